This design comes from an exercise in tuning for small area on the open sky130 flow, not from production work.
Where RTL was checked, it was by simulation tests only, not by an equivalence proof against the original.
The runs stand in the order in which they began. Some may have run side by side, so a run need not build on the results above it, and the first need not be the original design.
Not every run is shown, and edits may drop behaviour that the tests do not exercise.
Only the layout flow was run in runs 10 to 12; the RTL was not checked for function there.
Power figures rest on the tool's default switching activity, not on a simulated workload. The clock port is modelled as an ideal driver; clocking choices that lean on that would not hold on a real chip.

`design/flow/run.sh`:
```
#!/bin/bash
# synth_recipe.tcl (not shown) runs the flow's synth.tcl, then flattens the netlist and writes it again
# the make line also repeats each setting of config.mk as NAME=value (left out here)
make -C /OpenROAD-flow-scripts/flow DESIGN_CONFIG=/design/flow/config.mk WORK_HOME=/design/flow/orfs CLKGATE_MAP_FILE= SYNTH_SCRIPT=/design/flow/synth_recipe.tcl finish
```
`design/flow/config.mk`:
```
export PLATFORM = sky130hd
export DESIGN_NAME = selen_l1_cache
export DESIGN_NICKNAME = selen_l1_cache
export VERILOG_FILES = /design/flow/design.v
export SDC_FILE = /design/flow/constraint.sdc
export NUM_CORES = 8
export LEC_CHECK = 0
export CAP_MARGIN = 20
export CORE_MARGIN = 2
export CORE_UTILIZATION = 25
export PLACE_DENSITY = 0.45
export SLEW_MARGIN = 20
```
`design/flow/constraint.sdc`:
```
create_clock -name core_clock -period 12.0 [get_ports {clk}]
set_input_delay 2.4000 -clock core_clock [delete_from_list [all_inputs] [get_ports {clk}]]
set_output_delay 2.4000 -clock core_clock [all_outputs]
set_load 0.01 [all_outputs]
```
`design/flow/design.v`:
```
module sync_fifo
#(
  parameter DWIDTH = 8,
  parameter AWIDTH = 8
)
(
  input                        clk,
  input                        rst,
  input                        fifo_we,
  input                        fifo_re,
  input         [DWIDTH -1 :0] fifo_wd,
  output reg    [DWIDTH -1 :0] fifo_rd,
  output wire                  fifo_full,
  output wire                  fifo_empty
);
  wire [AWIDTH-1:0] fifo_wa, fifo_ra;
  reg [DWIDTH-1:0] fifo_array [0:(1<<AWIDTH)-1];
  reg [AWIDTH:0] fifo_wptr, fifo_rptr;
  wire                            fifo_full_w;
  wire                            fifo_empty_w;
  assign fifo_full = fifo_full_w;
  assign fifo_empty = fifo_empty_w;
  always @(posedge clk, posedge rst)
    if(rst) fifo_wptr <= {AWIDTH+1{1'b0}};
    else if (fifo_we & !fifo_full_w) fifo_wptr <= fifo_wptr + {{AWIDTH{1'b0}},1'b1};
  always @(posedge clk, posedge rst)
    if(rst) fifo_rptr <= {AWIDTH+1{1'b0}};
    else if (fifo_re & !fifo_empty_w) fifo_rptr <= fifo_rptr + {{AWIDTH{1'b0}},1'b1};
  assign fifo_wa = fifo_wptr[AWIDTH-1:0];
  assign fifo_ra = fifo_re? (fifo_rptr[AWIDTH-1:0] + {{AWIDTH-1{1'b0}},1'b1}) : fifo_rptr[AWIDTH-1:0];
  always @(posedge clk)
    if(fifo_we & !fifo_full_w) fifo_array[fifo_wa] <= fifo_wd;
  always @(posedge clk, posedge rst)
    if(rst) fifo_rd <= {DWIDTH{1'b0}};
    else if (fifo_we & (fifo_wa == fifo_ra) & !fifo_full_w) fifo_rd <= fifo_wd;
    else fifo_rd <= fifo_array[fifo_ra];
  assign fifo_full_w = (fifo_wptr[AWIDTH]^fifo_rptr[AWIDTH]) & (fifo_wptr[AWIDTH-1:0] == fifo_rptr[AWIDTH-1:0]);
  assign fifo_empty_w = (fifo_wptr[AWIDTH:0] == fifo_rptr[AWIDTH:0]);
endmodule
module sram_sp
#(
	parameter WIDTH = 32,
	parameter DEPTH = 10234
)
(
	input 											clka,
	input 											ena,
	input 											wea,
	input  [$clog2(DEPTH)-1:0] 	addra,
	input  [WIDTH-1:0] 					dina,
	output [WIDTH-1:0]          douta
);
	reg [WIDTH-1:0] ram [0:DEPTH-1];
	reg [$clog2(DEPTH)-1:0] addr_r;
	always @(posedge clka) begin
		if(ena) begin
			if(wea) ram[addra] <= dina;
			addr_r <= addra;
		end
	end
	assign douta = ram[addr_r];
endmodule
module sram_sp_be
#(
	parameter WIDTH = 32,
	parameter DEPTH = 10234
)
(
	input 											clka,
	input 											ena,
	input  [WIDTH/8-1:0]				wea,
	input  [$clog2(DEPTH)-1:0] 	addra,
	input  [WIDTH-1:0] 					dina,
	output [WIDTH-1:0]          douta
);
	reg [WIDTH-1:0] ram [0:DEPTH-1];
	reg [$clog2(DEPTH)-1:0] addr_r;
	wire [WIDTH-1:0] mask_data;
	genvar i;
	generate
		for(i = 0; i < WIDTH/8; i = i + 1) begin
			assign mask_data[i*8+:8] = (wea[i]) ? dina[i*8+:8] : ram[addra][i*8+:8];
		end
	endgenerate
	always @(posedge clka) begin
		if(ena) begin
			ram[addra] <= mask_data;
			addr_r <= addra;
		end
	end
	assign douta = ram[addr_r];
endmodule
module sram_dp
#(
	parameter WIDTH = 32,
	parameter DEPTH = 10234
)
(
	input 											clka,
	input 											ena,
	input 											wea,
	input  [$clog2(DEPTH)-1:0] 	addra,
	input  [WIDTH-1:0] 					dina,
	output [WIDTH-1:0]          douta,
	input 											clkb,
	input 											enb,
	input 											web,
	input  [$clog2(DEPTH)-1:0] 	addrb,
	input  [WIDTH-1:0] 					dinb,
	output [WIDTH-1:0]          doutb
);
	reg [WIDTH-1:0] ram [0:DEPTH-1];
	reg [$clog2(DEPTH)-1:0] addra_r;
	reg [$clog2(DEPTH)-1:0] addrb_r;
	always @(posedge clka) begin
		if(ena) begin
			if(wea) ram[addra] <= dina;
			else addra_r <= addra;
		end
	end
	assign douta = ram[addra_r];
	always @(posedge clkb) begin
		if(enb) begin
			if(web) ram[addrb] <= dinb;
			else addrb_r <= addrb;
		end
	end
	assign doutb = ram[addrb_r];
endmodule
module l1_lrum
(
	input 												clk,
	input 												rst_n,
	input 												req,
  input 	[1-1:0] idx,
  output                        ready,
  input   [4-1:0]     ld_val_vect,
  input   [4-1:0]     tag_cmp_vect,
	output 												hit,
  output                        evict_val,
	output 	[4-1:0] 	  way_vect
);
  localparam IDLE   = 1'b0;
  localparam READY  = 1'b1;
  reg                        rst_state_r;
  reg [1-1:0]  rst_addr_r;
  wire                       wen;
  wire [1-1:0] waddr;
  wire [4-1:0]     wdata;
  reg                        req_r;
  reg  [1-1:0] idx_r;
  reg                        bypass_r;
  reg  [4-1:0]     lru_used_bypass_r;
  wire [4-1:0]     lru_used_sram;
  wire [4-1:0]     lru_used;
  wire [4-1:0]     lru_used_inv;
  wire [4-1:0]     lru_used_upd;
 	wire [4-1:0] 		 lru_used_next;
	wire [4-1:0] 		 hit_vect;
	wire [4-1:0] 		 lru_ev_aloc_way_vect;
	wire 											 lru_is_evict;
  function [0:4-1] ms1_vec;
    input [0:4-1] vec;  
    integer i,j;
    reg     res0;
    for (i=0; i<4; i=i+1)
      if (i<(4-1)) begin
        res0=1'b0;
        for (j=i+1; j<4; j=j+1) res0=res0|vec[j];
        ms1_vec[i]=vec[i]& ~res0;
      end
      else
        ms1_vec[i]=vec[i];
  endfunction
  always @(posedge clk or negedge rst_n) begin
    if(~rst_n) begin
      rst_state_r <= IDLE;
    end else begin
      if(rst_state_r == IDLE) begin
        if(rst_addr_r == {1{1'b1}}) rst_state_r <= READY;
      end
    end
  end
  always @(posedge clk or negedge rst_n) begin
    if(~rst_n) begin
      rst_addr_r <= 0;
    end else begin
      if(rst_state_r == IDLE)
        rst_addr_r <= rst_addr_r + 1;
    end
  end
  assign ready  = ~(rst_state_r == IDLE);
  assign wen    = (rst_state_r == IDLE) ? 1'b1 : req_r;
  assign waddr  = (rst_state_r == IDLE) ? rst_addr_r : idx_r;
  assign wdata = (rst_state_r == IDLE) ? {4{1'b0}} : lru_used_next;
  always @(posedge clk, negedge rst_n)
    if(~rst_n) req_r <= 0;
    else req_r       <= req;
  always @(posedge clk) idx_r <= idx;
  always @(posedge clk,negedge rst_n)
    if(~rst_n)   bypass_r <= 0;
    else if(req) bypass_r <= (idx == idx_r);
  always @(posedge clk,negedge rst_n)
    if(~rst_n)     lru_used_bypass_r <= 0;
    else if(req_r) lru_used_bypass_r <= lru_used_next;
  assign lru_used = (bypass_r) ? lru_used_bypass_r : lru_used_sram;
	assign hit_vect = ld_val_vect & tag_cmp_vect;
  assign hit = |hit_vect & req_r;
  assign way_vect = (hit) ? hit_vect : lru_ev_aloc_way_vect;
  assign lru_is_evict  = &ld_val_vect;
  assign evict_val = ~hit & lru_is_evict;
  assign lru_used_inv = ~lru_used;
  assign lru_ev_aloc_way_vect = (lru_used == 0) ? (4'b1) : ms1_vec(lru_used_inv);
  assign lru_used_upd  = lru_used | way_vect;
  assign lru_used_next = (&lru_used_upd) ? way_vect : lru_used_upd;
  sram_dp
  #(
    .WIDTH (4),
    .DEPTH ((1 << 1))
  )
  mem
  (
    .clka   (clk),
    .ena    (wen),
    .wea    (1'b1),
    .addra  (waddr),
    .dina   (wdata),
    .douta  (),
    .clkb   (clk),
    .enb    (req),
    .web    (1'b0),
    .addrb  (idx),
    .dinb   (),
    .doutb  (lru_used_sram)
  );
endmodule
module l1_ld_mem
#(
	parameter WIDTH = 32,
	parameter DEPTH = 1024
)
(
	input 											CLK,
	input 											RST_N,
	input                       EN,
	input 	[$clog2(DEPTH)-1:0] ADDR,
	input                       WE,
	input 	[WIDTH-1:0] 				WDATA,
	output 	[WIDTH-1:0] 				RDATA,
	output                      ready
);
	localparam IDLE 	= 1'b0;
	localparam READY 	= 1'b1;
	reg 										rst_state_r;
	reg [$clog2(DEPTH)-1:0] rst_addr_r;
	wire 										 en;
	wire [$clog2(DEPTH)-1:0] addr;
	wire                     we;
	wire [WIDTH-1:0] 				 wdata;
	always @(posedge CLK or negedge RST_N) begin
		if(~RST_N) begin
			rst_state_r <= IDLE;
		end else begin
			if(rst_state_r == IDLE) begin
				if(rst_addr_r == {1{1'b1}}) rst_state_r <= READY;
			end
		end
	end
	always @(posedge CLK or negedge RST_N) begin
		if(~RST_N) begin
			rst_addr_r <= 0;
		end else begin
			if(rst_state_r == IDLE)
				rst_addr_r <= rst_addr_r + 1;
		end
	end
	assign ready = ~(rst_state_r == IDLE);
	assign en    = (rst_state_r == IDLE) ? 1'b1 : EN;
	assign we    = (rst_state_r == IDLE) ? 1'b1 : WE;
	assign addr  = (rst_state_r == IDLE) ? rst_addr_r : ADDR;
	assign wdata = (rst_state_r == IDLE) ? {WIDTH{1'b0}} : WDATA;
	sram_sp
	#(
		.WIDTH  (WIDTH),
		.DEPTH 	(DEPTH)
	)
	mem
	(
		.clka 	(CLK),
		.ena 		(en),
		.wea 		(we),
		.addra 	(addr),
		.dina 	(wdata),
		.douta 	(RDATA)
	);
endmodule
module l1_ld_dp_mem
#(
	parameter WIDTH = 32,
	parameter DEPTH = 1024
)
(
	input 											CLK,
	input 											RST_N,
	input                       REN,
	input 	[$clog2(DEPTH)-1:0] RADDR,
	output 	[WIDTH-1:0] 				RDATA,
	input                       WEN,
	input 	[$clog2(DEPTH)-1:0] WADDR,
	input 	[WIDTH-1:0] 				WDATA,
	output                      ready
);
	localparam IDLE 	= 1'b0;
	localparam READY 	= 1'b1;
	reg 										rst_state_r;
	reg [$clog2(DEPTH)-1:0] rst_addr_r;
	wire                     wen;
	wire [$clog2(DEPTH)-1:0] waddr;
	wire [WIDTH-1:0] 				 wdata;
	always @(posedge CLK or negedge RST_N) begin
		if(~RST_N) begin
			rst_state_r <= IDLE;
		end else begin
			if(rst_state_r == IDLE) begin
				if(rst_addr_r == {1{1'b1}}) rst_state_r <= READY;
			end
		end
	end
	always @(posedge CLK or negedge RST_N) begin
		if(~RST_N) begin
			rst_addr_r <= 0;
		end else begin
			if(rst_state_r == IDLE)
				rst_addr_r <= rst_addr_r + 1;
		end
	end
	assign ready = ~(rst_state_r == IDLE);
	assign wen   = (rst_state_r == IDLE) ? 1'b1 : WEN;
	assign waddr = (rst_state_r == IDLE) ? rst_addr_r : WADDR;
	assign wdata = (rst_state_r == IDLE) ? {WIDTH{1'b0}} : WDATA;
  sram_dp
  #(
    .WIDTH (WIDTH),
    .DEPTH (DEPTH)
  )
  mem
  (
		.clka 	(CLK),
		.ena 		(wen),
		.wea 		(1'b1),
		.addra 	(waddr),
		.dina 	(wdata),
		.douta 	(),
		.clkb 	(CLK),
		.enb 		(REN),
		.web 		(1'b0),
		.addrb 	(RADDR),
		.dinb 	(),
		.doutb 	(RDATA)
  );
endmodule
module l1_dm_mem
#(
	parameter WIDTH = 32,
	parameter DEPTH = 1024
)
(
	input 											CLK,
	input                       EN,
	input 	[$clog2(DEPTH)-1:0] ADDR,
	input                       WE,
	input   [WIDTH/8-1:0]       WBE,
	input 	[WIDTH-1:0] 				WDATA,
	output 	[WIDTH-1:0] 				RDATA
);
	wire [WIDTH/8-1:0] we;
	assign we = WBE & {WIDTH/8{WE}};
	sram_sp_be
	#(
		.WIDTH  (WIDTH),
		.DEPTH 	(DEPTH)
	)
	mem
	(
		.clka 	(CLK),
		.ena 		(EN),
		.wea 		(we),
		.addra 	(ADDR),
		.dina 	(WDATA),
		.douta 	(RDATA)
	);
endmodule
module l1_mau
(
	input	 												l1i_req_val,
	input  [32-1:0]	l1i_req_addr,
	output 												l1i_req_ack,
	output [256-1:0] 		l1i_ack_data,
	input	 												l1d_req_val,
	input                         l1d_req_nc,
	input                       	l1d_req_we,
	input  [32-1:0]	l1d_req_addr,
	input  [32-1:0] l1d_req_wdata,
	input  [(32 / 8)-1:0]   l1d_req_be,
	output 												l1d_req_ack,
	output [256-1:0] 		l1d_ack_data,
	output                        l1d_ack_nc,
	output                        l1d_ack_we,
	input 											 	wb_clk_i,
	input 											 	wb_rst_i,
	input  [32-1:0] wb_dat_i,
	output [32-1:0] wb_dat_o,
	input 											 	wb_ack_i,
	output [32-1:0] wb_adr_o,
	output                       	wb_cyc_o,
	input                        	wb_stall_i,
	input                        	wb_err_i, 	 
	output                      	wb_lock_o, 	 
	input                        	wb_rty_i, 	 
	output [(32 / 8)-1:0]   wb_sel_o,
	output                       	wb_stb_o,
	output                       	wb_tga_o, 	 
	output                       	wb_tgc_o, 	 
	output                       	wb_we_o
);
	localparam REQ_HDR_BUF_WIDTH = (1 + 1 + 32 + (32 / 8));
	localparam TR_IDLE 		= 1'b0;
	localparam TR_REQ 		= 1'b1;
	localparam TR_CNT_MAX = 256/32;
	parameter  ACK_BUF_WIDTH = $clog2(TR_CNT_MAX) + 1 + 1 + 1;
	localparam ACK_I  = 1'b0;
	localparam ACK_D  = 1'b1;
	localparam ACK_IDLE 	= 1'b0;
	localparam ACK_REC 		= 1'b1;
	wire 													req_wr;
	wire 													req_nc;
	wire [32-1:0] 	req_addr;
	wire [(32 / 8)-1:0]   	req_be;
	wire [32-1:0] 	req_wdata;
	wire [REQ_HDR_BUF_WIDTH-1:0]  req_hdr_data;
	wire                          req_hdr_val;
	wire                          req_hdr_finished;
	wire                          req_dat_val;
	wire                          req_dat_finished;
	wire                          req_ack;
	wire [REQ_HDR_BUF_WIDTH-1:0]  tr_hdr_data;
	wire 													tr_wr;
	wire 													tr_nc;
	wire [32-1:0] 	tr_addr;
	wire [(32 / 8)-1:0]   	tr_be;
	wire [32-1:0] 	tr_wdata;
	wire                        	req_hdr_buf_full;
	wire                        	req_hdr_buf_empty;
	wire                        	req_dat_buf_full;
	wire                        	req_dat_buf_empty;
	wire 													req_d_val;
	wire 													req_i_val;
	reg                           d_req_rd_accepted_r;
	reg                           i_req_rd_accepted_r;
	wire 													w_ack_type;
	wire 													w_ack_wr;
	wire                          w_ack_nc;
	wire [$clog2(TR_CNT_MAX)-1:0] w_ack_cnt;
	wire [ACK_BUF_WIDTH-1:0] 			w_ack_data;
	wire 													ack_type;
	wire 													ack_wr;
	wire                          ack_nc;
	wire [$clog2(TR_CNT_MAX)-1:0] ack_cnt;
	wire [ACK_BUF_WIDTH-1:0] 			ack_data;
	reg 													ack_type_r;
	reg 													ack_wr_r;
	reg                          	ack_nc_r;
	wire                          w_ack;
	wire                          r_ack;
	wire                          ack_buf_full;
	wire                          ack_buf_empty;
	reg [0:0]											tr_state_r;
	reg [0:0]											tr_state_next;
	reg [32-1:0] 		tr_addr_r;
	reg [32-1:0] 		tr_addr_next;
	reg [$clog2(TR_CNT_MAX)-1:0] 	tr_cnt_r;
	reg [$clog2(TR_CNT_MAX)-1:0]  tr_cnt_next;
	reg 													ack_state_r;
	reg 													ack_state_next;
	reg  [256-1:0] 			ack_data_r;
	reg  [$clog2(TR_CNT_MAX)-1:0] ack_cnt_r;
	reg  [$clog2(TR_CNT_MAX)-1:0] ack_cnt_next;
	assign req_d_val = l1d_req_val & ~req_hdr_buf_full & (~req_dat_buf_full | ~l1d_req_we) &
										~d_req_rd_accepted_r & ~ack_buf_full;
	assign req_i_val = l1i_req_val & ~req_hdr_buf_full & (~l1d_req_val | d_req_rd_accepted_r) &
	                   ~i_req_rd_accepted_r & ~ack_buf_full;
	always @(posedge wb_clk_i or posedge wb_rst_i) begin
		if(wb_rst_i) d_req_rd_accepted_r <= 1'b0;
		else begin
			if(d_req_rd_accepted_r) d_req_rd_accepted_r <= ~(req_ack & ~ack_wr_r & (ack_type_r == ACK_D));
			else d_req_rd_accepted_r <= req_d_val & ~l1d_req_we;
		end
	end
	always @(posedge wb_clk_i or posedge wb_rst_i) begin
		if(wb_rst_i) i_req_rd_accepted_r <= 1'b0;
		else begin
			if(i_req_rd_accepted_r) i_req_rd_accepted_r <= ~(req_ack & (ack_type_r == ACK_I));
			else i_req_rd_accepted_r <= req_i_val;
		end
	end
	assign req_hdr_val  = req_d_val | req_i_val;
	assign req_hdr_data = {req_wr, req_nc, req_be, req_addr};
	assign {tr_wr, tr_nc, tr_be, tr_addr} = tr_hdr_data;
	sync_fifo
	#(
		.DWIDTH (REQ_HDR_BUF_WIDTH),
		.AWIDTH (2)
	)
	req_hdr_buf
	(
  	.clk 				(wb_clk_i),
  	.rst 				(wb_rst_i),
  	.fifo_re 		(req_hdr_finished),
  	.fifo_we 		(req_hdr_val),
  	.fifo_wd 		(req_hdr_data),
  	.fifo_empty (req_hdr_buf_empty),
  	.fifo_full 	(req_hdr_buf_full),
  	.fifo_rd 		(tr_hdr_data)
	);
	assign req_dat_val = req_d_val & req_wr;
	sync_fifo
	#(
		.DWIDTH (32),
		.AWIDTH (1)
	)
	req_data_buf
	(
  	.clk 				(wb_clk_i),
  	.rst 				(wb_rst_i),
  	.fifo_re 		(req_dat_finished),
  	.fifo_we 		(req_dat_val),
  	.fifo_wd 		(req_wdata),
  	.fifo_empty (req_dat_buf_empty),
  	.fifo_full 	(req_dat_buf_full),
  	.fifo_rd 		(tr_wdata)
	);
	assign req_wdata = l1d_req_wdata;
	assign req_wr    = req_d_val & l1d_req_we;
	assign req_be    = l1d_req_be;
	assign req_nc    = req_d_val & l1d_req_nc;
	assign req_addr  = (req_d_val) ? l1d_req_addr : l1i_req_addr;
	assign w_ack_data = {w_ack_type, w_ack_wr, w_ack_nc, w_ack_cnt};
	assign {ack_type, ack_wr, ack_nc, ack_cnt} = ack_data;
	assign w_ack 		  = req_d_val | req_i_val;
	assign w_ack_type = (req_d_val) ? ACK_D : ACK_I;
	assign w_ack_cnt  = (req_d_val & (req_nc | req_wr)) ? 0 : TR_CNT_MAX - 1;
	assign w_ack_wr   = req_d_val & req_wr;
	assign w_ack_nc   = req_d_val & req_nc;
	assign r_ack   = (ack_state_next == ACK_REC) & (ack_cnt_next == 1'b0);
	assign req_ack = (ack_state_r == ACK_REC) & (ack_cnt_r == 0);
	always @(posedge wb_clk_i) begin
		if(r_ack) begin
			ack_type_r <= ack_type;
			ack_nc_r   <= ack_nc;
			ack_wr_r   <= ack_wr;
		end
	end
	sync_fifo
	#(
		.DWIDTH (ACK_BUF_WIDTH),
		.AWIDTH (2)
	)
	ack_buff
	(
  	.clk 				(wb_clk_i),
  	.rst 				(wb_rst_i),
  	.fifo_re 		(r_ack),
  	.fifo_we 		(w_ack),
  	.fifo_wd 		(w_ack_data),
  	.fifo_empty	(ack_buf_empty),
  	.fifo_full 	(ack_buf_full),
  	.fifo_rd 		(ack_data)
	);
	assign req_hdr_finished = (tr_state_r == TR_REQ) & (tr_cnt_r == 0) & ~wb_stall_i;
	assign req_dat_finished = (tr_state_r == TR_REQ) & (tr_cnt_r == 0) & ~wb_stall_i & tr_wr;
	always @(posedge wb_clk_i or posedge wb_rst_i) begin
		if(wb_rst_i) begin
			tr_state_r <= TR_IDLE;
			tr_addr_r  <= 0;
			tr_cnt_r 	 <= 0;
		end
		else begin
			tr_state_r <= tr_state_next;
			tr_addr_r  <= tr_addr_next;
			tr_cnt_r   <= tr_cnt_next;
		end
	end
	always @* begin
		case(tr_state_r)
			TR_IDLE: begin
				if(~req_hdr_buf_empty) begin
					tr_state_next = TR_REQ;
					tr_addr_next = tr_addr;
					if(tr_nc | tr_wr) tr_cnt_next = 0;
					else tr_cnt_next = TR_CNT_MAX - 1;
				end
				else begin
					tr_state_next = TR_IDLE;
					tr_addr_next = tr_addr_r;
					tr_cnt_next  = tr_cnt_r;
				end
			end
			TR_REQ: begin
				if(wb_stall_i) begin
					tr_state_next = TR_REQ;
					tr_addr_next = tr_addr_r;
					tr_cnt_next  = tr_cnt_r;
				end
				else begin
					if(tr_cnt_r == 0) begin
						tr_state_next = TR_IDLE;
						tr_addr_next = tr_addr_r;
						tr_cnt_next  = tr_cnt_r;
					end
					else begin
						tr_state_next = TR_REQ;
						tr_addr_next = tr_addr_r + 32/8;
						tr_cnt_next  = tr_cnt_r - 1'b1;
					end
				end
			end
		endcase
	end
	always @(posedge wb_clk_i or posedge wb_rst_i) begin
		if(wb_rst_i) begin
			ack_state_r <= ACK_IDLE;
			ack_cnt_r <= 0;
		end
		else begin
			ack_state_r <= ack_state_next;
			ack_cnt_r <= ack_cnt_next;
		end
	end
	always @* begin
		case(ack_state_r)
			ACK_IDLE: begin
				if(wb_ack_i) begin
					ack_state_next = ACK_REC;
					ack_cnt_next = ack_cnt;
				end
				else begin
					ack_state_next = ACK_IDLE;
					ack_cnt_next = ack_cnt_r;
				end
			end
			ACK_REC: begin
				if(ack_cnt_r == 0) begin
					if(wb_ack_i) begin
						ack_state_next = ACK_REC;
						ack_cnt_next = ack_cnt;
					end
					else begin
						ack_state_next = ACK_IDLE;
						ack_cnt_next = ack_cnt_r;
					end
				end
				else begin
					ack_state_next = ACK_REC;
					if(wb_ack_i) ack_cnt_next = ack_cnt_r - 1;
					else ack_cnt_next = ack_cnt_r;
				end
			end
		endcase
	end
	always @(posedge wb_clk_i or posedge wb_rst_i) begin
		if(wb_rst_i) begin
			ack_data_r   <= 0;
		end
		else begin
			if(wb_ack_i) ack_data_r <= {wb_dat_i, ack_data_r[256-1:32]};
		end
	end
	assign wb_cyc_o = ~ack_buf_empty;
	assign wb_stb_o = (tr_state_r == TR_REQ);
	assign wb_adr_o = tr_addr_r;
	assign wb_we_o  = tr_wr;
	assign wb_sel_o = tr_be;
	assign wb_dat_o = tr_wdata;
	assign l1i_req_ack = req_ack & (ack_type_r == ACK_I);
	assign l1i_ack_data = ack_data_r;
	assign l1d_req_ack = (w_ack & w_ack_wr) | (req_ack & (ack_type_r == ACK_D) & ~ack_wr_r);
	assign l1d_ack_data = ack_data_r;
	assign l1d_ack_nc 	= (w_ack & w_ack_wr & w_ack_nc) | ack_nc_r;
	assign l1d_ack_we   = w_ack_wr;
endmodule
module l1d_top
(
	input 															clk,
	input 															rst_n,
	input 															core_req_val,
	input 		 [32-1:0] 	core_req_addr,
	input 		 [3-1:0]   	core_req_cop,
	input 		 [32-1:0] 	core_req_wdata,
	input 	 	 [3-1:0]  	core_req_size,
	output                        			core_req_ack,
	output reg [32-1:0] 	core_ack_data,
	output	 														mau_req_val,
	output                         			mau_req_nc,
	output                       				mau_req_we,
	output 	   [32-1:0]		mau_req_addr,
	output     [32-1:0] 	mau_req_wdata,
	output reg [(32 / 8)-1:0]     mau_req_be,
	input 															mau_req_ack,
	input                               mau_ack_nc,
	input                               mau_ack_we,
	input 		 [256-1:0] 			mau_ack_data
);
  function [$clog2(4)-1:0] one_hot_num;
    input [4-1:0] one_hot_vector;
    integer i,j;
    reg [4-1:0] tmp;
    for(i = 0; i < $clog2(4); i=i+1) begin
      for(j = 0; j < 4; j=j+1) begin
        tmp[j] = one_hot_vector[j] & j[i];
      end
      one_hot_num[i] = |tmp;
    end
  endfunction
  wire 														cache_ready;
	wire                          	s0_req_val;
	wire [26-1:0] 			s0_req_tag;
	wire [1-1:0] 			s0_req_idx;
	wire [5-1:0] 	s0_req_offset;
  reg  [256/8-1:0]      s0_req_be;
	wire 														s0_req_nc;
	wire 														s0_req_wr;
	wire 														s0_req_rd;
  reg  [32/8-1:0]   s0_word_be;
  reg 											 			del_buf_val_r;
  reg  [32-1:0] 		del_buf_addr_r;
  reg  [32-1:0] 		del_buf_data_r;
  reg                             del_buf_hit_r;
  reg  [256/8-1:0]      del_buf_be_r;
  reg  [4-1:0]          del_buf_way_vect_r;
	wire [26-1:0] 			del_buf_tag;
	wire [1-1:0] 			del_buf_idx;
	wire [5-1:0] 	del_buf_offset;
	wire                            del_buf_clean;
	reg                             del_buf_dm_wr_r;
  wire 														del_buf_need_dm_wr;
  wire                            del_buf_addr_hit;
  wire                            del_buf_be_hit;
  reg                             del_buf_addr_hit_r;
  reg                             del_buf_be_hit_r;
  reg  [32/8-1:0]   del_buf_word_be_r;
	wire [32-1:0] 	  del_buf_dm_combined_data;
	reg                           	s1_req_val_r;
  reg  [32-1:0]     s1_req_addr_r;
	wire [26-1:0] 			s1_req_tag_r;
	wire [1-1:0] 			s1_req_idx_r;
	wire [5-1:0] 	s1_req_offset_r;
	reg  [32-1:0] 		s1_req_wdata_r;
	reg  [3-1:0]  		s1_req_size_r;
	reg                             s1_req_we_r;
	reg                             s1_req_nc_r;
	wire  [5-1:0] 	s1_alligned_offset;
	wire                           	stall;
	wire [4-1:0] 					tag_cmp_vect;
	wire                            req_ack;
	wire                            req_we_ack;
	wire                            req_rd_ack;
	wire [256-1:0]        core_line_data;
	wire [32-1:0] 	  core_line_dm_word;
	reg 														mau_req_ack_r;
	reg  [256-1:0]        mau_ack_data_r;
	reg      												mau_ack_nc_r;
	wire [4-1:0]					ld_ready_vect;
	wire [4-1:0]          ld_ren_vect;
	wire [1-1:0]      ld_raddr;
	wire [1-1:0]      ld_waddr;
	wire [(26 + 1)-1:0] 		ld_rdata 		[0:4-1];
	wire [4-1:0] 					ld_rd_val_vect;
	wire [26-1:0] 			ld_rd_tag   [0:4-1];
	wire [4-1:0]          ld_wen_vect;
	wire [(26 + 1)-1:0] 		ld_wdata;
	wire  													ld_wr_val;
	wire [26-1:0] 			ld_wr_tag;
	wire                            lru_req;
	reg                             lru_req_r;
	wire                            lru_ready;
	wire [4-1:0] 					lru_way_vect;
	reg  [4-1:0] 					lru_way_vect_r;
	wire 														lru_hit;
	wire                            lru_evict_val;
	wire [$clog2(4)-1:0]  lru_way_pos;
	reg  [4-1:0]          dm_en_vect;
	reg  [4-1:0]          dm_we_vect;
	reg  [1-1:0]      dm_addr;
	wire [256-1:0]        dm_rdata [0:4-1];
	wire [256-1:0] 				dm_wdata;
	wire [256/8-1:0]      dm_wr_be;
	wire                            dm_blocked;
	assign cache_ready = &ld_ready_vect & lru_ready;
	assign s0_req_val = core_req_val & ~stall;
	assign s0_req_nc = (core_req_cop == 3'b010) | (core_req_cop == 3'b011);
	assign s0_req_wr = (core_req_cop == 3'b001);
	assign s0_req_rd = (core_req_cop == 3'b000);
	assign {s0_req_tag, s0_req_idx, s0_req_offset} = core_req_addr;
	always @* begin
		if     (core_req_size == 1) s0_req_be = 4'b0001 << s0_req_offset;
		else if(core_req_size == 2) s0_req_be = 4'b0011 << s0_req_offset;
		else                        s0_req_be = 4'b1111 << s0_req_offset;
	end
	always @* begin
		if     (core_req_size == 1) s0_word_be = 4'b0001 << core_req_addr[1:0];
		else if(core_req_size == 2) s0_word_be = 4'b0011 << core_req_addr[1:0];
		else                        s0_word_be = 4'b1111;
	end
  assign del_buf_need_dm_wr = s1_req_val_r & s1_req_we_r & lru_hit;
  assign dm_blocked = (s0_req_val & s0_req_rd) | (mau_req_ack & ~mau_ack_nc & ~mau_ack_we);
  assign del_buf_clean = (del_buf_dm_wr_r & ~dm_blocked) | (~del_buf_dm_wr_r & ~del_buf_need_dm_wr);
	assign {del_buf_tag, del_buf_idx, del_buf_offset} = del_buf_addr_r;
	assign del_buf_addr_hit = (del_buf_addr_r[31:2] == core_req_addr[31:2]);
	assign del_buf_be_hit = (s0_word_be == (del_buf_word_be_r & s0_word_be));
	always @(posedge clk or negedge rst_n) begin
		if(~rst_n) begin
			del_buf_val_r <= 1'b0;
			del_buf_hit_r <= 1'b0;
		end else begin
			del_buf_val_r      <= (s0_req_val & s0_req_wr) | (del_buf_val_r & ~del_buf_clean);
			del_buf_addr_hit_r <= del_buf_val_r & s0_req_val & s0_req_rd & del_buf_addr_hit;
			del_buf_be_hit_r   <= del_buf_val_r & s0_req_val & s0_req_rd & del_buf_be_hit;
			del_buf_hit_r      <= del_buf_val_r & s0_req_val & s0_req_rd & del_buf_addr_hit & del_buf_be_hit;
		end
	end
	always @(posedge clk) begin
		if(s0_req_val & s0_req_wr) begin
			del_buf_addr_r 		<= core_req_addr;
			del_buf_data_r 		<= core_req_wdata;
			del_buf_be_r     	<= s0_req_be;
			del_buf_word_be_r <= s0_word_be;
		end
	end
	always @(posedge clk or negedge rst_n) begin
		if(~rst_n) begin
			del_buf_way_vect_r <= 0;
		end else begin
			if(del_buf_need_dm_wr) del_buf_way_vect_r <= lru_way_vect;
		end
	end
	always @(posedge clk or negedge rst_n) begin
		if(~rst_n) begin
			del_buf_dm_wr_r <= 1'b0;
		end else begin
			del_buf_dm_wr_r <= (del_buf_need_dm_wr & dm_blocked) | (del_buf_dm_wr_r & ~del_buf_clean);
		end
	end
	assign ld_ren_vect = {4{(s0_req_val & ~s0_req_nc)}};
	assign ld_raddr    = s0_req_idx;
	assign ld_wen_vect = {4{mau_req_ack & ~mau_ack_nc & ~mau_ack_we}} & (lru_way_vect_r);
	assign ld_waddr    = s1_req_idx_r;
	assign ld_wdata    = {ld_wr_val, ld_wr_tag};
	assign ld_wr_val   = 1'b1;
	assign ld_wr_tag   = s1_req_tag_r;
	assign lru_req = s0_req_val & (~s0_req_nc);
	always @(posedge clk or negedge rst_n) begin
		if(~rst_n) begin
			lru_req_r <= 1'b0;
		end else begin
			lru_req_r <= lru_req;
		end
	end
	always @(posedge clk) if(lru_req_r) lru_way_vect_r <= lru_way_vect;
	assign lru_way_pos = one_hot_num(lru_way_vect);
	always @* begin
		if(s0_req_val & s0_req_rd) begin
			dm_en_vect = {4{1'b1}};
			dm_we_vect = {4{1'b0}};
			dm_addr    = s0_req_idx;
		end
		else begin
			if(mau_req_ack & ~mau_ack_nc & ~mau_ack_we) begin
				dm_en_vect = lru_way_vect_r;
				dm_we_vect = lru_way_vect_r;
				dm_addr    = s1_req_idx_r;
			end
			else begin
				if(del_buf_val_r & del_buf_need_dm_wr) begin
					dm_en_vect = lru_way_vect;
					dm_we_vect = lru_way_vect;
					dm_addr    = del_buf_idx;
				end
				else begin
					dm_en_vect = del_buf_way_vect_r & {4{del_buf_dm_wr_r}};
					dm_we_vect = del_buf_way_vect_r;
					dm_addr    = del_buf_idx;
				end
			end
		end
	end
	assign dm_wdata = (mau_req_ack & ~mau_ack_nc & ~mau_ack_we) ? mau_ack_data : {256/32{del_buf_data_r}};
	assign dm_wr_be = (mau_req_ack & ~mau_ack_nc & ~mau_ack_we) ? {256/8{1'b1}} : del_buf_be_r;
	always @(posedge clk, negedge rst_n) begin
		if(~rst_n) s1_req_val_r <= 1'b0;
		else if(~stall) s1_req_val_r <= s0_req_val;
		else s1_req_val_r <= ~mau_req_ack ;
	end
	always @(posedge clk) if(~stall) s1_req_we_r    <= (core_req_cop == 3'b011) | (core_req_cop == 3'b001);
	always @(posedge clk) if(~stall) s1_req_nc_r    <= s0_req_nc;
	always @(posedge clk) if(~stall) s1_req_addr_r  <= core_req_addr;
	always @(posedge clk) if(~stall) s1_req_wdata_r <= core_req_wdata;
	always @(posedge clk) if(~stall) s1_req_size_r  <= core_req_size;
	assign {s1_req_tag_r, s1_req_idx_r, s1_req_offset_r} = s1_req_addr_r;
	assign stall = (s1_req_we_r) ? (s1_req_val_r & ~mau_req_ack) :
																 (s1_req_val_r & ~(lru_hit | del_buf_hit_r));
	assign mau_req_val 	 = s1_req_val_r & (s1_req_nc_r | s1_req_we_r | ~(lru_hit | del_buf_hit_r));
	assign mau_req_nc    = s1_req_nc_r;
  assign mau_req_we    = s1_req_we_r;
	assign mau_req_addr  = (s1_req_we_r | s1_req_nc_r) ? s1_req_addr_r : {s1_req_tag_r, s1_req_idx_r, {5{1'b0}}};
	assign mau_req_wdata = s1_req_wdata_r;
	always @* begin
		if     (s1_req_size_r == 1) mau_req_be = 4'b0001;
		else if(s1_req_size_r == 2) mau_req_be = 4'b0011;
		else                     		mau_req_be = 4'b1111;
	end
	always @(posedge clk) mau_req_ack_r  <= mau_req_ack & ~mau_ack_we;
	always @(posedge clk) mau_ack_data_r <= mau_ack_data;
	always @(posedge clk) mau_ack_nc_r   <= mau_ack_nc;
	assign req_ack    = req_rd_ack  | req_we_ack | mau_req_ack_r;
	assign req_rd_ack = ~s1_req_we_r & (lru_hit | del_buf_hit_r);
	assign req_we_ack = s1_req_val_r & s1_req_we_r & ~stall;
	assign core_req_ack   = req_ack;
	assign core_line_data = (lru_hit) ? dm_rdata[lru_way_pos] : mau_ack_data_r;
	assign s1_alligned_offset = {s1_req_offset_r[5-1:2], 2'b00};
	assign core_line_dm_word = core_line_data[s1_alligned_offset*8+:32];
	genvar b;
	generate
		for(b = 0; b < 4; b = b + 1) begin
			assign del_buf_dm_combined_data[b*8+:8] =
			(del_buf_word_be_r[b]) ? del_buf_data_r[b*8+:8] : core_line_dm_word[b*8+:8];
		end
	endgenerate
	always @* begin
		if(del_buf_hit_r) core_ack_data = del_buf_data_r;
		else if(del_buf_addr_hit_r) core_ack_data = del_buf_dm_combined_data;
		else if(mau_req_ack_r & mau_ack_nc_r) core_ack_data = core_line_data[256-1:256-32];
		else core_ack_data = core_line_data[s1_alligned_offset*8+:32];
	end
	genvar way;
	generate
		for(way = 0; way < 4; way = way + 1) begin
			assign {ld_rd_val_vect[way], ld_rd_tag[way]} = ld_rdata[way];
			assign tag_cmp_vect[way] = (ld_rd_tag[way] == s1_req_tag_r);
			l1_ld_dp_mem
			#(
				.WIDTH ((26 + 1)),
				.DEPTH ((1 << 1))
			)
			ld_mem
			(
				.CLK 		(clk),
				.RST_N 	(rst_n),
				.REN    (ld_ren_vect[way]),
				.RADDR  (ld_raddr),
				.RDATA 	(ld_rdata[way]),
				.WEN    (ld_wen_vect[way]),
				.WADDR 	(ld_waddr),
				.WDATA 	(ld_wdata),
				.ready  (ld_ready_vect[way])
			);
			l1_dm_mem
			#(
				.WIDTH (256),
				.DEPTH ((1 << 1))
			)
			dm_mem
			(
				.CLK 		(clk),
				.EN 		(dm_en_vect[way]),
				.ADDR 	(dm_addr),
				.WE 		(dm_we_vect[way]),
				.WBE    (dm_wr_be),
				.WDATA 	(dm_wdata),
				.RDATA 	(dm_rdata[way])
			);
		end
	endgenerate
	l1_lrum lrum
	(
		.clk 					(clk),
		.rst_n 				(rst_n),
		.req 					(lru_req),
 		.idx 					(s0_req_idx),
 		.ready        (lru_ready),
  	.tag_cmp_vect (tag_cmp_vect),
  	.ld_val_vect  (ld_rd_val_vect),
		.hit 					(lru_hit),
		.evict_val   	(lru_evict_val),
		.way_vect 		(lru_way_vect)
	);
endmodule
module l1i_top
(
	input 															clk,
	input 															rst_n,
	input 															core_req_val,
	input 			[32-1:0] 	core_req_addr,
	output                        			core_req_ack,
	output			[32-1:0] 	core_ack_data,
	output	 														mau_req_val,
	output 		 	[32-1:0]	mau_req_addr,
	input 															mau_req_ack,
	input 			[256-1:0] 		mau_ack_data
);
	reg  [32-1:0]   	core_req_addr_r;
	reg                           	core_req_val_r;
	wire                            cache_ready;
	reg                             cache_ready_r;
	wire [32-1:0]   	req_addr;
	wire [26-1:0] 			req_tag;
	wire [1-1:0] 			req_idx;
	wire [5-1:0] 	req_offset;
	wire                          	req_val;
	reg  [26-1:0] 			req_tag_r;
	reg  [1-1:0] 			req_idx_r;
	reg  [5-1:0] 	req_offset_r;
	reg                           	req_val_r;
	wire [4-1:0] 					tag_cmp_vect;
	wire                            req_ack;
	wire [256-1:0]        core_line_data;
	reg 														mau_req_was_send_r;
	reg 														mau_req_ack_r;
	reg  [256-1:0]        mau_ack_data_r;
	wire [4-1:0]					ld_ready_vect;
	wire [4-1:0]          ld_en_vect;
	wire [1-1:0]      ld_addr;
	wire [(26 + 1)-1:0] 		ld_rdata 		[0:4];
	wire [4-1:0] 					ld_rd_val_vect;
	wire [26-1:0] 			ld_rd_tag   [0:4];
	wire [4-1:0]          ld_we_vect;
	wire [(26 + 1)-1:0] 		ld_wdata;
	wire  													ld_wr_val;
	wire [26-1:0] 			ld_wr_tag;
	wire                            lru_ready;
	wire [4-1:0] 					lru_way_vect;
	reg  [4-1:0] 					lru_way_vect_r;
	wire 														lru_hit;
	wire                            lru_evict_val;
	wire [$clog2(4)-1:0]  lru_way_pos;
	wire [4-1:0]          dm_en_vect;
	wire [4-1:0]          dm_we_vect;
	wire [1-1:0]      dm_addr;
	wire [256-1:0]        dm_rdata [0:4];
	wire [256-1:0] 				dm_wdata;
  function [$clog2(4)-1:0] one_hot_num;
    input [4-1:0] one_hot_vector;
    integer i,j;
    reg [4-1:0] tmp;
    for(i = 0; i < $clog2(4); i=i+1) begin
      for(j = 0; j < 4; j=j+1) begin
        tmp[j] = one_hot_vector[j] & j[i];
      end
      one_hot_num[i] = |tmp;
    end
  endfunction
	always @(posedge clk) cache_ready_r <= cache_ready;
	assign req_val = cache_ready & core_req_val & (req_ack | ~cache_ready_r);
	assign req_addr = (cache_ready & ~cache_ready_r) ? core_req_addr_r : core_req_addr;
	assign {req_tag, req_idx, req_offset} = req_addr;
	always @(posedge clk) if(req_val) req_tag_r    <= req_tag;
	always @(posedge clk) if(req_val) req_idx_r    <= req_idx;
	always @(posedge clk) if(req_val) req_offset_r <= req_offset;
	always @(posedge clk, negedge rst_n) begin
		if(~rst_n) core_req_val_r <= 1'b0;
		else core_req_val_r <= core_req_val;
	end
	always @(posedge clk)
		if(~core_req_val_r) core_req_addr_r <= core_req_addr;
	always @(posedge clk, negedge rst_n)
		if(~rst_n) req_val_r <= 1'b0;
		else req_val_r <= req_val;
	assign req_ack = mau_req_ack_r | lru_hit;
	assign cache_ready = &ld_ready_vect & lru_ready;
	always @(posedge clk) if(req_val_r) lru_way_vect_r <= lru_way_vect;
	assign lru_way_pos = one_hot_num(lru_way_vect);
	assign ld_en_vect = {4{(req_val)}} | (lru_way_vect_r & ({4{(mau_req_ack)}}));
	assign ld_we_vect = lru_way_vect_r & ({4{(mau_req_ack)}});
	assign ld_addr   = (req_val) ? req_idx : req_idx_r;
	assign ld_wdata  = {ld_wr_val, ld_wr_tag};
	assign ld_wr_val = 1'b1;
	assign ld_wr_tag = req_tag_r;
	always @(posedge clk, negedge rst_n) begin
		if(~rst_n) mau_req_was_send_r <= 1'b0;
		else if(mau_req_was_send_r) mau_req_was_send_r <= ~mau_req_ack;
	 	else mau_req_was_send_r <= mau_req_val;
	end
	assign mau_req_val = (req_val_r & ~lru_hit) | mau_req_was_send_r;
	assign mau_req_addr = {req_tag_r, req_idx_r, {5{1'b0}}};
	always @(posedge clk) mau_req_ack_r  <= mau_req_ack;
	always @(posedge clk) mau_ack_data_r <= mau_ack_data;
	assign core_req_ack = req_ack;
	assign core_line_data = (lru_hit) ? dm_rdata[lru_way_pos] : mau_ack_data_r;
	assign core_ack_data = core_line_data[req_offset_r*8+:32];
	assign dm_en_vect = {4{(req_val)}} | (lru_way_vect_r & ({4{(mau_req_ack)}}));
	assign dm_we_vect = lru_way_vect_r & ({4{(mau_req_ack)}});
	assign dm_addr  = (req_val) ? req_idx : req_idx_r;
	assign dm_wdata = mau_ack_data;
	genvar way;
	generate
		for(way = 0; way < 4; way = way + 1) begin
			assign {ld_rd_val_vect[way], ld_rd_tag[way]} = ld_rdata[way];
			assign tag_cmp_vect[way] = (ld_rd_tag[way] == req_tag_r);
			l1_ld_mem
			#(
				.WIDTH ((26 + 1)),
				.DEPTH ((1 << 1))
			)
			ld_mem
			(
				.CLK 		(clk),
				.RST_N 	(rst_n),
				.EN     (ld_en_vect[way]),
				.WE     (ld_we_vect[way]),
				.ADDR 	(ld_addr),
				.RDATA 	(ld_rdata[way]),
				.WDATA 	(ld_wdata),
				.ready  (ld_ready_vect[way])
			);
			l1_dm_mem
			#(
				.WIDTH (256),
				.DEPTH ((1 << 1))
			)
			dm_mem
			(
				.CLK 		(clk),
				.EN 		(dm_en_vect[way]),
				.ADDR 	(dm_addr),
				.WE 		(dm_we_vect[way]),
				.WBE    ({256/8{1'b1}}),
				.WDATA 	(dm_wdata),
				.RDATA  (dm_rdata[way])
			);
		end
	endgenerate
	l1_lrum lrum
	(
		.clk 					(clk),
		.rst_n 				(rst_n),
		.req 					(req_val),
 		.idx 					(req_idx),
 		.ready        (lru_ready),
  	.tag_cmp_vect (tag_cmp_vect),
  	.ld_val_vect  (ld_rd_val_vect),
		.hit 					(lru_hit),
		.evict_val   	(lru_evict_val),
		.way_vect 		(lru_way_vect)
	);
endmodule
module l1_top
(
	input 													clk,
	input 													rst_n,
	input 													l1i_req_val,
	input 	[32-1:0] 	l1i_req_addr,
	output                        	l1i_req_ack,
	output	[32-1:0] 	l1i_ack_data,
	input 													l1d_req_val,
	input 	[32-1:0] 	l1d_req_addr,
	input 	[3-1:0]   l1d_req_cop,
	input 	[32-1:0] 	l1d_req_wdata,
	input 	[3-1:0]  l1d_req_size,
	output                        	l1d_req_ack,
	output	[32-1:0] 	l1d_ack_data,
	input 											 		wb_clk_i,
	input 											 		wb_rst_i,
	input  [32-1:0] 	wb_dat_i,
	output [32-1:0] 	wb_dat_o,
	input 											 		wb_ack_i,
	output [32-1:0] 	wb_adr_o,
	output                       		wb_cyc_o,
	input                        		wb_stall_i,
	input                        		wb_err_i, 	 
	output                      		wb_lock_o, 	 
	input                        		wb_rty_i, 	 
	output [(32 / 8)-1:0]   	wb_sel_o,
	output                       		wb_stb_o,
	output                       		wb_tga_o, 	 
	output                       		wb_tgc_o, 	 
	output                       		wb_we_o
);
	wire	 												l1i_mau_req_val;
	wire 	[32-1:0]	l1i_mau_req_addr;
	wire 													l1i_mau_req_ack;
	wire 	[256-1:0] 		l1i_mau_ack_data;
	wire	 												l1d_mau_req_val;
	wire                         	l1d_mau_req_nc;
	wire                       		l1d_mau_req_we;
	wire 	[32-1:0]	l1d_mau_req_addr;
	wire  [32-1:0] 	l1d_mau_req_wdata;
	wire  [(32 / 8)-1:0]    l1d_mau_req_be;
	wire 													l1d_mau_req_ack;
	wire 	[256-1:0] 		l1d_mau_ack_data;
	wire                          l1d_mau_ack_nc;
	wire                          l1d_mau_ack_we;
	l1i_top l1i
	(
		.clk 						 (clk),
		.rst_n 					 (rst_n),
		.core_req_val 	 (l1i_req_val),
		.core_req_addr 	 (l1i_req_addr),
		.core_req_ack 	 (l1i_req_ack),
		.core_ack_data 	 (l1i_ack_data),
		.mau_req_val 		 (l1i_mau_req_val),
		.mau_req_addr 	 (l1i_mau_req_addr),
		.mau_req_ack 		 (l1i_mau_req_ack),
		.mau_ack_data 	 (l1i_mau_ack_data)
	);
	l1d_top l1d
	(
		.clk 						(clk),
		.rst_n 					(rst_n),
		.core_req_val 	(l1d_req_val),
		.core_req_addr 	(l1d_req_addr),
		.core_req_cop 	(l1d_req_cop),
		.core_req_wdata (l1d_req_wdata),
		.core_req_size 	(l1d_req_size),
		.core_req_ack 	(l1d_req_ack),
		.core_ack_data 	(l1d_ack_data),
		.mau_req_val 		(l1d_mau_req_val),
		.mau_req_nc 		(l1d_mau_req_nc),
		.mau_req_we 		(l1d_mau_req_we),
		.mau_req_addr 	(l1d_mau_req_addr),
		.mau_req_wdata 	(l1d_mau_req_wdata),
		.mau_req_be 		(l1d_mau_req_be),
		.mau_req_ack 		(l1d_mau_req_ack),
		.mau_ack_data 	(l1d_mau_ack_data),
		.mau_ack_nc    	(l1d_mau_ack_nc),
		.mau_ack_we     (l1d_mau_ack_we)
	);
	l1_mau mau
	(
		.l1i_req_val 		 (l1i_mau_req_val),
		.l1i_req_addr 	 (l1i_mau_req_addr),
		.l1i_req_ack 		 (l1i_mau_req_ack),
		.l1i_ack_data 	 (l1i_mau_ack_data),
		.l1d_req_val 		 (l1d_mau_req_val),
		.l1d_req_we 		 (l1d_mau_req_we),
		.l1d_req_nc   	 (l1d_mau_req_nc),
		.l1d_req_addr 	 (l1d_mau_req_addr),
		.l1d_req_wdata 	 (l1d_mau_req_wdata),
		.l1d_req_be 		 (l1d_mau_req_be),
		.l1d_req_ack 	 	 (l1d_mau_req_ack),
		.l1d_ack_data 	 (l1d_mau_ack_data),
		.l1d_ack_nc      (l1d_mau_ack_nc),
		.l1d_ack_we   	 (l1d_mau_ack_we),
		.wb_clk_i 			 (wb_clk_i),
		.wb_rst_i 			 (wb_rst_i),
		.wb_dat_i 			 (wb_dat_i),
		.wb_dat_o 			 (wb_dat_o),
		.wb_ack_i 			 (wb_ack_i),
		.wb_adr_o 			 (wb_adr_o),
		.wb_cyc_o 			 (wb_cyc_o),
		.wb_stall_i 		 (wb_stall_i),
		.wb_err_i 			 (wb_err_i), 	 
		.wb_lock_o 			 (wb_lock_o), 	 
		.wb_rty_i 			 (wb_rty_i), 	 
		.wb_sel_o 			 (wb_sel_o),
		.wb_stb_o 			 (wb_stb_o),
		.wb_tga_o 			 (wb_tga_o), 	 
		.wb_tgc_o 			 (wb_tgc_o), 	 
		.wb_we_o 				 (wb_we_o)
	);
endmodule
module selen_l1_cache
(
	input                           clk,
	input                           rst_n,
	input                           l1i_req_val,
	input   [32-1:0]  l1i_req_addr,
	output                          l1i_req_ack,
	output  [32-1:0]  l1i_ack_data,
	input                           l1d_req_val,
	input   [32-1:0]  l1d_req_addr,
	input   [3-1:0]   l1d_req_cop,
	input   [32-1:0]  l1d_req_wdata,
	input   [3-1:0]  l1d_req_size,
	output                          l1d_req_ack,
	output  [32-1:0]  l1d_ack_data,
	input   [32-1:0]  wb_dat_i,
	output  [32-1:0]  wb_dat_o,
	input                           wb_ack_i,
	output  [32-1:0]  wb_adr_o,
	output                          wb_cyc_o,
	input                           wb_stall_i,
	output  [(32 / 8)-1:0]    wb_sel_o,
	output                          wb_stb_o,
	output                          wb_we_o
);
	l1_top l1
	(
		.clk           (clk),
		.rst_n         (rst_n),
		.l1i_req_val   (l1i_req_val),
		.l1i_req_addr  (l1i_req_addr),
		.l1i_req_ack   (l1i_req_ack),
		.l1i_ack_data  (l1i_ack_data),
		.l1d_req_val   (l1d_req_val),
		.l1d_req_addr  (l1d_req_addr),
		.l1d_req_cop   (l1d_req_cop),
		.l1d_req_wdata (l1d_req_wdata),
		.l1d_req_size  (l1d_req_size),
		.l1d_req_ack   (l1d_req_ack),
		.l1d_ack_data  (l1d_ack_data),
		.wb_clk_i      (clk),
		.wb_rst_i      (~rst_n),
		.wb_dat_i      (wb_dat_i),
		.wb_dat_o      (wb_dat_o),
		.wb_ack_i      (wb_ack_i),
		.wb_adr_o      (wb_adr_o),
		.wb_cyc_o      (wb_cyc_o),
		.wb_stall_i    (wb_stall_i),
		.wb_err_i      (1'b0),
		.wb_lock_o     (),
		.wb_rty_i      (1'b0),
		.wb_sel_o      (wb_sel_o),
		.wb_stb_o      (wb_stb_o),
		.wb_tga_o      (),
		.wb_tgc_o      (),
		.wb_we_o       (wb_we_o)
	);
endmodule
```
==> run notes, run 1 <==
- Most frequent cell after synthesis: edfxtp_1
- Final Cell Area: 0.280 sq mm
- Yosys warns: 269
- CTS Buf Count: 650
- Fraction of layout cells with a size suffix above 1: 0.148
- Routability Congestion: 0.984
- Synth top area share: 0.636
- Unique masters post-synth: 110
- Starting Density: 0.251
- Hold-fix buffers, CTS: 0
- Cell type with the highest aggregate area in the netlist: edfxtp_1
- Synth top cells by count: edfxtp_1, mux2i_1, nand2_1, a21oi_1, nor2_1
- MaxCap Viol Count: 0
- Synth Instances: 16065
- Crit Path Class: reg2out
- Synth top area cells: edfxtp_1, mux2i_1, dfrtp_1
- Leak pwr: 0.0955 uW
- Slew Limit Fails: 0
- Synth-to-layout area growth: 17.9%
- RSZ-0062 raised after global routing: no
- Setup Buffers After CTS: 0
- Final setup vio count: 0
- Via-to-Cell Ratio: 5.16
- First-pass GRT wire length: 1400 mm
- CP max FO: 49
- Routed via count: 153395
- Drt drc: 0
- All-Layer GR Usage: 0.216
- DIE AREA: 0.956 sq mm
- Gr ovfl total: 0
- Final cell count without fillers: 29739
- Post-Syn Area: 0.237 sq mm
- Ys flop type: edfxtp_1
- Gates resized, CTS repair: 0
- Fmax: 0.0844 GHz
- CTS tree: built
- Total Wirelength: 1070 mm
- Chip Width: 978 um
- Core area: 0.945 sq mm
- Iter 0 DRT Violations: 19808
- EDFF count, synth: 5024
- Power density over the cells: 243 mW/mm^2
- Skew final: 0.0838 ns
- Post-Syn Area per Cell: 14.8 sq um
- Placement row count: 357
- Register bit total from synthesis: 5730
- Setup WS pre-CTS: 1.21 ns
- Worst vdd ir: 0.000251 V
- Fin nets: 16710
- CTS Sinks: 5730
- Status: no timing/DRC/antenna violations
- WL per Instance: 36.1 um
- CP Launch Type: flop
- DP Cell Count: 28454
- Tcrit/Tclk final: 0.988
- Total number of H-tree levels: 6
- Post-layout util: 0.296
- Worst-Margin Slew: 1.42 ns
- Worst setup margin: 0.146 ns
- Die Height: 978 um
- Clock Latency Late Sink: 1.18 ns
- Pin count of the biggest net entering global routing: 146
- Crit path DAT: 9.45 ns
- Post-route minimum period: 11.85 ns
- Post-DP HPWL: 746 mm
- Number of port buffers: 276
- Crit path capture type: output pin
- TritonRoute pass-1 iters: 8
- Fraction of registers with async set/reset: 0.0749
- Clock slew seen by the registers of the worst setup and hold paths: 0.06 ns
- WP data required: 9.60 ns
- Seq/Total Area, Yosys: 0.705
- Initial antenna violation count: 127
- Clk root buf: clkbuf_16
- Placed inst area: 0.258 sq mm
- I/O pin cnt: 277
- Final hold violation count: 0
- Max-slew headroom: 0.0548
- Post-route antenna net violation count: 0
- Buffers from clock root to sink, at most: 4
- Number of global-route vias before repair: 145891
- Hold Path Class: reg2reg
[cell type report]
class / count / area (sq um)
Antenna cell: 67 / 168
Clock buffer: 909 / 18100
Clock inverter: 299 / 3140
Fill cell: 94752 / 666000
Inverter: 66 / 277
Multi-Input combinational cell: 9190 / 66200
Sequential cell: 5730 / 167000
Tap cell: 12565 / 15700
Timing Repair Buffer: 913 / 8800
[power breakdown]
| part | internal [uW] | total (uW) | switching, uW |
|---|---|---|---|
| clock network | 11400 | 20000 | 8560 |
| registers | 24200 | 27500 | 3220 |
| logic | 5790 | 20400 | 14700 |
[state kept, by name, indices dropped and copies added, names as in the netlist, 64 cells and up, named ones only]
name,flops
l1.mau.req_data_buf.fifo_array,64
l1.l1d.genblk2.ld_mem.mem.ram,216
l1.l1i.genblk1.dm_mem.mem.ram,2048
l1.mau.req_hdr_buf.fifo_array,144
l1.l1d.genblk2.dm_mem.mem.ram,2048
l1.l1i.genblk1.ld_mem.mem.ram,216
l1.mau.ack_data_r,256
l1.l1i.mau_ack_data_r,256
[metal layers]
layer / global-route usage / wire, um
met5: 0 / 145
met4: 0.137 / 83500
met2: 0.334 / 476000
met1: 0.274 / 424000
met3: 0.0475 / 89600
[critical path: stages, from the launching register on]
cell and delay [ns]:
dfxtp_4 0.91, buf_4 0.56, mux2i_1 0.27, xor2_1 0.17, nand4_1 0.13, or4_1 0.54, nor3_2 0.76, or4_1 0.26
nor2b_1 0.39, nand2_4 0.54, buf_12 0.42, a21oi_1 0.18, o22ai_1 0.14, o21ai_0 0.83, o21ai_0 0.14, o21ai_0 0.64
a21o_1 0.57, clkdlybuf4s50_1 0.64
[placed cells by master, fill, tap and decap left out, types with 94 or more instances in the layout]
master / count
clkbuf_1: 187
o221ai_1: 208
a211oi_1: 179
dfxtp_1: 268
nand2_1: 1355
buf_4: 537
mux2_2: 677
mux2i_1: 1980
a21oi_1: 884
nand3_1: 146
o21ai_0: 528
clkinv_1: 100
xnor2_1: 202
dfrtp_1: 425
edfxtp_1: 5024
buf_12: 94
nor2b_1: 163
nor2_1: 788
o22ai_1: 298
and2_1: 247
clkbuf_16: 662
clkdlybuf4s50_1: 274
a22oi_1: 130
[per-stage QoR]
stage | TNS [ns] | total power [uW] | hold WS, ns
after floorplan | -6745.87 | 35600 | 0.401
after global placement | 0 | 47800 | 0.406
after detailed placement | 0 | 47900 | 0.409
after CTS | 0 | 67800 | 0.424
after global routing | 0 | 69400 | 0.437
final | 0 | 67900 | 0.422
[worst paths after layout]
kind,start,endpoint,slack (ns),cells after the start
min in group asynchronous,rst_n,l1.l1i.lrum.req_r,1.34,1
worst max-delay path,flop,l1d_ack_data[2],0.15,17
worst min register to register,l1.mau.ack_buff.fifo_rd[5],l1.mau.ack_type_r,0.42,0
worst min-delay path,l1.mau.ack_buff.fifo_rd[5],l1.mau.ack_type_r,0.42,0
worst max register to register,flop,l1.l1d.genblk2[3].dm_mem.mem.ram[1][253],2.78,20
max in group asynchronous,rst_n,l1.mau.ack_data_r[137],8.44,3
[cells by family after synthesis]
group / share of synthesized area
other: 0.0000158
adder cells (fa/ha/maj): 0.00100
AND/OR/NAND/NOR: 0.0586
flip-flops: 0.705
XOR/XNOR: 0.0100
buffers and inverters: 0.0195
multiplexers: 0.122
AO/OA/AOI/OAI: 0.0838
==> run 2: changes to the inputs <==
==> design/flow/design.v (replaced) <==
module l1_lrum
(
	input               clk,
	input               rst_n,
	input               req,
	input               idx,
	input   [3:0]       ld_val_vect,
	input   [3:0]       tag_cmp_vect,
	output              hit,
	output  [3:0]       hit_vect,
	output  [3:0]       way_vect
);
	reg        req_r;
	reg        idx_r;
	reg        bypass_r;
	reg  [3:0] bypass_used_r;
	reg  [3:0] used0_r;
	reg  [3:0] used1_r;
	wire [3:0] used;
	wire [3:0] alloc;
	wire [3:0] upd;
	wire [3:0] used_next;
	always @(posedge clk or negedge rst_n)
		if(~rst_n) req_r <= 1'b0;
		else req_r <= req;
	always @(posedge clk) idx_r <= idx;
	always @(posedge clk or negedge rst_n)
		if(~rst_n) bypass_r <= 1'b0;
		else if(req) bypass_r <= (idx == idx_r);
	always @(posedge clk or negedge rst_n)
		if(~rst_n) bypass_used_r <= 4'b0;
		else if(req_r) bypass_used_r <= used_next;
	always @(posedge clk or negedge rst_n)
		if(~rst_n) used0_r <= 4'b0;
		else if(req_r & ~idx_r) used0_r <= used_next;
	always @(posedge clk or negedge rst_n)
		if(~rst_n) used1_r <= 4'b0;
		else if(req_r & idx_r) used1_r <= used_next;
	assign used = bypass_r ? bypass_used_r : (idx_r ? used1_r : used0_r);
	assign hit_vect = ld_val_vect & tag_cmp_vect;
	assign hit      = (|hit_vect) & req_r;
	assign alloc[0] = ~used[0];
	assign alloc[1] = ~used[1] & used[0];
	assign alloc[2] = ~used[2] & (&used[1:0]);
	assign alloc[3] = ~used[3] & (&used[2:0]);
	assign way_vect  = hit ? hit_vect : alloc;
	assign upd       = used | way_vect;
	assign used_next = (&upd) ? way_vect : upd;
endmodule
module l1_mau
(
	input               clk,
	input               rst_n,
	input               l1i_req_val,
	input       [26:0]  l1i_req_line,
	output              l1i_req_ack,
	output              l1i_beat_we,
	input               l1d_req_val,
	input               l1d_req_nc,
	input               l1d_req_we,
	input       [31:0]  l1d_req_addr,
	input       [31:0]  l1d_req_wdata,
	input       [1:0]   l1d_req_sz,
	output              l1d_req_ack,
	output              l1d_ack_nc,
	output              l1d_ack_we,
	output              l1d_beat_we,
	output              l1d_beat_nc_we,
	output      [2:0]   beat_idx,
	input               wb_ack_i,
	output      [31:0]  wb_dat_o,
	output      [31:0]  wb_adr_o,
	output              wb_cyc_o,
	input               wb_stall_i,
	output      [3:0]   wb_sel_o,
	output              wb_stb_o,
	output              wb_we_o
);
	reg  [2:0]  tok_r [0:3];
	reg  [2:0]  wp_r, ip_r, ap_r;
	reg  [31:0] ws_addr_r [0:1];
	reg  [31:0] ws_data_r [0:1];
	reg  [1:0]  ws_sz_r   [0:1];
	reg  [1:0]  wsw_r, wsr_r;
	wire        ack_full, ack_empty, hdr_empty, dat_full;
	wire        req_d_val, req_i_val, w_ack, w_ack_wr, w_ack_nc;
	reg         d_req_rd_accepted_r;
	reg         i_req_rd_accepted_r;
	reg         tr_state_r;
	reg  [2:0]  tr_cnt_r;
	wire [2:0]  h_tok = tok_r[ip_r[1:0]];
	wire        h_d  = h_tok[2];
	wire        h_wr = h_tok[1];
	wire        h_nc = h_tok[0];
	wire        tr_fin;
	reg         ack_state_r;
	reg  [2:0]  ack_cnt_r;
	reg         ack_state_next;
	reg  [2:0]  ack_cnt_next;
	wire [2:0]  a_tok = tok_r[ap_r[1:0]];
	wire        a_d  = a_tok[2];
	wire        a_wr = a_tok[1];
	wire        a_nc = a_tok[0];
	wire [2:0]  ack_cnt = (a_wr | a_nc) ? 3'd0 : 3'd7;
	wire        r_ack;
	wire        req_ack;
	reg         ack_type_r, ack_wr_r, ack_nc_r;
	assign ack_full  = (wp_r[2] ^ ap_r[2]) & (wp_r[1:0] == ap_r[1:0]);
	assign ack_empty = (wp_r == ap_r);
	assign hdr_empty = (wp_r == ip_r);
	assign dat_full  = (wsw_r[1] ^ wsr_r[1]) & (wsw_r[0] == wsr_r[0]);
	assign req_d_val = l1d_req_val & (~dat_full | ~l1d_req_we) & ~d_req_rd_accepted_r & ~ack_full;
	assign req_i_val = l1i_req_val & (~l1d_req_val | d_req_rd_accepted_r) & ~i_req_rd_accepted_r & ~ack_full;
	assign w_ack    = req_d_val | req_i_val;
	assign w_ack_wr = req_d_val & l1d_req_we;
	assign w_ack_nc = req_d_val & l1d_req_nc;
	always @(posedge clk or negedge rst_n) begin
		if(~rst_n) d_req_rd_accepted_r <= 1'b0;
		else if(d_req_rd_accepted_r) d_req_rd_accepted_r <= ~(req_ack & ~ack_wr_r & ack_type_r);
		else d_req_rd_accepted_r <= req_d_val & ~l1d_req_we;
	end
	always @(posedge clk or negedge rst_n) begin
		if(~rst_n) i_req_rd_accepted_r <= 1'b0;
		else if(i_req_rd_accepted_r) i_req_rd_accepted_r <= ~(req_ack & ~ack_type_r);
		else i_req_rd_accepted_r <= req_i_val;
	end
	always @(posedge clk) if(w_ack) tok_r[wp_r[1:0]] <= {req_d_val, w_ack_wr, w_ack_nc};
	always @(posedge clk)
		if(w_ack_wr) begin
			ws_addr_r[wsw_r[0]] <= l1d_req_addr;
			ws_data_r[wsw_r[0]] <= l1d_req_wdata;
			ws_sz_r[wsw_r[0]]   <= l1d_req_sz;
		end
	always @(posedge clk or negedge rst_n) begin
		if(~rst_n) begin
			wp_r  <= 3'd0;
			ip_r  <= 3'd0;
			ap_r  <= 3'd0;
			wsw_r <= 2'd0;
			wsr_r <= 2'd0;
		end else begin
			if(w_ack)           wp_r  <= wp_r + 3'd1;
			if(tr_fin)          ip_r  <= ip_r + 3'd1;
			if(r_ack)           ap_r  <= ap_r + 3'd1;
			if(w_ack_wr)        wsw_r <= wsw_r + 2'd1;
			if(tr_fin & h_wr)   wsr_r <= wsr_r + 2'd1;
		end
	end
	assign tr_fin = tr_state_r & (tr_cnt_r == 3'd0) & ~wb_stall_i;
	always @(posedge clk or negedge rst_n) begin
		if(~rst_n) begin
			tr_state_r <= 1'b0;
			tr_cnt_r   <= 3'd0;
		end else if(~tr_state_r) begin
			if(~hdr_empty) begin
				tr_state_r <= 1'b1;
				tr_cnt_r   <= (h_nc | h_wr) ? 3'd0 : 3'd7;
			end
		end else if(~wb_stall_i) begin
			if(tr_cnt_r == 3'd0) tr_state_r <= 1'b0;
			else tr_cnt_r <= tr_cnt_r - 3'd1;
		end
	end
	wire [31:0] ws_addr = ws_addr_r[wsr_r[0]];
	wire [31:0] h_addr  = h_wr ? ws_addr : h_d ? l1d_req_addr : {l1i_req_line, 5'b0};
	wire [1:0]  ws_sz   = ws_sz_r[wsr_r[0]];
	assign wb_stb_o = tr_state_r;
	assign wb_we_o  = h_wr;
	assign wb_adr_o = (h_wr | h_nc) ? h_addr : {h_addr[31:5], ~tr_cnt_r, 2'b00};
	assign wb_sel_o = ws_sz[0] ? 4'b0001 : ws_sz[1] ? 4'b0011 : 4'b1111;
	assign wb_dat_o = ws_data_r[wsr_r[0]];
	assign wb_cyc_o = ~ack_empty;
	always @* begin
		ack_state_next = ack_state_r;
		ack_cnt_next   = ack_cnt_r;
		if(~ack_state_r | (ack_cnt_r == 3'd0)) begin
			if(wb_ack_i) begin
				ack_state_next = 1'b1;
				ack_cnt_next   = ack_cnt;
			end else begin
				ack_state_next = 1'b0;
			end
		end else if(wb_ack_i) begin
			ack_cnt_next = ack_cnt_r - 3'd1;
		end
	end
	assign r_ack   = ack_state_next & (ack_cnt_next == 3'd0);
	assign req_ack = ack_state_r & (ack_cnt_r == 3'd0);
	always @(posedge clk or negedge rst_n) begin
		if(~rst_n) begin
			ack_state_r <= 1'b0;
			ack_cnt_r   <= 3'd0;
		end else begin
			ack_state_r <= ack_state_next;
			ack_cnt_r   <= ack_cnt_next;
		end
	end
	always @(posedge clk) begin
		if(r_ack) begin
			ack_type_r <= a_d;
			ack_nc_r   <= a_nc;
			ack_wr_r   <= a_wr;
		end
	end
	assign beat_idx       = (~ack_state_r | (ack_cnt_r == 3'd0)) ? 3'd0 : (3'd0 - ack_cnt_r);
	assign l1i_beat_we    = wb_ack_i & ~a_d;
	assign l1d_beat_we    = wb_ack_i & a_d & ~a_wr & ~a_nc;
	assign l1d_beat_nc_we = wb_ack_i & a_d & ~a_wr & a_nc;
	assign l1i_req_ack = req_ack & ~ack_type_r;
	assign l1d_req_ack = w_ack_wr | (req_ack & ack_type_r & ~ack_wr_r);
	assign l1d_ack_nc  = (w_ack_wr & w_ack_nc) | ack_nc_r;
	assign l1d_ack_we  = w_ack_wr;
endmodule
module l1d_top
(
	input               clk,
	input               rst_n,
	input               core_req_val,
	input       [31:0]  core_req_addr,
	input       [2:0]   core_req_cop,
	input       [31:0]  core_req_wdata,
	input       [2:0]   core_req_size,
	output              core_req_ack,
	output reg  [31:0]  core_ack_data,
	output              mau_req_val,
	output              mau_req_nc,
	output              mau_req_we,
	output      [31:0]  mau_req_addr,
	output      [31:0]  mau_req_wdata,
	output      [1:0]   mau_req_sz,
	input               mau_req_ack,
	input               mau_ack_nc,
	input               mau_ack_we,
	input               beat_we,
	input               beat_nc_we,
	input       [2:0]   beat_idx,
	input       [31:0]  beat_data
);
	wire        s0_req_val;
	wire        s0_req_nc;
	wire        s0_req_wr;
	wire        s0_req_rd;
	reg  [3:0]  s0_word_be;
	reg         del_buf_val_r;
	reg  [29:0] del_buf_addr_r;
	reg  [31:0] del_buf_data_r;
	reg  [3:0]  del_buf_word_be_r;
	reg         del_buf_hit_r;
	reg  [3:0]  del_buf_way_vect_r;
	reg         del_buf_dm_wr_r;
	wire        del_buf_need_dm_wr;
	wire        del_buf_clean;
	wire        del_buf_addr_hit;
	wire        del_buf_be_hit;
	reg         del_buf_addr_hit_r;
	wire        del_buf_idx = del_buf_addr_r[3];
	wire [2:0]  del_buf_word = del_buf_addr_r[2:0];
	wire [31:0] del_buf_dm_combined_data;
	reg         s1_req_val_r;
	reg  [31:0] s1_req_addr_r;
	reg         s1_req_we_r;
	reg         s1_req_nc_r;
	reg  [31:0] s1_req_wdata_r;
	reg  [1:0]  s1_req_sz_r;
	wire [25:0] s1_req_tag_r  = s1_req_addr_r[31:6];
	wire        s1_req_idx_r  = s1_req_addr_r[5];
	wire [2:0]  s1_req_word_r = s1_req_addr_r[4:2];
	wire        stall;
	wire        fill_ack;
	wire        dm_blocked;
	wire        req_ack;
	wire        req_we_ack;
	wire        req_rd_ack;
	reg         mau_req_ack_r;
	reg         mau_ack_nc_r;
	reg  [31:0] nc_data_r;
	reg  [25:0] tag_r [0:7];
	reg  [7:0]  vld_r;
	wire [3:0]  tag_cmp_vect;
	wire [3:0]  ld_val_vect;
	wire        lru_req;
	reg         lru_req_r;
	wire        lru_hit;
	wire [3:0]  hit_vect;
	wire [3:0]  lru_way_vect;
	reg  [3:0]  lru_way_vect_r;
	reg  [31:0] dm_r [0:63];
	wire        dbw_we;
	wire [3:0]  dbw_way;
	wire [31:0] dm_wdata;
	wire [3:0]  rd_way;
	reg  [31:0] dm_word;
	assign s0_req_val = core_req_val & ~stall;
	assign s0_req_nc  = (core_req_cop == 3'b010) | (core_req_cop == 3'b011);
	assign s0_req_wr  = (core_req_cop == 3'b001);
	assign s0_req_rd  = (core_req_cop == 3'b000);
	always @* begin
		if     (core_req_size == 1) s0_word_be = 4'b0001 << core_req_addr[1:0];
		else if(core_req_size == 2) s0_word_be = 4'b0011 << core_req_addr[1:0];
		else                        s0_word_be = 4'b1111;
	end
	assign del_buf_need_dm_wr = s1_req_val_r & s1_req_we_r & lru_hit;
	assign fill_ack   = mau_req_ack & ~mau_ack_nc & ~mau_ack_we;
	assign dm_blocked = (s0_req_val & s0_req_rd) | fill_ack;
	assign del_buf_clean = (del_buf_dm_wr_r & ~dm_blocked) | (~del_buf_dm_wr_r & ~del_buf_need_dm_wr);
	assign del_buf_addr_hit = (del_buf_addr_r == core_req_addr[31:2]);
	assign del_buf_be_hit   = (s0_word_be == (del_buf_word_be_r & s0_word_be));
	always @(posedge clk or negedge rst_n) begin
		if(~rst_n) begin
			del_buf_val_r      <= 1'b0;
			del_buf_hit_r      <= 1'b0;
			del_buf_addr_hit_r <= 1'b0;
		end else begin
			del_buf_val_r      <= (s0_req_val & s0_req_wr) | (del_buf_val_r & ~del_buf_clean);
			del_buf_addr_hit_r <= del_buf_val_r & s0_req_val & s0_req_rd & del_buf_addr_hit;
			del_buf_hit_r      <= del_buf_val_r & s0_req_val & s0_req_rd & del_buf_addr_hit & del_buf_be_hit;
		end
	end
	always @(posedge clk) begin
		if(s0_req_val & s0_req_wr) begin
			del_buf_addr_r    <= core_req_addr[31:2];
			del_buf_word_be_r <= s0_word_be;
		end
	end
	always @(posedge clk) if(s0_req_val & s0_req_wr) del_buf_data_r <= core_req_wdata;
	always @(posedge clk or negedge rst_n) begin
		if(~rst_n) del_buf_way_vect_r <= 4'b0;
		else if(del_buf_need_dm_wr) del_buf_way_vect_r <= lru_way_vect;
	end
	always @(posedge clk or negedge rst_n) begin
		if(~rst_n) del_buf_dm_wr_r <= 1'b0;
		else del_buf_dm_wr_r <= (del_buf_need_dm_wr & dm_blocked) | (del_buf_dm_wr_r & ~del_buf_clean);
	end
	assign lru_req = s0_req_val & ~s0_req_nc;
	always @(posedge clk or negedge rst_n) begin
		if(~rst_n) lru_req_r <= 1'b0;
		else lru_req_r <= lru_req;
	end
	always @(posedge clk) if(lru_req_r) lru_way_vect_r <= lru_way_vect;
	l1_lrum lrum
	(
		.clk          (clk),
		.rst_n        (rst_n),
		.req          (lru_req),
		.idx          (core_req_addr[5]),
		.ld_val_vect  (ld_val_vect),
		.tag_cmp_vect (tag_cmp_vect),
		.hit          (lru_hit),
		.hit_vect     (hit_vect),
		.way_vect     (lru_way_vect)
	);
	always @(posedge clk, negedge rst_n) begin
		if(~rst_n) s1_req_val_r <= 1'b0;
		else if(~stall) s1_req_val_r <= s0_req_val;
		else s1_req_val_r <= ~mau_req_ack;
	end
	always @(posedge clk) if(~stall) s1_req_we_r   <= (core_req_cop == 3'b011) | (core_req_cop == 3'b001);
	always @(posedge clk) if(~stall) s1_req_nc_r   <= s0_req_nc;
	always @(posedge clk) if(~stall) s1_req_addr_r <= core_req_addr;
	always @(posedge clk) if(~stall) s1_req_wdata_r <= core_req_wdata;
	always @(posedge clk) if(~stall) s1_req_sz_r    <= {core_req_size == 2, core_req_size == 1};
	assign stall = (s1_req_we_r) ? (s1_req_val_r & ~mau_req_ack) :
	                               (s1_req_val_r & ~(lru_hit | del_buf_hit_r));
	assign mau_req_val   = s1_req_val_r & (s1_req_nc_r | s1_req_we_r | ~(lru_hit | del_buf_hit_r));
	assign mau_req_nc    = s1_req_nc_r;
	assign mau_req_we    = s1_req_we_r;
	assign mau_req_addr  = (s1_req_we_r | s1_req_nc_r) ? s1_req_addr_r : {s1_req_tag_r, s1_req_idx_r, 5'b0};
	assign mau_req_wdata = s1_req_wdata_r;
	assign mau_req_sz    = s1_req_sz_r;
	always @(posedge clk or negedge rst_n)
		if(~rst_n) mau_req_ack_r <= 1'b0;
		else mau_req_ack_r <= mau_req_ack & ~mau_ack_we;
	always @(posedge clk) mau_ack_nc_r <= mau_ack_nc;
	always @(posedge clk) if(beat_nc_we) nc_data_r <= beat_data;
	assign req_ack    = req_rd_ack | req_we_ack | mau_req_ack_r;
	assign req_rd_ack = ~s1_req_we_r & (lru_hit | del_buf_hit_r);
	assign req_we_ack = s1_req_val_r & s1_req_we_r & ~stall;
	assign dbw_we  = ~(s0_req_val & s0_req_rd) & ~fill_ack &
	                 ((del_buf_val_r & del_buf_need_dm_wr) | del_buf_dm_wr_r);
	assign dbw_way = (del_buf_val_r & del_buf_need_dm_wr) ? lru_way_vect : del_buf_way_vect_r;
	assign dm_wdata = beat_we ? beat_data : del_buf_data_r;
	genvar w, k, b;
	generate
		for(w = 0; w < 4; w = w + 1) begin : g_way
			assign tag_cmp_vect[w] = (tag_r[{s1_req_idx_r, w[1:0]}] == s1_req_tag_r);
			assign ld_val_vect[w]  = vld_r[{s1_req_idx_r, w[1:0]}];
		end
		for(k = 0; k < 8; k = k + 1) begin : g_tag
			always @(posedge clk)
				if(fill_ack & lru_way_vect_r[k%4] & (s1_req_idx_r == k/4))
					tag_r[k] <= s1_req_tag_r;
			always @(posedge clk or negedge rst_n)
				if(~rst_n) vld_r[k] <= 1'b0;
				else if(fill_ack & lru_way_vect_r[k%4] & (s1_req_idx_r == k/4))
					vld_r[k] <= 1'b1;
		end
		for(k = 0; k < 64; k = k + 1) begin : g_dm
			wire fill_we = beat_we & lru_way_vect_r[(k/8)%4] & (s1_req_idx_r == k/32) & (beat_idx == k%8);
			wire dbw_hit = dbw_we & dbw_way[(k/8)%4] & (del_buf_idx == k/32) & (del_buf_word == k%8);
			for(b = 0; b < 4; b = b + 1) begin : g_byte
				always @(posedge clk)
					if(fill_we | dbw_hit & del_buf_word_be_r[b])
						dm_r[k][b*8+:8] <= dm_wdata[b*8+:8];
			end
		end
	endgenerate
	assign rd_way = lru_hit ? hit_vect : lru_way_vect_r;
	integer i;
	always @* begin
		dm_word = 32'b0;
		for(i = 0; i < 4; i = i + 1)
			if(rd_way[i]) dm_word = dm_word | dm_r[{s1_req_idx_r, i[1:0], s1_req_word_r}];
	end
	genvar bb;
	generate
		for(bb = 0; bb < 4; bb = bb + 1) begin : g_comb
			assign del_buf_dm_combined_data[bb*8+:8] =
				del_buf_word_be_r[bb] ? del_buf_data_r[bb*8+:8] : dm_word[bb*8+:8];
		end
	endgenerate
	assign core_req_ack = req_ack;
	always @* begin
		if(del_buf_hit_r) core_ack_data = del_buf_data_r;
		else if(del_buf_addr_hit_r) core_ack_data = del_buf_dm_combined_data;
		else if(mau_req_ack_r & mau_ack_nc_r) core_ack_data = nc_data_r;
		else core_ack_data = dm_word;
	end
endmodule
module l1i_top
(
	input               clk,
	input               rst_n,
	input               core_req_val,
	input       [31:0]  core_req_addr,
	output              core_req_ack,
	output      [31:0]  core_ack_data,
	output              mau_req_val,
	output      [26:0]  mau_req_line,
	input               mau_req_ack,
	input               beat_we,
	input       [2:0]   beat_idx,
	input       [31:0]  beat_data
);
	reg         rdy1_r, rdy2_r, rdy3_r;
	wire        req_val;
	reg  [29:0] req_addr_r;
	reg         req_val_r;
	wire [25:0] req_tag_r  = req_addr_r[29:4];
	wire        req_idx_r  = req_addr_r[3];
	wire [2:0]  req_word_r = req_addr_r[2:0];
	wire        req_ack;
	reg         mau_req_was_send_r;
	reg         mau_req_ack_r;
	reg  [25:0] tag_r [0:7];
	reg  [7:0]  vld_r;
	wire [3:0]  tag_cmp_vect;
	wire [3:0]  ld_val_vect;
	wire        lru_hit;
	wire [3:0]  hit_vect;
	wire [3:0]  lru_way_vect;
	reg  [3:0]  lru_way_vect_r;
	reg  [31:0] dm_r [0:63];
	wire [3:0]  rd_way;
	always @(posedge clk or negedge rst_n)
		if(~rst_n) begin
			rdy1_r <= 1'b0;
			rdy2_r <= 1'b0;
			rdy3_r <= 1'b0;
		end else begin
			rdy1_r <= 1'b1;
			rdy2_r <= rdy1_r;
			rdy3_r <= rdy2_r;
		end
	assign req_val = rdy2_r & core_req_val & (req_ack | ~rdy3_r);
	always @(posedge clk) if(req_val) req_addr_r <= core_req_addr[31:2];
	always @(posedge clk or negedge rst_n)
		if(~rst_n) req_val_r <= 1'b0;
		else req_val_r <= req_val;
	assign req_ack = mau_req_ack_r | lru_hit;
	always @(posedge clk) if(req_val_r) lru_way_vect_r <= lru_way_vect;
	l1_lrum lrum
	(
		.clk          (clk),
		.rst_n        (rst_n),
		.req          (req_val),
		.idx          (core_req_addr[5]),
		.ld_val_vect  (ld_val_vect),
		.tag_cmp_vect (tag_cmp_vect),
		.hit          (lru_hit),
		.hit_vect     (hit_vect),
		.way_vect     (lru_way_vect)
	);
	always @(posedge clk or negedge rst_n) begin
		if(~rst_n) mau_req_was_send_r <= 1'b0;
		else if(mau_req_was_send_r) mau_req_was_send_r <= ~mau_req_ack;
		else mau_req_was_send_r <= mau_req_val;
	end
	assign mau_req_val  = (req_val_r & ~lru_hit) | mau_req_was_send_r;
	assign mau_req_line = {req_tag_r, req_idx_r};
	always @(posedge clk or negedge rst_n)
		if(~rst_n) mau_req_ack_r <= 1'b0;
		else mau_req_ack_r <= mau_req_ack;
	genvar w, k;
	generate
		for(w = 0; w < 4; w = w + 1) begin : g_way
			assign tag_cmp_vect[w] = (tag_r[{req_idx_r, w[1:0]}] == req_tag_r);
			assign ld_val_vect[w]  = vld_r[{req_idx_r, w[1:0]}];
		end
		for(k = 0; k < 8; k = k + 1) begin : g_tag
			always @(posedge clk)
				if(mau_req_ack & lru_way_vect_r[k%4] & (req_idx_r == k/4))
					tag_r[k] <= req_tag_r;
			always @(posedge clk or negedge rst_n)
				if(~rst_n) vld_r[k] <= 1'b0;
				else if(mau_req_ack & lru_way_vect_r[k%4] & (req_idx_r == k/4))
					vld_r[k] <= 1'b1;
		end
		for(k = 0; k < 64; k = k + 1) begin : g_dm
			always @(posedge clk)
				if(beat_we & lru_way_vect_r[(k/8)%4] & (req_idx_r == k/32) & (beat_idx == k%8))
					dm_r[k] <= beat_data;
		end
	endgenerate
	assign rd_way = req_val_r ? hit_vect : lru_way_vect_r;
	reg [31:0] rd_data;
	integer i;
	always @* begin
		rd_data = 32'b0;
		for(i = 0; i < 4; i = i + 1)
			if(rd_way[i]) rd_data = rd_data | dm_r[{req_idx_r, i[1:0], req_word_r}];
	end
	assign core_req_ack  = req_ack;
	assign core_ack_data = rd_data;
endmodule
module selen_l1_cache
(
	input                           clk,
	input                           rst_n,
	input                           l1i_req_val,
	input   [32-1:0]  l1i_req_addr,
	output                          l1i_req_ack,
	output  [32-1:0]  l1i_ack_data,
	input                           l1d_req_val,
	input   [32-1:0]  l1d_req_addr,
	input   [3-1:0]   l1d_req_cop,
	input   [32-1:0]  l1d_req_wdata,
	input   [3-1:0]  l1d_req_size,
	output                          l1d_req_ack,
	output  [32-1:0]  l1d_ack_data,
	input   [32-1:0]  wb_dat_i,
	output  [32-1:0]  wb_dat_o,
	input                           wb_ack_i,
	output  [32-1:0]  wb_adr_o,
	output                          wb_cyc_o,
	input                           wb_stall_i,
	output  [(32 / 8)-1:0]    wb_sel_o,
	output                          wb_stb_o,
	output                          wb_we_o
);
	wire        i_mau_req_val;
	wire [26:0] i_mau_req_line;
	wire        i_mau_req_ack;
	wire        i_beat_we;
	wire        d_mau_req_val;
	wire        d_mau_req_nc;
	wire        d_mau_req_we;
	wire [31:0] d_mau_req_addr;
	wire [31:0] d_mau_req_wdata;
	wire [1:0]  d_mau_req_sz;
	wire        d_mau_req_ack;
	wire        d_mau_ack_nc;
	wire        d_mau_ack_we;
	wire        d_beat_we;
	wire        d_beat_nc_we;
	wire [2:0]  beat_idx;
	l1i_top l1i
	(
		.clk           (clk),
		.rst_n         (rst_n),
		.core_req_val  (l1i_req_val),
		.core_req_addr (l1i_req_addr),
		.core_req_ack  (l1i_req_ack),
		.core_ack_data (l1i_ack_data),
		.mau_req_val   (i_mau_req_val),
		.mau_req_line  (i_mau_req_line),
		.mau_req_ack   (i_mau_req_ack),
		.beat_we       (i_beat_we),
		.beat_idx      (beat_idx),
		.beat_data     (wb_dat_i)
	);
	l1d_top l1d
	(
		.clk            (clk),
		.rst_n          (rst_n),
		.core_req_val   (l1d_req_val),
		.core_req_addr  (l1d_req_addr),
		.core_req_cop   (l1d_req_cop),
		.core_req_wdata (l1d_req_wdata),
		.core_req_size  (l1d_req_size),
		.core_req_ack   (l1d_req_ack),
		.core_ack_data  (l1d_ack_data),
		.mau_req_val    (d_mau_req_val),
		.mau_req_nc     (d_mau_req_nc),
		.mau_req_we     (d_mau_req_we),
		.mau_req_addr   (d_mau_req_addr),
		.mau_req_wdata  (d_mau_req_wdata),
		.mau_req_sz     (d_mau_req_sz),
		.mau_req_ack    (d_mau_req_ack),
		.mau_ack_nc     (d_mau_ack_nc),
		.mau_ack_we     (d_mau_ack_we),
		.beat_we        (d_beat_we),
		.beat_nc_we     (d_beat_nc_we),
		.beat_idx       (beat_idx),
		.beat_data      (wb_dat_i)
	);
	l1_mau mau
	(
		.clk            (clk),
		.rst_n          (rst_n),
		.l1i_req_val    (i_mau_req_val),
		.l1i_req_line   (i_mau_req_line),
		.l1i_req_ack    (i_mau_req_ack),
		.l1i_beat_we    (i_beat_we),
		.l1d_req_val    (d_mau_req_val),
		.l1d_req_nc     (d_mau_req_nc),
		.l1d_req_we     (d_mau_req_we),
		.l1d_req_addr   (d_mau_req_addr),
		.l1d_req_wdata  (d_mau_req_wdata),
		.l1d_req_sz     (d_mau_req_sz),
		.l1d_req_ack    (d_mau_req_ack),
		.l1d_ack_nc     (d_mau_ack_nc),
		.l1d_ack_we     (d_mau_ack_we),
		.l1d_beat_we    (d_beat_we),
		.l1d_beat_nc_we (d_beat_nc_we),
		.beat_idx       (beat_idx),
		.wb_ack_i       (wb_ack_i),
		.wb_dat_o       (wb_dat_o),
		.wb_adr_o       (wb_adr_o),
		.wb_cyc_o       (wb_cyc_o),
		.wb_stall_i     (wb_stall_i),
		.wb_sel_o       (wb_sel_o),
		.wb_stb_o       (wb_stb_o),
		.wb_we_o        (wb_we_o)
	);
endmodule
--- a/design/flow/config.mk
+++ b/design/flow/config.mk
@@ -7,6 +7,6 @@
 export LEC_CHECK = 0
 export CAP_MARGIN = 20
 export CORE_MARGIN = 2
-export CORE_UTILIZATION = 25
-export PLACE_DENSITY = 0.45
+export CORE_UTILIZATION = 55
+export PLACE_DENSITY = 0.65
 export SLEW_MARGIN = 20
==> run 2 against run 1 <==
Compared with the run above:
- still clean
- via count fell by 26%
- synthesized area fell by 21%
- sequential share of layout area rose by 9.7 points
- synthesized cell count fell by 33%
- core utilization rose by 34 points
- setup slack improved by 1.9 ns
- clock skew fell by 0.030 ns
- non-clock buffer count fell by 67
- wire length fell by 43%
- die area fell by 64%
- critical path type unchanged
- largest power group unchanged
- highest routed layer unchanged
==> run notes, run 2 <==
- Status: no timing/DRC/antenna violations
- Leak pwr: 0.0676 uW
- Tcrit/Tclk final: 0.827
- Simple logic cell fraction of the synthesized area: 0.0398
- First-pass GRT wire length: 848 mm
- Synth Area in Adders: 0.000938
- Clock Latency Late Sink: 1.02 ns
- All-Layer GR Usage: 0.351
- Number of global-route vias before repair: 108169
- Hold-fix buffers, CTS: 0
- Die Height: 587 um
- Clk root buf: clkbuf_16
- Power density over the cells: 215 mW/mm^2
- Post-Syn Area: 0.187 sq mm
- Core area: 0.337 sq mm
- Setup_tns: 0 ns
- Fraction of layout cells with a size suffix above 1: 0.137
- Length in cells of the worst reg-to-reg path: 10
- Setup Buffers After CTS: 0
- Fmax: 0.101 GHz
- R2R Setup Slk: 5.92 ns
- Post-DP HPWL: 359 mm
- Drt drc: 0
- Yosys warns: 8
- Unique masters post-synth: 90
- Iter 0 DRT Violations: 18016
- Mux contribution to synthesized area: 0.0226
- Synth-to-layout area growth: 14.2%
- CP Launch Type: flop
- Synth top cells by count: edfxtp_1, a22oi_1, clkbuf_1, o21ai_0, a22o_1
- MaxCap Viol Count: 0
- Worst reg2reg endpoint: l1d.dm_r[45][3]
- Gates resized, CTS repair: 0
- Fin nets: 11524
- EDFF count, synth: 4863
- I/O pin cnt: 277
- Hold path endpoint: l1i.rdy2_r
- Final hold violation count: 0
- Clock slew seen by the registers of the worst setup and hold paths: 0.06 ns
- Total power: 45900 uW
- Post-route antenna net violation count: 0
- Number of port buffers: 273
- Routability Congestion: 0.998
- Critical Path Start: l1d.s1_req_addr_r[5]
- Synth Instances: 10755
- Total Wirelength: 615 mm
- Worst setup margin: 2.07 ns
- Skew final: 0.0533 ns
- Post-Syn Area per Cell: 17.4 sq um
- Chip Width: 587 um
- Starting Density: 0.554
- Hold_sp: l1i.rdy1_r
- Register bit total from synthesis: 4948
- Total number of H-tree levels: 5
- Final setup vio count: 0
- CTS tree: built
- WP data required: 9.60 ns
- Ys flop type: edfxtp_1
- Initial antenna violation count: 41
- Via-to-Cell Ratio: 6.95
- Most frequent cell after synthesis: edfxtp_1
- Most frequent cells in the layout: edfxtp_1, a22oi_1, buf_4
- Biggest regs: l1d.dm_r x2048, l1i.dm_r x2048
- Max-slew headroom: 0.153
- DR WL met3: 76.1 mm
- Met2 routed WL: 282 mm
- Crit path DAT: 7.53 ns
- Buffers from clock root to sink, at most: 4
- Commonest non-fill, non-tap cell in the layout: edfxtp_1
- TritonRoute pass-1 iters: 6
- Post-route minimum period: 9.93 ns
- RSZ-0062 raised after global routing: no
- Gr ovfl total: 0
- WL per Instance: 37.6 um
- Crit path capture type: output pin
- Fill count: 23593
- CTS Sinks: 4948
- Worst hold stages: 0
- XOR/XNOR Fraction of Synth Area: 0.0119
- CTS Buf Count: 481
- DIE AREA: 0.344 sq mm
- Synth top area share: 0.782
- Pin count of the biggest net entering global routing: 118
- Routed via count: 113680
- Fraction of registers with async set/reset: 0.0166
- Crit Path Class: reg2out
- Largest family of logic cells by synthesized area: compound AO/OA/AOI/OAI gates
- Seq/Total Area, Yosys: 0.793
- Met1 wire length: 216 mm
- Top sig layer: met5
- Setup WS pre-CTS: 3.30 ns
- Hold Path Class: reg2reg
- Worst vdd ir: 0.000323 V
- Cell type with the highest aggregate area in the netlist: edfxtp_1
- Slew Limit Fails: 0
- Worst-Margin Slew: 1.26 ns
- Placement row count: 213
- CP max FO: 117
- Synth top area cells: edfxtp_1, a22oi_1, a22o_1
- Synth Area in Compound Gates: 0.115
- Reg2Reg Launch Point: l1d.s1_req_addr_r[5]
==> run 2: changes by cell type after synthesis, moves of 274 or more <==
cell,change
a21oi_1,-627
a22o_1,+310
a22oi_1,+934
dfrtp_1,-347
dfxtp_1,-274
mux2_2,-578
mux2i_1,-1698
nand2_1,-1085
nor2_1,-547
==> run 2: cells by family after synthesis <==
family / count (synthesis)
AO/OA/AOI/OAI: 2949
XOR/XNOR: 254
adder cells (fa/ha/maj): 14
buffers and inverters: 757
flip-flops: 4948
multiplexers: 395
other: 1
AND/OR/NAND/NOR: 1437
==> run 2: worst max-delay path by stage <==
stage	slack [ns]	endpoint	depth (start not counted)
after global placement	3.38	l1d_ack_data[8]	13
final	2.07	l1d_ack_data[14]	12
after detailed placement	3.30	l1d_ack_data[8]	13
after CTS	2.21	l1d_ack_data[8]	13
after floorplan	3.70	l1d.del_buf_addr_r[0]	3
after global routing	1.99	l1d_ack_data[8]	13
==> run 2: cell type report <==
type                    count  area [sq um]  area share
multi-input cells        5051         36700       0.172
inverters                  42           158    0.000739
well taps                4515          5650      0.0265
flip-flops and latches   4948        148000       0.695
clock buffers             617         12700      0.0598
diodes                     54           135    0.000634
clock inverters           276          2480      0.0116
repair buffers            846          7270      0.0341
==> run 2: metrics by stage <==
stage	util	std cells	cell area, sq um	hold WS, ns
after detailed placement	0.586	15399	198000	0.350
after floorplan	-	10756	187000	0.331
after CTS	0.631	16292	213000	0.365
after global routing	0.632	16325	213000	0.379
final	0.632	16349	213000	0.346
after global placement	0.586	15398	198000	0.333
==> run 2: power by group <==
group,internal (uW),leakage [uW],switching [uW],total (uW)
logic,3040,0.0153,7440,10500
registers,20300,0.0448,452,20800
clock network,8290,0.00742,6410,14700
==> run 2: worst max-delay path, cell delays in order (launching register included) <==
cell and delay [ns]:
edfxtp_1 0.37, buf_12 0.61, mux2i_1 0.29, xor2_1 0.22, nor4b_1 0.32, nand4_1 0.32, or2_2 0.56, a31oi_4 0.49
buf_4 0.44, o22ai_1 0.32, a211oi_1 1.05, o21ai_0 0.69, clkdlybuf4s50_1 0.65
==> run 2: metal layers <==
metal | GRT usage | vias up
li1 | - | 45611
met1 | 0.458 | 57984
met2 | 0.544 | 8444
met3 | 0.0827 | 1626
met4 | 0.198 | 15
met5 | 0.00291 | -
==> run 3: changes to the inputs <==
==> design/flow/config.mk (replaced) <==
export PLATFORM = sky130hd
export DESIGN_NAME = selen_l1_cache
export DESIGN_NICKNAME = selen_l1_cache
export VERILOG_FILES = /design/flow/design.v
export SDC_FILE = /design/flow/constraint.sdc
export NUM_CORES = 8
export LEC_CHECK = 0
export CAP_MARGIN = 0
export CORE_MARGIN = 2
export CORE_UTILIZATION = 70
export CTS_CLUSTER_DIAMETER = 100
export CTS_CLUSTER_SIZE = 30
export PLACE_DENSITY = 0.75
export SLEW_MARGIN = 0
==> run 3 against run 2 <==
Compared with the run above:
- combinational power is essentially flat
- synthesized area unchanged
- wire length decreased by 3.9%
- power down 15%
- register-to-register slack lost 0.43 ns
- setup slack worse by 0.71 ns
- hold slack better by 0.031 ns
- cell area decreased by 5.4%
- sequential cell count stayed put
- clock-buffer cell count down 384
==> run notes, run 3 <==
- Via-to-Cell Ratio: 7.67
- Placement row count: 189
- Worst vdd ir: 0.000202 V
- TritonRoute pass-1 iters: 9
- Synth top cells by count: edfxtp_1, a22oi_1, clkbuf_1, o21ai_0, a22o_1
- Leak pwr: 0.0626 uW
- Hold Path Class: reg2reg
- Max-slew headroom: 0.0639
- Cell type with the highest aggregate area in the netlist: edfxtp_1
- Worst-path cell chain: buf_12 > mux2i_1 > xnor2_1 > nor4_1 > nand4_1 > o22a_1 > a31oi_4 > buf_4 > nor2_1 > o41ai_1 > nand2_1 > clkdlybuf4s50_1
- Placed inst area: 0.196 sq mm
- Synth-to-layout area growth: 8.03%
- Clock Latency Late Sink: 0.94 ns
- Fin nets: 11248
- Fraction of layout cells with a size suffix above 1: 0.104
- Seq/Total Area, Yosys: 0.793
- Most frequent cell after synthesis: edfxtp_1
- Power density over the cells: 193 mW/mm^2
- Yosys warns: 8
- WP data required: 9.60 ns
- Commonest non-fill, non-tap cell in the layout: edfxtp_1
- Hold-fix buffers, CTS: 0
- Register bit total from synthesis: 4948
- Biggest regs: l1d.dm_r x2048, l1i.dm_r x2048
- Synth top area cells: edfxtp_1, a22oi_1, a22o_1
- First-pass GRT wire length: 814 mm
- WL per Instance: 40.2 um
- Final cell count without fillers: 14725
- Die Height: 521 um
- Post-route minimum period: 10.64 ns
- Buffers from clock root to sink, at most: 4
- Fill count: 15127
- Clk root buf: clkbuf_16
- Number of port buffers: 273
- Initial antenna violation count: 53
- Tcrit/Tclk final: 0.886
- Total number of H-tree levels: 4
- Final hold violation count: 0
- Reg2Reg Launch Point: l1d.s1_req_addr_r[5]
- Fmax: 0.0940 GHz
- Total Wirelength: 591 mm
- Slew Limit Fails: 0
- CTS Sinks: 4948
- Hold_sp: l1i.rdy1_r
- DP Cell Count: 14433
- Unique masters post-synth: 90
- Status: no timing/DRC/antenna violations
- Routed via count: 112912
- MaxCap Viol Count: 0
- EDFF count, synth: 4863
- Skew final: 0.0655 ns
- Drt drc: 0
- CP Launch Type: flop
- Most frequent cells in the layout: edfxtp_1, a22oi_1, buf_4
- I/O pin cnt: 277
- Starting Density: 0.704
- Crit-path slowest cell: edfxtp_1
- Area of the multi-input gates: 0.0365 sq mm
- Register area: 0.148 sq mm
- Crit path capture type: output pin
- Final Cell Area: 0.202 sq mm
- Crit path DAT: 8.24 ns
- CTS tree: built
- Post-route antenna net violation count: 0
- Core area: 0.265 sq mm
- Synth Instances: 10755
- Setup_tns: 0 ns
- All-Layer GR Usage: 0.434
- Gates resized, CTS repair: 0
- Number of global-route vias before repair: 106699
- Routability Congestion: 1.01
- Ys flop type: edfxtp_1
- Chip Width: 521 um
- Critical Path Start: l1d.s1_req_addr_r[5]
- Post-DP HPWL: 349 mm
- Post-Syn Area per Cell: 17.4 sq um
- Setup Buffers After CTS: 0
- DIE AREA: 0.271 sq mm
- Final setup vio count: 0
- CP max FO: 55
- CTS Buf Count: 192
- Worst-Margin Slew: 1.40 ns
- Gr ovfl total: 0
- Synth top area share: 0.782
- Pin count of the biggest net entering global routing: 104
- Crit Path Class: reg2out
- RSZ-0062 raised after global routing: no
- Clock slew seen by the registers of the worst setup and hold paths: 0.11 ns
- Post-Syn Area: 0.187 sq mm
- Fraction of registers with async set/reset: 0.0166
- Iter 0 DRT Violations: 20257
- CP peak stage delay: 1.11 ns
run 3: cell counts after synthesis:
No cell type changed its count.
run 3: per-stage QoR:
stage | utilization | total power (uW) | setup slack, ns | hold slack, ns
global placement | 0.741 | 30600 | 2.87 | 0.333
finish | 0.760 | 38900 | 1.36 | 0.378
CTS | 0.760 | 38400 | 1.92 | 0.385
global route | 0.760 | 39500 | 1.49 | 0.382
floorplan | - | 25800 | 3.70 | 0.331
detailed placement | 0.741 | 30900 | 2.91 | 0.361
run 3: final timing paths:
| kind | end | slack, ns | cells after the start |
|---|---|---|---|
| min in group asynchronous | l1d.del_buf_way_vect_r[2] | 1.43 | 1 |
| max reg2reg | l1d.dm_r[20][13] | 5.49 | 12 |
| min | l1i.rdy2_r | 0.38 | 0 |
| max in group asynchronous | mau.wsr_r[0] | 9.34 | 2 |
| max | l1d_ack_data[15] | 1.36 | 12 |
| min reg2reg | l1i.rdy2_r | 0.38 | 0 |
run 3: worst max-delay path: cells and delay by family, from the launching register on:
kind / cells / cell delay (ns)
flip-flops: 1 / 1.11
AND/OR/NAND/NOR: 4 / 1.76
AO/OA/AOI/OAI: 3 / 2.39
buffers and inverters: 3 / 1.62
multiplexers: 1 / 0.26
XOR/XNOR: 1 / 0.08
run 3: power breakdown:
group / switching (uW) / total, uW / internal (uW)
Clock: 4880 / 7890 / 3010
Combinational: 7270 / 10300 / 3010
Sequential: 409 / 20700 / 20300
Total: 12600 / 38900 / 26300
run 3: cell families (layout without fill, tap and decap cells):
family,count (synthesis),count (layout),share of synthesized area
adders and majority gates,14,14,0.000938
other,1,50,0.0000201
AOI/OAI and AO/OA,2949,2949,0.115
xor gates and xnor gates,254,254,0.0119
muxes,395,395,0.0226
and+or+nand+nor,1437,1437,0.0398
buffers and inverters,757,1145,0.0168
DFF,4948,4948,0.793
run 3: area by class of cell:
type                            instances  share of cell area
Clock inverter                         11            0.000757
Sequential cell                      4948               0.734
Tap cell                             3533              0.0219
Timing Repair Buffer                  859              0.0358
Multi-Input combinational cell       5051               0.181
Clock buffer                          233              0.0248
Antenna cell                           48            0.000595
Inverter                               42            0.000781
run 3: per-layer routing:
layer / vias to the layer above / GRT usage / part of all wire
met5: - / 0.00351 / 0.00055
met2: 10234 / 0.651 / 0.45
met4: 30 / 0.284 / 0.084
met1: 55983 / 0.566 / 0.32
met3: 2091 / 0.121 / 0.15
li1: 44574 / - / -
==> run 4: changes to the inputs <==
==> design/flow/config.mk (replaced) <==
export PLATFORM = sky130hd
export DESIGN_NAME = selen_l1_cache
export DESIGN_NICKNAME = selen_l1_cache
export VERILOG_FILES = /design/flow/design.v
export SDC_FILE = /design/flow/constraint.sdc
export NUM_CORES = 8
export LEC_CHECK = 0
export CAP_MARGIN = 20
export CORE_MARGIN = 2
export CORE_UTILIZATION = 70
export CTS_CLUSTER_DIAMETER = 120
export CTS_CLUSTER_SIZE = 24
export PLACE_DENSITY = 0.75
export SLEW_MARGIN = 20
==> run 4 against run 3 <==
Compared with the run above:
- synthesized area stayed put
- critical endpoint unchanged
- hold slack worse by 0.0080 ns
- clock skew down 0.0035 ns
- clock power grew 8.9%
- core utilization grew 0.46 points
- highest routed layer unchanged
- sequential share of layout area decreased by 0.44 points
- first-iteration DRC count is 0.17% higher
- fmax up 4.2%
- power up 2.0%
- cell area is 0.60% higher
- global-route usage grew 0.33 points
- register-to-register slack better by 0.40 ns
==> run notes, run 4 <==
- CP peak stage delay: 0.97 ns
- CTS tree: built
- Final setup vio count: 0
- Setup_tns: 0 ns
- Biggest regs: l1d.dm_r x2048, l1i.dm_r x2048
- Crit path DAT: 7.80 ns
- CTS Buf Count: 232
- Chip Width: 521 um
- Post-DP HPWL: 349 mm
- Number of port buffers: 273
- Fraction of registers with async set/reset: 0.0166
- Via-to-Cell Ratio: 7.69
- Mux contribution to synthesized area: 0.0226
- TritonRoute pass-1 iters: 9
- Synth top area cells: edfxtp_1, a22oi_1, a22o_1
- Post-Syn Area per Cell: 17.4 sq um
- Worst-path cell chain: buf_12 > mux2i_1 > xnor2_1 > nor4_1 > nand4_1 > o22a_1 > a31oi_4 > buf_4 > nor2_1 > o41ai_1 > nand2_1 > clkdlybuf4s50_1
- Synth-to-layout area growth: 8.68%
- Area of the multi-input gates: 0.0367 sq mm
- Fill count: 15022
- Synth Area in Adders: 0.000938
- Reg2Reg Launch Point: l1d.s1_req_addr_r[5]
- Unique masters post-synth: 90
- Iter 0 DRT Violations: 20291
- Total number of H-tree levels: 4
- Core area: 0.265 sq mm
- Die Height: 521 um
- Simple logic cell fraction of the synthesized area: 0.0398
- Yosys warns: 8
- Worst-Margin Slew: 1.27 ns
- Hold Path Class: reg2reg
- Seq/Total Area, Yosys: 0.793
- Worst vdd ir: 0.000197 V
- Synth top area share: 0.782
- Buffers from clock root to sink, at most: 4
- Clock slew seen by the registers of the worst setup and hold paths: 0.09 ns
- All-Layer GR Usage: 0.438
- Gates resized, CTS repair: 0
- Post-route antenna net violation count: 0
- First-pass GRT wire length: 820 mm
- Most frequent cells in the layout: edfxtp_1, a22oi_1, buf_4
- Post-Syn Area: 0.187 sq mm
- MaxCap Viol Count: 0
- Fin nets: 11293
- Ys flop type: edfxtp_1
- Synth Area in Compound Gates: 0.115
- CTS Sinks: 4948
- Tcrit/Tclk final: 0.850
- Max-slew headroom: 0.148
- Register area: 0.148 sq mm
- DIE AREA: 0.271 sq mm
- EDFF count, synth: 4863
- RSZ-0062 raised after global routing: no
- CP max FO: 55
- Commonest non-fill, non-tap cell in the layout: edfxtp_1
- Leak pwr: 0.0633 uW
- Fraction of layout cells with a size suffix above 1: 0.108
- XOR/XNOR Fraction of Synth Area: 0.0119
- WP data required: 9.60 ns
- Routed via count: 113548
- Synth top cells by count: edfxtp_1, a22oi_1, clkbuf_1, o21ai_0, a22o_1
- Drt drc: 0
- Routability Congestion: 1.01
- WL per Instance: 40.2 um
- Number of global-route vias before repair: 107278
- Post-layout util: 0.765
- Hold-fix buffers, CTS: 0
- Gr ovfl total: 0
- Length in cells of the worst reg-to-reg path: 12
- Clock Latency Late Sink: 0.97 ns
- Crit Path Class: reg2out
- Post-route minimum period: 10.20 ns
- Pin count of the biggest net entering global routing: 104
- Cell type with the highest aggregate area in the netlist: edfxtp_1
- Setup Buffers After CTS: 0
- Total Wirelength: 594 mm
- Starting Density: 0.704
- Worst hold stages: 0
- Crit-path slowest cell: o41ai_1
- Register bit total from synthesis: 4948
- Power density over the cells: 195 mW/mm^2
- Largest family of logic cells by synthesized area: compound AO/OA/AOI/OAI gates
- Skew final: 0.0621 ns
- Initial antenna violation count: 48
- Clk root buf: clkbuf_16
- R2R Setup Slk: 5.89 ns
- Placement row count: 189
- Slew Limit Fails: 0
- Most frequent cell after synthesis: edfxtp_1
- Fmax: 0.0980 GHz
- Hold_sp: l1i.rdy1_r
- Final hold violation count: 0
- Crit path capture type: output pin
- CP Launch Type: flop
- Synth Instances: 10755
- Status: no timing/DRC/antenna violations
- I/O pin cnt: 277
- Hold path endpoint: l1i.rdy2_r
- Worst reg2reg endpoint: l1d.dm_r[9][5]
==> run 4: worst max path at each step <==
stage                                     from                     to  slack (ns)
after floorplan                    l1d_req_val  l1d.del_buf_addr_r[0]        3.70
after global placement    l1d.s1_req_addr_r[5]        l1d_ack_data[8]        2.87
after detailed placement  l1d.s1_req_addr_r[5]        l1d_ack_data[9]        2.92
after CTS                 l1d.s1_req_addr_r[5]        l1d_ack_data[9]        1.85
after global routing      l1d.s1_req_addr_r[5]       l1d_ack_data[15]        2.00
final                     l1d.s1_req_addr_r[5]       l1d_ack_data[15]        1.80
==> run 4: cell families (layout without fill, tap and decap cells) <==
logic type / count (synthesis) / count (layout)
simple gates: 1437 / 1437
buf+inv: 757 / 1197
other cells: 1 / 40
mux: 395 / 395
xor+xnor: 254 / 254
compound gates: 2949 / 2949
fa+ha+maj: 14 / 14
flops: 4948 / 4948
==> run 4: power breakdown <==
| group | internal (uW) | leakage, uW | switching, uW |
|---|---|---|---|
| Clock | 3570 | 0.00300 | 5020 |
| Sequential | 20300 | 0.0448 | 398 |
| Combinational | 3050 | 0.0154 | 7330 |
==> run 4: critical path, delay by kind of cell, from the launching register on <==
kind / cells / cell delay [ns]
multiplexers: 1 / 0.28
AO/OA/AOI/OAI: 3 / 2.33
buffers and inverters: 3 / 1.64
flip-flops: 1 / 0.59
XOR/XNOR: 1 / 0.11
AND/OR/NAND/NOR: 4 / 1.82
==> run 4: per-stage QoR <==
stage                     instance area, sq um  hold slack (ns)  worst slack [ns]  cells  total power [uW]
after floorplan                         187000            0.331              3.70  10756             25800
after global placement                  196000            0.333              2.87  14433             30600
after detailed placement                196000            0.361              2.92  14433             30900
after CTS                               203000            0.373              1.85  14724             39100
after global routing                    203000            0.373              2.00  14748             40300
final                                   203000            0.370              1.80  14767             39600
==> run 4: final cells by class <==
class                      count  share of cell area
clock inverter                 4            0.000370
tap                         3533              0.0218
inverter                      42            0.000777
timing repair buffer         864              0.0361
antenna                       38            0.000469
sequential                  4948               0.730
multi-input combinational   5051               0.181
clock buffer                 287              0.0300
==> run 4: routing by layer <==
layer  up-vias  part of all wire  global-route usage
met5         -           0.00047             0.00140
met4        36             0.084               0.285
met3      2183              0.15               0.125
met2     10425              0.45               0.656
met1     56195              0.32               0.569
li1      44709                 -                   -
==> run 5: changes to the inputs <==
--- a/design/flow/design.v
+++ b/design/flow/design.v
@@ -65,9 +65,10 @@
 	output              l1d_ack_nc,
 	output              l1d_ack_we,
 	output              l1d_beat_we,
-	output              l1d_beat_nc_we,
 	output      [2:0]   beat_idx,
+	output      [31:0]  nc_data,
 	input               wb_ack_i,
+	input       [31:0]  wb_dat_i,
 	output      [31:0]  wb_dat_o,
 	output      [31:0]  wb_adr_o,
 	output              wb_cyc_o,
@@ -103,6 +104,7 @@
 	wire        a_nc = a_tok[0];
 	wire [2:0]  ack_cnt = (a_wr | a_nc) ? 3'd0 : 3'd7;
 	wire        r_ack;
+	wire        l1d_beat_nc_we;
 	wire        req_ack;
 	reg         ack_type_r, ack_wr_r, ack_nc_r;
 	assign ack_full  = (wp_r[2] ^ ap_r[2]) & (wp_r[1:0] == ap_r[1:0]);
@@ -128,9 +130,11 @@
 	always @(posedge clk)
 		if(w_ack_wr) begin
 			ws_addr_r[wsw_r[0]] <= l1d_req_addr;
-			ws_data_r[wsw_r[0]] <= l1d_req_wdata;
 			ws_sz_r[wsw_r[0]]   <= l1d_req_sz;
 		end
+	always @(posedge clk)
+		if(w_ack_wr | l1d_beat_nc_we)
+			ws_data_r[wsw_r[0]] <= w_ack_wr ? l1d_req_wdata : wb_dat_i;
 	always @(posedge clk or negedge rst_n) begin
 		if(~rst_n) begin
 			wp_r  <= 3'd0;
@@ -169,6 +173,7 @@
 	assign wb_adr_o = (h_wr | h_nc) ? h_addr : {h_addr[31:5], ~tr_cnt_r, 2'b00};
 	assign wb_sel_o = ws_sz[0] ? 4'b0001 : ws_sz[1] ? 4'b0011 : 4'b1111;
 	assign wb_dat_o = ws_data_r[wsr_r[0]];
+	assign nc_data  = wb_dat_o;
 	assign wb_cyc_o = ~ack_empty;
 	always @* begin
 		ack_state_next = ack_state_r;
@@ -232,7 +237,7 @@
 	input               mau_ack_nc,
 	input               mau_ack_we,
 	input               beat_we,
-	input               beat_nc_we,
+	input       [31:0]  nc_data,
 	input       [2:0]   beat_idx,
 	input       [31:0]  beat_data
 );
@@ -273,7 +278,6 @@
 	wire        req_rd_ack;
 	reg         mau_req_ack_r;
 	reg         mau_ack_nc_r;
-	reg  [31:0] nc_data_r;
 	reg  [25:0] tag_r [0:7];
 	reg  [7:0]  vld_r;
 	wire [3:0]  tag_cmp_vect;
@@ -371,7 +375,6 @@
 		if(~rst_n) mau_req_ack_r <= 1'b0;
 		else mau_req_ack_r <= mau_req_ack & ~mau_ack_we;
 	always @(posedge clk) mau_ack_nc_r <= mau_ack_nc;
-	always @(posedge clk) if(beat_nc_we) nc_data_r <= beat_data;
 	assign req_ack    = req_rd_ack | req_we_ack | mau_req_ack_r;
 	assign req_rd_ack = ~s1_req_we_r & (lru_hit | del_buf_hit_r);
 	assign req_we_ack = s1_req_val_r & s1_req_we_r & ~stall;
@@ -422,7 +425,7 @@
 	always @* begin
 		if(del_buf_hit_r) core_ack_data = del_buf_data_r;
 		else if(del_buf_addr_hit_r) core_ack_data = del_buf_dm_combined_data;
-		else if(mau_req_ack_r & mau_ack_nc_r) core_ack_data = nc_data_r;
+		else if(mau_req_ack_r & mau_ack_nc_r) core_ack_data = nc_data;
 		else core_ack_data = dm_word;
 	end
 endmodule
@@ -438,7 +441,6 @@
 	output      [26:0]  mau_req_line,
 	input               mau_req_ack,
 	input               beat_we,
-	input       [2:0]   beat_idx,
 	input       [31:0]  beat_data
 );
 	reg         rdy1_r, rdy2_r, rdy3_r;
@@ -516,18 +518,31 @@
 					vld_r[k] <= 1'b1;
 		end
 		for(k = 0; k < 64; k = k + 1) begin : g_dm
+			wire [31:0] shift_in;
+			if(k%8 == 7) begin : g_top
+				assign shift_in = beat_data;
+			end else begin : g_mid
+				assign shift_in = dm_r[k+1];
+			end
 			always @(posedge clk)
-				if(beat_we & lru_way_vect_r[(k/8)%4] & (req_idx_r == k/32) & (beat_idx == k%8))
-					dm_r[k] <= beat_data;
+				if(beat_we & lru_way_vect_r[(k/8)%4] & (req_idx_r == k/32))
+					dm_r[k] <= shift_in;
 		end
 	endgenerate
 	assign rd_way = req_val_r ? hit_vect : lru_way_vect_r;
-	reg [31:0] rd_data;
+	wire [63:0] rd_sel;
+	reg  [31:0] rd_data;
+	genvar q;
+	generate
+		for(q = 0; q < 64; q = q + 1) begin : g_sel
+			assign rd_sel[q] = rd_way[(q/8)%4] & (req_idx_r == q/32) & (req_word_r == q%8);
+		end
+	endgenerate
 	integer i;
 	always @* begin
 		rd_data = 32'b0;
-		for(i = 0; i < 4; i = i + 1)
-			if(rd_way[i]) rd_data = rd_data | dm_r[{req_idx_r, i[1:0], req_word_r}];
+		for(i = 0; i < 64; i = i + 1)
+			rd_data = rd_data | ({32{rd_sel[i]}} & dm_r[i]);
 	end
 	assign core_req_ack  = req_ack;
 	assign core_ack_data = rd_data;
@@ -571,7 +586,7 @@
 	wire        d_mau_ack_nc;
 	wire        d_mau_ack_we;
 	wire        d_beat_we;
-	wire        d_beat_nc_we;
+	wire [31:0] nc_data;
 	wire [2:0]  beat_idx;
 	l1i_top l1i
 	(
@@ -585,7 +600,6 @@
 		.mau_req_line  (i_mau_req_line),
 		.mau_req_ack   (i_mau_req_ack),
 		.beat_we       (i_beat_we),
-		.beat_idx      (beat_idx),
 		.beat_data     (wb_dat_i)
 	);
 	l1d_top l1d
@@ -609,7 +623,7 @@
 		.mau_ack_nc     (d_mau_ack_nc),
 		.mau_ack_we     (d_mau_ack_we),
 		.beat_we        (d_beat_we),
-		.beat_nc_we     (d_beat_nc_we),
+		.nc_data        (nc_data),
 		.beat_idx       (beat_idx),
 		.beat_data      (wb_dat_i)
 	);
@@ -631,9 +645,10 @@
 		.l1d_ack_nc     (d_mau_ack_nc),
 		.l1d_ack_we     (d_mau_ack_we),
 		.l1d_beat_we    (d_beat_we),
-		.l1d_beat_nc_we (d_beat_nc_we),
 		.beat_idx       (beat_idx),
+		.nc_data        (nc_data),
 		.wb_ack_i       (wb_ack_i),
+		.wb_dat_i       (wb_dat_i),
 		.wb_dat_o       (wb_dat_o),
 		.wb_adr_o       (wb_adr_o),
 		.wb_cyc_o       (wb_cyc_o),
==> run 5 against run 4 <==
Compared with the run above:
- via count up 3.2%
- synthesized cell count up 1.1%
- critical path depth up 1
- critical endpoint is now l1i_ack_data[22]
- wire length up 0.89%
- global-route usage about the same
- non-clock buffer count down 60
- first-iteration DRC count up 5.7%
- sequential power about the same
- synthesized area up 0.49%
- combinational power down 17%
- register-to-register slack worse by 0.58 ns
==> run notes, run 5 <==
- Status: no timing/DRC/antenna violations
- Biggest regs: l1d.dm_r x2048, l1i.dm_r x2048
- Synth Instances: 10869
- First-pass GRT wire length: 834 mm
- Core area: 0.267 sq mm
- Power density over the cells: 187 mW/mm^2
- Placed inst area: 0.199 sq mm
- Final setup vio count: 0
- Total number of H-tree levels: 4
- Fraction of layout cells with a size suffix above 1: 0.116
- CP max FO: 121
- Leak pwr: 0.0660 uW
- Final hold violation count: 0
- Crit path DAT: 7.44 ns
- Max-slew headroom: 0.0818
- Iter 0 DRT Violations: 21452
- Fraction of registers with async set/reset: 0.0167
- Final Cell Area: 0.205 sq mm
- Most frequent cells in the layout: edfxtp_1, a22oi_1, buf_4
- Worst vdd ir: 0.000181 V
- R2R Setup Slk: 5.31 ns
- Clock Latency Late Sink: 0.98 ns
- Gates resized, CTS repair: 0
- Post-route antenna net violation count: 0
- Fin nets: 11271
- EDFF count, synth: 4831
- Post-Syn Area: 0.188 sq mm
- Number of port buffers: 273
- Worst-Margin Slew: 1.38 ns
- Synth top area share: 0.773
- Gr ovfl total: 0
- CP Launch Type: flop
- Skew final: 0.0744 ns
- Fmax: 0.102 GHz
- Post-DP HPWL: 358 mm
- Length in cells of the worst reg-to-reg path: 12
- Unique masters post-synth: 104
- WL per Instance: 40.6 um
- Clock slew seen by the registers of the worst setup and hold paths: 0.10 ns
- Crit path capture type: output pin
- Yosys warns: 8
- Hold_sp: l1i.rdy1_r
- Via-to-Cell Ratio: 7.94
- Synth top area cells: edfxtp_1, a22oi_1, mux2i_1
- Pin count of the biggest net entering global routing: 170
- Drt drc: 0
- Buffers from clock root to sink, at most: 4
- CTS tree: built
- DIE AREA: 0.272 sq mm
- All-Layer GR Usage: 0.437
- Synth top cells by count: edfxtp_1, a22oi_1, clkbuf_1, nand2_1, a22o_1
- Synth-to-layout area growth: 9.37%
- Placement row count: 190
- MaxCap Viol Count: 0
- Routability Congestion: 0.939
- Chip Width: 522 um
- CTS Buf Count: 226
- Post-Syn Area per Cell: 17.3 sq um
- Clk root buf: clkbuf_16
- Hold-fix buffers, CTS: 0
- Post-route minimum period: 9.84 ns
- Worst hold stages: 0
- Reg2Reg Launch Point: l1d.s1_req_addr_r[5]
- Critical Path End: l1i_ack_data[22]
- CTS Sinks: 4916
- Critical Path Start: l1i.req_addr_r[3]
- Hold Path Class: reg2reg
- Ys flop type: edfxtp_1
- I/O pin cnt: 277
- Die Height: 522 um
- Total Wirelength: 599 mm
- Tcrit/Tclk final: 0.820
- TritonRoute pass-1 iters: 9
- Routed via count: 117228
- Minimum hold slack: 0.365 ns
- Initial antenna violation count: 37
- Register bit total from synthesis: 4916
- Seq/Total Area, Yosys: 0.784
- Most frequent cell after synthesis: edfxtp_1
- WP data required: 9.60 ns
- Setup Buffers After CTS: 0
- Slew Limit Fails: 0
- Starting Density: 0.702
- Commonest non-fill, non-tap cell in the layout: edfxtp_1
- Cell type with the highest aggregate area in the netlist: edfxtp_1
- Worst reg2reg endpoint: l1d.dm_r[34][16]
- RSZ-0062 raised after global routing: no
- Crit Path Class: reg2out
- Number of global-route vias before repair: 112372
- Setup_tns: 0 ns
==> run 5: worst min path at each step <==
| stage | to | slack [ns] |
|---|---|---|
| after global placement | l1i.rdy2_r | 0.33 |
| after detailed placement | l1i.rdy2_r | 0.35 |
| after CTS | l1i.rdy2_r | 0.36 |
| final | l1i.rdy2_r | 0.37 |
| after global routing | l1i.rdy2_r | 0.38 |
| after floorplan | l1i.rdy2_r | 0.33 |
==> run 5: where the power goes <==
part	internal [uW]	switching, uW	total, uW
clock network	3540	5100	8640
logic	2750	5930	8680
registers	20400	592	21000
total	26700	11600	38300
==> run 5: routing by layer <==
metal  GRT usage  vias up  wire (um)  part of all wire
li1            -    45363          -                 -
met1       0.572    57951     190000              0.32
met2       0.644    11370     262000              0.44
met3       0.124     2512      93400              0.16
met4       0.302       32      53100             0.089
met5           0        -        251           0.00042
==> run 5: cell type report <==
type	count	area, sq um
antenna	26	65.1
clock buffer	286	6010
clock inverter	5	72.6
fill	14767	62000
inverter	45	171
multi-input combinational	5124	40300
sequential	4916	147000
tap	3552	4440
timing repair buffer	804	7050
==> run 5: cell families after synthesis <==
kind of cell / Yosys count / share of synthesized area
flip-flops: 4916 / 0.784
AO/OA/AOI/OAI: 2918 / 0.119
AND/OR/NAND/NOR: 1545 / 0.0431
buffers and inverters: 830 / 0.0182
multiplexers: 391 / 0.0221
XOR/XNOR: 254 / 0.0119
adder cells (fa/ha/maj): 14 / 0.000933
other: 1 / 0.0000200
==> run 5: critical path, stage by stage (launching register included) <==
cell	delay, ns
edfxtp_1	0.40
buf_12	0.62
mux2i_1	0.30
xnor2_1	0.08
nor4_1	0.86
nand2_1	0.36
o31ai_4	0.46
buf_4	0.52
nand2_1	0.77
buf_4	0.46
o211ai_1	0.21
and4b_1	0.22
nand4_1	0.36
clkdlybuf4s50_1	0.63
==> run 5: through the flow <==
step                       util  setup WS, ns  power [uW]  cells
after global placement    0.743          3.44       29400  14432
after floorplan               -          2.57       25800  10870
final                     0.768          2.16       38300  14758
after global routing      0.768          2.14       39100  14738
after CTS                 0.767          2.31       37900  14726
after detailed placement  0.744          3.38       29700  14435
==> run 6: changes to the inputs <==
--- a/design/flow/config.mk
+++ b/design/flow/config.mk
@@ -7,8 +7,8 @@
 export LEC_CHECK = 0
 export CAP_MARGIN = 20
 export CORE_MARGIN = 2
-export CORE_UTILIZATION = 70
+export CORE_UTILIZATION = 80
 export CTS_CLUSTER_DIAMETER = 120
 export CTS_CLUSTER_SIZE = 24
-export PLACE_DENSITY = 0.75
+export PLACE_DENSITY = 0.85
 export SLEW_MARGIN = 20
==> run 6 against run 5 <==
Compared with the run above:
- still clean on timing, DRC and antenna
- sequential power barely moved
- register-to-register slack improved by 0.10 ns
- global-route usage rose by 7.3 points
- cell area fell by 0.38%
- clock power fell by 2%
- clock skew fell by 0.025 ns
- setup slack got worse by 0.18 ns
- die area fell by 12%
- sequential share of layout area rose by 0.27 points
- critical path type unchanged
==> run notes, run 6 <==
- Biggest regs: l1d.dm_r x2048, l1i.dm_r x2048
- TritonRoute pass-1 iters: 11
- I/O pin cnt: 277
- Internal power: 26600 uW
- Drt drc: 0
- Sw Ratio: 0.307
- Chip Width: 488 um
- Post-DP HPWL: 357 mm
- CP Launch Type: flop
- Setup Buffers After CTS: 0
- Seq/Total Area, Yosys: 0.784
- Pin count of the biggest net entering global routing: 157
- Fraction of registers with async set/reset: 0.0167
- EDFF count, synth: 4831
- Crit Path Class: reg2out
- Fin nets: 11245
- Placed inst area: 0.198 sq mm
- CP max FO: 89
- Routed via count: 121423
- Starting Density: 0.805
- Most frequent cell after synthesis: edfxtp_1
- Post-Syn Area: 0.188 sq mm
- DIE AREA: 0.238 sq mm
- Synth top area share: 0.773
- NetSw: 11800 uW
- Clk root buf: clkbuf_16
- Number of port buffers: 273
- Hold-fix buffers, CTS: 0
- Clock slew seen by the registers of the worst setup and hold paths: 0.09 ns
- First-pass GRT wire length: 845 mm
- Initial antenna violation count: 48
- Fraction of layout cells with a size suffix above 1: 0.114
- Total power: 38400 uW
- RSZ-0062 raised after global routing: no
- Ys flop type: edfxtp_1
- CTS Buf Count: 222
- Clock power share: 0.221
- CTS tree: built
- Total number of H-tree levels: 4
- Buffers from clock root to sink, at most: 3
- Synth Instances: 10869
- Worst vdd ir: 0.000268 V
- All-Layer GR Usage: 0.510
- Final Cell Area: 0.204 sq mm
- Setup_tns: 0 ns
- Most frequent cells in the layout: edfxtp_1, a22oi_1, buf_4
- Clock Latency Late Sink: 0.94 ns
- Gates resized, CTS repair: 0
- WL per Instance: 42.4 um
- Leak pwr: 0.0660 uW
- Minimum hold slack: 0.357 ns
- Seq pwr share: 0.551
- MaxCap Viol Count: 0
- Routability Congestion: 1.00
- Yosys warns: 8
- Post-route minimum period: 10.02 ns
- Comb pwr share: 0.228
- Post-route antenna net violation count: 0
- Final setup vio count: 0
- Via-to-Cell Ratio: 8.47
- Tcrit/Tclk final: 0.835
- Status: no timing/DRC/antenna violations
- Final hold violation count: 0
- Iter 0 DRT Violations: 26113
- WP data required: 9.60 ns
- Crit path DAT: 7.62 ns
- Power density over the cells: 188 mW/mm^2
- Post-Syn Area per Cell: 17.3 sq um
- Synth-to-layout area growth: 8.95%
- Crit path capture type: output pin
- Synth top cells by count: edfxtp_1, a22oi_1, clkbuf_1, nand2_1, a22o_1
- Worst-Margin Slew: 1.41 ns
- Fill count: 8798
- Unique masters post-synth: 104
- Total Wirelength: 608 mm
- Core area: 0.233 sq mm
- Die Height: 488 um
- R2R Setup Slk: 5.41 ns
- Synth top area cells: edfxtp_1, a22oi_1, mux2i_1
- Skew final: 0.0496 ns
- Gr ovfl total: 0
- Cell type with the highest aggregate area in the netlist: edfxtp_1
- Fmax: 0.0998 GHz
- Slew Limit Fails: 0
- Commonest non-fill, non-tap cell in the layout: edfxtp_1
- Number of global-route vias before repair: 117503
- Register bit total from synthesis: 4916
- Hold Path Class: reg2reg
- Max-slew headroom: 0.0617
- Placement row count: 177
- CTS Sinks: 4916
## run 6: cell counts after synthesis
Identical to the previous run, type by type.
## run 6: logic make-up (layout without fill, tap and decap cells)
family / count (synthesis) / after routing / synth area share
buf+inv: 830 / 1117 / 0.0182
mux: 391 / 391 / 0.0221
xor+xnor: 254 / 254 / 0.0119
flops: 4916 / 4916 / 0.784
compound gates: 2918 / 2918 / 0.119
other cells: 1 / 55 / 0.0000200
fa+ha+maj: 14 / 14 / 0.000933
simple gates: 1545 / 1545 / 0.0431
## run 6: power by group through the flow
stage | Sequential [uW] | Clock [uW] | Combinational (uW)
after global placement | 21400 | 0 | 7810
after floorplan | 21300 | 0 | 4530
after detailed placement | 21500 | 0 | 8110
after global routing | 21200 | 8830 | 8810
final | 21100 | 8460 | 8760
after CTS | 21100 | 8330 | 8230
## run 6: critical path, stage by stage (launching register included)
cell	delay, ns
edfxtp_1	0.37
buf_4	0.53
buf_4	0.69
mux2i_1	0.33
xnor2_1	0.10
nor4_1	0.67
nand4_1	0.38
o31ai_4	0.37
buf_12	0.47
and2_1	1.08
a2111oi_0	0.27
and4b_1	0.26
nand4_1	0.30
clkdlybuf4s50_1	0.63
## run 6: path summary, 6_finish.rpt
check | from | to | cells past startpoint
worst min register to register | l1i.rdy1_r | l1i.rdy2_r | 0
worst max register to register | l1d.s1_req_addr_r[5] | l1d.dm_r[34][17] | 11
max in group asynchronous | rst_n | mau.wsr_r[0] | 2
worst max-delay path | l1i.req_addr_r[3] | l1i_ack_data[22] | 13
min in group asynchronous | rst_n | l1d.vld_r[5] | 1
worst min-delay path | l1i.rdy1_r | l1i.rdy2_r | 0
## run 6: layout make-up
type	count	area [sq um]	share of cell area
Antenna cell	53	133	0.000649
Clock buffer	283	5910	0.0289
Clock inverter	7	61.3	0.000300
Inverter	45	170	0.000832
Multi-Input combinational cell	5124	40300	0.197
Sequential cell	4916	147000	0.720
Tap cell	3132	3920	0.0192
Timing Repair Buffer	782	6780	0.0332
## run 6: layer usage
metal | track usage | wire length (um) | share of wire
met3 | 0.201 | 114000 | 0.19
met1 | 0.626 | 170000 | 0.28
met2 | 0.717 | 255000 | 0.42
met5 | 0.00408 | 560 | 0.00092
met4 | 0.432 | 68000 | 0.11
## run 6: per-stage QoR
stage,utilization,setup slack (ns),cells
5_1_grt,0.877,2.07,14299
3_5_place_dp,0.850,3.32,13995
4_1_cts,0.876,2.38,14285
2_1_floorplan,-,2.57,10870
3_3_place_gp,0.849,3.52,13993
6_report,0.878,1.98,14342
==> run 7: changes to the inputs <==
==> design/flow/flow/run.sh (new file) <==
#!/bin/bash
# Own layout flow: the standard flow (standard.sh) with these changes:
#  - synthesis maps the logic with an area-oriented ABC script (flow/abc_area.script)
#    in place of ORFS's delay-oriented one; everything else in the synthesis, and so
#    every register, its name and its cell, is the standard synthesis's
#  - the port buffers are sky130_fd_sc_hd__buf_1
#  - clock tree: sink clusters of up to 24 flip-flops within 120 um, no dummy loads
# Each tool's output is in orfs/logs/ (one log per step) and in flow.log here.
set -euo pipefail
W=$(pwd)
F=$W/flow

# The standard flow's synthesis script, with yosys' abc command given our script
{
	echo "proc abc {args} { set i [lsearch -exact \$args -script]; if {\$i >= 0} { lset args [expr {\$i + 1}] $F/abc_area.script }; yosys abc {*}\$args }"
	cat "$W/synth_recipe.tcl"
} > "$W/own_synth.tcl"
sed -e "s#SYNTH_SCRIPT=[^ ]*synth_recipe.tcl#SYNTH_SCRIPT=$W/own_synth.tcl#" "$W/standard.sh" > "$W/own_standard.sh"
grep -q "SYNTH_SCRIPT=$W/own_synth.tcl" "$W/own_standard.sh"

bash "$W/own_standard.sh" \
	"BUFFER_PORTS_ARGS=-buffer_cell sky130_fd_sc_hd__buf_1" \
	"CTS_ARGS=-sink_clustering_enable -repair_clock_nets -sink_clustering_size 24 -sink_clustering_max_diameter 120 -dont_use_dummy_load" \
	finish > "$W/flow.log" 2>&1
==> design/flow/flow/abc_area.script (new file) <==
strash
&get -n
&fraig -x
&put
scorr
dc2
dretime
strash
&get -n
&dch -f
&nf
&put
buffer -c
topo
stime -c
upsize -c
dnsize -c
==> design/flow/standard.sh (new file) <==
#!/bin/bash
# synth_recipe.tcl (not shown) runs the flow's synth.tcl, then flattens the netlist and writes it again
# the make line also repeats each setting of config.mk as NAME=value (left out here)
make -C /OpenROAD-flow-scripts/flow DESIGN_CONFIG=/design/flow/config.mk WORK_HOME=/design/flow/orfs CLKGATE_MAP_FILE= SYNTH_SCRIPT=/design/flow/synth_recipe.tcl "${@:-finish}"
--- a/design/flow/config.mk
+++ b/design/flow/config.mk
@@ -7,8 +7,6 @@
 export LEC_CHECK = 0
 export CAP_MARGIN = 20
 export CORE_MARGIN = 2
-export CORE_UTILIZATION = 80
-export CTS_CLUSTER_DIAMETER = 120
-export CTS_CLUSTER_SIZE = 24
-export PLACE_DENSITY = 0.85
+export CORE_UTILIZATION = 70
+export PLACE_DENSITY = 0.75
 export SLEW_MARGIN = 20
removed: design/flow/run.sh
==> run 7 against run 6 <==
Compared with the run above:
- combinational power down 29%
- sequential share of layout area rose by 3.4 points
- final cell count decreased by 4.6%
- clock-buffer cell count shrank 53
- critical path depth stayed put
- non-clock buffer count is 211 lower
- fmax increased by 0.16%
- core utilization shrank 13 points
- setup slack gained 0.016 ns
- highest routed layer unchanged
==> run notes, run 7 <==
- Status: no timing/DRC/antenna violations
- Total number of H-tree levels: 4
- Hold_sp: l1i.rdy1_r
- Cell type with the highest aggregate area in the netlist: edfxtp_1
- Register bit total from synthesis: 4916
- Crit Path Class: reg2out
- Synth top cells by count: edfxtp_1, a222oi_1, a22oi_1, clkbuf_1, nand2_1
- Routability Congestion: 0.939
- Post-layout util: 0.746
- Worst reg2reg endpoint: l1d.dm_r[19][18]
- Final hold violation count: 0
- Post-Syn Area: 0.184 sq mm
- Seq/Total Area, Yosys: 0.801
- First-pass GRT wire length: 748 mm
- Synth Instances: 10023
- Via-to-Cell Ratio: 7.93
- Hold-fix buffers, CTS: 0
- Area of the multi-input gates: 0.0339 sq mm
- Worst setup margin: 2.00 ns
- Synth top area share: 0.790
- Fraction of registers with async set/reset: 0.0167
- Drt drc: 0
- Gates resized, CTS repair: 0
- Fill count: 14800
- Synth-to-layout area growth: 6.25%
- Length in cells of the worst reg-to-reg path: 13
- Hold Path Class: reg2reg
- R2R Setup Slk: 6.28 ns
- All-Layer GR Usage: 0.399
- Post-DP HPWL: 312 mm
- Total power: 35400 uW
- EDFF count, synth: 4831
- I/O pin cnt: 277
- MaxCap Viol Count: 0
- Initial antenna violation count: 31
- Die Height: 516 um
- Clock slew seen by the registers of the worst setup and hold paths: 0.09 ns
- Leak pwr: 0.0603 uW
- WP data required: 9.60 ns
- Setup Buffers After CTS: 0
- TritonRoute pass-1 iters: 15
- Core area: 0.262 sq mm
- Buffers from clock root to sink, at most: 4
- Tcrit/Tclk final: 0.833
- Post-route antenna net violation count: 0
- Unique masters post-synth: 98
- CTS tree: built
- Slew Limit Fails: 0
- RSZ-0062 raised after global routing: no
- Setup WS pre-CTS: 3.37 ns
- Worst-Margin Slew: 1.27 ns
- WL per Instance: 39.2 um
- Synth top area cells: edfxtp_1, a222oi_1, a22oi_1
- Clock Latency Late Sink: 0.97 ns
- Total Wirelength: 536 mm
- Crit path capture type: output pin
- Fraction of layout cells with a size suffix above 1: 0.0824
- Yosys warns: 8
- Post-route minimum period: 10.00 ns
- Ys flop type: edfxtp_1
- CP Launch Type: flop
- Number of global-route vias before repair: 103275
- Most frequent cells in the layout: edfxtp_1, a222oi_1, a22oi_1
- Gr ovfl total: 0
- Setup_tns: 0 ns
- Starting Density: 0.702
- Commonest non-fill, non-tap cell in the layout: edfxtp_1
- Reg2Reg Launch Point: l1d.s1_req_addr_r[5]
- Most frequent cell after synthesis: edfxtp_1
- Fin nets: 10298
- Pin count of the biggest net entering global routing: 185
- Chip Width: 516 um
- CTS Sinks: 4916
- Post-Syn Area per Cell: 18.3 sq um
- Hold path endpoint: l1i.rdy2_r
- Final setup vio count: 0
- Placement row count: 188
- Biggest regs: l1d.dm_r x2048, l1i.dm_r x2048
- CP max FO: 120
- Fmax: 0.100 GHz
- DIE AREA: 0.267 sq mm
- Crit path DAT: 7.60 ns
- Iter 0 DRT Violations: 24081
- Power density over the cells: 181 mW/mm^2
- CTS Buf Count: 230
- Skew final: 0.0699 ns
- Clk root buf: clkbuf_16
- Number of port buffers: 273
- Worst hold stages: 0
- Worst vdd ir: 0.000177 V
- Max-slew headroom: 0.153
- Routed via count: 108411
- Register area: 0.147 sq mm
## run 7: changes by cell type in the layout (fill, tap and decap cells not counted), sizes merged, moves of 70 or more
cell | previous run | this run
a222oi | 95 | 846
a22oi | 1005 | 534
clkdlybuf4s50 | 272 | 0
a31o | 1 | 260
o41ai | 253 | 4
a22o | 293 | 51
a21oi | 272 | 88
a221oi | 281 | 153
xnor2 | 219 | 103
nor2 | 184 | 290
o22ai | 163 | 63
nand2 | 401 | 319
nor3 | 60 | 130
## run 7: area by class of cell
type                       count  area share
sequential                  4916       0.754
multi-input combinational   4357       0.174
clock buffer                 230      0.0295
tap                         3515      0.0225
timing repair buffer         571      0.0186
inverter                      68     0.00131
antenna                       22    0.000282
## run 7: logic make-up after synthesis
family	Yosys count	share of synthesized area
mux	381	0.0220
xor+xnor	141	0.00676
buf+inv	751	0.0187
simple gates	1437	0.0403
compound gates	2382	0.110
flops	4916	0.801
fa+ha+maj	14	0.000953
other cells	1	0.0000204
## run 7: power by group
part           internal (uW)  switching [uW]  leakage [uW]
Clock                   3410            4960       0.00283
Sequential             20300             548        0.0447
Combinational           1750            4460        0.0128
## run 7: layer usage
layer	share of wire	global-route usage
met1	0.32	0.538
met2	0.45	0.599
met3	0.15	0.0965
met4	0.076	0.243
met5	0.00018	0
## run 7: worst max-delay path, stage by stage (launching register included)
cell,delay (ns)
edfxtp_1,0.40
buf_12,0.63
mux2i_1,0.47
o22ai_1,0.17
or4_1,0.48
nor4_1,0.81
a31oi_4,0.53
nor3_4,1.10
buf_4,0.65
a222oi_1,0.43
nand4_1,0.22
a2111oi_0,0.09
nand3_1,0.25
buf_1,0.19
## run 7: worst max-delay path by stage
stage / startpoint / to / slack (ns) / depth (start not counted)
4_1_cts: l1i.req_addr_r[3] / l1i_ack_data[30] / 2.26 / 13
3_3_place_gp: l1i.req_addr_r[3] / l1i_ack_data[30] / 3.39 / 13
2_1_floorplan: wb_ack_i / l1i.dm_r[0][0] / -2.19 / 4
6_report: l1i.req_addr_r[3] / l1i_ack_data[30] / 2.00 / 13
3_5_place_dp: l1i.req_addr_r[3] / l1i_ack_data[30] / 3.37 / 13
5_1_grt: l1i.req_addr_r[3] / l1i_ack_data[21] / 1.89 / 14
## run 7: per-stage QoR
stage	hold slack (ns)	area, sq um	instances
global placement	0.337	189000	13425
global route	0.381	195000	13663
CTS	0.367	195000	13655
floorplan	0.331	184000	10024
finish	0.363	195000	13679
detailed placement	0.346	189000	13425
==> run 8: changes to the inputs <==
--- a/design/flow/design.v
+++ b/design/flow/design.v
@@ -260,7 +260,6 @@
 	reg         del_buf_addr_hit_r;
 	wire        del_buf_idx = del_buf_addr_r[3];
 	wire [2:0]  del_buf_word = del_buf_addr_r[2:0];
-	wire [31:0] del_buf_dm_combined_data;
 	reg         s1_req_val_r;
 	reg  [31:0] s1_req_addr_r;
 	reg         s1_req_we_r;
@@ -292,6 +291,11 @@
 	wire        dbw_we;
 	wire [3:0]  dbw_way;
 	wire [31:0] dm_wdata;
+	wire [3:0]  wr_way;
+	wire        wr_idx;
+	wire [2:0]  wr_word_idx;
+	wire [3:0]  wr_be;
+	wire        nc_sel;
 	wire [3:0]  rd_way;
 	reg  [31:0] dm_word;
 	assign s0_req_val = core_req_val & ~stall;
@@ -381,7 +385,11 @@
 	assign dbw_we  = ~(s0_req_val & s0_req_rd) & ~fill_ack &
 	                 ((del_buf_val_r & del_buf_need_dm_wr) | del_buf_dm_wr_r);
 	assign dbw_way = (del_buf_val_r & del_buf_need_dm_wr) ? lru_way_vect : del_buf_way_vect_r;
-	assign dm_wdata = beat_we ? beat_data : del_buf_data_r;
+	assign dm_wdata    = beat_we ? beat_data : del_buf_data_r;
+	assign wr_way      = beat_we ? lru_way_vect_r : dbw_way;
+	assign wr_idx      = beat_we ? s1_req_idx_r : del_buf_idx;
+	assign wr_word_idx = beat_we ? beat_idx : del_buf_word;
+	assign wr_be       = {4{beat_we}} | ({4{dbw_we}} & del_buf_word_be_r);
 	genvar w, k, b;
 	generate
 		for(w = 0; w < 4; w = w + 1) begin : g_way
@@ -398,36 +406,30 @@
 					vld_r[k] <= 1'b1;
 		end
 		for(k = 0; k < 64; k = k + 1) begin : g_dm
-			wire fill_we = beat_we & lru_way_vect_r[(k/8)%4] & (s1_req_idx_r == k/32) & (beat_idx == k%8);
-			wire dbw_hit = dbw_we & dbw_way[(k/8)%4] & (del_buf_idx == k/32) & (del_buf_word == k%8);
+			wire wr_word = wr_way[(k/8)%4] & (wr_idx == k/32) & (wr_word_idx == k%8);
 			for(b = 0; b < 4; b = b + 1) begin : g_byte
 				always @(posedge clk)
-					if(fill_we | dbw_hit & del_buf_word_be_r[b])
+					if(wr_word & wr_be[b])
 						dm_r[k][b*8+:8] <= dm_wdata[b*8+:8];
 			end
 		end
 	endgenerate
-	assign rd_way = lru_hit ? hit_vect : lru_way_vect_r;
+	assign nc_sel = mau_req_ack_r & mau_ack_nc_r;
+	assign rd_way = lru_hit ? hit_vect : (lru_way_vect_r & {4{~nc_sel}});
 	integer i;
 	always @* begin
-		dm_word = 32'b0;
+		dm_word = {32{nc_sel}} & nc_data;
 		for(i = 0; i < 4; i = i + 1)
 			if(rd_way[i]) dm_word = dm_word | dm_r[{s1_req_idx_r, i[1:0], s1_req_word_r}];
 	end
 	genvar bb;
 	generate
-		for(bb = 0; bb < 4; bb = bb + 1) begin : g_comb
-			assign del_buf_dm_combined_data[bb*8+:8] =
-				del_buf_word_be_r[bb] ? del_buf_data_r[bb*8+:8] : dm_word[bb*8+:8];
+		for(bb = 0; bb < 4; bb = bb + 1) begin : g_out
+			wire db_byte = del_buf_hit_r | (del_buf_addr_hit_r & del_buf_word_be_r[bb]);
+			always @* core_ack_data[bb*8+:8] = db_byte ? del_buf_data_r[bb*8+:8] : dm_word[bb*8+:8];
 		end
 	endgenerate
 	assign core_req_ack = req_ack;
-	always @* begin
-		if(del_buf_hit_r) core_ack_data = del_buf_data_r;
-		else if(del_buf_addr_hit_r) core_ack_data = del_buf_dm_combined_data;
-		else if(mau_req_ack_r & mau_ack_nc_r) core_ack_data = nc_data;
-		else core_ack_data = dm_word;
-	end
 endmodule
 module l1i_top
 (
==> design/flow/flow/abc_area.script (replaced) <==
strash
&get -n
&fraig -x
&put
scorr
dc2
dretime
strash
&get -n
&dch -f
&nf -R 1000
&put
==> run 8 against run 7 <==
Compared with the run above:
- still clean on timing, DRC and antenna
- fmax is 3.7% higher
- non-clock buffer count decreased by 21
- power is 1.9% lower
- setup slack better by 0.36 ns
- wire length down 2.1%
- via count shrank 3.9%
- sequential share of layout area up 1.5 points
- global-route usage increased by 0.66 points
- highest routed layer unchanged
==> run notes, run 8 <==
- Status: no timing/DRC/antenna violations
- Total Wirelength: 525 mm
- Tcrit/Tclk final: 0.804
- First-pass GRT wire length: 732 mm
- Sw Ratio: 0.278
- Post-layout util: 0.761
- CP Launch Type: flop
- Worst vdd ir: 0.000167 V
- Fmax: 0.104 GHz
- WL per Instance: 39.6 um
- CP peak stage delay: 1.07 ns
- Clock Latency Late Sink: 0.94 ns
- Max-slew headroom: 0.177
- Seq/Total Area, Yosys: 0.830
- Crit path capture type: output pin
- Gates resized, CTS repair: 0
- Iter 0 DRT Violations: 22541
- Post-DP HPWL: 305 mm
- Synth top area share: 0.819
- Register bit total from synthesis: 4916
- Post-Syn Area: 0.177 sq mm
- Final setup vio count: 0
- Total number of H-tree levels: 4
- I/O pin cnt: 277
- Crit Path Class: reg2out
- Synth top area cells: edfxtp_1, a222oi_1, a22oi_1
- Seq pwr share: 0.597
- Most frequent CP cell: buf_4
- Number of port buffers: 273
- EDFF count, synth: 4831
- Cell type with the highest aggregate area in the netlist: edfxtp_1
- Fraction of layout cells with a size suffix above 1: 0.0684
- Routability Congestion: 0.930
- Gr ovfl total: 0
- CTS tree: built
- Via-to-Cell Ratio: 7.85
- Post-route antenna net violation count: 0
- Initial antenna violation count: 36
- DP Cell Count: 13023
- Die Height: 507 um
- Final hold violation count: 0
- RSZ-0062 raised after global routing: no
- Skew final: 0.0639 ns
- Unique masters post-synth: 56
- CTS Sinks: 4916
- Most frequent cell after synthesis: edfxtp_1
- Worst-Margin Slew: 1.23 ns
- Setup WS pre-CTS: 3.33 ns
- Yosys warns: 8
- Starting Density: 0.704
- Core area: 0.252 sq mm
- Fill count: 13763
- CP max FO: 27
- Internal power: 25100 uW
- Crit path DAT: 7.24 ns
- All-Layer GR Usage: 0.406
- Setup_tns: 0 ns
- Pin count of the biggest net entering global routing: 171
- WP data required: 9.60 ns
- Routed via count: 104208
- Leak pwr: 0.0587 uW
- Buffers from clock root to sink, at most: 3
- MaxCap Viol Count: 0
- Most frequent cells in the layout: edfxtp_1, a222oi_1, nand2_1
- Placed inst area: 0.186 sq mm
- Commonest non-fill, non-tap cell in the layout: edfxtp_1
- Ys flop type: edfxtp_1
- Chip Width: 507 um
- Number of global-route vias before repair: 100579
- Fraction of registers with async set/reset: 0.0167
- Synth-to-layout area growth: 8.01%
- Setup Buffers After CTS: 0
- Drt drc: 0
- CTS Buf Count: 222
- TritonRoute pass-1 iters: 14
- Post-route minimum period: 9.64 ns
- Final cell count without fillers: 13269
- Hold-fix buffers, CTS: 0
- Synth top cells by count: edfxtp_1, a222oi_1, nor2_1, nand2_1, a22oi_1
- Slew Limit Fails: 0
- Fin nets: 10059
- Worst setup margin: 2.36 ns
- DIE AREA: 0.257 sq mm
- Biggest regs: l1d.dm_r x2048, l1i.dm_r x2048
- Post-Syn Area per Cell: 19.4 sq um
- Power density over the cells: 181 mW/mm^2
- Final Cell Area: 0.191 sq mm
- Comb pwr share: 0.167
- NetSw: 9650 uW
- Clock power share: 0.236
- Hold Path Class: reg2reg
- Synth Instances: 9132
- Placement row count: 184
- Clock slew seen by the registers of the worst setup and hold paths: 0.09 ns
- Clk root buf: clkbuf_16
- Worst-path cell chain: buf_4 > buf_4 > mux2i_1 > o21ai_0 > a211oi_1 > nand4_1 > nor4_1 > nand2_1 > o21ai_0 > nand2b_1 > nor2_4 > buf_4 > a222oi_1 > nand3_1 > nor4_1 > nand4_1 > buf_1
- Crit-path slowest cell: nor2_4
## run 8: final cells by class
| class | instances | area (sq um) | share of cell area |
|---|---|---|---|
| multi-input combinational | 4154 | 30800 | 0.161 |
| inverter | 61 | 229 | 0.00120 |
| timing repair buffer | 550 | 3430 | 0.0179 |
| tap | 3348 | 4190 | 0.0219 |
| antenna | 18 | 45.0 | 0.000235 |
| clock buffer | 222 | 5560 | 0.0290 |
| sequential | 4916 | 147000 | 0.769 |
## run 8: final timing paths
path | start | end | slack (ns) | depth (start not counted)
setup reg to reg | l1d.s1_req_addr_r[5] | l1d.dm_r[31][14] | 3.10 | 24
hold / removal | l1i.rdy1_r | l1i.rdy2_r | 0.36 | 0
max in group asynchronous | rst_n | mau.wsr_r[0] | 9.18 | 2
setup / recovery | l1i.req_addr_r[3] | l1i_ack_data[12] | 2.36 | 17
hold reg to reg | l1i.rdy1_r | l1i.rdy2_r | 0.36 | 0
min in group asynchronous | rst_n | l1i.vld_r[5] | 1.47 | 1
## run 8: layer usage
layer	part of all wire	track usage
met4	0.080	0.258
met3	0.15	0.0974
met1	0.32	0.537
met2	0.45	0.617
met5	0.00039	0
## run 8: stage by stage
step	total power (uW)	hold slack, ns
2_1_floorplan	24400	0.331
3_3_place_gp	26500	0.332
3_5_place_dp	26700	0.335
4_1_cts	34500	0.375
5_1_grt	35500	0.396
6_report	34700	0.359
## run 8: cell families (layout without fill, tap and decap cells)
family	Yosys count	after routing	share of synthesized area
other	1	20	0.0000212
flip-flops	4916	4916	0.830
multiplexers	347	347	0.0206
AND/OR/NAND/NOR	1610	1610	0.0420
adder cells (fa/ha/maj)	14	14	0.000988
buffers and inverters	63	833	0.00138
AO/OA/AOI/OAI	2043	2043	0.0977
XOR/XNOR	138	138	0.00682
## run 8: power groups by stage
stage	combinational [uW]	sequential (uW)	clock (uW)
after global placement	5450	21000	0
after floorplan	3090	21300	0
after global routing	6030	20800	8660
after CTS	5620	20700	8140
final	5810	20700	8190
after detailed placement	5600	21100	0
## run 8: critical path: cells and delay by family, from the launching register on
family                 cells  cell delay [ns]
buffers and inverters      4             1.66
multiplexers               1             0.30
flip-flops                 1             0.43
AND/OR/NAND/NOR            8             3.22
AO/OA/AOI/OAI              4             0.71
==> run 9: changes to the inputs <==
--- a/design/flow/design.v
+++ b/design/flow/design.v
@@ -79,10 +79,11 @@
 );
 	reg  [2:0]  tok_r [0:3];
 	reg  [2:0]  wp_r, ip_r, ap_r;
-	reg  [31:0] ws_addr_r [0:1];
-	reg  [31:0] ws_data_r [0:1];
-	reg  [1:0]  ws_sz_r   [0:1];
-	reg  [1:0]  wsw_r, wsr_r;
+	reg  [31:0] ws0_addr_r, ws1_addr_r;
+	reg  [31:0] ws0_data_r, ws1_data_r;
+	reg  [1:0]  ws0_sz_r,   ws1_sz_r;
+	reg         ws0_val_r,  ws1_val_r;
+	wire        ws_pop, ws_move;
 	wire        ack_full, ack_empty, hdr_empty, dat_full;
 	wire        req_d_val, req_i_val, w_ack, w_ack_wr, w_ack_nc;
 	reg         d_req_rd_accepted_r;
@@ -110,7 +111,7 @@
 	assign ack_full  = (wp_r[2] ^ ap_r[2]) & (wp_r[1:0] == ap_r[1:0]);
 	assign ack_empty = (wp_r == ap_r);
 	assign hdr_empty = (wp_r == ip_r);
-	assign dat_full  = (wsw_r[1] ^ wsr_r[1]) & (wsw_r[0] == wsr_r[0]);
+	assign dat_full  = ws0_val_r & ws1_val_r;
 	assign req_d_val = l1d_req_val & (~dat_full | ~l1d_req_we) & ~d_req_rd_accepted_r & ~ack_full;
 	assign req_i_val = l1i_req_val & (~l1d_req_val | d_req_rd_accepted_r) & ~i_req_rd_accepted_r & ~ack_full;
 	assign w_ack    = req_d_val | req_i_val;
@@ -127,27 +128,40 @@
 		else i_req_rd_accepted_r <= req_i_val;
 	end
 	always @(posedge clk) if(w_ack) tok_r[wp_r[1:0]] <= {req_d_val, w_ack_wr, w_ack_nc};
+	assign ws_pop  = tr_fin & h_wr;
+	assign ws_move = ws1_val_r & (~ws0_val_r | ws_pop);
 	always @(posedge clk)
 		if(w_ack_wr) begin
-			ws_addr_r[wsw_r[0]] <= l1d_req_addr;
-			ws_sz_r[wsw_r[0]]   <= l1d_req_sz;
+			ws1_addr_r <= l1d_req_addr;
+			ws1_sz_r   <= l1d_req_sz;
 		end
 	always @(posedge clk)
 		if(w_ack_wr | l1d_beat_nc_we)
-			ws_data_r[wsw_r[0]] <= w_ack_wr ? l1d_req_wdata : wb_dat_i;
+			ws1_data_r <= w_ack_wr ? l1d_req_wdata : wb_dat_i;
+	always @(posedge clk)
+		if(ws_move) begin
+			ws0_addr_r <= ws1_addr_r;
+			ws0_data_r <= ws1_data_r;
+			ws0_sz_r   <= ws1_sz_r;
+		end
+	always @(posedge clk or negedge rst_n) begin
+		if(~rst_n) begin
+			ws0_val_r <= 1'b0;
+			ws1_val_r <= 1'b0;
+		end else begin
+			ws0_val_r <= ws_move | (ws0_val_r & ~ws_pop);
+			ws1_val_r <= w_ack_wr | (ws1_val_r & ~ws_move);
+		end
+	end
 	always @(posedge clk or negedge rst_n) begin
 		if(~rst_n) begin
 			wp_r  <= 3'd0;
 			ip_r  <= 3'd0;
 			ap_r  <= 3'd0;
-			wsw_r <= 2'd0;
-			wsr_r <= 2'd0;
 		end else begin
 			if(w_ack)           wp_r  <= wp_r + 3'd1;
 			if(tr_fin)          ip_r  <= ip_r + 3'd1;
 			if(r_ack)           ap_r  <= ap_r + 3'd1;
-			if(w_ack_wr)        wsw_r <= wsw_r + 2'd1;
-			if(tr_fin & h_wr)   wsr_r <= wsr_r + 2'd1;
 		end
 	end
 	assign tr_fin = tr_state_r & (tr_cnt_r == 3'd0) & ~wb_stall_i;
@@ -165,15 +179,14 @@
 			else tr_cnt_r <= tr_cnt_r - 3'd1;
 		end
 	end
-	wire [31:0] ws_addr = ws_addr_r[wsr_r[0]];
-	wire [31:0] h_addr  = h_wr ? ws_addr : h_d ? l1d_req_addr : {l1i_req_line, 5'b0};
-	wire [1:0]  ws_sz   = ws_sz_r[wsr_r[0]];
+	wire [31:0] h_addr  = h_wr ? ws0_addr_r : h_d ? l1d_req_addr : {l1i_req_line, 5'b0};
+	wire [1:0]  ws_sz   = ws0_sz_r;
 	assign wb_stb_o = tr_state_r;
 	assign wb_we_o  = h_wr;
 	assign wb_adr_o = (h_wr | h_nc) ? h_addr : {h_addr[31:5], ~tr_cnt_r, 2'b00};
 	assign wb_sel_o = ws_sz[0] ? 4'b0001 : ws_sz[1] ? 4'b0011 : 4'b1111;
-	assign wb_dat_o = ws_data_r[wsr_r[0]];
-	assign nc_data  = wb_dat_o;
+	assign wb_dat_o = ws0_data_r;
+	assign nc_data  = ws1_data_r;
 	assign wb_cyc_o = ~ack_empty;
 	always @* begin
 		ack_state_next = ack_state_r;
--- a/design/flow/flow/run.sh
+++ b/design/flow/flow/run.sh
@@ -4,7 +4,7 @@
 #    in place of ORFS's delay-oriented one; everything else in the synthesis, and so
 #    every register, its name and its cell, is the standard synthesis's
 #  - the port buffers are sky130_fd_sc_hd__buf_1
-#  - clock tree: sink clusters of up to 24 flip-flops within 120 um, no dummy loads
+#  - clock tree: sink clusters of up to 28 flip-flops within 100 um, clkbuf_8 above the leaves, no dummy loads
 # Each tool's output is in orfs/logs/ (one log per step) and in flow.log here.
 set -euo pipefail
 W=$(pwd)
@@ -20,5 +20,5 @@
 
 bash "$W/own_standard.sh" \
 	"BUFFER_PORTS_ARGS=-buffer_cell sky130_fd_sc_hd__buf_1" \
-	"CTS_ARGS=-sink_clustering_enable -repair_clock_nets -sink_clustering_size 24 -sink_clustering_max_diameter 120 -dont_use_dummy_load" \
+	"CTS_ARGS=-sink_clustering_enable -repair_clock_nets -sink_clustering_size 28 -sink_clustering_max_diameter 100 -tree_buf sky130_fd_sc_hd__clkbuf_8 -dont_use_dummy_load" \
 	finish > "$W/flow.log" 2>&1
==> run 9 against run 8 <==
Compared with the run above:
- register-to-register slack improved by 0.54 ns
- clock skew is 0.023 ns higher
- final cell count fell by 1.3%
- via count shrank 1.9%
- still clean
- fmax decreased by 9.6%
- combinational power down 11%
- critical path type unchanged
==> run notes, run 9 <==
- Synth top area cells: edfxtp_1, a222oi_1, a22oi_1
- Gr ovfl total: 0
- TritonRoute pass-1 iters: 14
- Post-Syn Area: 0.176 sq mm
- I/O pin cnt: 277
- Hold-fix buffers, CTS: 0
- Fraction of registers with async set/reset: 0.0163
- Commonest non-fill, non-tap cell in the layout: edfxtp_1
- EDFF count, synth: 4831
- Synth Instances: 9033
- Area of the multi-input gates: 0.0300 sq mm
- XOR/XNOR Fraction of Synth Area: 0.00661
- Fmax: 0.0937 GHz
- CP Launch Type: flop
- Sw Ratio: 0.271
- Core area: 0.251 sq mm
- Simple logic cell fraction of the synthesized area: 0.0413
- Most frequent cell after synthesis: edfxtp_1
- Buffers from clock root to sink, at most: 3
- All-Layer GR Usage: 0.393
- Gates resized, CTS repair: 0
- First-pass GRT wire length: 710 mm
- Via-to-Cell Ratio: 7.81
- Chip Width: 506 um
- Power density over the cells: 177 mW/mm^2
- Placement row count: 184
- RSZ-0062 raised after global routing: no
- Final cell count without fillers: 13097
- Most frequent CP cell: nor4_1
- R2R Setup Slk: 3.64 ns
- WL per Instance: 38.7 um
- DP Cell Count: 12887
- Tcrit/Tclk final: 0.889
- Slew Limit Fails: 0
- Initial antenna violation count: 14
- Internal power: 24400 uW
- NetSw: 9070 uW
- Synth Area in Adders: 0.000993
- DIE AREA: 0.256 sq mm
- Largest family of logic cells by synthesized area: compound AO/OA/AOI/OAI gates
- Starting Density: 0.703
- Synth-to-layout area growth: 7.34%
- MaxCap Viol Count: 0
- Cell type with the highest aggregate area in the netlist: edfxtp_1
- Clock Latency Late Sink: 0.97 ns
- Register bit total from synthesis: 4914
- Clock slew seen by the registers of the worst setup and hold paths: 0.11 ns
- Number of port buffers: 273
- Synth Area in Compound Gates: 0.0972
- Comb pwr share: 0.155
- Minimum hold slack: 0.360 ns
- Die Height: 506 um
- Register area: 0.147 sq mm
- Fill count: 13953
- Status: no timing/DRC/antenna violations
- CTS Sinks: 4914
- CTS Buf Count: 193
- Final hold violation count: 0
- CP max FO: 133
- Pin count of the biggest net entering global routing: 186
- Crit path DAT: 8.27 ns
- Hold Path Class: reg2reg
- Biggest regs: l1d.dm_r x2048, l1i.dm_r x2048
- Skew final: 0.0869 ns
- WP data required: 9.60 ns
- Final setup vio count: 0
- Drt drc: 0
- Setup Buffers After CTS: 0
- Routability Congestion: 0.914
- Max-slew headroom: 0.176
- Seq/Total Area, Yosys: 0.834
- CP peak stage delay: 1.13 ns
- Clock power share: 0.224
- Fraction of layout cells with a size suffix above 1: 0.0616
- Yosys warns: 8
- Routed via count: 102265
- Leak pwr: 0.0578 uW
- Post-DP HPWL: 299 mm
- Mux contribution to synthesized area: 0.0182
- Unique masters post-synth: 60
- Synth top cells by count: edfxtp_1, a222oi_1, nor2_1, nand2_1, a22oi_1
- Post-route minimum period: 10.67 ns
- Setup_tns: 0 ns
- Most frequent cells in the layout: edfxtp_1, a222oi_1, nand2_1
- Post-Syn Area per Cell: 19.5 sq um
- Total Wirelength: 507 mm
- Synth top area share: 0.823
- Worst vdd ir: 0.000202 V
- Crit path capture type: output pin
- Seq pwr share: 0.621
- Iter 0 DRT Violations: 22814
- Worst-path cell chain: buf_12 > mux2i_1 > nor2_1 > a211oi_1 > o2111ai_1 > nor4_1 > nand3_1 > nor4_1 > mux2i_1 > nand2b_1 > nor2_4 > buf_4 > a222oi_1 > nand4_1 > nor4_1 > nand4_1 > buf_1
- Worst-Margin Slew: 1.23 ns
- CTS tree: built
- Total number of H-tree levels: 4
- Total power: 33400 uW
- Crit Path Class: reg2out
- Post-route antenna net violation count: 0
- Number of global-route vias before repair: 98250
- Clk root buf: clkbuf_16
- Crit-path slowest cell: nor2_4
- Fin nets: 9893
- Ys flop type: edfxtp_1
[run 9: cell count changes after synthesis, moves of 20 or more]
cell | previous run | this run
a22o_1 | 106 | 86
o211ai_1 | 33 | 5
xor2_1 | 66 | 38
nand4_1 | 211 | 188
nor2_1 | 508 | 543
a222oi_1 | 796 | 876
a221oi_1 | 270 | 240
xnor2_1 | 72 | 95
a2111oi_0 | 22 | 55
nand2b_1 | 43 | 17
a22oi_1 | 450 | 375
mux2_1 | 87 | 46
[run 9: metrics by stage]
step	utilization	worst slack [ns]	cell area [sq um]
6_report	0.754	1.33	189000
3_5_place_dp	0.735	2.63	184000
5_1_grt	0.754	1.27	189000
4_1_cts	0.753	1.58	189000
3_3_place_gp	0.735	2.63	184000
2_1_floorplan	-	-16.55	176000
[run 9: power groups by stage]
stage | Clock (uW) | Sequential, uW | Combinational (uW)
2_1_floorplan | 0 | 21200 | 2860
3_3_place_gp | 0 | 21100 | 4860
3_5_place_dp | 0 | 21100 | 5000
4_1_cts | 7460 | 20700 | 5020
5_1_grt | 7970 | 20800 | 5410
6_report | 7500 | 20800 | 5170
[run 9: worst paths after layout]
path / start / to / depth (start not counted)
hold reg to reg: l1i.rdy1_r / l1i.rdy2_r / 0
min in group asynchronous: rst_n / l1d.del_buf_val_r / 1
setup reg to reg: l1d.s1_req_addr_r[5] / l1d.dm_r[36][3] / 25
setup / recovery: l1i.req_addr_r[3] / l1i_ack_data[10] / 17
max in group asynchronous: rst_n / l1i.vld_r[5] / 2
hold / removal: l1i.rdy1_r / l1i.rdy2_r / 0
[run 9: metal layers]
metal | global-route usage | share of wire | up-vias
li1 | - | - | 40466
met1 | 0.539 | 0.32 | 50967
met2 | 0.593 | 0.45 | 9316
met3 | 0.0947 | 0.15 | 1508
met4 | 0.217 | 0.068 | 8
met5 | 0 | 0.000091 | -
[run 9: kinds of logic after synthesis]
kind of cell | count (synthesis)
compound gates | 2004
xor+xnor | 133
fa+ha+maj | 14
buf+inv | 54
flops | 4914
mux | 309
other cells | 1
simple gates | 1604
[run 9: area by class of cell]
type | count | area share
flip-flops and latches | 4914 | 0.777
multi-input cells | 4066 | 0.158
clock buffers | 193 | 0.0246
well taps | 3348 | 0.0221
repair buffers | 512 | 0.0163
inverters | 52 | 0.00104
diodes | 12 | 0.000159
[run 9: critical path, delay by kind of cell (launching register included)]
family	cells	cell delay (ns)
AOI/OAI and AO/OA	3	0.61
buffers and inverters	3	1.70
DFF	1	0.39
muxes	2	0.63
and+or+nand+nor	9	3.65
==> run 10: changes to the inputs <==
--- a/design/flow/design.v
+++ b/design/flow/design.v
@@ -264,7 +264,6 @@
 	reg  [31:0] del_buf_data_r;
 	reg  [3:0]  del_buf_word_be_r;
 	reg         del_buf_hit_r;
-	reg  [3:0]  del_buf_way_vect_r;
 	reg         del_buf_dm_wr_r;
 	wire        del_buf_need_dm_wr;
 	wire        del_buf_clean;
@@ -302,12 +301,10 @@
 	reg  [3:0]  lru_way_vect_r;
 	reg  [31:0] dm_r [0:63];
 	wire        dbw_we;
-	wire [3:0]  dbw_way;
 	wire [31:0] dm_wdata;
 	wire [3:0]  wr_way;
-	wire        wr_idx;
+	wire        wr_en;
 	wire [2:0]  wr_word_idx;
-	wire [3:0]  wr_be;
 	wire        nc_sel;
 	wire [3:0]  rd_way;
 	reg  [31:0] dm_word;
@@ -345,10 +342,6 @@
 	end
 	always @(posedge clk) if(s0_req_val & s0_req_wr) del_buf_data_r <= core_req_wdata;
 	always @(posedge clk or negedge rst_n) begin
-		if(~rst_n) del_buf_way_vect_r <= 4'b0;
-		else if(del_buf_need_dm_wr) del_buf_way_vect_r <= lru_way_vect;
-	end
-	always @(posedge clk or negedge rst_n) begin
 		if(~rst_n) del_buf_dm_wr_r <= 1'b0;
 		else del_buf_dm_wr_r <= (del_buf_need_dm_wr & dm_blocked) | (del_buf_dm_wr_r & ~del_buf_clean);
 	end
@@ -395,15 +388,18 @@
 	assign req_ack    = req_rd_ack | req_we_ack | mau_req_ack_r;
 	assign req_rd_ack = ~s1_req_we_r & (lru_hit | del_buf_hit_r);
 	assign req_we_ack = s1_req_val_r & s1_req_we_r & ~stall;
-	assign dbw_we  = ~(s0_req_val & s0_req_rd) & ~fill_ack &
-	                 ((del_buf_val_r & del_buf_need_dm_wr) | del_buf_dm_wr_r);
-	assign dbw_way = (del_buf_val_r & del_buf_need_dm_wr) ? lru_way_vect : del_buf_way_vect_r;
-	assign dm_wdata    = beat_we ? beat_data : del_buf_data_r;
-	assign wr_way      = beat_we ? lru_way_vect_r : dbw_way;
-	assign wr_idx      = beat_we ? s1_req_idx_r : del_buf_idx;
-	assign wr_word_idx = beat_we ? beat_idx : del_buf_word;
-	assign wr_be       = {4{beat_we}} | ({4{dbw_we}} & del_buf_word_be_r);
-	genvar w, k, b;
+	assign dbw_we      = del_buf_need_dm_wr;
+	assign wr_way      = beat_we ? lru_way_vect_r : lru_way_vect;
+	assign wr_word_idx = beat_we ? beat_idx : s1_req_word_r;
+	assign wr_en       = beat_we | dbw_we;
+	genvar mb;
+	generate
+		for(mb = 0; mb < 4; mb = mb + 1) begin : g_merge
+			assign dm_wdata[mb*8+:8] = beat_we ? beat_data[mb*8+:8] :
+			                           del_buf_word_be_r[mb] ? del_buf_data_r[mb*8+:8] : dm_word[mb*8+:8];
+		end
+	endgenerate
+	genvar w, k;
 	generate
 		for(w = 0; w < 4; w = w + 1) begin : g_way
 			assign tag_cmp_vect[w] = (tag_r[{s1_req_idx_r, w[1:0]}] == s1_req_tag_r);
@@ -419,12 +415,9 @@
 					vld_r[k] <= 1'b1;
 		end
 		for(k = 0; k < 64; k = k + 1) begin : g_dm
-			wire wr_word = wr_way[(k/8)%4] & (wr_idx == k/32) & (wr_word_idx == k%8);
-			for(b = 0; b < 4; b = b + 1) begin : g_byte
-				always @(posedge clk)
-					if(wr_word & wr_be[b])
-						dm_r[k][b*8+:8] <= dm_wdata[b*8+:8];
-			end
+			always @(posedge clk)
+				if(wr_en & wr_way[(k/8)%4] & (s1_req_idx_r == k/32) & (wr_word_idx == k%8))
+					dm_r[k] <= dm_wdata;
 		end
 	endgenerate
 	assign nc_sel = mau_req_ack_r & mau_ack_nc_r;
==> run 10 against run 9 <==
Compared with the run above:
- setup slack better by 0.56 ns
- core utilization grew 0.84 points
- first-iteration DRC count is 0.34% lower
- sequential share of layout area down 0.28 points
- via count grew 0.62%
- synthesized area is 0.54% lower
- clock power hardly changed
- hold slack worse by 0.0072 ns
- critical path type unchanged
- critical endpoint is now l1d_ack_data[29]
- largest power group unchanged
- highest routed layer unchanged
==> run notes, run 10 <==
- Skew final: 0.142 ns
- Biggest regs: l1d.dm_r x2048, l1i.dm_r x2048
- Hold-fix buffers, CTS: 0
- Crit path DAT: 7.71 ns
- Synth Instances: 8848
- Slew Limit Fails: 0
- Gr ovfl total: 0
- Synth top area cells: edfxtp_1, a222oi_1, a22oi_1
- MaxCap Viol Count: 0
- Post-Syn Area per Cell: 19.8 sq um
- RSZ-0062 raised after global routing: no
- Setup_tns: 0 ns
- Seq/Total Area, Yosys: 0.838
- Via-to-Cell Ratio: 7.92
- Fin nets: 9797
- Gates resized, CTS repair: 0
- Register bit total from synthesis: 4910
- Post-route antenna net violation count: 0
- Number of global-route vias before repair: 98628
- Buffers from clock root to sink, at most: 3
- Final hold violation count: 0
- Reg2Reg Launch Point: l1d.s1_req_addr_r[5]
- CP max FO: 72
- Post-DP HPWL: 294 mm
- Routed via count: 102894
- EDFF count, synth: 4831
- DIE AREA: 0.255 sq mm
- TritonRoute pass-1 iters: 12
- Setup WS pre-CTS: 3.05 ns
- Max-slew headroom: 0.105
- Starting Density: 0.705
- CTS Buf Count: 193
- Crit path capture type: output pin
- Post-layout util: 0.763
- Power density over the cells: 189 mW/mm^2
- Critical Path Start: l1d.s1_req_addr_r[5]
- Most frequent cells in the layout: edfxtp_1, a222oi_1, nand2_1
- CTS tree: built
- Leak pwr: 0.0583 uW
- Chip Width: 505 um
- Hold Path Class: reg2reg
- Setup Buffers After CTS: 0
- Clock slew seen by the registers of the worst setup and hold paths: 0.11 ns
- Drt drc: 0
- Hold_sp: l1i.dm_r[53][7]
- Routability Congestion: 0.882
- Most frequent cell after synthesis: edfxtp_1
- Iter 0 DRT Violations: 22736
- Placement row count: 183
- Fmax: 0.0989 GHz
- Fraction of registers with async set/reset: 0.0155
- Unique masters post-synth: 61
- Fraction of layout cells with a size suffix above 1: 0.0778
- Worst-Margin Slew: 1.34 ns
- Synth-to-layout area growth: 8.23%
- Worst setup margin: 1.89 ns
- Tcrit/Tclk final: 0.843
- Synth top area share: 0.827
- Crit Path Class: reg2out
- CP Launch Type: flop
- First-pass GRT wire length: 724 mm
- WP data required: 9.60 ns
- Status: no timing/DRC/antenna violations
- Final setup vio count: 0
- Die Height: 505 um
- Yosys warns: 8
- Number of port buffers: 273
- Post-Syn Area: 0.175 sq mm
- Cell type with the highest aggregate area in the netlist: edfxtp_1
- Total power: 35800 uW
- Pin count of the biggest net entering global routing: 183
- WL per Instance: 40.2 um
- CTS Sinks: 4910
- Ys flop type: edfxtp_1
- Commonest non-fill, non-tap cell in the layout: edfxtp_1
- Clock Latency Late Sink: 1.00 ns
- Core area: 0.249 sq mm
- Worst vdd ir: 0.000235 V
- All-Layer GR Usage: 0.405
- Clk root buf: clkbuf_16
- Synth top cells by count: edfxtp_1, a222oi_1, nand2_1, a22oi_1, nor2_1
- Total Wirelength: 522 mm
- Minimum hold slack: 0.353 ns
- Total number of H-tree levels: 4
- I/O pin cnt: 277
- Post-route minimum period: 10.11 ns
- Initial antenna violation count: 26
==> run 10: changes by cell type after synthesis, sizes merged, moves of 14 or more <==
cell | previous run | this run
clkinv | 52 | 83
a221oi | 240 | 281
mux2 | 46 | 18
o21ai | 98 | 112
a31oi | 29 | 12
nor2 | 543 | 320
a2111oi | 55 | 28
a211oi | 38 | 20
==> run 10: worst max-delay path: stages (launching register included) <==
cell	delay [ns]
edfxtp_1	0.97
buf_12	0.43
buf_12	0.38
mux2i_1	0.36
o21ai_0	0.12
or4_1	0.49
nor4_1	0.30
nand4_1	0.13
nor2_1	0.30
o41ai_4	0.23
nor2_1	0.24
a21o_2	0.45
buf_4	0.53
a31oi_1	0.29
a2111oi_0	0.80
a21oi_1	0.31
buf_1	0.21
==> run 10: cell families after synthesis <==
kind of cell / Yosys count / share of synthesized area
other cells: 1 / 0.0000214
xor+xnor: 135 / 0.00674
fa+ha+maj: 14 / 0.000999
compound gates: 2021 / 0.0984
mux: 270 / 0.0159
buf+inv: 85 / 0.00186
flops: 4910 / 0.838
simple gates: 1412 / 0.0377
==> run 10: power breakdown <==
group	internal, uW	switching [uW]	total (uW)
Clock	2740	4760	7500
Combinational	1590	4990	6590
Sequential	21200	575	21700
==> run 10: per-stage QoR <==
stage	instances	instance area [sq um]
after floorplan	8849	176000
after global placement	12771	185000
after detailed placement	12773	185000
after CTS	12966	189000
after global routing	12979	190000
final	12994	190000
==> run 10: final timing paths <==
kind / to / slack (ns) / cells after the start
max in group asynchronous: mau.ack_cnt_r[2] / 9.40 / 2
max: l1d_ack_data[29] / 1.89 / 16
min: l1i.dm_r[52][7] / 0.35 / 0
min in group asynchronous: l1d.vld_r[0] / 1.47 / 1
min reg2reg: l1i.dm_r[52][7] / 0.35 / 0
max reg2reg: l1d.dm_r[37][15] / 4.20 / 19
==> run 10: metal layers <==
layer	routed length (um)	vias to the layer above	track usage
met4	34000	26	0.208
met2	235000	10022	0.615
met1	165000	50962	0.542
met5	441	-	0
li1	-	40093	-
met3	87000	1791	0.120
==> run 10: final cells by class <==
cell class,instances,area (sq um)
fill,13572,59100
antenna,23,57.6
multi-input combinational,3854,29700
timing repair buffer,601,3930
clock buffer,193,4650
tap,3330,4170
sequential,4910,147000
inverter,83,314
==> run 11: changes to the inputs <==
--- a/design/flow/design.v
+++ b/design/flow/design.v
@@ -1,4 +1,7 @@
 module l1_lrum
+#(
+	parameter BYPASS = 1
+)
 (
 	input               clk,
 	input               rst_n,
@@ -24,12 +27,21 @@
 		if(~rst_n) req_r <= 1'b0;
 		else req_r <= req;
 	always @(posedge clk) idx_r <= idx;
-	always @(posedge clk or negedge rst_n)
-		if(~rst_n) bypass_r <= 1'b0;
-		else if(req) bypass_r <= (idx == idx_r);
-	always @(posedge clk or negedge rst_n)
-		if(~rst_n) bypass_used_r <= 4'b0;
-		else if(req_r) bypass_used_r <= used_next;
+	generate
+		if(BYPASS) begin : g_bypass
+			always @(posedge clk or negedge rst_n)
+				if(~rst_n) bypass_r <= 1'b0;
+				else if(req) bypass_r <= (idx == idx_r);
+			always @(posedge clk or negedge rst_n)
+				if(~rst_n) bypass_used_r <= 4'b0;
+				else if(req_r) bypass_used_r <= used_next;
+		end else begin : g_no_bypass
+			always @* begin
+				bypass_r      = 1'b0;
+				bypass_used_r = 4'b0;
+			end
+		end
+	endgenerate
 	always @(posedge clk or negedge rst_n)
 		if(~rst_n) used0_r <= 4'b0;
 		else if(req_r & ~idx_r) used0_r <= used_next;
@@ -264,6 +276,7 @@
 	reg  [31:0] del_buf_data_r;
 	reg  [3:0]  del_buf_word_be_r;
 	reg         del_buf_hit_r;
+	reg  [3:0]  del_buf_way_vect_r;
 	reg         del_buf_dm_wr_r;
 	wire        del_buf_need_dm_wr;
 	wire        del_buf_clean;
@@ -301,10 +314,12 @@
 	reg  [3:0]  lru_way_vect_r;
 	reg  [31:0] dm_r [0:63];
 	wire        dbw_we;
+	wire [3:0]  dbw_way;
 	wire [31:0] dm_wdata;
 	wire [3:0]  wr_way;
-	wire        wr_en;
+	wire        wr_idx;
 	wire [2:0]  wr_word_idx;
+	wire [3:0]  wr_be;
 	wire        nc_sel;
 	wire [3:0]  rd_way;
 	reg  [31:0] dm_word;
@@ -342,6 +357,10 @@
 	end
 	always @(posedge clk) if(s0_req_val & s0_req_wr) del_buf_data_r <= core_req_wdata;
 	always @(posedge clk or negedge rst_n) begin
+		if(~rst_n) del_buf_way_vect_r <= 4'b0;
+		else if(del_buf_need_dm_wr) del_buf_way_vect_r <= lru_way_vect;
+	end
+	always @(posedge clk or negedge rst_n) begin
 		if(~rst_n) del_buf_dm_wr_r <= 1'b0;
 		else del_buf_dm_wr_r <= (del_buf_need_dm_wr & dm_blocked) | (del_buf_dm_wr_r & ~del_buf_clean);
 	end
@@ -388,18 +407,15 @@
 	assign req_ack    = req_rd_ack | req_we_ack | mau_req_ack_r;
 	assign req_rd_ack = ~s1_req_we_r & (lru_hit | del_buf_hit_r);
 	assign req_we_ack = s1_req_val_r & s1_req_we_r & ~stall;
-	assign dbw_we      = del_buf_need_dm_wr;
-	assign wr_way      = beat_we ? lru_way_vect_r : lru_way_vect;
-	assign wr_word_idx = beat_we ? beat_idx : s1_req_word_r;
-	assign wr_en       = beat_we | dbw_we;
-	genvar mb;
-	generate
-		for(mb = 0; mb < 4; mb = mb + 1) begin : g_merge
-			assign dm_wdata[mb*8+:8] = beat_we ? beat_data[mb*8+:8] :
-			                           del_buf_word_be_r[mb] ? del_buf_data_r[mb*8+:8] : dm_word[mb*8+:8];
-		end
-	endgenerate
-	genvar w, k;
+	assign dbw_we  = ~(s0_req_val & s0_req_rd) & ~fill_ack &
+	                 ((del_buf_val_r & del_buf_need_dm_wr) | del_buf_dm_wr_r);
+	assign dbw_way = (del_buf_val_r & del_buf_need_dm_wr) ? lru_way_vect : del_buf_way_vect_r;
+	assign dm_wdata    = beat_we ? beat_data : del_buf_data_r;
+	assign wr_way      = beat_we ? lru_way_vect_r : dbw_way;
+	assign wr_idx      = beat_we ? s1_req_idx_r : del_buf_idx;
+	assign wr_word_idx = beat_we ? beat_idx : del_buf_word;
+	assign wr_be       = {4{beat_we}} | ({4{dbw_we}} & del_buf_word_be_r);
+	genvar w, k, b;
 	generate
 		for(w = 0; w < 4; w = w + 1) begin : g_way
 			assign tag_cmp_vect[w] = (tag_r[{s1_req_idx_r, w[1:0]}] == s1_req_tag_r);
@@ -415,9 +431,12 @@
 					vld_r[k] <= 1'b1;
 		end
 		for(k = 0; k < 64; k = k + 1) begin : g_dm
-			always @(posedge clk)
-				if(wr_en & wr_way[(k/8)%4] & (s1_req_idx_r == k/32) & (wr_word_idx == k%8))
-					dm_r[k] <= dm_wdata;
+			wire wr_word = wr_way[(k/8)%4] & (wr_idx == k/32) & (wr_word_idx == k%8);
+			for(b = 0; b < 4; b = b + 1) begin : g_byte
+				always @(posedge clk)
+					if(wr_word & wr_be[b])
+						dm_r[k][b*8+:8] <= dm_wdata[b*8+:8];
+			end
 		end
 	endgenerate
 	assign nc_sel = mau_req_ack_r & mau_ack_nc_r;
@@ -488,7 +507,7 @@
 		else req_val_r <= req_val;
 	assign req_ack = mau_req_ack_r | lru_hit;
 	always @(posedge clk) if(req_val_r) lru_way_vect_r <= lru_way_vect;
-	l1_lrum lrum
+	l1_lrum #(.BYPASS(0)) lrum
 	(
 		.clk          (clk),
 		.rst_n        (rst_n),
==> run 11 against run 10 <==
Compared with the run above:
- still clean on timing, DRC and antenna
- fmax is 0.69% lower
- setup slack worse by 0.070 ns
- die area is 0.51% higher
- sequential power is 5% lower
- via count is 0.15% lower
- register-to-register slack worse by 0.99 ns
- first-iteration DRC count is 3.0% lower
- sequential share of layout area is 0.14 points higher
- critical path type unchanged
- largest cell class unchanged
==> run notes, run 11 <==
- Status: no timing/DRC/antenna violations
- Worst-Margin Slew: 1.26 ns
- Hold-fix buffers, CTS: 0
- Clock Latency Late Sink: 0.95 ns
- CP max FO: 119
- Drt drc: 0
- Synth-to-layout area growth: 7.46%
- RSZ-0062 raised after global routing: no
- Clk root buf: clkbuf_16
- Seq/Total Area, Yosys: 0.834
- Commonest non-fill, non-tap cell in the layout: edfxtp_1
- Post-route minimum period: 10.18 ns
- Most frequent cells in the layout: edfxtp_1, a222oi_1, nand2_1
- Cell type with the highest aggregate area in the netlist: edfxtp_1
- Crit path capture type: output pin
- EDFF count, synth: 4831
- Fraction of layout cells with a size suffix above 1: 0.0635
- Setup WS pre-CTS: 3.04 ns
- Total number of H-tree levels: 4
- Die Height: 506 um
- Routed via count: 102742
- Chip Width: 506 um
- Placement row count: 184
- CP peak stage delay: 0.91 ns
- Hold Path Class: reg2reg
- Crit Path Class: reg2out
- Worst vdd ir: 0.000165 V
- Cell family with most CP delay: simple AND/OR/NAND/NOR gates
- Gr ovfl total: 0
- Number of global-route vias before repair: 98065
- Via-to-Cell Ratio: 7.82
- Crit path DAT: 7.78 ns
- MaxCap Viol Count: 0
- Fraction of registers with async set/reset: 0.0153
- Final Cell Area: 0.189 sq mm
- Register bit total from synthesis: 4909
- Buf+Inv Stages, Crit Path: 4
- I/O pin cnt: 277
- Met1 wire length: 166 mm
- Setup_tns: 0 ns
- All-Layer GR Usage: 0.397
- Number of port buffers: 273
- Met2 routed WL: 232 mm
- Skew final: 0.0921 ns
- Max-slew headroom: 0.158
- WL per Instance: 39.2 um
- Unique masters post-synth: 59
- Worst setup margin: 1.82 ns
- Routability Congestion: 0.907
- DR WL met3: 81.2 mm
- Gates resized, CTS repair: 0
- Iter 0 DRT Violations: 22063
- Core area: 0.251 sq mm
- Biggest regs: l1d.dm_r x2048, l1i.dm_r x2048
- Yosys warns: 9
- DIE AREA: 0.256 sq mm
- Initial antenna violation count: 30
- Synth Instances: 9020
- CTS Buf Count: 193
- Final setup vio count: 0
- Total Wirelength: 515 mm
- Fmax: 0.0982 GHz
- Crit-path slowest cell: nor4_1
- CP Launch Type: flop
- CTS tree: built
- Ys flop type: edfxtp_1
- Starting Density: 0.702
- CTS Sinks: 4909
- WP data required: 9.60 ns
- Synth top area cells: edfxtp_1, a222oi_1, a22oi_1
- Buffers from clock root to sink, at most: 3
- Fin nets: 9916
- Clock slew seen by the registers of the worst setup and hold paths: 0.11 ns
- Power density over the cells: 177 mW/mm^2
- Post-route antenna net violation count: 0
- Most frequent cell after synthesis: edfxtp_1
- Final hold violation count: 0
- Minimum hold slack: 0.363 ns
- First-pass GRT wire length: 716 mm
- Placed inst area: 0.185 sq mm
- Slew Limit Fails: 0
- Post-DP HPWL: 306 mm
- Pin count of the biggest net entering global routing: 175
- Leak pwr: 0.0579 uW
- Setup Buffers After CTS: 0
- Synth top area share: 0.823
- Worst-path cell chain: buf_12 > mux2i_1 > nor2_1 > or4_1 > or4_1 > nor4_1 > o31ai_1 > nand2_1 > nor2_1 > nor2_4 > buf_4 > o22ai_1 > a2111oi_0 > buf_4 > a21oi_1 > buf_1
- Post-Syn Area per Cell: 19.5 sq um
- Top sig layer: met5
- Tcrit/Tclk final: 0.848
- TritonRoute pass-1 iters: 11
- Fill count: 14059
- Post-Syn Area: 0.176 sq mm
- Synth top cells by count: edfxtp_1, a222oi_1, nor2_1, nand2_1, a22oi_1
run 11: cell count changes in the layout (fill, tap and decap cells not counted), sizes merged, moves of 19 or more:
cell / delta
nand3: -27
a222oi: -39
nor2: +199
a22o: +39
buf: -53
clkinv: -32
a22oi: -23
a21oi: -19
mux2: +30
o21ai: -20
run 11: layout make-up:
| cell class | count | area (sq um) | share of cell area |
|---|---|---|---|
| diodes | 26 | 65.1 | 0.000343 |
| clock buffers | 193 | 4650 | 0.0245 |
| inverters | 51 | 194 | 0.00102 |
| multi-input cells | 4059 | 29900 | 0.158 |
| flip-flops and latches | 4909 | 147000 | 0.776 |
| well taps | 3348 | 4190 | 0.0221 |
| repair buffers | 548 | 3380 | 0.0178 |
run 11: where the power goes:
group	total [uW]	switching [uW]	internal, uW
Sequential	20600	498	20100
Clock	7500	4760	2740
Combinational	5420	3930	1490
run 11: kinds of logic (layout without fill, tap and decap cells):
| kind of cell | after synthesis | in the layout | share of synthesized area |
|---|---|---|---|
| AO/OA/AOI/OAI | 1995 | 1995 | 0.0973 |
| adder cells (fa/ha/maj) | 14 | 14 | 0.000994 |
| multiplexers | 303 | 303 | 0.0179 |
| XOR/XNOR | 135 | 135 | 0.00671 |
| AND/OR/NAND/NOR | 1610 | 1610 | 0.0419 |
| other | 1 | 28 | 0.0000213 |
| buffers and inverters | 53 | 792 | 0.00117 |
| flip-flops | 4909 | 4909 | 0.834 |
run 11: path summary, 6_finish.rpt:
kind	to	from	slack, ns	depth (start not counted)
min in group asynchronous	l1i.vld_r[6]	rst_n	1.39	1
min	l1i.rdy2_r	l1i.rdy1_r	0.36	0
max in group asynchronous	mau.wp_r[0]	rst_n	9.32	2
max	l1d_ack_data[2]	l1d.s1_req_addr_r[5]	1.82	16
max reg2reg	l1d.dm_r[5][2]	l1d.s1_req_addr_r[5]	3.21	23
min reg2reg	l1i.rdy2_r	l1i.rdy1_r	0.36	0
run 11: per-layer routing:
metal	GRT usage	vias to the layer above
met2	0.595	9646
met4	0.228	16
li1	-	40525
met3	0.112	1520
met1	0.533	51035
met5	0	-
run 11: metrics by stage:
step            util  cells  total power [uW]
5_1_grt        0.755  13118             34300
3_5_place_dp   0.736  12911             26200
2_1_floorplan      -   9021             24000
3_3_place_gp   0.735  12907             26000
6_report       0.755  13134             33500
4_1_cts        0.754  13104             33300
==> run 12: changes to the inputs <==
--- a/design/flow/design.v
+++ b/design/flow/design.v
@@ -276,7 +276,6 @@
 	reg  [31:0] del_buf_data_r;
 	reg  [3:0]  del_buf_word_be_r;
 	reg         del_buf_hit_r;
-	reg  [3:0]  del_buf_way_vect_r;
 	reg         del_buf_dm_wr_r;
 	wire        del_buf_need_dm_wr;
 	wire        del_buf_clean;
@@ -314,12 +313,10 @@
 	reg  [3:0]  lru_way_vect_r;
 	reg  [31:0] dm_r [0:63];
 	wire        dbw_we;
-	wire [3:0]  dbw_way;
 	wire [31:0] dm_wdata;
 	wire [3:0]  wr_way;
-	wire        wr_idx;
+	wire        wr_en;
 	wire [2:0]  wr_word_idx;
-	wire [3:0]  wr_be;
 	wire        nc_sel;
 	wire [3:0]  rd_way;
 	reg  [31:0] dm_word;
@@ -357,10 +354,6 @@
 	end
 	always @(posedge clk) if(s0_req_val & s0_req_wr) del_buf_data_r <= core_req_wdata;
 	always @(posedge clk or negedge rst_n) begin
-		if(~rst_n) del_buf_way_vect_r <= 4'b0;
-		else if(del_buf_need_dm_wr) del_buf_way_vect_r <= lru_way_vect;
-	end
-	always @(posedge clk or negedge rst_n) begin
 		if(~rst_n) del_buf_dm_wr_r <= 1'b0;
 		else del_buf_dm_wr_r <= (del_buf_need_dm_wr & dm_blocked) | (del_buf_dm_wr_r & ~del_buf_clean);
 	end
@@ -407,15 +400,18 @@
 	assign req_ack    = req_rd_ack | req_we_ack | mau_req_ack_r;
 	assign req_rd_ack = ~s1_req_we_r & (lru_hit | del_buf_hit_r);
 	assign req_we_ack = s1_req_val_r & s1_req_we_r & ~stall;
-	assign dbw_we  = ~(s0_req_val & s0_req_rd) & ~fill_ack &
-	                 ((del_buf_val_r & del_buf_need_dm_wr) | del_buf_dm_wr_r);
-	assign dbw_way = (del_buf_val_r & del_buf_need_dm_wr) ? lru_way_vect : del_buf_way_vect_r;
-	assign dm_wdata    = beat_we ? beat_data : del_buf_data_r;
-	assign wr_way      = beat_we ? lru_way_vect_r : dbw_way;
-	assign wr_idx      = beat_we ? s1_req_idx_r : del_buf_idx;
-	assign wr_word_idx = beat_we ? beat_idx : del_buf_word;
-	assign wr_be       = {4{beat_we}} | ({4{dbw_we}} & del_buf_word_be_r);
-	genvar w, k, b;
+	assign dbw_we      = del_buf_need_dm_wr;
+	assign wr_way      = beat_we ? lru_way_vect_r : lru_way_vect;
+	assign wr_word_idx = beat_we ? beat_idx : s1_req_word_r;
+	assign wr_en       = beat_we | dbw_we;
+	genvar mb;
+	generate
+		for(mb = 0; mb < 4; mb = mb + 1) begin : g_merge
+			assign dm_wdata[mb*8+:8] = beat_we ? beat_data[mb*8+:8] :
+			                           del_buf_word_be_r[mb] ? del_buf_data_r[mb*8+:8] : dm_word[mb*8+:8];
+		end
+	endgenerate
+	genvar w, k;
 	generate
 		for(w = 0; w < 4; w = w + 1) begin : g_way
 			assign tag_cmp_vect[w] = (tag_r[{s1_req_idx_r, w[1:0]}] == s1_req_tag_r);
@@ -431,12 +427,9 @@
 					vld_r[k] <= 1'b1;
 		end
 		for(k = 0; k < 64; k = k + 1) begin : g_dm
-			wire wr_word = wr_way[(k/8)%4] & (wr_idx == k/32) & (wr_word_idx == k%8);
-			for(b = 0; b < 4; b = b + 1) begin : g_byte
-				always @(posedge clk)
-					if(wr_word & wr_be[b])
-						dm_r[k][b*8+:8] <= dm_wdata[b*8+:8];
-			end
+			always @(posedge clk)
+				if(wr_en & wr_way[(k/8)%4] & (s1_req_idx_r == k/32) & (wr_word_idx == k%8))
+					dm_r[k] <= dm_wdata;
 		end
 	endgenerate
 	assign nc_sel = mau_req_ack_r & mau_ack_nc_r;
==> run 12 against run 11 <==
Compared with the run above:
- die area decreased by 0.61%
- setup slack got worse by 0.15 ns
- clock power about the same
- final cell count down 1.3%
- power up 6.8%
- hold slack about the same
- still clean on timing, DRC and antenna
- combinational power increased by 25%
- wire length is 1.6% higher
- non-clock buffer count grew 49
- critical path type unchanged
- synthesized cell count decreased by 2.2%
==> run notes, run 12 <==
- Status: no timing/DRC/antenna violations
- Fill count: 13623
- Slew Limit Fails: 0
- Most frequent cell after synthesis: edfxtp_1
- Critical Path End: l1i_ack_data[8]
- RSZ-0062 raised after global routing: no
- CP Launch Type: flop
- Setup Buffers After CTS: 0
- Post-route minimum period: 10.33 ns
- Most frequent cells in the layout: edfxtp_1, a222oi_1, nand2_1
- Core area: 0.249 sq mm
- Crit path DAT: 7.93 ns
- Post-Syn Area per Cell: 19.9 sq um
- Yosys warns: 9
- Clock power share: 0.209
- Initial antenna violation count: 34
- NetSw: 10400 uW
- Number of global-route vias before repair: 98044
- Iter 0 DRT Violations: 22204
- Final hold violation count: 0
- Total number of H-tree levels: 4
- All-Layer GR Usage: 0.407
- Synth top area share: 0.828
- Cell type with the highest aggregate area in the netlist: edfxtp_1
- Biggest regs: l1d.dm_r x2048, l1i.dm_r x2048
- Critical Path Start: l1i.req_addr_r[3]
- Chip Width: 504 um
- Gr ovfl total: 0
- WL per Instance: 40.3 um
- Internal power: 25400 uW
- Via-to-Cell Ratio: 7.89
- Worst-Margin Slew: 1.23 ns
- Crit path capture type: output pin
- Seq pwr share: 0.603
- Synth Instances: 8822
- Number of port buffers: 273
- Clk root buf: clkbuf_16
- CTS tree: built
- Buffers from clock root to sink, at most: 3
- Placement row count: 183
- Starting Density: 0.705
- Routed via count: 102281
- Seq/Total Area, Yosys: 0.839
- Power density over the cells: 189 mW/mm^2
- Leak pwr: 0.0584 uW
- Post-route antenna net violation count: 0
- TritonRoute pass-1 iters: 13
- MaxCap Viol Count: 0
- Unique masters post-synth: 59
- Register bit total from synthesis: 4905
- Hold-fix buffers, CTS: 0
- Synth top cells by count: edfxtp_1, a222oi_1, nand2_1, nor2_1, a22oi_1
- Drt drc: 0
- Sw Ratio: 0.291
- Clock slew seen by the registers of the worst setup and hold paths: 0.10 ns
- Hold Path Class: reg2reg
- Fraction of registers with async set/reset: 0.0145
- Synth-to-layout area growth: 8.29%
- Final setup vio count: 0
- Worst vdd ir: 0.000209 V
- CP max FO: 28
- Crit Path Class: reg2out
- Placed inst area: 0.185 sq mm
- Die Height: 504 um
- Setup_tns: 0 ns
- Gates resized, CTS repair: 0
- Max-slew headroom: 0.179
- Fraction of layout cells with a size suffix above 1: 0.0791
- EDFF count, synth: 4831
- Skew final: 0.108 ns
- Routability Congestion: 0.868
- Reg2Reg Launch Point: l1d.s1_req_addr_r[5]
- Post-layout util: 0.763
- Total Wirelength: 523 mm
- I/O pin cnt: 277
- Worst reg2reg endpoint: l1d.dm_r[8][9]
- First-pass GRT wire length: 726 mm
- Ys flop type: edfxtp_1
- Final Cell Area: 0.190 sq mm
- CTS Sinks: 4905
- Post-Syn Area: 0.175 sq mm
- CTS Buf Count: 193
- Comb pwr share: 0.189
- Fin nets: 9767
- Fmax: 0.0968 GHz
- Synth top area cells: edfxtp_1, a222oi_1, mux2i_1
- Tcrit/Tclk final: 0.861
- Length in cells of the worst reg-to-reg path: 15
- Pin count of the biggest net entering global routing: 172
- Clock Latency Late Sink: 0.97 ns
- R2R Setup Slk: 4.61 ns
- Commonest non-fill, non-tap cell in the layout: edfxtp_1
- DIE AREA: 0.254 sq mm
- WP data required: 9.60 ns
- Post-DP HPWL: 289 mm
-- run 12: cell types whose count changed after synthesis, moves of 21 or more --
cell	change
o21ai_0	+26
mux2_1	-35
a221oi_1	-45
nand3_1	+41
xor2_1	+25
a22o_1	-38
clkinv_1	+40
a222oi_1	+92
a22oi_1	-44
xnor2_1	-26
nor2_1	-219
nand4_1	-21
-- run 12: worst max-delay path, stage by stage (launching register included) --
cell       delay, ns
edfxtp_1        1.02
buf_4           0.55
mux2i_1         0.33
o21ai_0         0.14
or4_1           0.53
a2111oi_0       0.39
nand4_1         0.30
o21ai_0         0.29
nand2b_1        0.55
nor2_4          1.05
buf_4           0.63
a22o_1          0.24
a221oi_1        0.06
and4_1          0.24
nand3_1         0.08
nor4_1          0.07
nand4_1         0.27
buf_1           0.20
-- run 12: worst min-delay path by stage --
stage	startpoint	to	slack [ns]	cells after the start
2_1_floorplan	l1i.rdy1_r	l1i.rdy2_r	0.33	0
3_3_place_gp	l1i.rdy1_r	l1i.rdy2_r	0.34	0
3_5_place_dp	l1i.rdy1_r	l1i.rdy2_r	0.34	0
4_1_cts	l1i.rdy1_r	l1i.rdy2_r	0.37	0
5_1_grt	l1i.rdy1_r	l1i.rdy2_r	0.38	0
6_report	l1i.rdy1_r	l1i.rdy2_r	0.36	0
-- run 12: per-layer routing --
metal,vias up,global-route usage,part of all wire,routed length [um]
met5,-,0,0.00024,128
met4,16,0.236,0.074,38700
met3,1764,0.114,0.16,84100
met2,9756,0.620,0.45,236000
met1,50743,0.535,0.31,164000
li1,40002,-,-,-
-- run 12: logic make-up after synthesis --
family	after synthesis	synth area share
DFF	4905	0.839
AOI/OAI and AO/OA	1984	0.0979
and+or+nand+nor	1423	0.0380
muxes	268	0.0158
xor gates and xnor gates	134	0.00670
buffers and inverters	93	0.00204
adders and majority gates	14	0.00100
other	1	0.0000214
-- run 12: power groups by stage --
stage / clock [uW] / sequential, uW / combinational [uW]
2_1_floorplan: 0 / 22100 / 3410
3_3_place_gp: 0 / 21900 / 6240
3_5_place_dp: 0 / 22000 / 6480
4_1_cts: 7460 / 21600 / 6490
5_1_grt: 7990 / 21700 / 6970
6_report: 7480 / 21600 / 6760
-- run 12: area by class of cell --
class	instances	area, sq um	share of cell area
Antenna cell	26	65.1	0.000343
Clock buffer	193	4650	0.0245
Inverter	91	344	0.00181
Multi-Input combinational cell	3825	29700	0.156
Sequential cell	4905	147000	0.774
Tap cell	3330	4170	0.0220
Timing Repair Buffer	597	3910	0.0206
-- run 12: metrics by stage --
stage	hold WS (ns)	power (uW)	worst slack (ns)	instances
5_1_grt	0.376	36600	1.49	12949
4_1_cts	0.366	35500	1.76	12933
2_1_floorplan	0.331	25500	-16.53	8823
6_report	0.363	35800	1.67	12967
3_5_place_dp	0.339	28400	2.83	12740
3_3_place_gp	0.335	28100	2.93	12734
==> run 13: changes to the inputs <==
==> design/flow/design.v: back to that of run 9 <==
--- a/design/flow/config.mk
+++ b/design/flow/config.mk
@@ -7,6 +7,6 @@
 export LEC_CHECK = 0
 export CAP_MARGIN = 20
 export CORE_MARGIN = 2
-export CORE_UTILIZATION = 70
-export PLACE_DENSITY = 0.75
+export CORE_UTILIZATION = 76
+export PLACE_DENSITY = 0.8
 export SLEW_MARGIN = 20
==> run 13 against run 12 <==
Compared with the run above:
- still clean
- synthesized cell count grew 2.4%
- power shrank 6.4%
- setup slack lost 0.15 ns
- clock-buffer cell count is the same
- synthesized area grew 0.65%
- via count grew 2.6%
- first-iteration DRC count grew 7.4%
==> run notes, run 13 <==
- Clock slew seen by the registers of the worst setup and hold paths: 0.10 ns
- Fraction of registers with async set/reset: 0.0163
- TritonRoute pass-1 iters: 14
- Fraction of layout cells with a size suffix above 1: 0.0636
- Hold_sp: l1i.rdy1_r
- Max-slew headroom: 0.0990
- Final cell count without fillers: 12838
- Core area: 0.230 sq mm
- Most frequent cells in the layout: edfxtp_1, a222oi_1, nand2_1
- WL per Instance: 40.7 um
- Crit path capture type: output pin
- Leak pwr: 0.0579 uW
- Commonest non-fill, non-tap cell in the layout: edfxtp_1
- Crit Path Class: reg2out
- Placement row count: 176
- Initial antenna violation count: 33
- Crit-path slowest cell: nor2_4
- Placed inst area: 0.184 sq mm
- Synth top cells by count: edfxtp_1, a222oi_1, nor2_1, nand2_1, a22oi_1
- EDFF count, synth: 4831
- Gr ovfl total: 0
- Status: no timing/DRC/antenna violations
- Post-route antenna net violation count: 0
- Final hold violation count: 0
- DP Cell Count: 12584
- Ys flop type: edfxtp_1
- Routability Congestion: 0.941
- Pin count of the biggest net entering global routing: 162
- Unique masters post-synth: 60
- Routed via count: 104946
- Biggest regs: l1d.dm_r x2048, l1i.dm_r x2048
- Number of port buffers: 273
- RSZ-0062 raised after global routing: no
- Buffers from clock root to sink, at most: 3
- Fmax: 0.0954 GHz
- WP data required: 9.60 ns
- Most frequent cell after synthesis: edfxtp_1
- Total Wirelength: 522 mm
- Worst setup margin: 1.52 ns
- Synth-to-layout area growth: 7.25%
- Yosys warns: 8
- Worst-path cell chain: buf_4 > mux2i_1 > nor2_1 > a211oi_1 > o2111ai_1 > nor4_1 > nand3_1 > nor4_1 > mux2i_1 > nand2b_1 > nor2_4 > buf_4 > a222oi_1 > nand2_1 > a221oi_1 > and3_1 > nand4_1 > buf_1
- Final setup vio count: 0
- Synth Instances: 9033
- Post-Syn Area: 0.176 sq mm
- Worst vdd ir: 0.000150 V
- Drt drc: 0
- Setup WS pre-CTS: 2.70 ns
- Post-Syn Area per Cell: 19.5 sq um
- CTS Sinks: 4914
- Hold-fix buffers, CTS: 0
- Crit path DAT: 8.08 ns
- Reg2Reg Launch Point: l1d.s1_req_addr_r[5]
- Number of global-route vias before repair: 101223
- Hold Path Class: reg2reg
- Clk root buf: clkbuf_16
- Skew final: 0.0922 ns
- Minimum hold slack: 0.360 ns
- Via-to-Cell Ratio: 8.17
- Cell type with the highest aggregate area in the netlist: edfxtp_1
- Iter 0 DRT Violations: 23854
- Gates resized, CTS repair: 0
- Register bit total from synthesis: 4914
- MaxCap Viol Count: 0
- DIE AREA: 0.236 sq mm
- Tcrit/Tclk final: 0.873
- Slew Limit Fails: 0
- CTS Buf Count: 193
- Synth top area cells: edfxtp_1, a222oi_1, a22oi_1
- CP peak stage delay: 1.09 ns
- I/O pin cnt: 277
- Synth top area share: 0.823
- Post-DP HPWL: 305 mm
- Fin nets: 9913
- Chip Width: 486 um
- Worst-Margin Slew: 1.35 ns
- Clock Latency Late Sink: 0.96 ns
- CTS tree: built
- Total number of H-tree levels: 4
- Post-route minimum period: 10.48 ns
- Critical Path Start: l1i.req_addr_r[3]
- Setup Buffers After CTS: 0
- CP Launch Type: flop
- All-Layer GR Usage: 0.442
- Final Cell Area: 0.189 sq mm
- Fill count: 10776
- Starting Density: 0.765
- Power density over the cells: 177 mW/mm^2
- Die Height: 486 um
- CP max FO: 60
- Seq/Total Area, Yosys: 0.834
- First-pass GRT wire length: 727 mm
-- run 13: worst max-delay path, delay by kind of cell, from the launching register on --
family	cells	cell delay, ns
mux	2	0.65
compound gates	4	0.62
simple gates	9	3.90
buf+inv	3	1.51
flops	1	0.37
-- run 13: logic make-up (layout without fill, tap and decap cells) --
kind of cell             count (synthesis)  count (layout)  synth area share
flip-flops                            4914            4914             0.834
AND/OR/NAND/NOR                       1604            1604            0.0413
adder cells (fa/ha/maj)                 14              14          0.000993
buffers and inverters                   54             777           0.00119
XOR/XNOR                               133             133           0.00661
multiplexers                           309             309            0.0182
other                                    1              57         0.0000213
AO/OA/AOI/OAI                         2004            2004            0.0972
-- run 13: path summary, 6_finish.rpt --
kind	cells after the start	slack, ns	end
max	18	1.52	l1i_ack_data[12]
min	0	0.36	l1i.rdy2_r
max reg2reg	22	3.96	l1d.dm_r[46][4]
min reg2reg	0	0.36	l1i.rdy2_r
max in group asynchronous	2	9.23	l1d.lrum.used0_r[3]
min in group asynchronous	1	1.51	mau.ip_r[0]
-- run 13: stage by stage --
step           power [uW]  setup TNS [ns]  utilization
2_1_floorplan       24100        -9348.40            -
3_3_place_gp        25900               0        0.799
3_5_place_dp        26100               0        0.799
4_1_cts             33200               0        0.819
5_1_grt             34200               0        0.821
6_report            33500               0        0.821
-- run 13: per-layer routing --
| metal | vias to the layer above | part of all wire | track usage |
|---|---|---|---|
| li1 | 40595 | - | - |
| met1 | 51013 | 0.30 | 0.573 |
| met2 | 11068 | 0.45 | 0.661 |
| met3 | 2248 | 0.17 | 0.128 |
| met4 | 22 | 0.083 | 0.298 |
| met5 | - | 0.00076 | 0.000612 |
-- run 13: area by class of cell --
| cell class | instances | area [sq um] | area share |
|---|---|---|---|
| antenna | 55 | 138 | 0.000728 |
| clock buffer | 193 | 4650 | 0.0246 |
| inverter | 52 | 198 | 0.00105 |
| multi-input combinational | 4066 | 29900 | 0.158 |
| sequential | 4914 | 147000 | 0.778 |
| tap | 3026 | 3790 | 0.0200 |
| timing repair buffer | 532 | 3280 | 0.0173 |
-- run 13: power by group --
part	internal (uW)	switching [uW]
clock	2740	4770
sequential	20200	585
combinational	1440	3810
total	24400	9170
==> run 14: changes to the inputs <==
--- a/design/flow/config.mk
+++ b/design/flow/config.mk
@@ -7,6 +7,6 @@
 export LEC_CHECK = 0
 export CAP_MARGIN = 20
 export CORE_MARGIN = 2
-export CORE_UTILIZATION = 76
-export PLACE_DENSITY = 0.8
+export CORE_UTILIZATION = 64
+export PLACE_DENSITY = 0.7
 export SLEW_MARGIN = 20
==> run 14 against run 13 <==
Compared with the run above:
- still clean
- sequential power about the same
- core utilization decreased by 13 points
- clock power increased by 4.1%
- sequential share of layout area decreased by 0.41 points
- register-to-register slack got worse by 1.3 ns
- clock-buffer cell count increased by 5
- fmax decreased by 0.27%
- synthesized area unchanged
- hold slack got worse by 0.0013 ns
- cell area increased by 0.53%
- critical path depth increased by 2
- largest cell class unchanged
- largest power group unchanged
- highest routed layer unchanged
==> run notes, run 14 <==
- Synth-to-layout area growth: 7.83%
- First-pass GRT wire length: 731 mm
- Post-Syn Area per Cell: 19.5 sq um
- MaxCap Viol Count: 0
- Clk root buf: clkbuf_16
- Starting Density: 0.644
- Fraction of registers with async set/reset: 0.0163
- Total number of H-tree levels: 4
- TritonRoute pass-1 iters: 14
- DP Cell Count: 13134
- Chip Width: 529 um
- Core area: 0.274 sq mm
- Power density over the cells: 178 mW/mm^2
- Unique masters post-synth: 60
- Most Crowded Layer GR: met2
- Slew Limit Fails: 0
- Post-route antenna net violation count: 0
- Crit Path Class: reg2out
- Buffers from clock root to sink, at most: 4
- Post-DP HPWL: 306 mm
- Leak pwr: 0.0580 uW
- RSZ-0062 raised after global routing: no
- Post-Syn Area: 0.176 sq mm
- Clock slew seen by the registers of the worst setup and hold paths: 0.09 ns
- DIE AREA: 0.280 sq mm
- Setup Buffers After CTS: 0
- Seq/Total Area, Yosys: 0.834
- Worst setup margin: 1.49 ns
- Clock Latency Late Sink: 1.02 ns
- All-Layer GR Usage: 0.372
- Crit path capture type: output pin
- CP Launch Type: flop
- Crit path DAT: 8.11 ns
- WP data required: 9.60 ns
- CTS Sinks: 4914
- Routed via count: 101969
- Fin nets: 9907
- Status: no timing/DRC/antenna violations
- Ys flop type: edfxtp_1
- Met2 GRT Util: 0.570
- Final cell count without fillers: 13374
- GR Util met3: 0.0934
- Total Wirelength: 524 mm
- Met1 Use GR: 0.504
- Post-route minimum period: 10.51 ns
- I/O pin cnt: 277
- Worst-Margin Slew: 1.25 ns
- Gr ovfl total: 0
- Hold_sp: l1i.rdy1_r
- Yosys warns: 8
- Number of global-route vias before repair: 97398
- Cell type with the highest aggregate area in the netlist: edfxtp_1
- Max-slew headroom: 0.164
- Die Height: 529 um
- Register bit total from synthesis: 4914
- Synth top area cells: edfxtp_1, a222oi_1, a22oi_1
- EDFF count, synth: 4831
- Biggest regs: l1d.dm_r x2048, l1i.dm_r x2048
- WL per Instance: 39.2 um
- Tcrit/Tclk final: 0.876
- Worst reg2reg endpoint: l1d.dm_r[0][4]
- Fmax: 0.0951 GHz
- Via-to-Cell Ratio: 7.62
- Setup WS pre-CTS: 2.54 ns
- Most frequent cell after synthesis: edfxtp_1
- Commonest non-fill, non-tap cell in the layout: edfxtp_1
- Worst vdd ir: 0.000160 V
- Fraction of layout cells with a size suffix above 1: 0.0631
- Synth top area share: 0.823
- Most frequent cells in the layout: edfxtp_1, a222oi_1, nand2_1
- Hold path endpoint: l1i.rdy2_r
- Hold-fix buffers, CTS: 0
- Number of port buffers: 273
- Routability Congestion: 0.909
- Synth top cells by count: edfxtp_1, a222oi_1, nor2_1, nand2_1, a22oi_1
- Placement row count: 192
- R2R Setup Slk: 2.71 ns
- Drt drc: 0
- Pin count of the biggest net entering global routing: 182
- Skew final: 0.0999 ns
- Final hold violation count: 0
- Hold Path Class: reg2reg
- Reg2Reg Launch Point: l1d.s1_req_addr_r[5]
- CTS Buf Count: 198
- Iter 0 DRT Violations: 21229
- CP max FO: 21
- Final setup vio count: 0
- Synth Instances: 9033
- Gates resized, CTS repair: 0
- Initial antenna violation count: 24
- Total power: 33900 uW
- Worst hold stages: 0
- Length in cells of the worst reg-to-reg path: 24
- CTS tree: built
[run 14: cell counts after synthesis]
No cell type changed its count.
[run 14: worst max-delay path, cell delays in order (launching register included)]
cell and delay, ns:
edfxtp_1 1.00, buf_4 0.47, mux2i_1 0.25, xor2_1 0.15, o21ai_0 0.10, a2111oi_0 0.43, nand4_1 0.19, nor4_1 0.23
nand4_1 0.26, nor3_1 0.37, nand2_1 0.14, o21ai_0 0.20, nand2b_1 0.55, nor2_4 0.95, buf_4 0.69, a222oi_1 0.17
and3_1 0.24, nand4_1 0.09, nor4_1 0.07, nand4_1 0.12, buf_1 0.42
[run 14: cell type report]
| class | count | area (sq um) |
|---|---|---|
| sequential | 4914 | 147000 |
| fill | 17084 | 83700 |
| multi-input combinational | 4066 | 30000 |
| clock buffer | 198 | 4910 |
| tap | 3589 | 4490 |
| timing repair buffer | 521 | 3340 |
| inverter | 52 | 198 |
| antenna | 34 | 85.1 |
[run 14: worst max path at each step]
stage	startpoint	endpoint	slack (ns)	depth (start not counted)
2_1_floorplan	l1i.req_addr_r[3]	l1i.dm_r[0][0]	-16.55	1
3_3_place_gp	l1d.s1_req_addr_r[5]	l1d_ack_data[20]	2.34	17
6_report	l1i.req_addr_r[3]	l1i_ack_data[28]	1.49	20
3_5_place_dp	l1d.s1_req_addr_r[5]	l1d_ack_data[20]	2.54	17
4_1_cts	l1d.s1_req_addr_r[5]	l1d_ack_data[20]	1.49	17
5_1_grt	l1i.req_addr_r[3]	l1i_ack_data[28]	1.40	20
[run 14: layer usage]
metal / share of wire / vias to the layer above / routed length, um
met2: 0.46 / 8470 / 241000
li1: - / 40560 / -
met3: 0.14 / 1334 / 75200
met1: 0.34 / 51593 / 177000
met5: 0.00024 / - / 124
met4: 0.057 / 12 / 30000
[run 14: cell families after synthesis]
| logic type | after synthesis | synth area share |
|---|---|---|
| flip-flops | 4914 | 0.834 |
| AO/OA/AOI/OAI | 2004 | 0.0972 |
| buffers and inverters | 54 | 0.00119 |
| multiplexers | 309 | 0.0182 |
| XOR/XNOR | 133 | 0.00661 |
| AND/OR/NAND/NOR | 1604 | 0.0413 |
| adder cells (fa/ha/maj) | 14 | 0.000993 |
| other | 1 | 0.0000213 |
[run 14: metrics by stage]
step | instance area (sq um) | TNS, ns | hold slack (ns) | utilization
6_report | 190000 | 0 | 0.358 | 0.694
5_1_grt | 190000 | 0 | 0.388 | 0.694
4_1_cts | 190000 | 0 | 0.361 | 0.693
3_5_place_dp | 185000 | 0 | 0.339 | 0.675
3_3_place_gp | 185000 | 0 | 0.334 | 0.675
2_1_floorplan | 176000 | -9348.40 | 0.331 | -
[run 14: power by group]
part,switching [uW],internal [uW]
Sequential,600,20200
Combinational,3790,1460
Clock,4890,2940

==> re-timing with driven ports <==
The flow's constraints put no driver on any port. The routed layouts listed below were extracted and timed again, unchanged, in two steps. Step 1 (the two cells are an assumption about what drives the block):
set clk [get_ports {clk}]
set_driving_cell -lib_cell sky130_fd_sc_hd__clkbuf_16 $clk
set_driving_cell -lib_cell sky130_fd_sc_hd__buf_2 [delete_from_list [all_inputs] $clk]
Step 2 moves the port delays by t, midway between the first and last clock arrival at a register: inputs arrive t later, outputs are due t later. That takes back most of the time a late clock gives input paths. a / b / c = ideal / step 1 / step 2; a / b = the first two.
run	t, ns	slack for setup (ns)	worst setup path after step 2	latest minus earliest clock arrival (ns)
run 1	1.268	0.146 / 0.011 / 1.278	register to output	0.094 / 0.093
run 2	1.103	2.072 / 1.961 / 3.064	register to output	0.056 / 0.056
run 3	1.013	1.364 / 1.259 / 2.272	register to output	0.069 / 0.068
run 4	1.050	1.795 / 1.688 / 2.738	register to output	0.067 / 0.067
run 5	1.051	2.163 / 2.055 / 3.106	register to output	0.078 / 0.078
run 6	1.028	1.983 / 1.871 / 2.899	register to output	0.051 / 0.051
run 7	1.043	1.999 / 1.893 / 2.936	register to output	0.075 / 0.075
run 8	1.012	2.356 / 2.244 / 3.097	register to register	0.069 / 0.069
run 9	1.026	1.331 / 1.231 / 2.256	register to output	0.095 / 0.095
run 10	1.029	1.888 / 1.786 / 2.815	register to output	0.144 / 0.144
run 11	1.008	1.818 / 1.716 / 2.724	register to output	0.116 / 0.116
run 12	1.012	1.672 / 1.565 / 2.578	register to output	0.137 / 0.137
run 13	1.016	1.519 / 1.416 / 2.433	register to output	0.099 / 0.099
run 14	1.072	1.490 / 1.389 / 2.461	register to output	0.107 / 0.107
After both steps every run listed still meets setup and hold.
